Background: an optimization exercise with open tools, aiming at small area. Do not read the settings as production practice. Where RTL was checked, it was by simulation tests only, not by an equivalence proof against the original. Order is by start time. A run may have started before the one above it ended, and the first run may already hold edits. The series may have gaps, and a smaller design here may also do less where the tests do not look. Only the layout flow was run in runs 1 to 4; the RTL was not checked for function there. No activity file was given, so power comes from the tool's default toggle rates.

===== constraint.sdc =====
create_clock -name core_clock -period 10.0 [get_ports {sys_clk}]
set_input_delay 2.0000 -clock core_clock [delete_from_list [all_inputs] [get_ports {sys_clk}]]
set_output_delay 2.0000 -clock core_clock [all_outputs]
set_load 0.01 [all_outputs]

===== design.v =====
module my_rand(clk,
               rst,
               seed0,
               num
              );
input clk;
input rst;
input [31:0]  seed0;
output [31:0] num;
reg [31:0] num;
reg [31:0] seed;
reg [31:0] seed1,seed2;
reg [5:0]  rst_d;
always @(posedge clk) begin
  rst_d <= {rst_d[4:0], rst};
end
wire rnd_rst = | rst_d ;
always @(posedge clk) begin
      seed <= seed0;
end
always @(posedge clk) begin
    num <= seed ^ seed1 ^ ~seed2;
end
reg [31:0] s1,s2;
always @(posedge clk) begin
  s1 = seed1;
  s2 = seed2;
  if(rnd_rst) begin
    seed1 <= 32'hab312def;
    seed2 <= 32'hcd975130;
  end else begin
	s1[31] = s2[00]|  ~s1[09]| s1[13];
	s1[30] =  ~seed[17]^  ~s1[06]|  ~s2[01];
	s1[29] = s1[08]^  ~seed[07]^ s1[03];
	s1[28] = s2[20]^ s1[02]&  ~s2[01];
	s1[27] =  ~s1[01]& seed[18]^  ~s1[13];
	s1[26] = seed[04]^ seed[16]|  ~s2[22];
	s1[25] =  ~s2[20]| s1[14]^  ~seed[05];
	s1[24] =  ~seed[04]^ seed[20]&  ~s1[22];
	s1[23] = seed[15]^  ~s2[07]^ s1[08];
	s1[22] = s2[05]| s1[13]^ s1[20];
	s1[21] =  ~s1[12]& seed[14]^  ~s1[16];
	s1[20] =  ~seed[11]^  ~s1[11]^ s2[01];
	s1[19] = s2[00]^ seed[08]^  ~s2[18];
	s1[18] =  ~s1[13]^ s2[08]^ s2[15];
	s1[17] =  ~seed[12]&  ~seed[16]| seed[15];
	s1[16] =  ~s2[14]|  ~s1[17]|  ~seed[20];
	s1[15] =  ~seed[18]&  ~s1[08]^ s2[07];
	s1[14] = seed[13]^  ~seed[15]^  ~s1[12];
	s1[13] = seed[10]^  ~s1[13]^  ~seed[22];
	s1[12] =  ~s2[07]& s2[03]& s2[01];
	s1[11] =  ~seed[06]^  ~s2[11]|  ~s1[02];
	s1[10] = s1[19]^ s1[03]^  ~s1[22];
	s1[09] = seed[15]^ s2[11]^  ~s1[10];
	s1[08] =  ~s1[15]^ s2[22]^ seed[07];
	s1[07] =  ~s1[10]&  ~s2[10]| seed[01];
	s1[06] =  ~s2[05]^  ~seed[16]^  ~s1[01];
	s1[05] = s1[22]&  ~s2[00]^ s1[07];
	s1[04] = seed[12]&  ~s1[15]^  ~seed[02];
	s1[03] =  ~s2[22]&  ~seed[12]|  ~s1[03];
	s1[02] = s2[17]^  ~s1[02]^  ~s1[21];
	s1[01] = s2[05]^  ~s2[09]^  ~seed[02];
	s1[00] = s1[31] ^ s2[16]^  ~s1[14];
	s2[31] =  ~s1[20]& s1[14]^ s1[18];
	s2[30] = s1[12]&  ~s1[04]^  ~seed[15];
	s2[29] =  ~s2[04]^ s1[02]| s1[02];
	s2[28] = s2[15]^  ~seed[10]| seed[15];
	s2[27] = s2[04]& seed[01]^ s1[18];
	s2[26] =  ~seed[09]^ s1[22]^  ~s1[20];
	s2[25] =  ~seed[08]|  ~seed[19]^  ~seed[02];
	s2[24] = seed[19]^ s1[09]|  ~seed[08];
	s2[23] = s1[21]^ s1[13]^  ~s2[02];
	s2[22] = s2[16]|  ~seed[03]|  ~s2[17];
	s2[21] = seed[07]| s1[20]^ s1[13];
	s2[20] =  ~s2[22]& seed[22]& s1[15];
	s2[19] = seed[06]& s2[04]^ s2[12];
	s2[18] = s2[21]^ s2[01]^  ~s2[21];
	s2[17] =  ~s1[00]^  ~seed[15]^ s2[08];
	s2[16] =  ~s2[21]^  ~s1[07]^  ~s1[06];
	s2[15] =  ~s2[20]^ seed[20]| s1[00];
	s2[14] =  ~s2[09]^ s2[18]^ s1[14];
	s2[13] =  ~seed[02]&  ~seed[08]^  ~s1[02];
	s2[12] =  ~seed[10]| s1[19]^  ~s2[03];
	s2[11] = seed[02]^  ~seed[15]^ seed[11];
	s2[10] = seed[15]^  ~s1[19]^  ~seed[03];
	s2[09] =  ~s2[14]^ s2[22]^  ~s1[06];
	s2[08] = seed[02]^ s1[21]|  ~s2[15];
	s2[07] =  ~s1[17]^ s1[03]^ s1[18];
	s2[06] =  ~seed[21]^ s1[16]^  ~s1[22];
	s2[05] = s2[20]^ s2[10]|  ~seed[09];
	s2[04] = s2[18]|  ~seed[21]^  ~seed[14];
	s2[03] = s2[14]^  ~s1[13]^  ~seed[10];
	s2[02] =  ~s2[06]|  ~seed[03]^  ~seed[15];
	s2[01] =  ~s2[03]^  ~seed[13]| s1[05];
	s2[00] =  ~s2[31] &  ~seed[15]&  ~s1[22];
	seed1 <= s1;
	seed2 <= s2;
  end
end
endmodule
module audio_driver( clk,
                     rst_n,
                     snd_sel,
                     audio_o
                   );
input clk;
input rst_n;
input wire[1:0] snd_sel;
output reg audio_o;
reg  [14:0] timer_1ms;
reg         msec;
reg  [3:0]  cycle_cnt;
reg  [3:0]  t1,t2,t3,t4;
reg  [3:0]  on_time,off_time;
always @(posedge clk) begin
   if(!rst_n) begin
      timer_1ms <= 15999;
   end else begin
      timer_1ms <= (timer_1ms==0) ? 15999 : timer_1ms -1;
   end
end
always @(posedge clk) begin
  if(!rst_n) begin
      msec <= 0;
  end else begin
      msec <= (timer_1ms==1) ? 1'b1 : 1'b0;
  end
end
reg[1:0] snd;
reg[3:0] state;
always @(posedge clk) begin
  if(!rst_n) begin
     snd     <= 0;
     t1      <= 0;
     t2      <= 0;
     t3      <= 0;
     t4      <= 0;
     audio_o <= 0;
     cycle_cnt <= 0;
     on_time   <= 0;
     off_time  <= 0;
     state <= 0;
  end else begin
     if( snd_sel!=0 && state ==0) begin
        cycle_cnt <= 10;
        state <= 1;
        case(snd_sel)
           0: begin   
                 t1 <= 0; t2 <= 0;
                 t3 <= 0; t4 <= 0;
              end
           1: begin  
                 on_time <= 3;
                 t1 <= 3; t2 <= 1;
                 t3 <= 0; t4 <= 10;
              end
           2: begin  
                 on_time <= 3;
                 t1 <= 3; t2 <= 1;
                 t3 <= 0; t4 <= 0;
              end
           3: begin  
                 on_time <= 0;
                 t1 <= 0; t2 <= 2;
                 t3 <= 2; t4 <= 2;
              end
        endcase
     end else begin
        if(msec==1) begin 
           case( state )
               1: begin
                     audio_o <= 1'b1;
                     on_time <=  (on_time==0) ? 0 : on_time-1;
                     if (on_time==0) begin
                        state <=2;
                        off_time <= t2;
                     end
                  end
               2: begin
                     audio_o <= 1'b0;
                     off_time <= ( off_time==0) ? 0 : off_time-1;
                     if (off_time==0) begin
                        cycle_cnt <= ( cycle_cnt==0) ? 0 : cycle_cnt-1;
                        if(cycle_cnt ==0) begin 
                           state <=3;
                           on_time <= t3;
                           cycle_cnt <= 10;
                        end else begin
                           state <=1;
                           on_time <= t1;
                        end
                     end
                  end
              3: begin
                     audio_o <= 1'b1;
                     on_time <= ( on_time==0) ? 0 : on_time-1;
                     if (on_time==0) begin
                        state <=4;
                        off_time <= t4;
                     end
                  end
               4: begin
                     audio_o <= 1'b0;
                     off_time <= ( off_time==0) ? 0 : off_time-1;
                     if (off_time==0) begin
                        cycle_cnt <= ( cycle_cnt==0) ? 0 : cycle_cnt-1;
                        if(cycle_cnt ==0) begin
                           state <=0;
                           on_time <= 0;
                           off_time <= 0;
                        end else begin
                           state <=3;
                           on_time <= t3;
                        end
                     end
                  end
           endcase 
        end  
     end 
  end  
end
endmodule
module vid_score #(parameter POSITION = 114 )
                  (clk,
                   rst_n,
                   score,
                   vid_time,
                   x,
                   y,
                   num 
                  );
localparam NUM_LOW = POSITION;
localparam NUM_HI  = POSITION+3;
input            clk;
input            rst_n;
input  wire[3:0] score;
input  wire      vid_time;
input  wire[8:0] x;
input  wire[7:0] y;
output reg       num;
always @(posedge clk) begin
   if(~rst_n) begin
      num <= 0;     
   end else begin
      case(score)
          0: begin
                num <= (vid_time==1 && (x>=NUM_LOW && x<=NUM_HI ) && (y==19  || y==20 ) ) ||
                        (vid_time==1 && (x==NUM_LOW || x==NUM_HI ) && (y>=19  && y<=32 ) ) ||
                        (vid_time==1 && (x>=NUM_LOW && x<=NUM_HI ) && (y==31  || y==32 ) ) ;
             end
          1: begin
                num <= (vid_time==1 && (         x==NUM_HI ) && (y>=19  && y<=32 ) ) ;
             end
          2: begin
                num <= (vid_time==1 && (x>=NUM_LOW && x<=NUM_HI ) && (y==19  || y==20 ) ) ||
                        (vid_time==1 && (x==NUM_HI          ) && (y>=19  && y<=26 ) ) ||
                        (vid_time==1 && (x>=NUM_LOW && x<=NUM_HI ) && (y==25  || y==26 ) ) ||
                        (vid_time==1 && (x==NUM_LOW          ) && (y>=25  && y<=32 ) ) ||
                        (vid_time==1 && (x>=NUM_LOW && x<=NUM_HI ) && (y==31  || y==32 ) ) ;
             end
          3: begin
                num <= (vid_time==1 && (x>=NUM_LOW    && x<=NUM_HI ) && (y==19  || y==20 ) ) ||
                       (vid_time==1 && (x>=(NUM_LOW+1) && x<=NUM_HI ) && (y==25  || y==26 ) ) ||
                       (vid_time==1 && (                   x==NUM_HI ) && (y>=19  && y<=32 ) ) ||
                       (vid_time==1 && (x>=NUM_LOW     && x<=NUM_HI ) && (y==31  || y==32 ) ) ;
             end
          4: begin
                num <= (vid_time==1 && (x==NUM_LOW          ) && (y>=19 && y<=26 ) ) ||
                       (vid_time==1 && (         x==NUM_HI ) && (y>=19 && y<=32 ) ) ||
                       (vid_time==1 && (x>=NUM_LOW && x<=NUM_HI ) && (y==25  || y==26 ) ) ;
             end
          5: begin
                num <= (vid_time==1 && (x>=NUM_LOW && x<=NUM_HI ) && (y==19  || y==20 ) ) ||
                       (vid_time==1 && (x==NUM_LOW          ) && (y>=19  && y<=26 ) ) ||
                       (vid_time==1 && (x>=NUM_LOW && x<=NUM_HI ) && (y==25  || y==26 ) ) ||
                       (vid_time==1 && (x==NUM_HI          ) && (y>=25  && y<=32 ) ) ||
                       (vid_time==1 && (x>=NUM_LOW && x<=NUM_HI ) && (y==31  || y==32 ) ) ;
             end
          6: begin
                num <= (vid_time==1 && (x>=NUM_LOW && x<=NUM_HI ) && (y==19  || y==20 ) ) ||
                       (vid_time==1 && (x==NUM_LOW          ) && (y>=19  && y<=32 ) ) ||
                       (vid_time==1 && (x>=NUM_LOW && x<=NUM_HI ) && (y==25  || y==26 ) ) ||
                       (vid_time==1 && (x==NUM_HI          ) && (y>=25  && y<=32 ) ) ||
                       (vid_time==1 && (x>=NUM_LOW && x<=NUM_HI ) && (y==31  || y==32 ) ) ;
             end
          7: begin
                num <= (vid_time==1 && (x>=NUM_LOW && x<=NUM_HI ) && (y==19  || y==20 ) ) ||
                       (vid_time==1 && (x==NUM_HI          ) && (y>=19  && y<=32 ) ) ;
             end
          8: begin
                num <= (vid_time==1 && (x>=NUM_LOW && x<=NUM_HI ) && (y==19  || y==20 ) ) ||
                       (vid_time==1 && (x==NUM_LOW          ) && (y>=19  && y<=32 ) ) ||
                       (vid_time==1 && (x>=NUM_LOW && x<=NUM_HI ) && (y==25  || y==26 ) ) ||
                       (vid_time==1 && (x==NUM_HI          ) && (y>=19  && y<=32 ) ) ||
                       (vid_time==1 && (x>=NUM_LOW && x<=NUM_HI ) && (y==31  || y==32 ) ) ;
             end
          9: begin
                num <= (vid_time==1 && (x>=NUM_LOW && x<=NUM_HI ) && (y==19  || y==20 ) ) ||
                       (vid_time==1 && (x==NUM_LOW          ) && (y>=19  && y<=26 ) ) ||
                       (vid_time==1 && (x>=NUM_LOW && x<=NUM_HI ) && (y==25  || y==26 ) ) ||
                       (vid_time==1 && (x==NUM_HI          ) && (y>=19  && y<=32 ) ) ||
                       (vid_time==1 && (x>=NUM_LOW && x<=NUM_HI ) && (y==31  || y==32 ) ) ;
             end
      endcase
   end
end
endmodule 
module vid_timer16(clk,
                 rst_n,
                 vid_sync,
                 vid_time,
                 x,
                 y
                 );
input           clk;
input           rst_n;
output reg      vid_sync;
output          vid_time;
output reg[8:0] x;
output reg[8:0] y;
parameter FULL_TIMER = 1016;
parameter HALF_TIMER = 507;
parameter TIMEA    = 1016-75;
parameter TIMEB    = 507-75;
reg[10:0] sf_cnt;
reg[11:0] timer;
wire      hs_time;
wire      hs1_time;
reg[7:0]  h_pulse;
reg[7:0]  h1_pulse;
reg[4:0]  state;
reg       hs;
reg       vid_time;
reg[4:0]  x_timer;
always @(posedge clk) begin
  vid_sync <= (~hs) ^ (h_pulse!=0 && (state != 1 && state!=5)) ^ (h1_pulse!=0 && (state==1 || state==5 ));
end
always @(posedge clk) begin
   if(rst_n==0) begin
      sf_cnt  <= 0;
   end else begin
      if(timer==FULL_TIMER || timer==HALF_TIMER) begin
        sf_cnt <= (sf_cnt==1049) ? 11'h0 : sf_cnt+11'h1;   
      end
   end
end
assign hs_time =  (timer==0 || (( sf_cnt<=17 || (sf_cnt>=524 && sf_cnt<=541 )) && timer==HALF_TIMER) );
assign hs1_time = (state==1  && (timer==HALF_TIMER || timer==TIMEA) ) ||
                  (state==5  && (timer==TIMEA) || (timer==TIMEB) );
always @(posedge clk) begin
   if(rst_n==0) begin
      hs <= 1;
      state <= 0; 
   end else begin
      case( state) 
        5'h0:  begin   
                 hs <= 0;
                 if(sf_cnt== 6) state <= 5'h1;   
               end
        5'h1:  begin   
                 hs <= 1;
                 if(sf_cnt== 12) state <= 5'h2;   
               end
        5'h2:  begin   
                 hs <= 0;
                 if(sf_cnt== 18) state <= 5'h3;   
               end
        5'h3:  begin   
                 hs <= 0;
                 if(sf_cnt== 525) state <= 5'h4;   
               end
        5'h4:  begin   
                 hs <= 0;
                 if(sf_cnt== 531) state <= 5'h5;   
               end
        5'h5:  begin   
                 hs <= 1;
                 if(sf_cnt== 537) state <= 5'h6;   
               end
        5'h6:  begin   
                 hs <= 0;
                 if(sf_cnt== 542) state <= 5'h7;   
               end
        5'h7:  begin   
                 hs <= 0;
                 if(sf_cnt== 1049) state <= 5'h0;   
               end
      endcase
   end
end
always @(posedge clk) begin
  if(rst_n==0) begin
     vid_time    <= 0;
     x_timer     <= 5'h0;
  end else begin
     vid_time    <= (((state==3 && sf_cnt>21)  || (state==7 && sf_cnt>545)) && h_pulse==0 && hs_time==0 ) ? 1'b1 : 1'b0;
     x_timer <= (vid_time ==1'b0 || x_timer==3) ? 5'h0 :  x_timer+1 ;
  end
end
always @(posedge clk) begin
  x <= (vid_time ==1'b0) ? 9'h000 : x_timer==3 ? x+1 : x;
end
always @(posedge clk) begin
  y <= (state==3 && sf_cnt==22) ? 8'h00 : (state==7 && sf_cnt==546) ? 9'h001 : (timer==0) ? y+9'h002 : y;
end
always @(posedge clk) begin
  if(rst_n==0) begin
    h_pulse  <= 8'h0;
    h1_pulse <= 8'h0;
  end else begin
    h_pulse  <= (hs_time ==1'b1 ) ? 75 : (h_pulse  !=0) ? h_pulse  -1 : 0;
    h1_pulse <= (hs1_time==1'b1 ) ? 75 : (h1_pulse !=0) ? h1_pulse -1 : 0;
  end
end
always @(posedge clk) begin
 if(rst_n==0) begin
   timer <= 12'h0;
 end else begin
   timer <= (timer==FULL_TIMER) ? 12'h0 : timer+12'h001;
 end
end
endmodule
module vid_driver(clk,
                  rst_n,
                  vid_time,
                  x,
                  y,
                  padl0,
                  padl1,
                  vid,
                  audio_o,
                  DEMO_MODE,
                  serv_ball,
                  game_rst,
                  ball_speed
                 );
input  clk;
input  rst_n;
input  vid_time;
input  wire[8:0] x;
input  wire[7:0] y;
input  wire[7:0] padl0;
input  wire[7:0] padl1;
input  DEMO_MODE;
input  serv_ball;
input  game_rst;
input  wire[1:0] ball_speed;
output reg vid;
output     audio_o;
localparam  X_L = 27;    
localparam  X_R = 219;   
localparam  Y_T = 17;    
localparam  Y_B = 243;   
localparam  BAR      = 124;   
localparam  NUM0_POS = BAR-10;  
localparam  NUM1_POS = BAR+7;   
localparam  MISS     = 2'b01;
localparam  BOUNCE   = 2'b10;
localparam  HIT      = 2'b11;
wire      num0,num1;
reg       ball;
reg [2:0] new_dir;   
reg [2:0] newy_dir;  
reg       p0,p1,bar,xlr8;
reg [7:0] padl0_l;  
reg [7:0] padl0_m0;  
reg [7:0] padl0_m1;  
reg [7:0] padl0_h;  
reg       p0_hit;   
reg       stop_game;
reg [7:0] padl1_l;  
reg [7:0] padl1_m0;  
reg [7:0] padl1_m1;  
reg [7:0] padl1_h;   
reg       p1_hit;    
reg [1:0] snd_sel;
reg [1:0] pad_snd_sel; 
reg [1:0] wall_snd_sel; 
reg      GO_GAME;
reg      winner;
reg[3:0] score0;
reg[3:0] score1;
reg       frame0;
reg       frame0_dly;
wire      sof;
reg[7:0] ballx;
reg[7:0] ballx_step;
reg[1:0] ballx_dir;   
reg[7:0] bally;
reg[7:0] bally_step;
reg[1:0] bally_dir;   
reg rst_n1;
reg rst_n2;
reg rst_n3;
reg rst_n4;
always @(posedge clk) begin
   if(!rst_n) begin
       GO_GAME <= 0;
   end else begin
       case( {serv_ball, stop_game})
          2'b00: GO_GAME <= GO_GAME;
          2'b01: GO_GAME <= 1'b0;
          2'b10: GO_GAME <= 1'b1;
          2'b11: GO_GAME <= 1'b1;
       endcase
   end
end
always @(posedge clk) begin
   if(!rst_n) begin
      vid <=0;
   end else begin
      vid <= ( p0   ||    
               p1   ||    
               num0 ||    
               num1 ||    
               ball ||    
               xlr8 ||
               bar ) ? 1'b1 : 1'b0; 
   end
end
always @(posedge clk) begin
    p0  <= ( vid_time==1 && (x>=25  && x<=26)  && (y>=padl0_l && y<=padl0_h) ) ;  
    p1  <= ( vid_time==1 && (x>=221 && x<=222) && (y>=padl1_l && y<=padl1_h) ) ;  
    bar <= ( vid_time==1 && (x==BAR) && (y>=18 && y<=243) ) ;                     
end
reg xx;
reg xl;
reg xr;
reg x8;
always @(posedge clk) begin
   xlr8 <= (vid_time==1 && winner==1 && (xx || xl || xr || x8) );
   xx   <= ( y==80 &&                              (x>=79 && x<=90 )) ||
           ((y==81 || y==82 || y==101|| y==102) && (x==91 || x==102)) ||
           ((y==83 || y==84 || y==99 || y==100) && (x==92 || x==101)) ||
           ((y==85 || y==86 || y==97 || y==98 ) && (x==93 || x==100)) ||
           ((y==87 || y==88 || y==95 || y==96 ) && (x==94 || x==99)) ||
           ((y==89 || y==90 || y==93 || y==94 ) && (x==95 || x==98)) ||
           ((y==91 || y==92)                    && (x==96 || x==97) );
   xl   <= (x>=110 && x<=119 && y==102) || (x==110 && y >=80 && y<= 102) ;
   xr   <= (x>=130 && x<=138 && y==80)   || (x==130 && y >=80 && y<=102) ||
           (x>=130 && x<=138 && y==91)   || (x==139 && y >=81 && y<= 90) ||
           (x==133 && (y==91  || y==92)) || (x==134 && (y==93 || y==94)) ||
           (x==135 && (y==95  || y==96)) || (x==136 && (y==97 || y==98)) ||
           (x==137 && (y==99  || y==100))|| (x==138 && (y==101 || y==102)) ||
           ((x>=139 && x<=151) && y==102);
   x8   <= ((x>=144 && x<=150)  && (y==85 || y==92 || y==99)) ||
           ((x==143 || x==151)  && y>=86 && y<=91) ||
           ((x==143 || x==151)  && y>=93 && y<=98) ;
end
always @(posedge clk) begin
   if (sof==1) begin
      if(padl0 <= 17 ) begin
         padl0_l  <= 17;
         padl0_m0 <= 17+5;
         padl0_m1 <= 17+10;
         padl0_h  <= 17+14;
      end 
      if(padl0 > 17 && padl0<= 228) begin 
         padl0_l  <= padl0;
         padl0_m0 <= padl0+5;
         padl0_m1 <= padl0+10;
         padl0_h  <= padl0+15;
      end
      if(padl0 >  228) begin
         padl0_l  <= 229;
         padl0_m0 <= 229+5;
         padl0_m1 <= 229+10;
         padl0_h  <= 243;
      end 
   end 
end
always @(posedge clk) begin
   if (sof==1) begin
       if(padl1 <= 17 ) begin
         padl1_l  <= 17;
         padl1_m0 <= 17+5;
         padl1_m1 <= 17+10;
         padl1_h  <= 17+14;
      end 
      if(padl1 > 17 && padl1<= 228) begin 
         padl1_l  <= padl1;
         padl1_m0 <= padl1+5;
         padl1_m1 <= padl1+10;
         padl1_h  <= padl1+15;
      end
      if(padl1 > 228) begin
         padl1_l  <= 229;
         padl1_m0 <= 229+5;
         padl1_m1 <= 229+10;
         padl1_h  <= 243;
      end 
   end 
end
reg[25:0] cnt;
always @(posedge clk) begin
   if(~rst_n) begin
      cnt <= 50000000;
   end else begin
      cnt <= (cnt!=0) ? cnt-1 : 50000000;
   end
end
always @(posedge clk) begin
   if(!rst_n) begin
       snd_sel <= 2'b00;
   end else begin
       snd_sel <= (pad_snd_sel!=0) ? pad_snd_sel : (wall_snd_sel != 0) ? wall_snd_sel : 2'b00;
   end
end
always @(posedge clk) begin
   if(~rst_n || game_rst) begin
      score0    <= 0;   
      score1    <= 0;   
      p0_hit    <= 0;
      p1_hit    <= 0;
      new_dir   <= 3'b100;
      stop_game <= 0;
      winner    <= 0;
      pad_snd_sel <= 2'b00;
   end else begin
      new_dir <= 3'b100;
      pad_snd_sel <= 2'b00;
      if( ! DEMO_MODE ) begin  
         if(serv_ball) begin
            stop_game <= 1'b0;
         end
         if( ballx <= X_L ) begin
            if( (bally >= padl0_l)  &&  (bally <= padl0_h)) begin  
               p0_hit    <= 1'b1;
               stop_game <= 1'b0;
               pad_snd_sel   <= HIT;
               casez( { (bally >= padl0_l && bally < padl0_m0), (bally > padl0_m1 && bally <= padl0_h)} )
                  2'b01:   new_dir <= 3'b110;  
                  2'b10:   new_dir <= 3'b101;  
                  default: new_dir <= 3'b111;  
               endcase
            end else begin
               if(stop_game==0 && winner==0) score1 <= (score1==9) ? 9 : score1+1;
               if(score1==9) winner <= 1;
               p0_hit <=0;
               stop_game <= 1'b1;
               pad_snd_sel   <= MISS;
            end
         end
         if( ballx >= X_R ) begin
            if( (bally >= padl1_l)  &&  (bally <= padl1_h)) begin  
               p1_hit    <= 1'b1;
               stop_game <= 1'b0;
               pad_snd_sel   <= HIT;
               casez( { (bally >= padl1_l && bally < padl1_m0), (bally > padl1_m1 && bally <= padl1_h)} )
                  2'b01:   new_dir <= 3'b110;  
                  2'b10:   new_dir <= 3'b101;  
                  default: new_dir <= 3'b111;  
               endcase
            end else begin
               if(stop_game == 0 && winner==0) score0 <= (score0==9) ? 9 : score0+1;
               if(score0 == 9) winner <=1;
               p1_hit <=0;
               stop_game <= 1'b1;
               pad_snd_sel   <= MISS;
            end
         end 
      end else begin
         stop_game <= 1'b0;
      end
   end
end
vid_score #(.POSITION (NUM0_POS))
      p0_score (.clk      (clk),
                .rst_n    (rst_n),
                .score    (score0),
                .vid_time (vid_time),
                .x        (x),
                .y        (y),
                .num      (num0)
               );
vid_score #(.POSITION (NUM1_POS))
      p1_score (.clk      (clk),
                .rst_n    (rst_n),
                .score    (score1),
                .vid_time (vid_time),
                .x        (x),
                .y        (y),
                .num      (num1)
               );
always @(posedge clk) begin
    frame0_dly <= frame0;
    frame0     <= (vid_time==1 && x==0 && y==0);
end
assign sof = frame0 && ~frame0_dly;
reg[31:0]  new_sd;
wire[31:0] rnd_data;
always @(posedge clk) begin
  if(rst_n==0 && rst_n4==1) begin
     new_sd <= 82582568;
  end else begin
     new_sd <= {rnd_data[30:0], rnd_data[31]};
  end
end
my_rand gen_rnd(.clk (clk),
                 .rst ( ((~rst_n) && (rst_n1))),
                 .seed0 (new_sd),
                 .num   (rnd_data)
                );
audio_driver audio(.clk     (clk),
                   .rst_n   (rst_n),
                   .snd_sel (snd_sel),
                   .audio_o (audio_o)
                  );
wire end_rst = (rst_n3==1) && (rst_n4==0);
wire [3:0] x_state = {end_rst, sof==1 , ballx_dir};
wire [3:0] y_state = {end_rst, sof==1 , bally_dir};
always @(posedge clk) begin
  if(~rst_n) begin
     bally_dir <= 2'b00;
  end else begin
     if(new_dir == 3'b111 || newy_dir == 3'b111) bally_dir <= 2'b00;   
     if(new_dir == 3'b110 || newy_dir == 3'b110) bally_dir <= 2'b10;   
     if(new_dir == 3'b101 || newy_dir == 3'b101) bally_dir <= 2'b01;   
  end 
end
always @(posedge clk) begin
 if(~rst_n) begin
    ball <= 0;
    newy_dir <= 3'b100;
    wall_snd_sel <= 2'b00;
 end else begin
    ball <= (vid_time==1 && (GO_GAME||DEMO_MODE) && (x==ballx ) && (y==bally || y==bally+1 )) ? 1'b1 : 1'b0;
    wall_snd_sel <= 2'b00;
    casez( {(DEMO_MODE && end_rst),(GO_GAME|| DEMO_MODE), sof==1 , ballx_dir}) 
      5'b010??: ballx <= ballx;
      5'b01100: ballx <= ballx;
      5'b01101: begin  
                 if(ballx <= X_L ) begin
                    ballx <= ballx + ballx_step;   
                    ballx_dir <= 2;
                    wall_snd_sel <= BOUNCE;
                 end else begin
                    ballx <= ballx - ballx_step;
                 end            
              end
      5'b01110: begin 
                 if(ballx >= X_R ) begin
                    ballx <= ballx - ballx_step;   
                    ballx_dir <= 1;
                    wall_snd_sel <= BOUNCE;
                 end else begin
                    ballx <= ballx + ballx_step;
                 end            
              end
      5'b01111: ballx <= ballx;
      5'b00???: begin
                  ballx      <= 124;
                  ballx_step <= ball_speed;
                  ballx_dir  <=  (rnd_data[13]==1) ? 2'b01 : 2'b10;
                end
      5'b1????: begin
                  ballx      <= 124;
                  ballx_step <= ball_speed;
                  ballx_dir  <=  (rnd_data[13]==1) ? 2'b01 : 2'b10;
               end
    endcase
    casez( {(DEMO_MODE && end_rst),(GO_GAME || DEMO_MODE), sof==1 , bally_dir}) 
      5'b010??: begin 
                   bally <= bally;
                   newy_dir <= 3'b000;
                end
      5'b01100: begin
                   bally <= bally;
                   newy_dir <= 3'b000;
                end
      5'b01101: begin  
                   if( bally <= Y_T ) begin   
                      bally <= bally + bally_step;  
                      newy_dir <= 3'b110;
                      wall_snd_sel <= BOUNCE;
                   end else begin
                      bally <= bally - bally_step;
                      newy_dir <= 3'b000;
                   end            
                end
      5'b01110: begin 
                   if( bally >= Y_B ) begin   
                      bally <= bally - bally_step;   
                      newy_dir <= 3'b101;            
                      wall_snd_sel <= BOUNCE;
                   end else begin
                      bally <= bally + bally_step;
                      newy_dir <= 3'b000;
                   end            
                end
      5'b01111: begin
                   bally <= bally;
                   newy_dir <= 3'b000;
                end
      5'b00???: begin
                  bally      <=  rnd_data[6:0]+67;
                  case(rnd_data[9:8])
                     2'b00: newy_dir <= 3'b100;
                     2'b01: newy_dir <= 3'b101;
                     2'b10: newy_dir <= 3'b110;
                     2'b11: newy_dir <= 3'b111;
                  endcase
                  bally_step <= {6'h0, ball_speed};
                end
      5'b1????: begin 
                  bally      <=  rnd_data[6:0]+67;
                  case(rnd_data[9:8])
                     2'b00: newy_dir <= 3'b100;
                     2'b01: newy_dir <= 3'b101;
                     2'b10: newy_dir <= 3'b110;
                     2'b11: newy_dir <= 3'b111;
                  endcase
                  bally_step <= {6'h0,ball_speed};
                end
    endcase
 end  
end  
always @(posedge clk) begin
  rst_n4 <= rst_n3;
  rst_n3 <= rst_n2;
  rst_n2 <= rst_n1;
  rst_n1 <= rst_n;
end
endmodule
module pong16 (sys_clk,
               rst_n,
               dm_sel,
               ramadr,
               ramwe,
               ramre,
               dbus_in,
               vid_sync_o,
               vid_o,
               audio_o
              );
input            sys_clk;
input            rst_n;
input wire       dm_sel;
input wire       ramwe;
input wire       ramre;
input wire [7:0] ramadr;
input [7:0]      dbus_in;
output      vid_sync_o;
output      vid_o;
output      audio_o;
localparam PAD0_ADDR  = 8'hE0;
localparam PAD1_ADDR  = 8'hE1;
localparam PNGCR_ADDR = 8'hE2;
wire vid_sync;
wire vid;
reg vid_sync_o;
reg vid_o;
reg       rst_ph;
always @(posedge sys_clk) begin
   if(!rst_n) rst_ph <= 1'b0;
   else       rst_ph <= ~rst_ph;
end
reg[7:0]  PAD0;
reg[7:0]  PAD1;
reg       DEMO_MODE;
wire      serv_ball;
wire      game_rst;
reg[3:0]  serv_ball_cnt;
reg[3:0]  game_rst_cnt;
reg[1:0]  ball_speed;
assign pad0_sel  = (dm_sel && ramadr == PAD0_ADDR);
assign pad1_sel  = (dm_sel && ramadr == PAD1_ADDR);
assign pngcr_sel = (dm_sel && ramadr == PNGCR_ADDR);
assign pad0_we   = pad0_sel & ramwe;
assign pad1_we   = pad1_sel & ramwe;
assign pngcr_we  = pngcr_sel & ramwe;
always @(posedge sys_clk) begin
  if(!rst_n) begin
     PAD0 <= 100;
  end else if( pad0_we) begin
     PAD0  <= dbus_in ;
  end
end
always @(posedge sys_clk) begin
  if(!rst_n) begin
     PAD1 <= 100;
  end else if( pad1_we) begin
     PAD1  <= dbus_in ;
  end
end
assign serv_ball = | serv_ball_cnt;
always @(posedge sys_clk) begin
  if(!rst_n) begin
     serv_ball_cnt <= 0; 
  end else begin
     serv_ball_cnt <= (pngcr_we && dbus_in[1] ) ? 10 : (serv_ball_cnt != 0) ? serv_ball_cnt-1 : 0;
  end
end
assign game_rst = | game_rst_cnt;
always @(posedge sys_clk) begin
  if(!rst_n) begin
     game_rst_cnt <= 0; 
  end else begin
     game_rst_cnt <= (pngcr_we && dbus_in[0] ) ? 10 : (game_rst_cnt != 0) ? game_rst_cnt-1 : 0;
  end
end
always @(posedge sys_clk) begin
  if(!rst_n) begin
     ball_speed <= 2'b01;
  end else if( pngcr_we) begin
     ball_speed <= (dbus_in[4]==1) ? 2'b10 : 2'b01;
  end
end
always @(posedge sys_clk) begin
  if(!rst_n) begin
     DEMO_MODE <= 1;
  end else if( pngcr_we) begin
     DEMO_MODE <= dbus_in[7];
  end
end
reg[23:0] cntr;
reg       rst_na;
always @(posedge sys_clk) begin
  if(~rst_n) begin
     cntr <= 400;
  end else if(!rst_ph) begin
     cntr <= (cntr!=0) ? cntr-1 : 0;
  end
end
always @(posedge sys_clk) begin
  if(~rst_n) begin
     rst_na <= 1'b1;
  end else if(rst_ph) begin
     rst_na <= (cntr>10 && cntr <200) ? 1'b0 : 1'b1;
  end
end
always @(posedge sys_clk) begin
  vid_sync_o <= vid_sync;
  vid_o <= vid;
end
wire[8:0] x,y;
wire      vid_time;
vid_timer16 v_timer(.clk       (sys_clk),
                    .rst_n     (rst_na),
                    .vid_sync  (vid_sync),
                    .vid_time  (vid_time),
                    .x         (x),
                    .y         (y)
                   );
vid_driver v_drvr(.clk        (sys_clk),
                  .rst_n      (rst_na),
                  .vid_time   (vid_time),
                  .x          (x),
                  .y          (y[8:1]), 
                  .vid        (vid),
                  .audio_o    (audio_o),
                  .padl0      (PAD0),
                  .padl1      (PAD1),
                  .DEMO_MODE  (DEMO_MODE),
                  .serv_ball  (serv_ball),
                  .game_rst   (game_rst),
                  .ball_speed (ball_speed)
                 );
endmodule

===== run.sh =====
#!/bin/bash
# synth_recipe.tcl (not shown) runs the flow's synth.tcl, then flattens the netlist and writes it again
# the make line also repeats each setting of config.mk as NAME=value (left out here)
make -C /OpenROAD-flow-scripts/flow DESIGN_CONFIG=/design/flow/config.mk WORK_HOME=/design/flow/orfs CLKGATE_MAP_FILE= SYNTH_SCRIPT=/design/flow/synth_recipe.tcl finish

===== config.mk =====
export PLATFORM = sky130hd
export DESIGN_NAME = pong16
export DESIGN_NICKNAME = pong16
export VERILOG_FILES = /design/flow/design.v
export SDC_FILE = /design/flow/constraint.sdc
export NUM_CORES = 4
export LEC_CHECK = 0
export CAP_MARGIN = 20
export CORE_MARGIN = 2
export CORE_UTILIZATION = 40
export SLEW_MARGIN = 20

==> results.cfg, run 1 <==
[logic_synthesis]
syn_nets = 2736
syn_area_sq_um = 23000
synth_top_area_share_pct = 31.7
yosys.cell_types.count = 86
synth-main-ff-cell = dfxtp_1
syn_inst = 2561
synth_top_area_cell = dfxtp_1
syn_avg_cell_area_sq_um = 9.00
synth-seq-cells = 447
synth_edf_count = 82
synthTopCellsByArea = dfxtp_1, edfxtp_1, ha_1
synth.most_common_cell = dfxtp_1
ys_top_cells_by_count = dfxtp_1, nor2_1, nand2_1
ys_seq_area_share_pct = 42.4
async_flop_share_pct = 0
ys_warn_count = 13

[die]
core_area_sq_um = 56700
fp-row-count = 87
start_util_pct = 40.6
ioPinCount = 24
die_h_um = 244
die_w_um = 244
fp.dieArea_sq_um = 59500

[worst_setup_path]
start_kind = primary input
r2r_end = v_drvr.p0_score.num
r2r_slack_ns = 6.72
critPathRequiredTime_ns = 10.51
regToRegStartpoint = v_timer.y[1]
cp_max_fo = 6
worstRegToRegCells = 10
cp-end-kind = flip-flop
crit_arrival_ns = 4.12
critical_path_class = primary input to flip-flop

[global_route]
grt_max_degree = 64
antenna_found_initial = 0
grt-ovfl-total = 0
grt_pass1_wl_mm = 90.0
grt_pass1_vias = 17400
grt_util_all_layers_pct = 18.3

[clocking]
cts.sink_count = 447
htreeDepth = 2
ctsHoldBuffers = 0
cts_tree = done
numCtsBuffers = 51
ctsRootBufferMaster = clkbuf_16
post_cts_buffers = 0
clkLatencyLatePin_ns = 0.62
clk_pin_slew_ns = 0.06
ctsResizeCount = 0
max-clock-path-buffers = 3

[pwr]
powerDensity_nw_per_um2 = 238
sw_frac_of_total_pct = 31.7
pwr-share-seq_pct = 43.6
pwr-share-clk_pct = 31.4
pwr-share-comb_pct = 25.1
p_leak_nw = 10.2
p_int_mw = 4.17
peakVddDrop_mv = 0.192
p_sw_mw = 1.93

[routing]
wire_per_inst_um = 16.4
vias = 17800
dr.pass1.iters = 7
drc_errors = 0
viasPerCell = 5.35
ant_nets = 0
drt_iter0_markers = 1318
wl_mm = 54.7

[sta]
drv_slew = 0
hold_viol_final = 0
tightest_slew_ns = 0.965
period_minus_slack_ns = 3.61
clock.fmax_mhz = 277
relSlewSlack_pct = 34.7
finalSetupViolCount = 0
min_period_over_period_pct = 36.1
rsz0062_at_grt = false
fin_skew_ns = 0.0339
setup_tns_ns = 0

[run_status]
outcome = timing/DRC/antenna clean

[placement]
place_area_sq_um = 23900
io_buffers = 22
hpwl_mm = 38.8
gp_congestion = 0.915

[layout]
nets = 2706
nFillCells = 5371
antenna_cells = 0
ff_latch_area_sq_um = 9770
multi_input_area_sq_um = 12400
area_delta_synth_final_pct = 11.4
final_area_sq_um = 25700
drive_above_1_share_pct = 4.82

[hold_path]
hp-start = v_drvr.new_sd[27]
min_delay_worst_endpoint = v_drvr.gen_rnd.seed[27]
min_path_cells = 0
hold_class = flip-flop to flip-flop

[job]
cap_violations = 0
[routing by layer]
metal / part of all wire [%] / vias to the layer above / global-route usage, %
met2: 46 / 439 / 29.7
met4: 2.5 / 0 / 6.01
met1: 47 / 8448 / 24.8
met5: 0 / - / 0
li1: - / 8833 / -
met3: 4.9 / 99 / 2.86
[final cells by class]
type	instances	share of cell area, %
clock buffers	71	5.67
well taps	756	3.69
flip-flops and latches	447	38.1
repair buffers	38	1.33
clock inverters	25	1.23
inverters	129	1.89
multi-input cells	1864	48.1
[sequential cells by signal (all words and copies together) (netlist names), 9 cells and up]
name                    count
v_drvr.gen_rnd.num         32
v_drvr.gen_rnd.seed1       32
v_drvr.gen_rnd.seed2       32
v_drvr.gen_rnd.seed        32
v_drvr.new_sd              32
cntr                       24
v_drvr.audio.timer_1ms     15
v_timer.timer              12
v_timer.sf_cnt             11
v_timer.x                   9
[cells by family after synthesis]
| logic type | count (synthesis) | share of synthesized area [%] |
|---|---|---|
| buf+inv | 250 | 4.10 |
| xor+xnor | 283 | 10.8 |
| simple gates | 940 | 20.4 |
| fa+ha+maj | 154 | 8.49 |
| compound gates | 462 | 12.8 |
| flops | 447 | 42.4 |
| mux | 25 | 1.09 |
[layout by cell type (no fill, tap or decap), drive strengths merged, types with 17 or more instances in the layout]
cell	synthesis	routed
o21a	22	22
xor2	137	137
clkinv	1	17
nor3	64	64
a21oi	119	119
ha	150	150
nor3b	17	17
nor2b	44	44
clkdlybuf4s50	0	22
or3	26	26
nand3	71	71
a21o	20	20
edfxtp	82	82
nor2	244	244
nand2b	57	57
nand2	230	230
clkbuf	107	71
nand4	28	28
xnor2	146	146
inv	128	128
nor4	34	34
dfxtp	365	365
mux2i	24	24
and3	28	28
and2	45	45
o21ai	126	126
[power by group through the flow]
| stage | logic (mW) | clock network [mW] | registers, mW |
|---|---|---|---|
| final | 1.53 | 1.92 | 2.66 |
| after global routing | 1.73 | 2.04 | 2.71 |
| after CTS | 1.55 | 1.97 | 2.66 |
| after detailed placement | 1.53 | 0 | 2.69 |
| after global placement | 1.49 | 0 | 2.68 |
| after floorplan | 1.28 | 0 | 2.53 |
[worst max path at each step]
| stage | startpoint | end | slack, ns | cells after the start |
|---|---|---|---|---|
| after floorplan | v_drvr.frame0 | v_drvr.ballx[5] | 6.10 | 7 |
| after global placement | ramadr[6] | game_rst_cnt[0] | 5.78 | 7 |
| after detailed placement | ramadr[7] | game_rst_cnt[2] | 5.74 | 7 |
| after CTS | v_drvr.audio.audio_o | audio_o | 6.35 | 1 |
| after global routing | ramadr[7] | game_rst_cnt[0] | 6.19 | 7 |
| final | ramadr[7] | serv_ball_cnt[0] | 6.39 | 7 |
[critical path: stages]
cell and delay, ns:
clkdlybuf4s50_1 0.46, nand4_1 0.08, or4_1 0.53, nor3b_1 0.64, nand2_1 0.19, nand3b_1 0.16
nor2_1 0.05
[metrics by stage]
| stage | utilization [%] | hold slack (ns) | setup slack (ns) | power (mW) | std cells |
|---|---|---|---|---|---|
| after CTS | 45.2 | 0.326 | 6.35 | 6.18 | 3330 |
| after global routing | 45.2 | 0.328 | 6.19 | 6.48 | 3330 |
| after global placement | 42.1 | 0.309 | 5.78 | 4.18 | 3234 |
| after detailed placement | 42.1 | 0.312 | 5.74 | 4.23 | 3234 |
| final | 45.2 | 0.323 | 6.39 | 6.11 | 3330 |
| after floorplan | - | 0.310 | 6.10 | 3.82 | 2561 |
==> inputs of run 2 (changes only) <==
--- a/config.mk
+++ b/config.mk
@@ -7,2 +7,3 @@
 export LEC_CHECK = 0
+export ABC_AREA = 1
 export CAP_MARGIN = 20
==> results.cfg, run 2 <==
[pwr]
peakVddDrop_mv = 0.205
powerDensity_nw_per_um2 = 235
power_mw = 6.15
p_leak_nw = 11.6

[logic_synthesis]
syn_avg_cell_area_sq_um = 7.89
synth_xor_xnor_area_share_pct = 7.66
syn_area_sq_um = 23500
synthAdderAreaFrac_pct = 8.34
synth-main-ff-cell = dfxtp_1
yosys.area_share.simple_pct = 21.8
syn_nets = 3149
synth_compound_area_share_pct = 12.1
synth_edf_count = 82
synth_top_family_by_area = simple AND/OR/NAND/NOR gates
synthTopCellsByArea = dfxtp_1, edfxtp_1, ha_1
yosys.cell_types.count = 73
ys_top_cells_by_count = nand2_1, inv_1, dfxtp_1
synth_top_area_cell = dfxtp_1
synth_top_area_share_pct = 31.1
muxShareOfSynthArea_pct = 0.0426
ys_warn_count = 13
ys_seq_area_share_pct = 41.6
syn_inst = 2974
async_flop_share_pct = 0
synth-seq-cells = 447
synth.most_common_cell = nand2_1

[sta]
fin_skew_ns = 0.0584
tightest_slew_ns = 0.956
finalSetupViolCount = 0
period_minus_slack_ns = 3.53
rsz0062_at_grt = false
hold_viol_final = 0
drv_slew = 0
layout_setup_ws_ns = 6.47
clock.fmax_mhz = 284
min_period_over_period_pct = 35.3
setup_tns_ns = 0
relSlewSlack_pct = 36.0

[layout]
area_delta_synth_final_pct = 11.6
ff_latch_area_sq_um = 9770
multi_input_area_sq_um = 11700
antenna_cells = 0
mostFrequentLayoutCell = nand2_1
final_util_pct = 45.3
drive_above_1_share_pct = 5.93
nFillCells = 5718
nets = 3166
final_cell_mix = nand2_1, inv_1, dfxtp_1

[global_route]
antenna_found_initial = 0
grt_pass1_wl_mm = 93.7
grt_max_degree = 65
grt-ovfl-total = 0
met1_usage_pct = 24.7
met2_usage_pct = 31.7
grt_util_all_layers_pct = 18.9
grt_pass1_vias = 18800
use_met3_pct = 3.22
top_usage_layer = met2

[clocking]
ctsHoldBuffers = 0
clk_pin_slew_ns = 0.06
htreeDepth = 2
post_cts_buffers = 0
max-clock-path-buffers = 3
ctsRootBufferMaster = clkbuf_16
cts.sink_count = 447
clkLatencyLatePin_ns = 0.63
cts_tree = done
numCtsBuffers = 50
ctsResizeCount = 0

[worst_setup_path]
crit_arrival_ns = 4.08
worstRegToRegCells = 7
worst_path_max_delay_cell = clkdlybuf4s50_1
cp_slowest_stage_delay_ns = 0.90
r2r_slack_ns = 6.81
critPathRequiredTime_ns = 10.56
cp-end-kind = flip-flop
critical_path_class = primary input to flip-flop
cp_max_fo = 19
path_cells = clkdlybuf4s50_1 > inv_1 > nor2_1 > inv_2 > a21oi_1
regToRegStartpoint = DEMO_MODE
r2r_end = v_drvr.ballx[3]
start_kind = primary input

[run_status]
outcome = timing/DRC/antenna clean

[die]
die_w_um = 246
core_area_sq_um = 57800
fp.dieArea_sq_um = 60600
ioPinCount = 24
fp-row-count = 88
start_util_pct = 40.6
die_h_um = 246

[hold_path]
hold_class = flip-flop to flip-flop
min_path_cells = 0
hp-start = v_drvr.new_sd[31]
min_delay_worst_endpoint = v_drvr.gen_rnd.seed[31]

[routing]
wire_per_inst_um = 15.1
viasPerCell = 5.07
wl_mm = 57.4
ant_nets = 0
drc_errors = 0
vias = 19300
drt_iter0_markers = 1226
dr.pass1.iters = 6

[job]
cap_violations = 0

[placement]
hpwl_mm = 42.3
io_buffers = 22
gp_congestion = 0.919
dpl_worst_slack_ns = 5.80
run 2: changes by cell type after synthesis, moves of 57 or more:
| cell | change |
|---|---|
| inv_1 | +313 |
| a21oi_1 | +73 |
| clkbuf_1 | -63 |
| nand2b_1 | -57 |
| nand2_1 | +250 |
| xnor2_1 | -64 |
| nor2_1 | +114 |
run 2: worst max-delay path: cells and delay by family:
family                 cells  cell delay (ns)
buffers and inverters      3             1.50
and+or+nand+nor            1             0.41
AOI/OAI and AO/OA          1             0.17
run 2: where the power goes:
group / total, mW / switching, mW / leakage [nW] / internal [mW]
registers: 2.64 / 0.342 / 3.75 / 2.30
clock network: 1.94 / 0.783 / 0.858 / 1.16
logic: 1.57 / 0.899 / 7.03 / 0.671
total: 6.15 / 2.02 / 11.6 / 4.13
run 2: worst max path at each step:
stage,startpoint,end,slack [ns]
after floorplan,v_drvr.frame0,v_drvr.ballx[0],5.28
after CTS,v_drvr.audio.audio_o,audio_o,6.43
after detailed placement,rst_n,cntr[13],5.80
after global placement,rst_n,cntr[19],5.83
after global routing,rst_n,cntr[12],6.26
final,rst_n,cntr[13],6.47
run 2: cells by family (layout without fill, tap and decap cells):
group	count (synthesis)	after routing
AND/OR/NAND/NOR	1170	1170
AO/OA/AOI/OAI	485	485
buffers and inverters	515	574
adder cells (fa/ha/maj)	154	154
XOR/XNOR	202	202
multiplexers	1	1
flip-flops	447	447
run 2: per-stage QoR:
step | hold WS [ns] | instances | cell area, sq um
final | 0.320 | 3798 | 26200
after global routing | 0.327 | 3798 | 26200
after CTS | 0.319 | 3798 | 26200
after detailed placement | 0.312 | 3704 | 24400
after global placement | 0.310 | 3704 | 24400
after floorplan | 0.310 | 2974 | 23500
run 2: cell type report:
class                           count  area share (%)
Clock buffer                       66            5.36
Clock inverter                     28            1.44
Inverter                          452            6.47
Multi-Input combinational cell   2012            44.8
Sequential cell                   447            37.3
Tap cell                          765            3.65
Timing Repair Buffer               28            1.01
run 2: routing by layer:
layer  wire (um)  share of wire (%)
met1       26100                 46
met2       26400                 46
met3        3220                5.6
met4        1570                2.7
met5           0                  0
==> inputs of run 3 (changes only) <==
==> design.v (replaced) <==
module my_rand(clk,
               rnd_rst,
               seed0,
               num
              );
input clk;
input rnd_rst;
input [31:0]  seed0;
output [31:0] num;
reg [31:0] num;
reg [31:0] seed;
reg [31:0] seed1,seed2;
always @(posedge clk) begin
      seed <= seed0;
end
always @(posedge clk) begin
    num <= seed ^ seed1 ^ ~seed2;
end
reg [31:0] s1,s2;
always @(posedge clk) begin
  s1 = seed1;
  s2 = seed2;
  if(rnd_rst) begin
    seed1 <= 32'hab312def;
    seed2 <= 32'hcd975130;
  end else begin
	s1[31] = s2[00]|  ~s1[09]| s1[13];
	s1[30] =  ~seed[17]^  ~s1[06]|  ~s2[01];
	s1[29] = s1[08]^  ~seed[07]^ s1[03];
	s1[28] = s2[20]^ s1[02]&  ~s2[01];
	s1[27] =  ~s1[01]& seed[18]^  ~s1[13];
	s1[26] = seed[04]^ seed[16]|  ~s2[22];
	s1[25] =  ~s2[20]| s1[14]^  ~seed[05];
	s1[24] =  ~seed[04]^ seed[20]&  ~s1[22];
	s1[23] = seed[15]^  ~s2[07]^ s1[08];
	s1[22] = s2[05]| s1[13]^ s1[20];
	s1[21] =  ~s1[12]& seed[14]^  ~s1[16];
	s1[20] =  ~seed[11]^  ~s1[11]^ s2[01];
	s1[19] = s2[00]^ seed[08]^  ~s2[18];
	s1[18] =  ~s1[13]^ s2[08]^ s2[15];
	s1[17] =  ~seed[12]&  ~seed[16]| seed[15];
	s1[16] =  ~s2[14]|  ~s1[17]|  ~seed[20];
	s1[15] =  ~seed[18]&  ~s1[08]^ s2[07];
	s1[14] = seed[13]^  ~seed[15]^  ~s1[12];
	s1[13] = seed[10]^  ~s1[13]^  ~seed[22];
	s1[12] =  ~s2[07]& s2[03]& s2[01];
	s1[11] =  ~seed[06]^  ~s2[11]|  ~s1[02];
	s1[10] = s1[19]^ s1[03]^  ~s1[22];
	s1[09] = seed[15]^ s2[11]^  ~s1[10];
	s1[08] =  ~s1[15]^ s2[22]^ seed[07];
	s1[07] =  ~s1[10]&  ~s2[10]| seed[01];
	s1[06] =  ~s2[05]^  ~seed[16]^  ~s1[01];
	s1[05] = s1[22]&  ~s2[00]^ s1[07];
	s1[04] = seed[12]&  ~s1[15]^  ~seed[02];
	s1[03] =  ~s2[22]&  ~seed[12]|  ~s1[03];
	s1[02] = s2[17]^  ~s1[02]^  ~s1[21];
	s1[01] = s2[05]^  ~s2[09]^  ~seed[02];
	s1[00] = s1[31] ^ s2[16]^  ~s1[14];
	s2[31] =  ~s1[20]& s1[14]^ s1[18];
	s2[30] = s1[12]&  ~s1[04]^  ~seed[15];
	s2[29] =  ~s2[04]^ s1[02]| s1[02];
	s2[28] = s2[15]^  ~seed[10]| seed[15];
	s2[27] = s2[04]& seed[01]^ s1[18];
	s2[26] =  ~seed[09]^ s1[22]^  ~s1[20];
	s2[25] =  ~seed[08]|  ~seed[19]^  ~seed[02];
	s2[24] = seed[19]^ s1[09]|  ~seed[08];
	s2[23] = s1[21]^ s1[13]^  ~s2[02];
	s2[22] = s2[16]|  ~seed[03]|  ~s2[17];
	s2[21] = seed[07]| s1[20]^ s1[13];
	s2[20] =  ~s2[22]& seed[22]& s1[15];
	s2[19] = seed[06]& s2[04]^ s2[12];
	s2[18] = s2[21]^ s2[01]^  ~s2[21];
	s2[17] =  ~s1[00]^  ~seed[15]^ s2[08];
	s2[16] =  ~s2[21]^  ~s1[07]^  ~s1[06];
	s2[15] =  ~s2[20]^ seed[20]| s1[00];
	s2[14] =  ~s2[09]^ s2[18]^ s1[14];
	s2[13] =  ~seed[02]&  ~seed[08]^  ~s1[02];
	s2[12] =  ~seed[10]| s1[19]^  ~s2[03];
	s2[11] = seed[02]^  ~seed[15]^ seed[11];
	s2[10] = seed[15]^  ~s1[19]^  ~seed[03];
	s2[09] =  ~s2[14]^ s2[22]^  ~s1[06];
	s2[08] = seed[02]^ s1[21]|  ~s2[15];
	s2[07] =  ~s1[17]^ s1[03]^ s1[18];
	s2[06] =  ~seed[21]^ s1[16]^  ~s1[22];
	s2[05] = s2[20]^ s2[10]|  ~seed[09];
	s2[04] = s2[18]|  ~seed[21]^  ~seed[14];
	s2[03] = s2[14]^  ~s1[13]^  ~seed[10];
	s2[02] =  ~s2[06]|  ~seed[03]^  ~seed[15];
	s2[01] =  ~s2[03]^  ~seed[13]| s1[05];
	s2[00] =  ~s2[31] &  ~seed[15]&  ~s1[22];
	seed1 <= s1;
	seed2 <= s2;
  end
end
endmodule
module audio_driver( clk,
                     rst_n,
                     snd_sel,
                     audio_o
                   );
input clk;
input rst_n;
input wire[1:0] snd_sel;
output reg audio_o;
reg  [13:0] timer_1ms;
reg  [3:0]  cycle_cnt;
reg  [3:0]  tm;
reg  [2:0]  state;
reg  [1:0]  kind;
always @(posedge clk) begin
   if(!rst_n) timer_1ms <= 14'd15999;
   else       timer_1ms <= (timer_1ms==0) ? 14'd15999 : timer_1ms - 14'd1;
end
wire msec = (timer_1ms == 0);
wire [3:0] t1 = (kind == 2'd3) ? 4'd0 : 4'd3;
wire [3:0] t2 = (kind == 2'd3) ? 4'd2 : 4'd1;
wire [3:0] t3 = (kind == 2'd3) ? 4'd2 : 4'd0;
wire [3:0] t4 = (kind == 2'd3) ? 4'd2 : (kind == 2'd1) ? 4'd10 : 4'd0;
wire tz = (tm == 0);
always @(posedge clk) begin
  if(!rst_n) begin
     audio_o   <= 0;
     cycle_cnt <= 0;
     tm        <= 0;
     state     <= 0;
  end else if(snd_sel!=0 && state==0) begin
     cycle_cnt <= 10;
     state     <= 1;
     kind      <= snd_sel;
     tm        <= (snd_sel == 2'd3) ? 4'd0 : 4'd3;
  end else if(msec) begin
     case(state)
       3'd1: begin
                audio_o <= 1'b1;
                if (tz) begin state <= 2; tm <= t2; end
                else    tm <= tm - 4'd1;
             end
       3'd2: begin
                audio_o <= 1'b0;
                if (tz) begin
                   if (cycle_cnt == 0) begin
                      state <= 3; tm <= t3; cycle_cnt <= 10;
                   end else begin
                      state <= 1; tm <= t1; cycle_cnt <= cycle_cnt - 4'd1;
                   end
                end else tm <= tm - 4'd1;
             end
       3'd3: begin
                audio_o <= 1'b1;
                if (tz) begin state <= 4; tm <= t4; end
                else    tm <= tm - 4'd1;
             end
       3'd4: begin
                audio_o <= 1'b0;
                if (tz) begin
                   if (cycle_cnt == 0) begin
                      state <= 0; tm <= 0;
                   end else begin
                      state <= 3; tm <= t3; cycle_cnt <= cycle_cnt - 4'd1;
                   end
                end else tm <= tm - 4'd1;
             end
       default: ;
     endcase
  end
end
endmodule
module vid_score #(parameter POSITION = 114 )
                  (score,
                   x,
                   y,
                   num
                  );
localparam NUM_LOW = POSITION;
localparam NUM_HI  = POSITION+3;
input  wire[3:0] score;
input  wire[7:0] x;
input  wire[7:0] y;
output reg       num;
wire xl  = (x == NUM_LOW);
wire xh  = (x == NUM_HI);
wire xa  = (x >= NUM_LOW && x <= NUM_HI);
wire xa1 = (x >= NUM_LOW+1 && x <= NUM_HI);
wire yt  = (y == 19 || y == 20);             
wire ym  = (y == 25 || y == 26);             
wire yb  = (y == 31 || y == 32);             
wire yu  = (y >= 19 && y <= 26);             
wire yl  = (y >= 25 && y <= 32);             
wire yf  = (y >= 19 && y <= 32);             
always @(*) begin
   case(score)
      4'd0: num = (xa && (yt || yb)) || ((xl || xh) && yf);
      4'd1: num = xh && yf;
      4'd2: num = (xa && (yt || ym || yb)) || (xh && yu) || (xl && yl);
      4'd3: num = (xa && (yt || yb)) || (xa1 && ym) || (xh && yf);
      4'd4: num = (xl && yu) || (xh && yf) || (xa && ym);
      4'd5: num = (xa && (yt || ym || yb)) || (xl && yu) || (xh && yl);
      4'd6: num = (xa && (yt || ym || yb)) || (xl && yf) || (xh && yl);
      4'd7: num = (xa && yt) || (xh && yf);
      4'd8: num = (xa && (yt || ym || yb)) || ((xl || xh) && yf);
      4'd9: num = (xa && (yt || ym || yb)) || (xl && yu) || (xh && yf);
      default: num = 1'b0;
   endcase
end
endmodule
module vid_timer16(clk,
                 rst_n,
                 vid_sync,
                 vid_time,
                 xstart,
                 x,
                 y
                 );
input           clk;
input           rst_n;
output reg      vid_sync;
output reg      vid_time;
output          xstart;
output [7:0]    x;
output reg[7:0] y;
localparam T_FULL = 10'd939;    
localparam T_HALF = 10'd430;    
localparam T_A    = 10'd864;    
localparam T_B    = 10'd355;    
localparam T_ZERO = 10'd940;    
reg[10:0] sf_cnt;
reg[9:0]  tq;
reg[2:0]  state;
reg       hs;
assign x = tq[9:2];
assign xstart = (tq == 10'd0);
wire t_full = (tq == T_FULL);
wire t_half = (tq == T_HALF);
wire t_zero = (tq == T_ZERO);
wire w_a = (tq >= 10'd941) && (tq <= 10'd1015);    
wire w_b = (tq >= 10'd431) && (tq <= 10'd505);     
wire w_c = (tq >= 10'd356) && (tq <= 10'd430);     
wire w_d = (tq >= 10'd865) && (tq <= 10'd939);     
wire half_sf = ((sf_cnt >= 11'd1) && (sf_cnt <= 11'd17)) || ((sf_cnt >= 11'd525) && (sf_cnt <= 11'd541));
wire s1  = (state == 3'd1);
wire s15 = (state == 3'd1) || (state == 3'd5);
wire hp  = w_a || (w_b && half_sf);
wire h1p = w_c || (w_d && s15) || (w_b && s1);
always @(posedge clk) begin
  vid_sync <= (~hs) ^ (hp && !s15) ^ (h1p && s15);
end
always @(posedge clk) begin
   if(rst_n==0) begin
      sf_cnt  <= 0;
   end else if(t_full || t_half) begin
      sf_cnt <= (sf_cnt==11'd1049) ? 11'h0 : sf_cnt+11'h1;
   end
end
wire hs_time = t_zero || (((sf_cnt<=11'd17) || (sf_cnt>=11'd524 && sf_cnt<=11'd541)) && t_half);
always @(posedge clk) begin
   if(rst_n==0) begin
      hs <= 1;
      state <= 0;
   end else begin
      hs <= s15;
      case(state)
        3'h0: if(sf_cnt== 6)    state <= 3'h1;
        3'h1: if(sf_cnt== 12)   state <= 3'h2;
        3'h2: if(sf_cnt== 18)   state <= 3'h3;
        3'h3: if(sf_cnt== 525)  state <= 3'h4;
        3'h4: if(sf_cnt== 531)  state <= 3'h5;
        3'h5: if(sf_cnt== 537)  state <= 3'h6;
        3'h6: if(sf_cnt== 542)  state <= 3'h7;
        3'h7: if(sf_cnt== 1049) state <= 3'h0;
      endcase
   end
end
always @(posedge clk) begin
  if(rst_n==0) vid_time <= 0;
  else         vid_time <= ((state==3 && sf_cnt>21) || (state==7 && sf_cnt>545)) && !hp && !hs_time;
end
always @(posedge clk) begin
  y <= ((state==3 && sf_cnt==22) || (state==7 && sf_cnt==546)) ? 8'h00 : t_zero ? y+8'h01 : y;
end
always @(posedge clk) begin
 if(rst_n==0)   tq <= T_ZERO;
 else           tq <= (tq==10'd1016) ? 10'h0 : tq+10'd1;
end
endmodule
module vid_driver(clk,
                  rst_n,
                  vid_time,
                  xstart,
                  x,
                  y,
                  padl0,
                  padl1,
                  vid,
                  audio_o,
                  DEMO_MODE,
                  serv_ball,
                  game_rst,
                  speed2
                 );
input  clk;
input  rst_n;
input  vid_time;
input  xstart;       
input  wire[7:0] x;
input  wire[7:0] y;
input  wire[7:0] padl0;
input  wire[7:0] padl1;
input  DEMO_MODE;
input  serv_ball;
input  game_rst;
input  speed2;
output reg vid;
output     audio_o;
localparam  X_L = 27;
localparam  X_R = 219;
localparam  Y_T = 17;
localparam  Y_B = 243;
localparam  BAR      = 124;
localparam  NUM0_POS = BAR-10;
localparam  NUM1_POS = BAR+7;
localparam  MISS     = 2'b01;
localparam  BOUNCE   = 2'b10;
localparam  HIT      = 2'b11;
localparam  DIR_STR  = 2'b00;
localparam  DIR_UP   = 2'b01;
localparam  DIR_DOWN = 2'b10;
localparam  DIR_NONE = 2'b11;
reg       GO_GAME;
reg       stop_game;
reg       winner;
reg [3:0] score0;
reg [3:0] score1;
reg [7:0] ballx;
reg       ballx_inc;    
reg [7:0] bally;
reg [1:0] bally_dir;    
reg       step2;        
wire[7:0] step = {6'd0, step2, ~step2};
reg [1:0] dir_cmd;      
reg [1:0] snd_pre;      
reg [1:0] snd_sel;
reg rst_n1, rst_n2, rst_n3, rst_n4, rst_n5, rst_n6, rst_n7;
always @(posedge clk) begin
  rst_n7 <= rst_n6;
  rst_n6 <= rst_n5;
  rst_n5 <= rst_n4;
  rst_n4 <= rst_n3;
  rst_n3 <= rst_n2;
  rst_n2 <= rst_n1;
  rst_n1 <= rst_n;
end
wire end_rst = rst_n3 & ~rst_n4;
reg  sof;
always @(posedge clk) sof <= vid_time && xstart && (y == 8'd0);
reg [7:0] pl0, pl1;
reg       ps0, ps1;
always @(posedge clk) begin
   if (sof) begin
      if (padl0 <= 17)       begin pl0 <= 8'd17;  ps0 <= 1'b1; end
      else if (padl0 <= 228) begin pl0 <= padl0;  ps0 <= 1'b0; end
      else                   begin pl0 <= 8'd229; ps0 <= 1'b1; end
      if (padl1 <= 17)       begin pl1 <= 8'd17;  ps1 <= 1'b1; end
      else if (padl1 <= 228) begin pl1 <= padl1;  ps1 <= 1'b0; end
      else                   begin pl1 <= 8'd229; ps1 <= 1'b1; end
   end
end
wire [8:0] bd0 = {1'b0, bally} - {1'b0, pl0};
wire [8:0] bd1 = {1'b0, bally} - {1'b0, pl1};
wire hit0 = ~bd0[8] && (bd0[7:4] == 4'd0) && !(ps0 && bd0[3:0] == 4'd15);
wire hit1 = ~bd1[8] && (bd1[7:4] == 4'd0) && !(ps1 && bd1[3:0] == 4'd15);
wire top0 = ~bd0[8] && (bd0[7:0] <= 8'd4);
wire top1 = ~bd1[8] && (bd1[7:0] <= 8'd4);
wire bot0 = hit0 && (bd0[3:0] >= 4'd11);
wire bot1 = hit1 && (bd1[3:0] >= 4'd11);
wire [1:0] hdir0 = top0 ? DIR_UP : bot0 ? DIR_DOWN : DIR_STR;
wire [1:0] hdir1 = top1 ? DIR_UP : bot1 ? DIR_DOWN : DIR_STR;
wire [8:0] yd0 = {1'b0, y} - {1'b0, pl0};
wire [8:0] yd1 = {1'b0, y} - {1'b0, pl1};
wire yin0 = ~yd0[8] && (yd0[7:4] == 4'd0) && !(ps0 && yd0[3:0] == 4'd15);
wire yin1 = ~yd1[8] && (yd1[7:4] == 4'd0) && !(ps1 && yd1[3:0] == 4'd15);
always @(posedge clk) begin
   if(!rst_n) begin
       GO_GAME <= 0;
   end else if (serv_ball) begin
       GO_GAME <= 1'b1;
   end else if (stop_game) begin
       GO_GAME <= 1'b0;
   end
end
wire go = GO_GAME | DEMO_MODE;
wire at_l = (ballx <= X_L);
wire at_r = (ballx >= X_R);
reg [1:0] pad_snd;
reg [1:0] pad_dir;
always @(*) begin
   pad_snd = 2'b00;
   pad_dir = DIR_NONE;
   if (!DEMO_MODE && !game_rst) begin
      if (at_l) begin
         pad_snd = hit0 ? HIT : MISS;
         if (hit0) pad_dir = hdir0;
      end
      if (at_r) begin
         pad_snd = hit1 ? HIT : MISS;
         if (hit1) pad_dir = hdir1;
      end
   end
end
always @(posedge clk) begin
   if(~rst_n || game_rst) begin
      score0    <= 0;
      score1    <= 0;
      stop_game <= 0;
      winner    <= 0;
   end else if (DEMO_MODE) begin
      stop_game <= 1'b0;
   end else begin
      if(serv_ball) stop_game <= 1'b0;
      if (at_l) begin
         if (hit0) begin
            stop_game <= 1'b0;
         end else begin
            if(stop_game==0 && winner==0 && score1!=9) score1 <= score1+1;
            if(score1==9) winner <= 1;
            stop_game <= 1'b1;
         end
      end
      if (at_r) begin
         if (hit1) begin
            stop_game <= 1'b0;
         end else begin
            if(stop_game==0 && winner==0 && score0!=9) score0 <= score0+1;
            if(score0==9) winner <= 1;
            stop_game <= 1'b1;
         end
      end
   end
end
reg [1:0] wall_snd;
reg [1:0] wall_dir;
wire serve = (DEMO_MODE && end_rst) || !go;
always @(*) begin
   wall_snd = 2'b00;
   wall_dir = DIR_NONE;
   if (serve) begin
      case (rnd_data[9:8])
         2'b00: wall_dir = DIR_NONE;
         2'b01: wall_dir = DIR_UP;
         2'b10: wall_dir = DIR_DOWN;
         2'b11: wall_dir = DIR_STR;
      endcase
   end else if (sof) begin
      if ((!ballx_inc && at_l) || (ballx_inc && at_r)) wall_snd = BOUNCE;
      if (bally_dir == 2'b01 && bally <= Y_T) begin
         wall_snd = BOUNCE;
         wall_dir = DIR_DOWN;
      end
      if (bally_dir == 2'b10 && bally >= Y_B) begin
         wall_snd = BOUNCE;
         wall_dir = DIR_UP;
      end
   end
end
always @(posedge clk) begin
   if (rst_n) begin
      if (serve) begin
         ballx     <= 8'd124;
         step2     <= speed2;
         ballx_inc <= ~rnd_data[13];
         bally     <= rnd_data[6:0] + 8'd67;
      end else if (sof) begin
         if (!ballx_inc) begin
            if (at_l) begin
               ballx     <= ballx + step;
               ballx_inc <= 1'b1;
            end else begin
               ballx     <= ballx - step;
            end
         end else begin
            if (at_r) begin
               ballx     <= ballx - step;
               ballx_inc <= 1'b0;
            end else begin
               ballx     <= ballx + step;
            end
         end
         if (bally_dir == 2'b01) bally <= (bally <= Y_T) ? bally + step : bally - step;
         if (bally_dir == 2'b10) bally <= (bally >= Y_B) ? bally - step : bally + step;
      end
   end
end
wire [1:0] next_cmd = (pad_dir == DIR_UP   || wall_dir == DIR_UP)   ? DIR_UP :
                      (pad_dir == DIR_DOWN || wall_dir == DIR_DOWN) ? DIR_DOWN :
                      (pad_dir == DIR_STR  || wall_dir == DIR_STR)  ? DIR_STR : DIR_NONE;
always @(posedge clk) begin
   if (~rst_n) begin
      dir_cmd   <= DIR_NONE;
      snd_pre   <= 2'b00;
      snd_sel   <= 2'b00;
      bally_dir <= 2'b00;
   end else begin
      dir_cmd   <= next_cmd;
      snd_pre   <= (pad_snd != 2'b00) ? pad_snd : wall_snd;
      snd_sel   <= snd_pre;
      if (dir_cmd != DIR_NONE) bally_dir <= dir_cmd;
   end
end
reg xlr8_pix;    
always @(posedge clk) begin
   xlr8_pix <= ( y==80 &&                              (x>=79 && x<=90 )) ||
               ((y==81 || y==82 || y==101|| y==102) && (x==91 || x==102)) ||
               ((y==83 || y==84 || y==99 || y==100) && (x==92 || x==101)) ||
               ((y==85 || y==86 || y==97 || y==98 ) && (x==93 || x==100)) ||
               ((y==87 || y==88 || y==95 || y==96 ) && (x==94 || x==99)) ||
               ((y==89 || y==90 || y==93 || y==94 ) && (x==95 || x==98)) ||
               ((y==91 || y==92)                    && (x==96 || x==97) ) ||
               (x>=110 && x<=119 && y==102) || (x==110 && y >=80 && y<= 102) ||
               (x>=130 && x<=138 && y==80)   || (x==130 && y >=80 && y<=102) ||
               (x>=130 && x<=138 && y==91)   || (x==139 && y >=81 && y<= 90) ||
               (x==133 && (y==91  || y==92)) || (x==134 && (y==93 || y==94)) ||
               (x==135 && (y==95  || y==96)) || (x==136 && (y==97 || y==98)) ||
               (x==137 && (y==99  || y==100))|| (x==138 && (y==101 || y==102)) ||
               ((x>=139 && x<=151) && y==102) ||
               ((x>=144 && x<=150)  && (y==85 || y==92 || y==99)) ||
               ((x==143 || x==151)  && y>=86 && y<=91) ||
               ((x==143 || x==151)  && y>=93 && y<=98);
end
wire num0, num1;
vid_score #(.POSITION (NUM0_POS)) p0_score (.score(score0), .x(x), .y(y), .num(num0));
vid_score #(.POSITION (NUM1_POS)) p1_score (.score(score1), .x(x), .y(y), .num(num1));
wire p0   = (x==25  || x==26)  && yin0;
wire p1   = (x==221 || x==222) && yin1;
wire bar  = (x==BAR) && (y>=18 && y<=243);
wire ball = go && (x==ballx) && (y==bally || {1'b0,y}=={1'b0,bally}+9'd1);
reg pix;
always @(posedge clk) begin
   pix <= vid_time && (p0 || p1 || bar || (winner && xlr8_pix) || (rst_n && (num0 || num1 || ball)));
end
always @(posedge clk) begin
   if(!rst_n) vid <= 0;
   else       vid <= pix;
end
reg [31:0]  new_sd;
wire[31:0]  rnd_data;
always @(posedge clk) begin
  if(rst_n==0 && rst_n4==1) new_sd <= 82582568;
  else                      new_sd <= {rnd_data[30:0], rnd_data[31]};
end
wire rnd_rst = (~rst_n1 & rst_n2) | (~rst_n2 & rst_n3) | (~rst_n3 & rst_n4) |
               (~rst_n4 & rst_n5) | (~rst_n5 & rst_n6) | (~rst_n6 & rst_n7);
my_rand gen_rnd(.clk     (clk),
                .rnd_rst (rnd_rst),
                .seed0   (new_sd),
                .num     (rnd_data)
               );
audio_driver audio(.clk     (clk),
                   .rst_n   (rst_n),
                   .snd_sel (snd_sel),
                   .audio_o (audio_o)
                  );
endmodule
module pong16 (sys_clk,
               rst_n,
               dm_sel,
               ramadr,
               ramwe,
               ramre,
               dbus_in,
               vid_sync_o,
               vid_o,
               audio_o
              );
input            sys_clk;
input            rst_n;
input wire       dm_sel;
input wire       ramwe;
input wire       ramre;
input wire [7:0] ramadr;
input [7:0]      dbus_in;
output      vid_sync_o;
output      vid_o;
output      audio_o;
localparam PAD0_ADDR  = 8'hE0;
localparam PAD1_ADDR  = 8'hE1;
localparam PNGCR_ADDR = 8'hE2;
wire vid_sync;
wire vid;
reg vid_sync_o;
reg vid_o;
reg[7:0]  PAD0;
reg[7:0]  PAD1;
reg       DEMO_MODE;
reg[3:0]  serv_ball_cnt;
reg[3:0]  game_rst_cnt;
reg       speed2;
wire wsel = dm_sel & ramwe & (ramadr[7:2] == 6'b111000);
wire pad0_we  = wsel & (ramadr[1:0] == 2'd0);
wire pad1_we  = wsel & (ramadr[1:0] == 2'd1);
wire pngcr_we = wsel & (ramadr[1:0] == 2'd2);
always @(posedge sys_clk) begin
  if(!rst_n)       PAD0 <= 100;
  else if(pad0_we) PAD0 <= dbus_in;
end
always @(posedge sys_clk) begin
  if(!rst_n)       PAD1 <= 100;
  else if(pad1_we) PAD1 <= dbus_in;
end
wire serv_ball = |serv_ball_cnt;
always @(posedge sys_clk) begin
  if(!rst_n) serv_ball_cnt <= 0;
  else       serv_ball_cnt <= (pngcr_we && dbus_in[1]) ? 4'd10 : serv_ball ? serv_ball_cnt-4'd1 : 4'd0;
end
wire game_rst = |game_rst_cnt;
always @(posedge sys_clk) begin
  if(!rst_n) game_rst_cnt <= 0;
  else       game_rst_cnt <= (pngcr_we && dbus_in[0]) ? 4'd10 : game_rst ? game_rst_cnt-4'd1 : 4'd0;
end
always @(posedge sys_clk) begin
  if(!rst_n) begin
     speed2    <= 1'b0;
     DEMO_MODE <= 1'b1;
  end else if(pngcr_we) begin
     speed2    <= dbus_in[4];
     DEMO_MODE <= dbus_in[7];
  end
end
reg [9:0] cntr;
always @(posedge sys_clk) begin
  if(~rst_n)          cntr <= 10'd800;
  else if(cntr != 0)  cntr <= cntr - 10'd1;
end
wire rst_na = ~((cntr >= 10'd21) && (cntr <= 10'd398));
always @(posedge sys_clk) begin
  vid_sync_o <= vid_sync;
  vid_o <= vid;
end
wire [7:0] x, y;
wire       vid_time;
wire       xstart;
vid_timer16 v_timer(.clk       (sys_clk),
                    .rst_n     (rst_na),
                    .vid_sync  (vid_sync),
                    .vid_time  (vid_time),
                    .xstart    (xstart),
                    .x         (x),
                    .y         (y)
                   );
vid_driver v_drvr(.clk        (sys_clk),
                  .rst_n      (rst_na),
                  .vid_time   (vid_time),
                  .xstart     (xstart),
                  .x          (x),
                  .y          (y),
                  .vid        (vid),
                  .audio_o    (audio_o),
                  .padl0      (PAD0),
                  .padl1      (PAD1),
                  .DEMO_MODE  (DEMO_MODE),
                  .serv_ball  (serv_ball),
                  .game_rst   (game_rst),
                  .speed2     (speed2)
                 );
endmodule
--- a/config.mk
+++ b/config.mk
@@ -7,3 +7,2 @@
 export LEC_CHECK = 0
-export ABC_AREA = 1
 export CAP_MARGIN = 20
==> results.cfg, run 3 <==
[placement]
hpwl_mm = 29.5
gp_congestion = 0.914
dpl_worst_slack_ns = 5.77
io_buffers = 22

[job]
cap_violations = 0

[layout]
antenna_cells = 0
final_cell_mix = dfxtp_1, nor2_1, nand2_1
mostFrequentLayoutCell = dfxtp_1
final_util_pct = 45.3
drive_above_1_share_pct = 5.18
area_delta_synth_final_pct = 11.3
nets = 2026
nFillCells = 4006

[die]
fp.dieArea_sq_um = 44500
start_util_pct = 40.7
die_h_um = 211
ioPinCount = 24
die_w_um = 211
core_area_sq_um = 42100
fp-row-count = 75

[clocking]
clkLatencyLatePin_ns = 0.58
cts.sink_count = 327
ctsRootBufferMaster = clkbuf_16
post_cts_buffers = 0
htreeDepth = 2
cts_tree = done
max-clock-path-buffers = 3
ctsResizeCount = 0
ctsHoldBuffers = 0
clk_pin_slew_ns = 0.06
numCtsBuffers = 37

[routing]
vias = 13600
drc_errors = 0
wire_per_inst_um = 16.7
wl_mm = 41.6
dr.pass1.iters = 6
ant_nets = 0
drt_iter0_markers = 932
viasPerCell = 5.47

[pwr]
sw_frac_of_total_pct = 36.3
pwr-share-seq_pct = 40.0
pwr-share-clk_pct = 25.9
pwr-share-comb_pct = 34.1
power_mw = 5.46
peakVddDrop_mv = 0.189
p_leak_nw = 7.47
p_sw_mw = 1.98
powerDensity_nw_per_um2 = 286
p_int_mw = 3.48

[global_route]
grt_pass1_wl_mm = 68.0
grt-ovfl-total = 0
grt_pass1_vias = 13100
grt_util_all_layers_pct = 18.8
antenna_found_initial = 0
grt_max_degree = 35

[hold_path]
hold_class = flip-flop to flip-flop

[logic_synthesis]
synth-main-ff-cell = dfxtp_1
ys_seq_area_share_pct = 40.4
ys_warn_count = 7
syn_avg_cell_area_sq_um = 8.82
syn_area_sq_um = 17100
synth-seq-cells = 327
synth.most_common_cell = dfxtp_1
synth_top_area_share_pct = 33.8
synthTopCellsByArea = dfxtp_1, edfxtp_1, xnor2_1
syn_nets = 2049
ys_top_cells_by_count = dfxtp_1, nor2_1, nand2_1
yosys.cell_types.count = 82
syn_inst = 1943
synth_top_area_cell = dfxtp_1
synth_edf_count = 38
async_flop_share_pct = 0

[worst_setup_path]
critical_path_class = flip-flop to flip-flop
cp_max_fo = 8
cp_slowest_stage_delay_ns = 0.56
r2r_slack_ns = 6.34
cp-end-kind = flip-flop
critPathRequiredTime_ns = 10.45
start_kind = flip-flop
worst_path_max_delay_cell = o21ai_1
critPathMostFrequentCell = inv_1
crit_arrival_ns = 4.11
path_cells = inv_1 > ha_1 > inv_1 > fa_1 > a211oi_1 > o21ai_0 > a21oi_1 > nor2_1 > o21ai_1 > a2bb2oi_1 > o31ai_1 > a211o_1

[sta]
setup_tns_ns = 0
clock.fmax_mhz = 273
rsz0062_at_grt = false
fin_skew_ns = 0.0310
period_minus_slack_ns = 3.66
drv_slew = 0
min_period_over_period_pct = 36.6
finalSetupViolCount = 0
relSlewSlack_pct = 33.4
hold_viol_final = 0
layout_setup_ws_ns = 6.34
tightest_slew_ns = 0.997

[run_status]
outcome = timing/DRC/antenna clean
[run 3: cells by family after synthesis]
kind of cell	Yosys count	share of synthesized area [%]
simple gates	728	21.7
flops	327	40.4
compound gates	353	13.4
buf+inv	184	4.05
fa+ha+maj	85	6.56
xor+xnor	231	11.8
mux	35	2.07
[run 3: routing by layer]
layer	up-vias	global-route usage [%]	routed length (um)
met2	349	29.4	18500
met3	100	2.82	2270
met4	0	7.33	1350
li1	6725	-	-
met5	-	0	0
met1	6421	26.2	19500
[run 3: cell type report]
type	count	area, sq um	area share, %
clock inverters	19	262	1.37
well taps	539	674	3.54
clock buffers	48	1050	5.50
multi-input cells	1432	9520	49.9
repair buffers	35	318	1.67
inverters	87	327	1.71
flip-flops and latches	327	6930	36.3
[run 3: critical path, delay by kind of cell, from the launching register on]
kind,cells,cell delay (ns)
AND/OR/NAND/NOR,1,0.07
adder cells (fa/ha/maj),2,0.68
AO/OA/AOI/OAI,7,1.99
buffers and inverters,2,0.30
flip-flops,1,0.50
[run 3: path summary, 6_finish.rpt]
| kind | from | end | depth (start not counted) |
|---|---|---|---|
| worst max-delay path | v_drvr.bally[0] | v_drvr.dir_cmd[1] | 12 |
| worst min register to register | v_drvr.new_sd[22] | v_drvr.gen_rnd.seed[22] | 0 |
| worst min-delay path | v_drvr.new_sd[22] | v_drvr.gen_rnd.seed[22] | 0 |
| worst max register to register | v_drvr.bally[0] | v_drvr.dir_cmd[1] | 12 |
[run 3: stage by stage]
| step | instance area [sq um] | cells | hold WS [ns] |
|---|---|---|---|
| final | 19100 | 2487 | 0.326 |
| after global routing | 19100 | 2487 | 0.329 |
| after CTS | 19100 | 2487 | 0.325 |
| after detailed placement | 17800 | 2420 | 0.312 |
| after global placement | 17800 | 2420 | 0.310 |
| after floorplan | 17100 | 1943 | 0.310 |
[run 3: power groups by stage]
stage / Sequential, mW / Combinational, mW / Clock (mW)
final: 2.18 / 1.86 / 1.41
after detailed placement: 2.20 / 1.84 / 0
after global routing: 2.23 / 2.08 / 1.50
after global placement: 2.19 / 1.81 / 0
after floorplan: 2.00 / 1.54 / 0
after CTS: 2.18 / 1.86 / 1.45
==> inputs of run 4 (changes only) <==
--- a/design.v
+++ b/design.v
@@ -167,4 +167,5 @@
 endmodule
-module vid_score #(parameter POSITION = 114 )
-                  (score,
+module vid_score #(parameter NUM0_POS = 114, parameter NUM1_POS = 131)
+                  (score0,
+                   score1,
                    x,
@@ -173,5 +174,4 @@
                   );
-localparam NUM_LOW = POSITION;
-localparam NUM_HI  = POSITION+3;
-input  wire[3:0] score;
+input  wire[3:0] score0;
+input  wire[3:0] score1;
 input  wire[7:0] x;
@@ -179,6 +179,7 @@
 output reg       num;
-wire xl  = (x == NUM_LOW);
-wire xh  = (x == NUM_HI);
-wire xa  = (x >= NUM_LOW && x <= NUM_HI);
-wire xa1 = (x >= NUM_LOW+1 && x <= NUM_HI);
+wire [3:0] score = x[7] ? score1 : score0;
+wire xl  = (x == NUM0_POS)   || (x == NUM1_POS);
+wire xh  = (x == NUM0_POS+3) || (x == NUM1_POS+3);
+wire xa  = (x >= NUM0_POS && x <= NUM0_POS+3) || (x >= NUM1_POS && x <= NUM1_POS+3);
+wire xa1 = xa && !xl;
 wire yt  = (y == 19 || y == 20);             
@@ -366,16 +367,13 @@
 end
-wire [8:0] bd0 = {1'b0, bally} - {1'b0, pl0};
-wire [8:0] bd1 = {1'b0, bally} - {1'b0, pl1};
-wire hit0 = ~bd0[8] && (bd0[7:4] == 4'd0) && !(ps0 && bd0[3:0] == 4'd15);
-wire hit1 = ~bd1[8] && (bd1[7:4] == 4'd0) && !(ps1 && bd1[3:0] == 4'd15);
-wire top0 = ~bd0[8] && (bd0[7:0] <= 8'd4);
-wire top1 = ~bd1[8] && (bd1[7:0] <= 8'd4);
-wire bot0 = hit0 && (bd0[3:0] >= 4'd11);
-wire bot1 = hit1 && (bd1[3:0] >= 4'd11);
-wire [1:0] hdir0 = top0 ? DIR_UP : bot0 ? DIR_DOWN : DIR_STR;
-wire [1:0] hdir1 = top1 ? DIR_UP : bot1 ? DIR_DOWN : DIR_STR;
-wire [8:0] yd0 = {1'b0, y} - {1'b0, pl0};
-wire [8:0] yd1 = {1'b0, y} - {1'b0, pl1};
-wire yin0 = ~yd0[8] && (yd0[7:4] == 4'd0) && !(ps0 && yd0[3:0] == 4'd15);
-wire yin1 = ~yd1[8] && (yd1[7:4] == 4'd0) && !(ps1 && yd1[3:0] == 4'd15);
+wire [7:0] plb = ballx[7] ? pl1 : pl0;
+wire       psb = ballx[7] ? ps1 : ps0;
+wire [8:0] bd  = {1'b0, bally} - {1'b0, plb};
+wire hit  = ~bd[8] && (bd[7:4] == 4'd0) && !(psb && bd[3:0] == 4'd15);
+wire top  = ~bd[8] && (bd[7:0] <= 8'd4);
+wire bot  = hit && (bd[3:0] >= 4'd11);
+wire [1:0] hdir = top ? DIR_UP : bot ? DIR_DOWN : DIR_STR;
+wire [7:0] ply = x[7] ? pl1 : pl0;
+wire       psy = x[7] ? ps1 : ps0;
+wire [8:0] yd  = {1'b0, y} - {1'b0, ply};
+wire yin = ~yd[8] && (yd[7:4] == 4'd0) && !(psy && yd[3:0] == 4'd15);
 always @(posedge clk) begin
@@ -398,9 +396,5 @@
    if (!DEMO_MODE && !game_rst) begin
-      if (at_l) begin
-         pad_snd = hit0 ? HIT : MISS;
-         if (hit0) pad_dir = hdir0;
-      end
-      if (at_r) begin
-         pad_snd = hit1 ? HIT : MISS;
-         if (hit1) pad_dir = hdir1;
+      if (at_l || at_r) begin
+         pad_snd = hit ? HIT : MISS;
+         if (hit) pad_dir = hdir;
       end
@@ -419,3 +413,3 @@
       if (at_l) begin
-         if (hit0) begin
+         if (hit) begin
             stop_game <= 1'b0;
@@ -428,3 +422,3 @@
       if (at_r) begin
-         if (hit1) begin
+         if (hit) begin
             stop_game <= 1'b0;
@@ -441,2 +435,7 @@
 wire serve = (DEMO_MODE && end_rst) || !go;
+wire x_bounce = ballx_inc ? at_r : at_l;
+wire x_up     = ballx_inc ^ x_bounce;
+wire y_top    = (bally <= Y_T);
+wire y_bot    = (bally >= Y_B);
+wire y_up     = bally_dir[1] ? !y_bot : y_top;    
 always @(*) begin
@@ -452,4 +451,4 @@
    end else if (sof) begin
-      if ((!ballx_inc && at_l) || (ballx_inc && at_r)) wall_snd = BOUNCE;
-      if (bally_dir == 2'b01 && bally <= Y_T) begin
+      if (x_bounce) wall_snd = BOUNCE;
+      if (bally_dir == 2'b01 && y_top) begin
          wall_snd = BOUNCE;
@@ -457,3 +456,3 @@
       end
-      if (bally_dir == 2'b10 && bally >= Y_B) begin
+      if (bally_dir == 2'b10 && y_bot) begin
          wall_snd = BOUNCE;
@@ -471,19 +470,5 @@
       end else if (sof) begin
-         if (!ballx_inc) begin
-            if (at_l) begin
-               ballx     <= ballx + step;
-               ballx_inc <= 1'b1;
-            end else begin
-               ballx     <= ballx - step;
-            end
-         end else begin
-            if (at_r) begin
-               ballx     <= ballx - step;
-               ballx_inc <= 1'b0;
-            end else begin
-               ballx     <= ballx + step;
-            end
-         end
-         if (bally_dir == 2'b01) bally <= (bally <= Y_T) ? bally + step : bally - step;
-         if (bally_dir == 2'b10) bally <= (bally >= Y_B) ? bally - step : bally + step;
+         ballx <= ballx + (x_up ? step : -step);
+         if (x_bounce) ballx_inc <= ~ballx_inc;
+         if (bally_dir == 2'b01 || bally_dir == 2'b10) bally <= bally + (y_up ? step : -step);
       end
@@ -527,12 +512,11 @@
 end
-wire num0, num1;
-vid_score #(.POSITION (NUM0_POS)) p0_score (.score(score0), .x(x), .y(y), .num(num0));
-vid_score #(.POSITION (NUM1_POS)) p1_score (.score(score1), .x(x), .y(y), .num(num1));
-wire p0   = (x==25  || x==26)  && yin0;
-wire p1   = (x==221 || x==222) && yin1;
+wire num;
+vid_score #(.NUM0_POS (NUM0_POS), .NUM1_POS (NUM1_POS)) scores (.score0(score0), .score1(score1), .x(x), .y(y), .num(num));
+wire pad  = (x==25 || x==26 || x==221 || x==222) && yin;
+wire [8:0] byd = {1'b0, y} - {1'b0, bally};
 wire bar  = (x==BAR) && (y>=18 && y<=243);
-wire ball = go && (x==ballx) && (y==bally || {1'b0,y}=={1'b0,bally}+9'd1);
+wire ball = go && (x==ballx) && (byd[8:1] == 8'd0);
 reg pix;
 always @(posedge clk) begin
-   pix <= vid_time && (p0 || p1 || bar || (winner && xlr8_pix) || (rst_n && (num0 || num1 || ball)));
+   pix <= vid_time && (pad || bar || (winner && xlr8_pix) || (rst_n && (num || ball)));
 end
==> results.cfg, run 4 <==
[routing]
viasPerCell = 5.41
ant_nets = 0
wire_per_inst_um = 16.1
drc_errors = 0
dr.pass1.iters = 7
vias = 12900
drt_iter0_markers = 906
wl_mm = 38.5

[run_status]
outcome = timing/DRC/antenna clean

[global_route]
use_met3_pct = 2.49
grt_util_all_layers_pct = 17.6
grt_pass1_wl_mm = 63.5
grt-ovfl-total = 0
top_usage_layer = met2
grt_pass1_vias = 12300
met2_usage_pct = 27.8
grt_max_degree = 37
antenna_found_initial = 0
met1_usage_pct = 24.6

[placement]
gp_congestion = 0.908
hpwl_mm = 26.9
io_buffers = 22

[clocking]
ctsHoldBuffers = 0
clkLatencyLatePin_ns = 0.58
clk_pin_slew_ns = 0.06
post_cts_buffers = 0
htreeDepth = 2
cts.sink_count = 327
cts_tree = done
ctsRootBufferMaster = clkbuf_16
numCtsBuffers = 38
ctsResizeCount = 0
max-clock-path-buffers = 3

[sta]
setup_tns_ns = 0
clock.fmax_mhz = 272
drv_slew = 0
min_period_over_period_pct = 36.8
relSlewSlack_pct = 32.9
fin_skew_ns = 0.0293
tightest_slew_ns = 1.00
hold_viol_final = 0
rsz0062_at_grt = false
finalHoldWorstSlack_ns = 0.323
finalSetupViolCount = 0
period_minus_slack_ns = 3.68

[layout]
area_delta_synth_final_pct = 11.7
mostFrequentLayoutCell = dfxtp_1
drive_above_1_share_pct = 6.05
nets = 1915
final_cell_mix = dfxtp_1, nor2_1, nand2_1
antenna_cells = 0

[logic_synthesis]
syn_avg_cell_area_sq_um = 9.05
ys_seq_area_share_pct = 41.6
synth-main-ff-cell = dfxtp_1
syn_inst = 1839
synth_top_area_share_pct = 34.8
synth_top_area_cell = dfxtp_1
synth.most_common_cell = dfxtp_1
syn_area_sq_um = 16600
yosys.cell_types.count = 89
ys_warn_count = 6
synth_edf_count = 38
synthTopCellsByArea = dfxtp_1, edfxtp_1, xnor2_1
async_flop_share_pct = 0
synth-seq-cells = 327
syn_nets = 1932
ys_top_cells_by_count = dfxtp_1, nor2_1, nand2_1

[die]
fp-row-count = 74
core_area_sq_um = 40900
die_w_um = 208
fp.dieArea_sq_um = 43200
die_h_um = 208
start_util_pct = 40.7
ioPinCount = 24

[worst_setup_path]
critPathRequiredTime_ns = 10.41
cp_max_fo = 9
crit_arrival_ns = 4.09
cp-end-kind = flip-flop
start_kind = primary input
critical_path_class = primary input to flip-flop

[pwr]
powerDensity_nw_per_um2 = 285
power_mw = 5.29
peakVddDrop_mv = 0.234
p_leak_nw = 7.31

[job]
cap_violations = 0

[hold_path]
hold_class = flip-flop to flip-flop
[run 4: cells by family (layout without fill, tap and decap cells)]
group                      Yosys count  after routing  share of synthesized area [%]
AOI/OAI and AO/OA                  341            341                           13.3
xor gates and xnor gates           208            208                           10.9
adders and majority gates           72             72                           5.64
buffers and inverters              163            176                           3.84
DFF                                327            327                           41.6
muxes                               48             48                           2.93
and+or+nand+nor                    680            680                           21.7
[run 4: where the power goes]
part	internal (mW)	switching (mW)
combinational	0.809	0.870
sequential	1.77	0.390
clock	0.857	0.595
[run 4: worst max-delay path, cell delays in order]
cell and delay [ns]:
clkdlybuf4s50_1 0.46, nand4b_1 0.08, or4_1 0.56, nor2_1 0.46, nand2_1 0.31, nand2_1 0.14
nand3_1 0.08
[run 4: area by class of cell]
class                   count  area [sq um]
flip-flops and latches    327          6930
multi-input cells        1349          9080
repair buffers             32           295
well taps                 532           666
clock buffers              51          1080
fillers                  3925         22300
inverters                  74           278
clock inverters            19           255
[run 4: stage by stage]
stage                     utilization [%]  std cells  setup slack, ns  instance area (sq um)
final                                45.4       2384             6.32                  18600
after floorplan                         -       1839             6.44                  16600
after global routing                 45.4       2384             5.99                  18600
after detailed placement             42.1       2314             5.69                  17200
after CTS                            45.4       2384             6.31                  18600
after global placement               42.1       2314             5.71                  17200
[run 4: metal layers]
metal / share of wire (%) / up-vias
met1: 48 / 6130
met5: 0 / -
met4: 2.5 / 0
li1: - / 6418
met3: 4.2 / 66
met2: 45 / 280
[run 4: final timing paths]
check | depth (start not counted) | startpoint | slack [ns] | end
hold reg to reg | 0 | v_drvr.new_sd[17] | 0.32 | v_drvr.gen_rnd.seed[17]
setup / recovery | 7 | ramadr[7] | 6.32 | PAD1[2]
setup reg to reg | 11 | v_drvr.ballx[7] | 6.37 | v_drvr.score1[3]
hold / removal | 0 | v_drvr.new_sd[17] | 0.32 | v_drvr.gen_rnd.seed[17]
==> inputs of run 5 (changes only) <==
--- a/design.v
+++ b/design.v
@@ -220,11 +220,10 @@
 output [7:0]    x;
-output reg[7:0] y;
+output [7:0]    y;
 localparam T_FULL = 10'd939;    
 localparam T_HALF = 10'd430;    
-localparam T_A    = 10'd864;    
-localparam T_B    = 10'd355;    
 localparam T_ZERO = 10'd940;    
-reg[10:0] sf_cnt;
 reg[9:0]  tq;
-reg[2:0]  state;
+reg       fld;
+reg[9:0]  hl;
+reg       s1, s5;
 reg       hs;
@@ -232,2 +231,3 @@
 assign xstart = (tq == 10'd0);
+assign y = hl[8:1];
 wire t_full = (tq == T_FULL);
@@ -239,7 +239,7 @@
 wire w_d = (tq >= 10'd865) && (tq <= 10'd939);     
-wire half_sf = ((sf_cnt >= 11'd1) && (sf_cnt <= 11'd17)) || ((sf_cnt >= 11'd525) && (sf_cnt <= 11'd541));
-wire s1  = (state == 3'd1);
-wire s15 = (state == 3'd1) || (state == 3'd5);
+wire half_sf = fld ? (hl >= 10'd504 && hl <= 10'd521) : (hl >= 10'd502 && hl <= 10'd519);
+wire s15 = s1 | s5;
 wire hp  = w_a || (w_b && half_sf);
 wire h1p = w_c || (w_d && s15) || (w_b && s1);
+wire hs_time = t_zero || (half_sf && t_half);
 always @(posedge clk) begin
@@ -249,8 +249,13 @@
    if(rst_n==0) begin
-      sf_cnt  <= 0;
+      fld <= 1'b1;
+      hl  <= 10'd504;
    end else if(t_full || t_half) begin
-      sf_cnt <= (sf_cnt==11'd1049) ? 11'h0 : sf_cnt+11'h1;
+      if (hl == (fld ? 10'd525 : 10'd523)) begin
+         fld <= ~fld;
+         hl  <= 10'd0;
+      end else begin
+         hl  <= hl + 10'd1;
+      end
    end
 end
-wire hs_time = t_zero || (((sf_cnt<=11'd17) || (sf_cnt>=11'd524 && sf_cnt<=11'd541)) && t_half);
 always @(posedge clk) begin
@@ -258,15 +263,10 @@
       hs <= 1;
-      state <= 0;
+      s1 <= 0;
+      s5 <= 0;
    end else begin
       hs <= s15;
-      case(state)
-        3'h0: if(sf_cnt== 6)    state <= 3'h1;
-        3'h1: if(sf_cnt== 12)   state <= 3'h2;
-        3'h2: if(sf_cnt== 18)   state <= 3'h3;
-        3'h3: if(sf_cnt== 525)  state <= 3'h4;
-        3'h4: if(sf_cnt== 531)  state <= 3'h5;
-        3'h5: if(sf_cnt== 537)  state <= 3'h6;
-        3'h6: if(sf_cnt== 542)  state <= 3'h7;
-        3'h7: if(sf_cnt== 1049) state <= 3'h0;
-      endcase
+      if (fld && hl == 10'd510) s1 <= 1'b1;       
+      if (fld && hl == 10'd516) s1 <= 1'b0;       
+      if (!fld && hl == 10'd509) s5 <= 1'b1;      
+      if (!fld && hl == 10'd515) s5 <= 1'b0;      
    end
@@ -275,6 +275,3 @@
   if(rst_n==0) vid_time <= 0;
-  else         vid_time <= ((state==3 && sf_cnt>21) || (state==7 && sf_cnt>545)) && !hp && !hs_time;
-end
-always @(posedge clk) begin
-  y <= ((state==3 && sf_cnt==22) || (state==7 && sf_cnt==546)) ? 8'h00 : t_zero ? y+8'h01 : y;
+  else         vid_time <= ((hl <= 10'd502) || (fld && hl == 10'd503 && tq == 10'd431)) && !hp && !hs_time;
 end
--- a/config.mk
+++ b/config.mk
@@ -10,2 +10,5 @@
 export CORE_UTILIZATION = 40
+export CTS_BUF_LIST = sky130_fd_sc_hd__clkbuf_8
+export CTS_CLUSTER_DIAMETER = 60
+export CTS_CLUSTER_SIZE = 20
 export SLEW_MARGIN = 20
==> results.cfg, run 5 <==
[worst_setup_path]
crit_arrival_ns = 4.35
start_kind = flip-flop
cp_max_fo = 16
regToRegStartpoint = v_drvr.ballx[7]
critPathRequiredTime_ns = 10.54
cp-end-kind = flip-flop
r2r_end = v_drvr.score1[3]
critical_path_class = flip-flop to flip-flop
worstRegToRegCells = 11
r2r_slack_ns = 6.19
endpoint = v_drvr.score1[3]
cp-startpoint = v_drvr.ballx[7]

[run_status]
outcome = timing/DRC/antenna clean

[clocking]
ctsResizeCount = 0
cts_tree = done
htreeDepth = 1
max-clock-path-buffers = 3
post_cts_buffers = 0
ctsHoldBuffers = 0
ctsRootBufferMaster = clkbuf_8
clk_pin_slew_ns = 0.10
clkLatencyLatePin_ns = 0.62
cts.sink_count = 318
numCtsBuffers = 29

[routing]
dr.pass1.iters = 5
vias = 11900
viasPerCell = 5.33
wl_mm = 36.4
drc_errors = 0
ant_nets = 0
drt_iter0_markers = 801
wire_per_inst_um = 16.3

[sta]
finalSetupViolCount = 0
setup_tns_ns = 0
hold_viol_final = 0
period_minus_slack_ns = 3.81
min_period_over_period_pct = 38.1
rsz0062_at_grt = false
fin_skew_ns = 0.0349
relSlewSlack_pct = 26.6
drv_slew = 0
clock.fmax_mhz = 262
tightest_slew_ns = 1.10
finalHoldWorstSlack_ns = 0.317

[layout]
nets = 1790
drive_above_1_share_pct = 5.11
mostFrequentLayoutCell = dfxtp_1
final_cell_mix = dfxtp_1, nand2_1, nor2_1
nFillCells = 3773
area_delta_synth_final_pct = 8.15
antenna_cells = 0

[logic_synthesis]
syn_nets = 1804
async_flop_share_pct = 0
ys_warn_count = 6
syn_inst = 1715
yosys.cell_types.count = 83
ys_seq_area_share_pct = 43.1
syn_area_sq_um = 15700
synth-seq-cells = 318
synth_top_area_cell = dfxtp_1
synthTopCellsByArea = dfxtp_1, edfxtp_1, xnor2_1
syn_avg_cell_area_sq_um = 9.13
synth_top_area_share_pct = 35.8
synth-main-ff-cell = dfxtp_1
synth.most_common_cell = dfxtp_1
ys_top_cells_by_count = dfxtp_1, nand2_1, nor2_1
synth_edf_count = 38

[die]
fp.dieArea_sq_um = 40700
die_w_um = 202
die_h_um = 202
fp-row-count = 72
core_area_sq_um = 38600
start_util_pct = 40.5
ioPinCount = 24

[global_route]
grt_util_all_layers_pct = 17.9
grt_pass1_vias = 11400
grt_pass1_wl_mm = 59.9
grt-ovfl-total = 0
grt_max_degree = 36
antenna_found_initial = 0

[placement]
hpwl_mm = 25.7
io_buffers = 22
gp_congestion = 0.884

[pwr]
power_mw = 4.68
powerDensity_nw_per_um2 = 276
peakVddDrop_mv = 0.229
p_leak_nw = 6.67

[job]
cap_violations = 0

[hold_path]
hold_class = flip-flop to flip-flop
==> run 5: critical path: stages (launching register included) <==
cell and delay (ns):
edfxtp_1 0.85, mux2_2 0.29, ha_1 0.16, inv_1 0.06, fa_1 0.42, a21o_1 0.20
a221o_1 0.36, o22ai_1 0.15, nand2_1 0.16, o311ai_2 0.73, o21ai_0 0.21, a21oi_1 0.15
==> run 5: report_power, final <==
group,internal [mW],switching [mW]
combinational,0.812,0.872
clock,0.317,0.524
sequential,1.73,0.425
==> run 5: kinds of logic (layout without fill, tap and decap cells) <==
group                      after synthesis  in the layout  synth area share (%)
AOI/OAI and AO/OA                      316            316                  12.8
adders and majority gates               68             68                  5.67
muxes                                   54             54                  3.52
buffers and inverters                  153            159                  3.84
xor gates and xnor gates               203            203                  11.4
DFF                                    318            318                  43.1
and+or+nand+nor                        603            603                  19.7
==> run 5: per-stage QoR <==
| stage | setup slack, ns | instance area [sq um] | utilization (%) | std cells |
|---|---|---|---|---|
| final | 6.19 | 16900 | 43.8 | 2239 |
| after floorplan | 6.29 | 15700 | - | 1715 |
| after CTS | 6.17 | 16900 | 43.8 | 2239 |
| after global routing | 5.80 | 16900 | 43.8 | 2239 |
| after global placement | 5.54 | 16300 | 42.2 | 2188 |
| after detailed placement | 5.49 | 16300 | 42.2 | 2188 |
==> run 5: final cells by class <==
cell class / count / area (sq um) / area share (%)
Clock buffer: 29 / 399 / 2.36
Inverter: 74 / 278 / 1.64
Timing Repair Buffer: 34 / 310 / 1.83
Sequential cell: 318 / 6750 / 39.8
Clock inverter: 22 / 241 / 1.43
Multi-Input combinational cell: 1244 / 8310 / 49.1
Tap cell: 518 / 648 / 3.83
==> run 5: layer usage <==
layer / wire [um] / global-route usage [%]
met1: 17400 / 25.4
met4: 750 / 4.41
met2: 16500 / 28.8
met3: 1820 / 2.35
met5: 0 / 0
==> run 5: worst min-delay path by stage <==
stage	startpoint	to	slack, ns	cells after the start
floorplan	v_drvr.new_sd[0]	v_drvr.gen_rnd.seed[0]	0.31	0
CTS	v_drvr.new_sd[28]	v_drvr.gen_rnd.seed[28]	0.32	0
global placement	v_drvr.new_sd[23]	v_drvr.gen_rnd.seed[23]	0.31	0
global route	v_drvr.new_sd[28]	v_drvr.gen_rnd.seed[28]	0.31	0
finish	v_drvr.new_sd[28]	v_drvr.gen_rnd.seed[28]	0.32	0
detailed placement	v_drvr.new_sd[22]	v_drvr.gen_rnd.seed[22]	0.31	0
==> inputs of run 6 (changes only) <==
--- a/config.mk
+++ b/config.mk
@@ -10,5 +10,5 @@
 export CORE_UTILIZATION = 40
-export CTS_BUF_LIST = sky130_fd_sc_hd__clkbuf_8
-export CTS_CLUSTER_DIAMETER = 60
-export CTS_CLUSTER_SIZE = 20
+export CTS_BUF_LIST = sky130_fd_sc_hd__clkbuf_4
+export CTS_CLUSTER_DIAMETER = 50
+export CTS_CLUSTER_SIZE = 10
 export SLEW_MARGIN = 20
==> results.cfg, run 6 <==
[run_status]
outcome = timing/DRC/antenna clean

[sta]
rsz0062_at_grt = false
fin_skew_ns = 0.0467
hold_viol_final = 0
period_minus_slack_ns = 3.86
tightest_slew_ns = 1.04
drv_slew = 0
finalSetupViolCount = 0
relSlewSlack_pct = 30.6
min_period_over_period_pct = 38.6
clock.fmax_mhz = 259
setup_tns_ns = 0

[routing]
ant_nets = 0
viasPerCell = 5.33
dr.pass1.iters = 6
wl_mm = 36.9
wire_per_inst_um = 16.3
drc_errors = 0
met2RoutedLength_mm = 16.7
drt_iter0_markers = 842
met3WireLength_mm = 1.91
met1_length_mm = 17.4
top_layer_used = met4
vias = 12100

[pwr]
peakVddDrop_mv = 0.200
p_leak_nw = 6.66
powerDensity_nw_per_um2 = 276

[die]
core_area_sq_um = 38600
start_util_pct = 40.5
die_w_um = 202
fp-row-count = 72
die_h_um = 202
ioPinCount = 24
fp.dieArea_sq_um = 40700

[placement]
io_buffers = 22
gp_congestion = 0.884
dp_cells = 2188
hpwl_mm = 25.7

[clocking]
post_cts_buffers = 0
clk_pin_slew_ns = 0.10
ctsResizeCount = 0
ctsHoldBuffers = 0
clkLatencyLatePin_ns = 0.80
ctsRootBufferMaster = clkbuf_4
numCtsBuffers = 44
max-clock-path-buffers = 3
cts.sink_count = 318
htreeDepth = 2
cts_tree = done

[global_route]
antenna_found_initial = 2
grt-ovfl-total = 0
grt_pass1_vias = 11700
grt_pass1_wl_mm = 60.7
grt_max_degree = 36
grt_util_all_layers_pct = 18.3

[logic_synthesis]
ys_warn_count = 6
synth_edf_count = 38
syn_inst = 1715
ys_seq_area_share_pct = 43.1
synth_top_area_cell = dfxtp_1
syn_avg_cell_area_sq_um = 9.13
synth.most_common_cell = dfxtp_1
synth-seq-cells = 318
synthTopCellsByArea = dfxtp_1, edfxtp_1, xnor2_1
syn_area_sq_um = 15700
ys_top_cells_by_count = dfxtp_1, nand2_1, nor2_1
syn_nets = 1804
yosys.cell_types.count = 83
synth_top_area_share_pct = 35.8
async_flop_share_pct = 0
synth-main-ff-cell = dfxtp_1

[layout]
area_delta_synth_final_pct = 7.82
final_cells = 2261
nets = 1805
drive_above_1_share_pct = 6.15
mostFrequentLayoutCell = dfxtp_1
final_cell_mix = dfxtp_1, nand2_1, nor2_1

[hold_path]
hold_class = flip-flop to flip-flop
min_path_cells = 0
hp-start = v_drvr.new_sd[22]
min_delay_worst_endpoint = v_drvr.gen_rnd.seed[22]

[worst_setup_path]
cp-end-kind = flip-flop
critPathRequiredTime_ns = 10.68
r2r_end = v_drvr.score1[1]
regToRegStartpoint = v_drvr.ballx[7]
r2r_slack_ns = 6.14
cp_max_fo = 16
critical_path_class = flip-flop to flip-flop
worstRegToRegCells = 11
start_kind = flip-flop
crit_arrival_ns = 4.54

[job]
cap_violations = 0
-- run 6: cell counts after synthesis --
Identical to the previous run, type by type.
-- run 6: per-stage QoR --
| step | utilization (%) | setup WS, ns | hold slack (ns) | instance area, sq um | power [mW] |
|---|---|---|---|---|---|
| after global routing | 43.7 | 5.78 | 0.329 | 16900 | 5.01 |
| after detailed placement | 42.2 | 5.49 | 0.312 | 16300 | 3.86 |
| after floorplan | - | 6.29 | 0.310 | 15700 | 3.42 |
| after CTS | 43.6 | 6.12 | 0.319 | 16900 | 4.69 |
| after global placement | 42.2 | 5.54 | 0.309 | 16300 | 3.83 |
| final | 43.7 | 6.14 | 0.326 | 16900 | 4.65 |
-- run 6: layer usage --
layer / up-vias / global-route usage (%)
li1: 5993 / -
met1: 5696 / 25.1
met2: 301 / 29.3
met3: 60 / 3.56
met4: 0 / 5.30
met5: - / 0
-- run 6: cells by family after synthesis --
group / share of synthesized area [%]
xor gates and xnor gates: 11.4
adders and majority gates: 5.67
AOI/OAI and AO/OA: 12.8
buffers and inverters: 3.84
DFF: 43.1
and+or+nand+nor: 19.7
muxes: 3.52
-- run 6: layout make-up --
type / count / area, sq um
Sequential cell: 318 / 6750
Clock buffer: 54 / 405
Clock inverter: 15 / 173
Tap cell: 518 / 648
Multi-Input combinational cell: 1244 / 8310
Inverter: 74 / 278
Timing Repair Buffer: 34 / 310
Fill cell: 3803 / 21800
Antenna cell: 4 / 10.0
-- run 6: how the worst max path moves through the flow --
| stage | from | cells past startpoint | endpoint | slack, ns |
|---|---|---|---|---|
| detailed placement | ramadr[4] | 7 | game_rst_cnt[2] | 5.49 |
| finish | v_drvr.ballx[7] | 11 | v_drvr.score1[1] | 6.14 |
| global route | v_drvr.ballx[7] | 11 | v_drvr.score1[0] | 5.78 |
| floorplan | ramadr[4] | 6 | PAD1[2] | 6.29 |
| global placement | ramadr[4] | 7 | game_rst_cnt[2] | 5.54 |
| CTS | v_drvr.ballx[7] | 11 | v_drvr.score1[1] | 6.12 |
-- run 6: critical path, cell delays in order, from the launching register on --
cell and delay [ns]:
edfxtp_1 0.84, mux2_2 0.29, ha_1 0.17, inv_1 0.06, fa_1 0.42, a21o_1 0.20, a221o_1 0.36, o22ai_1 0.15
nand2_1 0.16, o311ai_2 0.74, o21ai_0 0.21, a21oi_1 0.15
-- run 6: where the power goes --
part,switching [mW],total (mW),internal [mW]
logic,0.871,1.68,0.812
registers,0.425,2.16,1.73
clock network,0.472,0.811,0.338
==> inputs of run 7 (changes only) <==
--- a/design.v
+++ b/design.v
@@ -104,2 +104,4 @@
 output reg audio_o;
+localparam MS_START = 14'd2298;
+localparam MS_END   = 14'd1149;
 reg  [13:0] timer_1ms;
@@ -109,7 +111,8 @@
 reg  [1:0]  kind;
+wire msec = (timer_1ms == MS_END);
+wire ms_fb = timer_1ms[13] ^ timer_1ms[11] ^ timer_1ms[1] ^ timer_1ms[0] ^ msec;
 always @(posedge clk) begin
-   if(!rst_n) timer_1ms <= 14'd15999;
-   else       timer_1ms <= (timer_1ms==0) ? 14'd15999 : timer_1ms - 14'd1;
+   if(!rst_n) timer_1ms <= MS_START;
+   else       timer_1ms <= {timer_1ms[12:0], ms_fb};
 end
-wire msec = (timer_1ms == 0);
 wire [3:0] t1 = (kind == 2'd3) ? 4'd0 : 4'd3;
==> flow/run.sh (new file) <==
#!/bin/bash
# Layout flow: the standard synthesis, then the combinational logic
# re-mapped by ABC for area (the registers, their names and cell types are
# left as the standard synthesis made them), then the standard layout.
set -euo pipefail
W=$(pwd)
R=$W/orfs/results/$FLOW_PLATFORM/pong16/base
LIB=$FLOW_HOME/platforms/$FLOW_PLATFORM/lib/sky130_fd_sc_hd__tt_025C_1v80.lib
YOSYS=$FLOW_HOME/../tools/install/yosys/bin/yosys
[ -x "$YOSYS" ] || YOSYS=$(command -v yosys)

# 1. standard synthesis
bash standard.sh "$R/1_2_yosys.v" > "$W/flow_synth.log" 2>&1

# 2. re-map the combinational logic
DONT=$(sed -n '/DONT_USE_CELLS += /,/^$/p' "$FLOW_HOME/platforms/$FLOW_PLATFORM/config.mk" \
       | grep -o 'sky130_fd_sc_hd__[a-z0-9_]*' | sed 's/^/-dont_use /' | tr '\n' ' ')
FLOPS=$(grep -o '^ *sky130_fd_sc_hd__[a-z0-9_]*' "$R/1_2_yosys.v" | sort -u | grep -E 'df|dl|sdf|edf' | tr '\n' ' ')
cp "$R/1_2_yosys.v" "$W/std_synth.v"
sed -e "s#@LIB@#$LIB#g" -e "s#@DONT@#$DONT#g" -e "s#@FLOPS@#$FLOPS#g" \
    -e "s#@IN@#$W/std_synth.v#g" -e "s#@OUT@#$W/reabc.v#g" -e "s#@TOP@#$FLOW_TOP#g" \
    "$W/flow/reabc.ys.in" > "$W/reabc.ys"
"$YOSYS" -s "$W/reabc.ys" > "$W/flow_reabc.log" 2>&1
cp "$W/reabc.v" "$R/1_2_yosys.v"

# 3. the rest of the standard layout
bash standard.sh "$@" > "$W/flow_layout.log" 2>&1
==> flow/reabc.ys.in (new file) <==
read_liberty -ignore_miss_func -ignore_miss_dir @LIB@
read_verilog @IN@
hierarchy -top @TOP@
blackbox @FLOPS@
flatten
hierarchy -top @TOP@
opt_clean
tee -o std_stat.txt stat
abc -liberty @LIB@ @DONT@ -script +strash;ifraig;scorr;dc2;dch,-f;map,-a;topo
opt_clean -purge
hilomap -singleton -hicell sky130_fd_sc_hd__conb_1 HI -locell sky130_fd_sc_hd__conb_1 LO
insbuf -buf sky130_fd_sc_hd__buf_1 A X
read_liberty -lib -ignore_miss_dir @LIB@
tee -o reabc_stat.txt stat -liberty @LIB@
check -assert -mapped
write_verilog -noattr -nohex -nodec @OUT@
==> standard.sh (new file) <==
#!/bin/bash
# synth_recipe.tcl (not shown) runs the flow's synth.tcl, then flattens the netlist and writes it again
# the make line also repeats each setting of config.mk as NAME=value (left out here)
make -C /OpenROAD-flow-scripts/flow DESIGN_CONFIG=/design/flow/config.mk WORK_HOME=/design/flow/orfs CLKGATE_MAP_FILE= SYNTH_SCRIPT=/design/flow/synth_recipe.tcl "${@:-finish}"
removed: run.sh
==> results.cfg, run 7 <==
[run_status]
outcome = timing/DRC/antenna clean

[layout]
mostFrequentLayoutCell = nor2_1
drive_above_1_share_pct = 5.71
area_delta_synth_final_pct = 10.0
final_cell_mix = nor2_1, clkinv_1, dfxtp_1
nets = 1923

[worst_setup_path]
critical_path_class = flip-flop to flip-flop
critPathRequiredTime_ns = 10.62
crit_arrival_ns = 4.66
cp-end-kind = flip-flop
cp_max_fo = 19
start_kind = flip-flop

[clocking]
clkLatencyLatePin_ns = 0.72
ctsHoldBuffers = 0
clk_pin_slew_ns = 0.11
max-clock-path-buffers = 3
htreeDepth = 2
post_cts_buffers = 0
numCtsBuffers = 42
ctsResizeCount = 0
cts_tree = done
ctsRootBufferMaster = clkbuf_4
cts.sink_count = 318

[die]
die_h_um = 192
fp.dieArea_sq_um = 37000
start_util_pct = 40.8
fp-row-count = 68
ioPinCount = 24
core_area_sq_um = 34700
die_w_um = 192

[routing]
viasPerCell = 5.18
drc_errors = 0
wire_per_inst_um = 15.4
drt_iter0_markers = 892
dr.pass1.iters = 6
wl_mm = 36.8
ant_nets = 0
vias = 12300

[placement]
io_buffers = 22
gp_congestion = 0.911
hpwl_mm = 27.5

[global_route]
grt_pass1_vias = 11600
grt_max_degree = 37
grt_pass1_wl_mm = 59.9
grt_util_all_layers_pct = 20.5
antenna_found_initial = 2
grt-ovfl-total = 0

[sta]
relSlewSlack_pct = 33.8
finalSetupViolCount = 0
hold_viol_final = 0
fin_skew_ns = 0.0444
clock.fmax_mhz = 247
setup_tns_ns = 0
period_minus_slack_ns = 4.04
tightest_slew_ns = 0.988
min_period_over_period_pct = 40.4
rsz0062_at_grt = false
drv_slew = 0

[pwr]
peakVddDrop_mv = 0.199
p_leak_nw = 5.85
powerDensity_nw_per_um2 = 287
power_mw = 4.47

[logic_synthesis]
syn_nets = 1847
syn_avg_cell_area_sq_um = 7.76
syn_area_sq_um = 14200
syn_inst = 1826
ys_warn_count = 6

[hold_path]
hold_class = flip-flop to flip-flop

[job]
cap_violations = 0
## run 7: final cells by class
type,count,area [sq um]
antenna,2,5.00
clock buffer,54,405
inverter,284,1070
clock inverter,13,135
multi-input combinational,1224,6370
timing repair buffer,32,303
fill,3584,19100
tap,455,569
sequential,318,6750
## run 7: path summary, 6_finish.rpt
kind                                   startpoint                      end  slack, ns  cells past startpoint
worst max-delay path              v_drvr.ballx[7]         v_drvr.score1[3]       5.96                     20
worst min-delay path            v_drvr.new_sd[10]  v_drvr.gen_rnd.seed[10]       0.32                      0
worst max register to register    v_drvr.ballx[7]         v_drvr.score1[3]       5.96                     20
worst min register to register  v_drvr.new_sd[10]  v_drvr.gen_rnd.seed[10]       0.32                      0
## run 7: power breakdown
part	internal, mW	switching, mW	total [mW]
Sequential	1.74	0.344	2.09
Combinational	0.647	0.974	1.62
Clock	0.311	0.451	0.762
## run 7: per-layer routing
metal	up-vias	track usage (%)	wire (um)
met5	-	0	0
met2	339	31.9	15900
met1	5677	28.5	17800
li1	6250	-	-
met3	77	4.20	2210
met4	0	6.08	884
## run 7: critical path: stages, from the launching register on
cell	delay (ns)
edfxtp_1	0.68
clkinv_1	0.35
or2_2	0.36
o21ai_0	0.14
nor2_1	0.10
nor2_1	0.15
a21oi_1	0.11
maj3_1	0.39
xnor2_1	0.26
o2111ai_1	0.15
o2111ai_1	0.10
a221oi_1	0.07
nand2_1	0.20
clkinv_1	0.12
nor3_1	0.19
nand3_1	0.10
clkinv_1	0.08
nand2_1	0.08
nor2_1	0.14
nand2_1	0.06
a21oi_1	0.12
## run 7: stage by stage
step                worst slack (ns)  area (sq um)  hold WS (ns)  util (%)  instances
global route                    5.44         15600         0.334      44.9       2382
global placement                5.96         15000         0.310      43.3       2312
floorplan                       5.51         14200         0.310         -       1826
CTS                             5.97         15600         0.325      44.9       2379
detailed placement              5.88         15000         0.312      43.3       2312
finish                          5.96         15600         0.324      44.9       2382
==> inputs of run 8 (changes only) <==
--- a/flow/run.sh
+++ b/flow/run.sh
@@ -25,3 +25,6 @@
 
-# 3. the rest of the standard layout
+# 3. the rest of the standard layout, with smaller port buffers and a
+# clock tree of clkbuf_4 without dummy loads
+export BUFFER_PORTS_ARGS="-buffer_cell sky130_fd_sc_hd__buf_1"
+export CTS_ARGS="-sink_clustering_enable -repair_clock_nets -sink_clustering_size 10 -sink_clustering_max_diameter 50 -buf_list sky130_fd_sc_hd__clkbuf_4 -dont_use_dummy_load"
 bash standard.sh "$@" > "$W/flow_layout.log" 2>&1
--- a/flow/reabc.ys.in
+++ b/flow/reabc.ys.in
@@ -8,3 +8,3 @@
 tee -o std_stat.txt stat
-abc -liberty @LIB@ @DONT@ -script +strash;ifraig;scorr;dc2;dch,-f;map,-a;topo
+abc -liberty @LIB@ @DONT@ -script +strash;dch,-f;amap,-F,2;topo
 opt_clean -purge
--- a/config.mk
+++ b/config.mk
@@ -10,5 +10,2 @@
 export CORE_UTILIZATION = 40
-export CTS_BUF_LIST = sky130_fd_sc_hd__clkbuf_4
-export CTS_CLUSTER_DIAMETER = 50
-export CTS_CLUSTER_SIZE = 10
 export SLEW_MARGIN = 20
==> results.cfg, run 8 <==
[run_status]
outcome = timing/DRC/antenna clean

[sta]
clock.fmax_mhz = 216
rsz0062_at_grt = false
fin_skew_ns = 0.0975
setup_tns_ns = 0
drv_slew = 0
tightest_slew_ns = 0.962
finalSetupViolCount = 0
min_period_over_period_pct = 46.3
layout_setup_ws_ns = 5.37
period_minus_slack_ns = 4.63
hold_viol_final = 0
relSlewSlack_pct = 35.6

[pwr]
peakVddDrop_mv = 0.139
powerDensity_nw_per_um2 = 258
p_leak_nw = 5.23

[logic_synthesis]
syn_nets = 1784
ys_warn_count = 6
syn_area_sq_um = 14000
syn_inst = 1763
syn_avg_cell_area_sq_um = 7.94

[placement]
gp_congestion = 0.943
hpwl_mm = 27.6
dp_cells = 2251
io_buffers = 22
dpl_worst_slack_ns = 5.54
place_area_sq_um = 14800

[layout]
area_delta_synth_final_pct = 7.65
final_area_sq_um = 15100
final_cells = 2293
final_cell_mix = nor2_1, dfxtp_1, clkinv_1
nFillCells = 3568
mostFrequentLayoutCell = nor2_1
multi_input_area_sq_um = 6420
ff_latch_area_sq_um = 6750
nets = 1860
drive_above_1_share_pct = 2.99

[routing]
dr.pass1.iters = 5
drt_iter0_markers = 921
viasPerCell = 5.59
ant_nets = 0
vias = 12800
wire_per_inst_um = 16.5
drc_errors = 0
wl_mm = 37.8

[clocking]
ctsResizeCount = 0
clk_pin_slew_ns = 0.12
post_cts_buffers = 0
numCtsBuffers = 41
htreeDepth = 2
max-clock-path-buffers = 3
clkLatencyLatePin_ns = 0.70
ctsHoldBuffers = 0
cts_tree = done
cts.sink_count = 318
ctsRootBufferMaster = clkbuf_4

[job]
cap_violations = 0

[worst_setup_path]
critPathRequiredTime_ns = 10.57
r2r_slack_ns = 5.37
regToRegStartpoint = v_drvr.ballx[7]
start_kind = flip-flop
cp_max_fo = 16
worstRegToRegCells = 19
crit_arrival_ns = 5.21
cp-startpoint = v_drvr.ballx[7]
r2r_end = v_drvr.score1[2]
critical_path_class = flip-flop to flip-flop
cp-end-kind = flip-flop
endpoint = v_drvr.score1[2]

[global_route]
grt_pass1_vias = 11800
grt-ovfl-total = 0
grt_pass1_wl_mm = 61.3
antenna_found_initial = 3
grt_max_degree = 44
grt_util_all_layers_pct = 20.8

[die]
fp-row-count = 68
die_h_um = 191
start_util_pct = 40.5
die_w_um = 191
fp.dieArea_sq_um = 36500
ioPinCount = 24
core_area_sq_um = 34500

[hold_path]
hold_class = flip-flop to flip-flop
run 8: through the flow:
step	power [mW]	hold WS, ns	util, %
3_5_place_dp	3.30	0.312	42.7
2_1_floorplan	2.87	0.310	-
6_report	3.89	0.293	43.6
4_1_cts	3.90	0.286	43.6
3_3_place_gp	3.28	0.311	42.7
5_1_grt	4.20	0.297	43.6
run 8: cell type report:
type	instances	area share (%)
sequential	318	44.7
multi-input combinational	1214	42.6
inverter	231	5.75
tap	455	3.78
clock buffer	41	2.04
timing repair buffer	33	1.10
antenna	1	0.0166
run 8: metal layers:
metal	vias up	global-route usage (%)	routed length, um
met3	93	3.51	2580
met4	4	6.98	1080
li1	6450	-	-
met2	449	32.9	16500
met1	5830	28.8	17500
met5	-	0	27
run 8: worst min path at each step:
| stage | from | end | slack (ns) | depth (start not counted) |
|---|---|---|---|---|
| finish | v_drvr.new_sd[14] | v_drvr.gen_rnd.seed[14] | 0.29 | 0 |
| CTS | v_drvr.new_sd[21] | v_drvr.gen_rnd.seed[21] | 0.29 | 0 |
| floorplan | v_drvr.new_sd[0] | v_drvr.gen_rnd.seed[0] | 0.31 | 0 |
| global placement | v_drvr.new_sd[19] | v_drvr.gen_rnd.seed[19] | 0.31 | 0 |
| global route | v_drvr.new_sd[14] | v_drvr.gen_rnd.seed[14] | 0.30 | 0 |
| detailed placement | v_drvr.new_sd[18] | v_drvr.gen_rnd.seed[18] | 0.31 | 0 |
run 8: critical path, cell delays in order, from the launching register on:
cell,delay (ns)
edfxtp_1,0.68
clkinv_1,0.40
o22ai_1,0.30
nor2_1,0.12
nor2_1,0.17
nor2_1,0.06
a21oi_1,0.16
nand2_1,0.08
o21ai_0,0.12
nor2b_1,0.26
nor2_1,0.06
nor3_1,0.35
nor4b_1,0.10
o21ai_0,0.54
clkinv_1,0.32
or3_1,0.42
nor2_1,0.19
nor2_1,0.06
a21oi_1,0.11
nor2_1,0.05
run 8: power breakdown:
| part | internal [mW] | total (mW) | leakage, nW | switching (mW) |
|---|---|---|---|---|
| Sequential | 1.71 | 2.02 | 2.69 | 0.309 |
| Clock | 0.189 | 0.588 | 0.189 | 0.399 |
| Combinational | 0.454 | 1.28 | 2.35 | 0.825 |
==> inputs of run 9 (changes only) <==
--- a/design.v
+++ b/design.v
@@ -181,8 +181,24 @@
 input  wire[7:0] y;
-output reg       num;
+output wire      num;
 wire [3:0] score = x[7] ? score1 : score0;
+reg [6:0] seg;    
+always @(*) begin
+   case(score)
+      4'd0: seg = 7'b1111110;
+      4'd1: seg = 7'b0110000;
+      4'd2: seg = 7'b1101101;
+      4'd3: seg = 7'b1111001;
+      4'd4: seg = 7'b0110011;
+      4'd5: seg = 7'b1011011;
+      4'd6: seg = 7'b1011111;
+      4'd7: seg = 7'b1110000;
+      4'd8: seg = 7'b1111111;
+      4'd9: seg = 7'b1111011;
+      default: seg = 7'b0000000;
+   endcase
+end
+wire sa = seg[6], sb = seg[5], sc = seg[4], sd = seg[3], se = seg[2], sf = seg[1], sg = seg[0];
 wire xl  = (x == NUM0_POS)   || (x == NUM1_POS);
 wire xh  = (x == NUM0_POS+3) || (x == NUM1_POS+3);
-wire xa  = (x >= NUM0_POS && x <= NUM0_POS+3) || (x >= NUM1_POS && x <= NUM1_POS+3);
-wire xa1 = xa && !xl;
+wire xm  = (x == NUM0_POS+1) || (x == NUM0_POS+2) || (x == NUM1_POS+1) || (x == NUM1_POS+2);
 wire yt  = (y == 19 || y == 20);             
@@ -192,18 +208,7 @@
 wire yl  = (y >= 25 && y <= 32);             
-wire yf  = (y >= 19 && y <= 32);             
-always @(*) begin
-   case(score)
-      4'd0: num = (xa && (yt || yb)) || ((xl || xh) && yf);
-      4'd1: num = xh && yf;
-      4'd2: num = (xa && (yt || ym || yb)) || (xh && yu) || (xl && yl);
-      4'd3: num = (xa && (yt || yb)) || (xa1 && ym) || (xh && yf);
-      4'd4: num = (xl && yu) || (xh && yf) || (xa && ym);
-      4'd5: num = (xa && (yt || ym || yb)) || (xl && yu) || (xh && yl);
-      4'd6: num = (xa && (yt || ym || yb)) || (xl && yf) || (xh && yl);
-      4'd7: num = (xa && yt) || (xh && yf);
-      4'd8: num = (xa && (yt || ym || yb)) || ((xl || xh) && yf);
-      4'd9: num = (xa && (yt || ym || yb)) || (xl && yu) || (xh && yf);
-      default: num = 1'b0;
-   endcase
-end
+wire horiz = (yt && sa) || (yb && sd);
+assign num = ((xl || xm || xh) && horiz) ||
+             ((xm || xh) && ym && sg) ||
+             (xl && ((yu && sf) || (yl && se))) ||
+             (xh && ((yu && sb) || (yl && sc)));
 endmodule
@@ -338,3 +343,2 @@
 reg       step2;        
-wire[7:0] step = {6'd0, step2, ~step2};
 reg [1:0] dir_cmd;      
@@ -440,2 +444,4 @@
 wire y_up     = bally_dir[1] ? !y_bot : y_top;    
+wire [7:0] x_delta = {{6{~x_up}}, step2 | ~x_up, ~step2};
+wire [7:0] y_delta = {{6{~y_up}}, step2 | ~y_up, ~step2};
 always @(*) begin
@@ -470,5 +476,5 @@
       end else if (sof) begin
-         ballx <= ballx + (x_up ? step : -step);
+         ballx <= ballx + x_delta;
          if (x_bounce) ballx_inc <= ~ballx_inc;
-         if (bally_dir == 2'b01 || bally_dir == 2'b10) bally <= bally + (y_up ? step : -step);
+         if (bally_dir == 2'b01 || bally_dir == 2'b10) bally <= bally + y_delta;
       end
@@ -591,6 +597,9 @@
 end
+localparam PULSE_START = 4'd6;
+localparam PULSE_LAST  = 4'd8;
 wire serv_ball = |serv_ball_cnt;
 always @(posedge sys_clk) begin
-  if(!rst_n) serv_ball_cnt <= 0;
-  else       serv_ball_cnt <= (pngcr_we && dbus_in[1]) ? 4'd10 : serv_ball ? serv_ball_cnt-4'd1 : 4'd0;
+  if(!rst_n)                      serv_ball_cnt <= 4'd0;
+  else if(pngcr_we && dbus_in[1]) serv_ball_cnt <= PULSE_START;
+  else                            serv_ball_cnt <= {serv_ball_cnt[2:0], (serv_ball_cnt[3] ^ serv_ball_cnt[2]) & (serv_ball_cnt != PULSE_LAST)};
 end
@@ -598,4 +607,5 @@
 always @(posedge sys_clk) begin
-  if(!rst_n) game_rst_cnt <= 0;
-  else       game_rst_cnt <= (pngcr_we && dbus_in[0]) ? 4'd10 : game_rst ? game_rst_cnt-4'd1 : 4'd0;
+  if(!rst_n)                      game_rst_cnt <= 4'd0;
+  else if(pngcr_we && dbus_in[0]) game_rst_cnt <= PULSE_START;
+  else                            game_rst_cnt <= {game_rst_cnt[2:0], (game_rst_cnt[3] ^ game_rst_cnt[2]) & (game_rst_cnt != PULSE_LAST)};
 end
@@ -610,8 +620,17 @@
 end
+localparam CNT_START = 10'd732;
+localparam CNT_FALL  = 10'd838;
+localparam CNT_RISE  = 10'd690;
+localparam CNT_LAST  = 10'd512;
 reg [9:0] cntr;
+reg       rst_na;
+always @(posedge sys_clk) begin
+  if(~rst_n) cntr <= CNT_START;
+  else       cntr <= {cntr[8:0], (cntr[9] ^ cntr[6]) & (cntr != CNT_LAST)};
+end
 always @(posedge sys_clk) begin
-  if(~rst_n)          cntr <= 10'd800;
-  else if(cntr != 0)  cntr <= cntr - 10'd1;
+  if(~rst_n)                  rst_na <= 1'b1;
+  else if(cntr == CNT_FALL)   rst_na <= 1'b0;
+  else if(cntr == CNT_RISE)   rst_na <= 1'b1;
 end
-wire rst_na = ~((cntr >= 10'd21) && (cntr <= 10'd398));
 always @(posedge sys_clk) begin
--- a/config.mk
+++ b/config.mk
@@ -7,5 +7,5 @@
 export LEC_CHECK = 0
-export CAP_MARGIN = 20
+export CAP_MARGIN = 5
 export CORE_MARGIN = 2
 export CORE_UTILIZATION = 40
-export SLEW_MARGIN = 20
+export SLEW_MARGIN = 5
==> results.cfg, run 9 <==
[routing]
wire_per_inst_um = 16.2
vias = 12200
drc_errors = 0
dr.pass1.iters = 8
viasPerCell = 5.51
ant_nets = 0
drt_iter0_markers = 1209
wl_mm = 35.9

[global_route]
grt_pass1_vias = 11200
grt_pass1_wl_mm = 58.2
antenna_found_initial = 1
grt-ovfl-total = 0
grt_util_all_layers_pct = 20.3
grt_max_degree = 41

[clocking]
ctsRootBufferMaster = clkbuf_4
post_cts_buffers = 0
htreeDepth = 2
max-clock-path-buffers = 3
clk_pin_slew_ns = 0.11
numCtsBuffers = 43
ctsHoldBuffers = 0
ctsResizeCount = 0
clkLatencyLatePin_ns = 0.78
cts.sink_count = 319
cts_tree = done

[die]
fp.dieArea_sq_um = 35800
die_h_um = 189
fp-row-count = 67
core_area_sq_um = 33700
ioPinCount = 24
start_util_pct = 40.7
die_w_um = 189

[worst_setup_path]
critPathBufInv = 4
cp_max_fo = 14
worst_path_max_delay_cell = edfxtp_1
start_kind = flip-flop
path_cells = clkinv_1 > o22ai_1 > nor2_1 > nor2_1 > nor2_1 > a21oi_1 > nand2_1 > o21ai_0 > nor2_1 > nor2_1 > clkinv_1 > o221ai_1 > clkinv_1 > nor4b_1 > nand2_1 > clkinv_1 > nand2_1 > nor2_1 > nor2_1 > a21oi_1 > nor2_1
crit_family = simple AND/OR/NAND/NOR gates
crit_arrival_ns = 5.02
critPathRequiredTime_ns = 10.57
cp_slowest_stage_delay_ns = 0.65
critPathMostFrequentCell = nor2_1
cp-end-kind = flip-flop
critical_path_class = flip-flop to flip-flop

[sta]
layout_setup_ws_ns = 5.55
clock.fmax_mhz = 225
relSlewSlack_pct = 26.9
setup_tns_ns = 0
hold_viol_final = 0
period_minus_slack_ns = 4.45
fin_skew_ns = 0.151
min_period_over_period_pct = 44.5
finalSetupViolCount = 0
drv_slew = 0
rsz0062_at_grt = false
tightest_slew_ns = 1.10

[placement]
gp_congestion = 0.927
io_buffers = 22
place_area_sq_um = 14500
hpwl_mm = 26.4
dpl_worst_slack_ns = 5.65
dp_cells = 2174

[layout]
drive_above_1_share_pct = 3.11
area_delta_synth_final_pct = 7.66
final_area_sq_um = 14800
final_cells = 2218
mostFrequentLayoutCell = nor2_1
final_cell_mix = nor2_1, dfxtp_1, clkinv_1
nets = 1792

[job]
cap_violations = 0

[pwr]
p_leak_nw = 5.19
pwr-share-seq_pct = 52.4
sw_frac_of_total_pct = 38.6
p_int_mw = 2.32
powerDensity_nw_per_um2 = 255
p_sw_mw = 1.46
pwr-share-comb_pct = 31.5
peakVddDrop_mv = 0.168
pwr-share-clk_pct = 16.0
power_mw = 3.78

[logic_synthesis]
syn_nets = 1715
syn_inst = 1694
ys_warn_count = 6
syn_area_sq_um = 13700
syn_avg_cell_area_sq_um = 8.10

[run_status]
outcome = timing/DRC/antenna clean

[hold_path]
hold_class = flip-flop to flip-flop
## run 9: layer usage
metal | vias up | share of wire [%] | global-route usage, % | wire length (um)
met5 | - | 0 | 0 | 0
met4 | 0 | 3.8 | 9.24 | 1350
met3 | 92 | 6.1 | 3.32 | 2200
met2 | 381 | 43 | 31.2 | 15500
met1 | 5556 | 47 | 28.0 | 16900
li1 | 6191 | - | - | -
## run 9: layout make-up
| type | count | area, sq um |
|---|---|---|
| Sequential cell | 319 | 6770 |
| Timing Repair Buffer | 32 | 158 |
| Inverter | 218 | 818 |
| Multi-Input combinational cell | 1157 | 6150 |
| Clock buffer | 43 | 323 |
| Tap cell | 448 | 561 |
| Antenna cell | 1 | 2.50 |
| Fill cell | 3391 | 18900 |
## run 9: final timing paths
path / slack (ns) / endpoint / cells past startpoint / start
max: 5.55 / v_drvr.score1[3] / 21 / v_drvr.ballx[7]
min: 0.26 / v_drvr.gen_rnd.seed[10] / 0 / v_drvr.new_sd[10]
max reg2reg: 5.55 / v_drvr.score1[3] / 21 / v_drvr.ballx[7]
min reg2reg: 0.26 / v_drvr.gen_rnd.seed[10] / 0 / v_drvr.new_sd[10]
## run 9: power by group through the flow
stage / logic [mW] / registers [mW] / clock network, mW
after global placement: 1.17 / 2.00 / 0
after CTS: 1.19 / 1.98 / 0.639
final: 1.19 / 1.98 / 0.605
after global routing: 1.36 / 2.03 / 0.687
after floorplan: 0.873 / 1.91 / 0
after detailed placement: 1.18 / 2.00 / 0
## run 9: per-stage QoR
step	utilization, %	hold slack [ns]
floorplan	-	0.310
global placement	42.9	0.310
detailed placement	42.9	0.312
CTS	43.9	0.286
global route	43.9	0.295
finish	43.9	0.262
==> inputs of run 10 (changes only) <==
--- a/flow/run.sh
+++ b/flow/run.sh
@@ -28,3 +28,3 @@
 export BUFFER_PORTS_ARGS="-buffer_cell sky130_fd_sc_hd__buf_1"
-export CTS_ARGS="-sink_clustering_enable -repair_clock_nets -sink_clustering_size 10 -sink_clustering_max_diameter 50 -buf_list sky130_fd_sc_hd__clkbuf_4 -dont_use_dummy_load"
+export CTS_ARGS="-sink_clustering_enable -repair_clock_nets -sink_clustering_size 8 -sink_clustering_max_diameter 40 -buf_list sky130_fd_sc_hd__clkbuf_4 -dont_use_dummy_load"
 bash standard.sh "$@" > "$W/flow_layout.log" 2>&1
--- a/config.mk
+++ b/config.mk
@@ -9,3 +9,3 @@
 export CORE_MARGIN = 2
-export CORE_UTILIZATION = 40
+export CORE_UTILIZATION = 55
 export SLEW_MARGIN = 5
==> results.cfg, run 10 <==
[routing]
wl_mm = 34.9
wire_per_inst_um = 16.6
dr.pass1.iters = 7
viasPerCell = 5.82
drc_errors = 0
drt_iter0_markers = 1123
vias = 12200
ant_nets = 0

[worst_setup_path]
worstRegToRegCells = 17
start_kind = flip-flop
crit_arrival_ns = 5.32
cp_max_fo = 10
regToRegStartpoint = v_drvr.ballx[3]
critical_path_class = flip-flop to flip-flop
cp-end-kind = flip-flop
critPathRequiredTime_ns = 10.38
r2r_slack_ns = 5.06
r2r_end = v_drvr.ballx[7]

[layout]
final_cell_mix = nor2_1, dfxtp_1, clkinv_1
area_delta_synth_final_pct = 6.90
drive_above_1_share_pct = 3.44
nFillCells = 2239
mostFrequentLayoutCell = nor2_1
ff_latch_area_sq_um = 6770
multi_input_area_sq_um = 6150
nets = 1798

[logic_synthesis]
syn_area_sq_um = 13700
syn_avg_cell_area_sq_um = 8.10
syn_nets = 1715
ys_warn_count = 6
syn_inst = 1694

[clocking]
cts.sink_count = 319
cts_tree = done
clkLatencyLatePin_ns = 0.68
ctsHoldBuffers = 0
ctsResizeCount = 0
post_cts_buffers = 0
ctsRootBufferMaster = clkbuf_4
max-clock-path-buffers = 3
htreeDepth = 2
clk_pin_slew_ns = 0.09
numCtsBuffers = 51

[die]
fp-row-count = 57
fp.dieArea_sq_um = 26200
die_h_um = 162
ioPinCount = 24
core_area_sq_um = 24400
start_util_pct = 56.3
die_w_um = 162

[sta]
tightest_slew_ns = 1.14
finalSetupViolCount = 0
min_period_over_period_pct = 49.4
setup_tns_ns = 0
clock.fmax_mhz = 202
relSlewSlack_pct = 23.3
period_minus_slack_ns = 4.94
drv_slew = 0
rsz0062_at_grt = false
fin_skew_ns = 0.0639
hold_viol_final = 0

[job]
cap_violations = 0

[pwr]
peakVddDrop_mv = 0.209
powerDensity_nw_per_um2 = 260
p_leak_nw = 5.22
p_sw_mw = 1.46
p_int_mw = 2.35
power_mw = 3.81
sw_frac_of_total_pct = 38.3
pwr-share-comb_pct = 31.3
pwr-share-clk_pct = 16.7
pwr-share-seq_pct = 52.0

[global_route]
grt-ovfl-total = 0
grt_max_degree = 41
grt_pass1_wl_mm = 57.6
antenna_found_initial = 2
grt_pass1_vias = 11500
grt_util_all_layers_pct = 27.1

[placement]
gp_congestion = 0.930
io_buffers = 22
hpwl_mm = 25.9

[hold_path]
min_delay_worst_endpoint = vid_o
hold_class = flip-flop to flip-flop
min_path_cells = 0
hp-start = v_drvr.vid

[run_status]
outcome = timing/DRC/antenna clean
run 10: final cells by class:
class / count / share of cell area (%)
sequential: 319 / 46.1
timing repair buffer: 30 / 0.972
antenna: 3 / 0.0512
tap: 324 / 2.76
clock buffer: 51 / 2.61
multi-input combinational: 1157 / 41.9
inverter: 218 / 5.58
run 10: layer usage:
layer  wire length (um)  track usage, %  vias to the layer above
li1                   -               -                     6204
met1              16400            38.4                     5524
met2              14800            42.0                      417
met3               2590            4.67                       87
met4               1070            9.73                        0
met5                  0               0                        -
run 10: worst max-delay path: stages (launching register included):
cell and delay (ns):
edfxtp_1 0.44, clkinv_1 0.12, nor3_1 0.08, o311ai_0 0.96
clkinv_1 0.37, nor2_1 0.58, clkinv_1 0.42, nor3_1 0.31
o21bai_1 0.19, o21ai_0 0.12, o21ai_0 0.12, nor2_1 0.08
a21oi_1 0.21, o22ai_1 0.18, nand3_1 0.14, o211ai_1 0.11
xor2_1 0.20, nor2_1 0.05
run 10: worst max-delay path by stage:
stage,from,to,slack [ns],cells past startpoint
CTS,v_drvr.ballx[3],v_drvr.ballx[7],5.21,17
global route,v_drvr.ballx[3],v_drvr.ballx[7],4.61,17
floorplan,v_drvr.rst_n4,v_drvr.gen_rnd.seed2[12],4.84,4
finish,v_drvr.ballx[3],v_drvr.ballx[7],5.06,17
detailed placement,v_drvr.ballx[3],v_drvr.ballx[7],5.27,17
global placement,v_drvr.ballx[3],v_drvr.ballx[7],5.28,17
run 10: power by group through the flow:
stage                     clock (mW)  combinational (mW)  sequential, mW
final                          0.636                1.20            1.98
after global routing           0.713                1.36            2.03
after CTS                      0.660                1.18            1.98
after detailed placement           0                1.17            2.00
after global placement             0                1.17            2.00
after floorplan                    0               0.873            1.91
run 10: per-stage QoR:
step           cell area, sq um  worst slack (ns)  std cells  hold slack [ns]  utilization [%]
2_1_floorplan             13700              4.84       1694            0.310                -
3_3_place_gp              14300              5.28       2048            0.310             58.6
3_5_place_dp              14300              5.27       2048            0.312             58.6
4_1_cts                   14700              5.21       2099            0.322             60.1
5_1_grt                   14700              4.61       2102            0.330             60.2
6_report                  14700              5.06       2102            0.311             60.2
==> inputs of run 11 (changes only) <==
--- a/flow/run.sh
+++ b/flow/run.sh
@@ -28,3 +28,3 @@
 export BUFFER_PORTS_ARGS="-buffer_cell sky130_fd_sc_hd__buf_1"
-export CTS_ARGS="-sink_clustering_enable -repair_clock_nets -sink_clustering_size 8 -sink_clustering_max_diameter 40 -buf_list sky130_fd_sc_hd__clkbuf_4 -dont_use_dummy_load"
+export CTS_ARGS="-sink_clustering_enable -repair_clock_nets -sink_clustering_size 10 -sink_clustering_max_diameter 50 -buf_list sky130_fd_sc_hd__clkbuf_4 -dont_use_dummy_load"
 bash standard.sh "$@" > "$W/flow_layout.log" 2>&1
==> results.cfg, run 11 <==
[die]
core_area_sq_um = 24400
die_h_um = 162
fp.dieArea_sq_um = 26200
die_w_um = 162
start_util_pct = 56.3
ioPinCount = 24
fp-row-count = 57

[logic_synthesis]
syn_area_sq_um = 13700
syn_inst = 1694
syn_avg_cell_area_sq_um = 8.10
syn_nets = 1715
ys_warn_count = 6

[sta]
period_minus_slack_ns = 4.95
finalSetupViolCount = 0
clock.fmax_mhz = 202
min_period_over_period_pct = 49.5
rsz0062_at_grt = false
setup_tns_ns = 0
drv_slew = 0
tightest_slew_ns = 1.14
layout_setup_ws_ns = 5.05
relSlewSlack_pct = 23.1
fin_skew_ns = 0.0682
finalHoldWorstSlack_ns = 0.323
hold_viol_final = 0

[layout]
ff_latch_area_sq_um = 6770
nets = 1789
area_delta_synth_final_pct = 6.37
final_cell_mix = nor2_1, dfxtp_1, clkinv_1
mostFrequentLayoutCell = nor2_1
final_util_pct = 59.9
nFillCells = 2254
drive_above_1_share_pct = 2.94
final_area_sq_um = 14600
final_cells = 2091
multi_input_area_sq_um = 6150

[clocking]
htreeDepth = 2
numCtsBuffers = 42
ctsRootBufferMaster = clkbuf_4
cts.sink_count = 319
ctsResizeCount = 0
max-clock-path-buffers = 3
clkLatencyLatePin_ns = 0.67
clk_pin_slew_ns = 0.10
post_cts_buffers = 0
ctsHoldBuffers = 0
cts_tree = done

[routing]
top_layer_used = met4
dr.pass1.iters = 5
wl_mm = 35.0
met3WireLength_mm = 2.54
met2RoutedLength_mm = 14.9
drt_iter0_markers = 1127
drc_errors = 0
wire_per_inst_um = 16.7
met1_length_mm = 16.5
vias = 12200
ant_nets = 0
viasPerCell = 5.86

[placement]
io_buffers = 22
hpwl_mm = 25.9
dpl_worst_slack_ns = 5.27
gp_congestion = 0.930
dp_cells = 2048
place_area_sq_um = 14300

[worst_setup_path]
worst_path_max_delay_cell = o311ai_0
r2r_slack_ns = 5.05
cp_max_fo = 10
regToRegStartpoint = v_drvr.ballx[3]
critPathRequiredTime_ns = 10.37
start_kind = flip-flop
critical_path_class = flip-flop to flip-flop
cp-end-kind = flip-flop
worstRegToRegCells = 17
crit_arrival_ns = 5.33
critPathBufInv = 3
r2r_end = v_drvr.ballx[7]
path_cells = clkinv_1 > nor3_1 > o311ai_0 > clkinv_1 > nor2_1 > clkinv_1 > nor3_1 > o21bai_1 > o21ai_0 > o21ai_0 > nor2_1 > a21oi_1 > o22ai_1 > nand3_1 > o211ai_1 > xor2_1 > nor2_1
crit_family = compound AO/OA/AOI/OAI gates
cp_slowest_stage_delay_ns = 0.97

[pwr]
p_int_mw = 2.31
pwr-share-clk_pct = 15.7
p_sw_mw = 1.45
powerDensity_nw_per_um2 = 258
peakVddDrop_mv = 0.214
pwr-share-seq_pct = 52.6
p_leak_nw = 5.18
sw_frac_of_total_pct = 38.6
power_mw = 3.77
pwr-share-comb_pct = 31.7

[global_route]
grt_max_degree = 41
antenna_found_initial = 2
grt_util_all_layers_pct = 27.1
grt_pass1_vias = 11500
grt_pass1_wl_mm = 57.5
grt-ovfl-total = 0

[run_status]
outcome = timing/DRC/antenna clean

[job]
cap_violations = 0

[hold_path]
hp-start = v_timer.vid_sync
min_path_cells = 0
hold_class = flip-flop to flip-flop
min_delay_worst_endpoint = vid_sync_o
## run 11: worst reg2reg max path, stage by stage, from the launching register on
cell and delay, ns:
edfxtp_1 0.45, clkinv_1 0.12, nor3_1 0.07, o311ai_0 0.97, clkinv_1 0.36, nor2_1 0.59, clkinv_1 0.43, nor3_1 0.31
o21bai_1 0.19, o21ai_0 0.12, o21ai_0 0.13, nor2_1 0.08, a21oi_1 0.21, o22ai_1 0.18, nand3_1 0.14, o211ai_1 0.10
xor2_1 0.20, nor2_1 0.05
## run 11: area by class of cell
cell class / count / share of cell area (%)
repair buffers: 30 / 0.977
inverters: 218 / 5.60
diodes: 1 / 0.0171
flip-flops and latches: 319 / 46.3
multi-input cells: 1157 / 42.1
well taps: 324 / 2.78
clock buffers: 42 / 2.16
## run 11: worst max path at each step
| stage | from | endpoint | slack (ns) | cells after the start |
|---|---|---|---|---|
| after detailed placement | v_drvr.ballx[3] | v_drvr.ballx[7] | 5.27 | 17 |
| after CTS | v_drvr.ballx[3] | v_drvr.ballx[7] | 5.22 | 17 |
| after global routing | v_drvr.ballx[3] | v_drvr.ballx[7] | 4.62 | 17 |
| final | v_drvr.ballx[3] | v_drvr.ballx[7] | 5.05 | 17 |
| after global placement | v_drvr.ballx[3] | v_drvr.ballx[7] | 5.28 | 17 |
| after floorplan | v_drvr.rst_n4 | v_drvr.gen_rnd.seed2[12] | 4.84 | 4 |
## run 11: layer usage
layer | up-vias | global-route usage (%)
li1 | 6187 | -
met1 | 5552 | 38.7
met2 | 427 | 41.9
met3 | 81 | 4.62
met4 | 0 | 9.17
met5 | - | 0
## run 11: power groups by stage
stage	Sequential, mW	Combinational [mW]	Clock [mW]
global placement	2.00	1.17	0
detailed placement	2.00	1.17	0
CTS	1.98	1.18	0.608
finish	1.98	1.19	0.591
global route	2.03	1.36	0.664
floorplan	1.91	0.873	0
==> inputs of run 12 (changes only) <==
--- a/config.mk
+++ b/config.mk
@@ -9,3 +9,3 @@
 export CORE_MARGIN = 2
-export CORE_UTILIZATION = 55
+export CORE_UTILIZATION = 70
 export SLEW_MARGIN = 5
==> results.cfg, run 12 <==
[routing]
wl_mm = 35.3
viasPerCell = 6.29
wire_per_inst_um = 17.4
dr.pass1.iters = 7
drc_errors = 0
ant_nets = 0
drt_iter0_markers = 1228
vias = 12800

[layout]
multi_input_area_sq_um = 6150
nets = 1787
final_cells = 2030
final_util_pct = 75.1
final_area_sq_um = 14500
ff_latch_area_sq_um = 6770
area_delta_synth_final_pct = 5.72
mostFrequentLayoutCell = nor2_1
final_cell_mix = nor2_1, dfxtp_1, clkinv_1
nFillCells = 1502
drive_above_1_share_pct = 2.83

[sta]
drv_slew = 0
fin_skew_ns = 0.0888
rsz0062_at_grt = false
period_minus_slack_ns = 4.88
layout_setup_ws_ns = 5.12
tightest_slew_ns = 1.08
hold_viol_final = 0
setup_tns_ns = 0
finalHoldWorstSlack_ns = 0.323
min_period_over_period_pct = 48.8
finalSetupViolCount = 0
clock.fmax_mhz = 205
relSlewSlack_pct = 26.9

[clocking]
htreeDepth = 2
ctsRootBufferMaster = clkbuf_4
cts.sink_count = 319
ctsResizeCount = 0
clk_pin_slew_ns = 0.10
numCtsBuffers = 40
post_cts_buffers = 0
ctsHoldBuffers = 0
clkLatencyLatePin_ns = 0.69
max-clock-path-buffers = 3
cts_tree = done

[pwr]
pwr-share-seq_pct = 52.4
power_mw = 3.80
pwr-share-clk_pct = 15.3
p_sw_mw = 1.49
powerDensity_nw_per_um2 = 262
p_leak_nw = 5.17
peakVddDrop_mv = 0.233
pwr-share-comb_pct = 32.3
sw_frac_of_total_pct = 39.3
p_int_mw = 2.31

[worst_setup_path]
r2r_end = v_drvr.ballx[7]
crit_arrival_ns = 5.28
start_kind = flip-flop
regToRegStartpoint = v_drvr.ballx[3]
critPathRequiredTime_ns = 10.41
r2r_slack_ns = 5.12
worstRegToRegCells = 17
cp-end-kind = flip-flop
endpoint = v_drvr.ballx[7]
critical_path_class = flip-flop to flip-flop
cp_max_fo = 10
cp-startpoint = v_drvr.ballx[3]

[die]
ioPinCount = 24
fp.dieArea_sq_um = 20700
die_w_um = 144
core_area_sq_um = 19300
fp-row-count = 51
start_util_pct = 71.0
die_h_um = 144

[logic_synthesis]
ys_warn_count = 6
syn_inst = 1694
syn_area_sq_um = 13700
syn_avg_cell_area_sq_um = 8.10
syn_nets = 1715

[placement]
place_area_sq_um = 14200
dp_cells = 1989
hpwl_mm = 26.1
gp_congestion = 1.04
io_buffers = 22
dpl_worst_slack_ns = 5.27

[global_route]
grt_pass1_wl_mm = 56.4
antenna_found_initial = 1
grt_max_degree = 41
grt-ovfl-total = 0
grt_util_all_layers_pct = 34.2
grt_pass1_vias = 11700

[job]
cap_violations = 0

[hold_path]
hold_class = flip-flop to flip-flop
hp-start = v_timer.vid_sync

[run_status]
outcome = timing/DRC/antenna clean
run 12: cell types whose count changed in the layout (fill, tap and decap cells not counted):
| cell | delta |
|---|---|
| clkbuf_4 | -2 |
run 12: routing by layer:
layer	vias up	share of wire, %	global-route usage (%)
met2	665	45	54.6
li1	6187	-	-
met3	109	9.7	6.16
met1	5815	43	47.0
met5	-	0	0
met4	0	2.8	12.4
run 12: final cells by class:
cell class,count,share of cell area (%)
Multi-Input combinational cell,1157,42.4
Sequential cell,319,46.6
Tap cell,265,2.28
Timing Repair Buffer,30,0.983
Antenna cell,1,0.0172
Inverter,218,5.64
Clock buffer,40,2.07
run 12: worst min path at each step:
stage,end,slack [ns],cells past startpoint
global route,vid_sync_o,0.33,0
detailed placement,v_drvr.gen_rnd.seed[15],0.31,0
global placement,vid_sync_o,0.31,0
finish,vid_sync_o,0.32,0
CTS,vid_sync_o,0.33,0
floorplan,v_drvr.gen_rnd.seed[0],0.31,0
run 12: worst max-delay path: stages, from the launching register on:
cell and delay, ns:
edfxtp_1 0.46, clkinv_1 0.12, nor3_1 0.07, o311ai_0 0.92, clkinv_1 0.36, nor2_1 0.57, clkinv_1 0.42, nor3_1 0.29
o21bai_1 0.18, o21ai_0 0.11, o21ai_0 0.14, nor2_1 0.10, a21oi_1 0.23, o22ai_1 0.18, nand3_1 0.14, o211ai_1 0.10
xor2_1 0.19, nor2_1 0.05
run 12: power groups by stage:
stage	clock (mW)	sequential, mW	combinational [mW]
finish	0.580	1.99	1.23
global route	0.631	2.03	1.38
CTS	0.586	1.98	1.20
detailed placement	0	2.01	1.19
global placement	0	1.99	1.14
floorplan	0	1.91	0.873
==> inputs of run 13 (changes only) <==
--- a/flow/run.sh
+++ b/flow/run.sh
@@ -3,3 +3,5 @@
 # re-mapped by ABC for area (the registers, their names and cell types are
-# left as the standard synthesis made them), then the standard layout.
+# left as the standard synthesis made them; of a few area-mapping scripts the
+# one with the smallest cell area is kept), then the standard layout with
+# smaller port buffers and a clock tree of clkbuf_4 without dummy loads.
 set -euo pipefail
@@ -19,10 +21,25 @@
 cp "$R/1_2_yosys.v" "$W/std_synth.v"
-sed -e "s#@LIB@#$LIB#g" -e "s#@DONT@#$DONT#g" -e "s#@FLOPS@#$FLOPS#g" \
-    -e "s#@IN@#$W/std_synth.v#g" -e "s#@OUT@#$W/reabc.v#g" -e "s#@TOP@#$FLOW_TOP#g" \
-    "$W/flow/reabc.ys.in" > "$W/reabc.ys"
-"$YOSYS" -s "$W/reabc.ys" > "$W/flow_reabc.log" 2>&1
-cp "$W/reabc.v" "$R/1_2_yosys.v"
+best=""; best_area=""
+i=0
+for SCRIPT in "strash;dch,-f;amap,-F,2;topo" \
+              "strash;dch,-f;amap,-F,2,-E,0;topo" \
+              "strash;dc2;dch,-f;amap,-F,2;topo" \
+              "strash;balance;rewrite,-z;refactor,-z;rewrite,-z;dch,-f;amap,-F,2;topo"; do
+  i=$((i+1))
+  sed -e "s#@LIB@#$LIB#g" -e "s#@DONT@#$DONT#g" -e "s#@FLOPS@#$FLOPS#g" \
+      -e "s#@IN@#$W/std_synth.v#g" -e "s#@OUT@#$W/reabc_$i.v#g" -e "s#@TOP@#$FLOW_TOP#g" \
+      -e "s#@SCRIPT@#$SCRIPT#g" -e "s#@STAT@#reabc_stat_$i.txt#g" \
+      "$W/flow/reabc.ys.in" > "$W/reabc_$i.ys"
+  if "$YOSYS" -s "$W/reabc_$i.ys" > "$W/flow_reabc_$i.log" 2>&1; then
+    a=$(awk '/Chip area for module/ {print $NF}' "$W/reabc_stat_$i.txt")
+    echo "script $i ($SCRIPT): area $a" >> "$W/flow_reabc_choice.log"
+    if [ -z "$best_area" ] || awk -v a="$a" -v b="$best_area" 'BEGIN{exit !(a<b)}'; then
+      best=$i; best_area=$a
+    fi
+  fi
+done
+echo "kept script $best: area $best_area" >> "$W/flow_reabc_choice.log"
+cp "$W/reabc_$best.v" "$R/1_2_yosys.v"
 
-# 3. the rest of the standard layout, with smaller port buffers and a
-# clock tree of clkbuf_4 without dummy loads
+# 3. the rest of the standard layout
 export BUFFER_PORTS_ARGS="-buffer_cell sky130_fd_sc_hd__buf_1"
--- a/flow/reabc.ys.in
+++ b/flow/reabc.ys.in
@@ -8,3 +8,3 @@
 tee -o std_stat.txt stat
-abc -liberty @LIB@ @DONT@ -script +strash;dch,-f;amap,-F,2;topo
+abc -liberty @LIB@ @DONT@ -script +@SCRIPT@
 opt_clean -purge
@@ -13,3 +13,3 @@
 read_liberty -lib -ignore_miss_dir @LIB@
-tee -o reabc_stat.txt stat -liberty @LIB@
+tee -o @STAT@ stat -liberty @LIB@
 check -assert -mapped
--- a/config.mk
+++ b/config.mk
@@ -9,3 +9,3 @@
 export CORE_MARGIN = 2
-export CORE_UTILIZATION = 70
+export CORE_UTILIZATION = 55
 export SLEW_MARGIN = 5
==> results.cfg, run 13 <==
[pwr]
powerDensity_nw_per_um2 = 259
p_leak_nw = 5.51
peakVddDrop_mv = 0.194

[logic_synthesis]
syn_inst = 1675
syn_nets = 1696
syn_avg_cell_area_sq_um = 8.13
ys_warn_count = 6
syn_area_sq_um = 13600

[job]
cap_violations = 0

[global_route]
grt_util_all_layers_pct = 27.2
grt_pass1_vias = 11300
grt_max_degree = 46
antenna_found_initial = 1
grt-ovfl-total = 0
grt_pass1_wl_mm = 57.0

[sta]
fin_skew_ns = 0.0663
layout_setup_ws_ns = 5.61
min_period_over_period_pct = 43.9
period_minus_slack_ns = 4.39
setup_tns_ns = 0
hold_viol_final = 0
clock.fmax_mhz = 228
rsz0062_at_grt = false
relSlewSlack_pct = 25.9
finalSetupViolCount = 0
finalHoldWorstSlack_ns = 0.309
drv_slew = 0
tightest_slew_ns = 1.11

[worst_setup_path]
cp-end-kind = flip-flop
cp_max_fo = 14
regToRegStartpoint = v_drvr.ballx[7]
critPathRequiredTime_ns = 10.51
crit_arrival_ns = 4.90
endpoint = v_drvr.score1[3]
worstRegToRegCells = 21
critical_path_class = flip-flop to flip-flop
r2r_slack_ns = 5.61
start_kind = flip-flop
cp-startpoint = v_drvr.ballx[7]
r2r_end = v_drvr.score1[3]

[routing]
ant_nets = 0
wire_per_inst_um = 17.1
vias = 12400
viasPerCell = 5.98
drc_errors = 0
dr.pass1.iters = 8
wl_mm = 35.4
drt_iter0_markers = 1310

[clocking]
ctsRootBufferMaster = clkbuf_4
clk_pin_slew_ns = 0.11
htreeDepth = 2
cts.sink_count = 319
ctsHoldBuffers = 0
ctsResizeCount = 0
numCtsBuffers = 40
post_cts_buffers = 0
max-clock-path-buffers = 3
clkLatencyLatePin_ns = 0.65
cts_tree = done

[placement]
dpl_worst_slack_ns = 5.80
io_buffers = 22
place_area_sq_um = 14200
hpwl_mm = 25.8
gp_congestion = 0.956

[die]
die_w_um = 161
fp-row-count = 57
fp.dieArea_sq_um = 26000
die_h_um = 161
start_util_pct = 56.0
ioPinCount = 24
core_area_sq_um = 24300

[layout]
final_area_sq_um = 14500
area_delta_synth_final_pct = 6.28
final_cell_mix = nand2_1, dfxtp_1, clkinv_1
drive_above_1_share_pct = 2.75
mostFrequentLayoutCell = nand2_1
nets = 1766
final_util_pct = 59.5

[hold_path]
hold_class = flip-flop to flip-flop

[run_status]
outcome = timing/DRC/antenna clean
[run 13: how the worst min path moves through the flow]
stage	cells after the start	to	from
floorplan	0	v_drvr.gen_rnd.seed[0]	v_drvr.new_sd[0]
global placement	0	vid_o	v_drvr.vid
detailed placement	0	v_drvr.gen_rnd.seed[13]	v_drvr.new_sd[13]
CTS	0	v_drvr.gen_rnd.seed[10]	v_drvr.new_sd[10]
global route	0	v_drvr.gen_rnd.seed[10]	v_drvr.new_sd[10]
finish	0	v_drvr.gen_rnd.seed[9]	v_drvr.new_sd[9]
[run 13: power breakdown]
part           switching (mW)  leakage, nW  internal, mW
Clock                   0.392        0.184         0.185
Sequential              0.285         2.67          1.70
Combinational           0.771         2.66         0.415
[run 13: layout make-up]
cell class,instances,area (sq um)
fillers,2248,9850
flip-flops and latches,319,6770
multi-input cells,1135,6040
inverters,221,830
well taps,324,405
clock buffers,40,300
repair buffers,28,128
diodes,1,2.50
[run 13: through the flow]
stage | power, mW | cells
2_1_floorplan | 2.76 | 1675
3_5_place_dp | 3.16 | 2027
4_1_cts | 3.74 | 2067
3_3_place_gp | 3.13 | 2027
5_1_grt | 4.01 | 2068
6_report | 3.74 | 2068
[run 13: worst max-delay path, cell delays in order (launching register included)]
cell and delay, ns:
edfxtp_1 0.65, clkinv_1 0.51, o22ai_1 0.31, nand2_1 0.12
or2_0 0.25, nand2_1 0.09, nor2_1 0.05, a21oi_1 0.20
nand2_1 0.07, o21ai_0 0.17, nand2_1 0.10, o21ai_0 0.09
nand3_1 0.09, o2111ai_1 0.25, clkinv_1 0.18, nor3_1 0.35
nand2_1 0.17, nor2_1 0.18, nand2_1 0.11, nand2_1 0.07
o21ai_0 0.07, and3_1 0.18
[run 13: per-layer routing]
layer  up-vias  global-route usage (%)  wire [um]
met5         -                       0          0
met4         0                    8.69        908
li1       6159                       -          -
met3        79                    4.44       2890
met2       517                    41.9      15200
met1      5619                    39.2      16400
==> inputs of run 14 (changes only) <==
--- a/design.v
+++ b/design.v
@@ -359,16 +359,16 @@
 always @(posedge clk) sof <= vid_time && xstart && (y == 8'd0);
-reg [7:0] pl0, pl1;
-reg       ps0, ps1;
+reg [7:0] pc0, pc1;
 always @(posedge clk) begin
    if (sof) begin
-      if (padl0 <= 17)       begin pl0 <= 8'd17;  ps0 <= 1'b1; end
-      else if (padl0 <= 228) begin pl0 <= padl0;  ps0 <= 1'b0; end
-      else                   begin pl0 <= 8'd229; ps0 <= 1'b1; end
-      if (padl1 <= 17)       begin pl1 <= 8'd17;  ps1 <= 1'b1; end
-      else if (padl1 <= 228) begin pl1 <= padl1;  ps1 <= 1'b0; end
-      else                   begin pl1 <= 8'd229; ps1 <= 1'b1; end
+      pc0 <= padl0;
+      pc1 <= padl1;
    end
 end
-wire [7:0] plb = ballx[7] ? pl1 : pl0;
-wire       psb = ballx[7] ? ps1 : ps0;
+function [8:0] clamp;    
+   input [7:0] v;
+   clamp = (v <= 17) ? {1'b1, 8'd17} : (v <= 228) ? {1'b0, v} : {1'b1, 8'd229};
+endfunction
+wire [7:0] plb;
+wire       psb;
+assign {psb, plb} = clamp(ballx[7] ? pc1 : pc0);
 wire [8:0] bd  = {1'b0, bally} - {1'b0, plb};
@@ -378,4 +378,5 @@
 wire [1:0] hdir = top ? DIR_UP : bot ? DIR_DOWN : DIR_STR;
-wire [7:0] ply = x[7] ? pl1 : pl0;
-wire       psy = x[7] ? ps1 : ps0;
+wire [7:0] ply;
+wire       psy;
+assign {psy, ply} = clamp(x[7] ? pc1 : pc0);
 wire [8:0] yd  = {1'b0, y} - {1'b0, ply};
--- a/flow/run.sh
+++ b/flow/run.sh
@@ -45,3 +45,3 @@
 export BUFFER_PORTS_ARGS="-buffer_cell sky130_fd_sc_hd__buf_1"
-export CTS_ARGS="-sink_clustering_enable -repair_clock_nets -sink_clustering_size 10 -sink_clustering_max_diameter 50 -buf_list sky130_fd_sc_hd__clkbuf_4 -dont_use_dummy_load"
+export CTS_ARGS="-sink_clustering_enable -repair_clock_nets -sink_clustering_size 18 -sink_clustering_max_diameter 60 -buf_list sky130_fd_sc_hd__clkbuf_8 -dont_use_dummy_load"
 bash standard.sh "$@" > "$W/flow_layout.log" 2>&1
==> results.cfg, run 14 <==
[run_status]
outcome = timing/DRC/antenna clean

[pwr]
p_sw_mw = 1.62
p_int_mw = 2.43
pwr-share-clk_pct = 15.7
pwr-share-comb_pct = 34.2
sw_frac_of_total_pct = 40.0
p_leak_nw = 5.14
peakVddDrop_mv = 0.206
powerDensity_nw_per_um2 = 279
pwr-share-seq_pct = 50.1

[logic_synthesis]
ys_warn_count = 6
syn_nets = 1691
syn_inst = 1670
syn_avg_cell_area_sq_um = 8.12
syn_area_sq_um = 13600

[placement]
gp_congestion = 0.972
place_area_sq_um = 14100
io_buffers = 22
dp_cells = 2027
hpwl_mm = 26.4

[worst_setup_path]
r2r_slack_ns = 4.60
cp_max_fo = 14
crit_family = compound AO/OA/AOI/OAI gates
regToRegStartpoint = v_drvr.ballx[7]
start_kind = flip-flop
worstRegToRegCells = 20
path_cells = clkinv_1 > o22ai_1 > clkinv_1 > nor4_1 > nor2_1 > clkinv_1 > nor2_1 > nor2_1 > nor2_1 > o22ai_1 > nor2_1 > nor2_1 > nand2_1 > o32a_1 > a2111oi_0 > clkinv_1 > nor2_1 > clkinv_1 > o21a_1 > o221ai_1
cp_slowest_stage_delay_ns = 0.65
cp-end-kind = flip-flop
worst_path_max_delay_cell = a2111oi_0
critPathMostFrequentCell = nor2_1
crit_arrival_ns = 5.91
r2r_end = v_drvr.dir_cmd[1]
critPathBufInv = 5
critical_path_class = flip-flop to flip-flop
critPathRequiredTime_ns = 10.52

[clocking]
htreeDepth = 1
cts.sink_count = 317
ctsRootBufferMaster = clkbuf_8
ctsResizeCount = 0
clk_pin_slew_ns = 0.11
ctsHoldBuffers = 0
clkLatencyLatePin_ns = 0.61
numCtsBuffers = 28
cts_tree = done
post_cts_buffers = 0
max-clock-path-buffers = 3

[sta]
clock.fmax_mhz = 185
finalSetupViolCount = 0
rsz0062_at_grt = false
setup_tns_ns = 0
tightest_slew_ns = 1.21
drv_slew = 0
hold_viol_final = 0
relSlewSlack_pct = 18.2
period_minus_slack_ns = 5.40
min_period_over_period_pct = 54.0
fin_skew_ns = 0.0791

[die]
ioPinCount = 24
start_util_pct = 55.9
die_w_um = 161
core_area_sq_um = 24200
die_h_um = 161
fp-row-count = 57
fp.dieArea_sq_um = 25900

[routing]
drc_errors = 0
wl_mm = 35.9
wire_per_inst_um = 17.5
dr.pass1.iters = 7
viasPerCell = 5.91
drt_iter0_markers = 1185
vias = 12200
ant_nets = 0

[layout]
area_delta_synth_final_pct = 7.20
mostFrequentLayoutCell = nor2_1
final_cells = 2055
drive_above_1_share_pct = 2.37
ff_latch_area_sq_um = 6710
final_area_sq_um = 14500
multi_input_area_sq_um = 6070
final_cell_mix = nor2_1, dfxtp_1, clkinv_1
nFillCells = 2252
antenna_cells = 0
nets = 1754

[job]
cap_violations = 0

[global_route]
grt_util_all_layers_pct = 27.5
grt_pass1_vias = 10800
grt_pass1_wl_mm = 57.4
grt_max_degree = 45
antenna_found_initial = 0
grt-ovfl-total = 0

[hold_path]
hp-start = v_drvr.new_sd[21]
min_path_cells = 0
hold_class = flip-flop to flip-flop
min_delay_worst_endpoint = v_drvr.gen_rnd.seed[21]
run 14: cell types whose count changed in the layout (fill, tap and decap cells not counted), sizes merged, moves of 31 or more:
cell / previous run / this run
nand2: 319 / 137
and2: 39 / 2
o22ai: 114 / 83
nor2: 114 / 297
nor3: 26 / 68
nor2b: 1 / 37
nand3: 59 / 18
run 14: worst max path at each step:
| stage | startpoint | endpoint | slack, ns | cells after the start |
|---|---|---|---|---|
| finish | v_drvr.ballx[7] | v_drvr.dir_cmd[1] | 4.60 | 20 |
| global placement | v_drvr.ballx[7] | v_drvr.dir_cmd[1] | 4.83 | 20 |
| global route | v_drvr.ballx[7] | v_drvr.dir_cmd[1] | 4.12 | 21 |
| detailed placement | v_drvr.ballx[7] | v_drvr.dir_cmd[1] | 4.77 | 21 |
| floorplan | v_drvr.ballx[7] | v_drvr.dir_cmd[1] | 5.89 | 20 |
| CTS | v_drvr.ballx[7] | v_drvr.dir_cmd[1] | 4.73 | 21 |
run 14: cell type report:
type	instances	share of cell area (%)
Inverter	212	5.48
Multi-Input combinational cell	1141	41.8
Tap cell	324	2.79
Timing Repair Buffer	33	1.14
Sequential cell	317	46.2
Clock buffer	28	2.65
run 14: layer usage:
metal / global-route usage, % / up-vias / part of all wire (%)
met5: 0 / - / 0
met4: 8.00 / 0 / 2.9
met3: 5.57 / 87 / 8.8
met2: 40.4 / 475 / 41
met1: 41.0 / 5533 / 48
li1: - / 6057 / -
run 14: power groups by stage:
stage          Combinational [mW]  Sequential, mW  Clock [mW]
5_1_grt                      1.56            2.08       0.705
2_1_floorplan               0.991            1.95           0
6_report                     1.39            2.03       0.637
4_1_cts                      1.36            2.02       0.657
3_3_place_gp                 1.34            2.05           0
3_5_place_dp                 1.36            2.05           0
run 14: per-stage QoR:
step | util, % | power (mW) | setup slack (ns) | hold WS [ns]
3_3_place_gp | 58.3 | 3.38 | 4.83 | 0.310
5_1_grt | 59.9 | 4.34 | 4.12 | 0.329
4_1_cts | 59.9 | 4.04 | 4.73 | 0.327
2_1_floorplan | - | 2.94 | 5.89 | 0.310
3_5_place_dp | 58.3 | 3.40 | 4.77 | 0.312
6_report | 59.9 | 4.06 | 4.60 | 0.327
==> inputs of run 15 (changes only) <==
--- a/flow/run.sh
+++ b/flow/run.sh
@@ -45,3 +45,3 @@
 export BUFFER_PORTS_ARGS="-buffer_cell sky130_fd_sc_hd__buf_1"
-export CTS_ARGS="-sink_clustering_enable -repair_clock_nets -sink_clustering_size 18 -sink_clustering_max_diameter 60 -buf_list sky130_fd_sc_hd__clkbuf_8 -dont_use_dummy_load"
+export CTS_ARGS="-sink_clustering_enable -repair_clock_nets -sink_clustering_size 10 -sink_clustering_max_diameter 50 -buf_list sky130_fd_sc_hd__clkbuf_4 -dont_use_dummy_load"
 bash standard.sh "$@" > "$W/flow_layout.log" 2>&1
==> results.cfg, run 15 <==
[layout]
final_util_pct = 59.6
final_area_sq_um = 14500
nets = 1767
final_cell_mix = nor2_1, dfxtp_1, clkinv_1
mostFrequentLayoutCell = nor2_1
final_cells = 2070
drive_above_1_share_pct = 3.10
nFillCells = 2277
area_delta_synth_final_pct = 6.66

[pwr]
pwr-share-comb_pct = 34.7
peakVddDrop_mv = 0.190
p_leak_nw = 5.12
power_mw = 4.01
p_int_mw = 2.37
p_sw_mw = 1.63
powerDensity_nw_per_um2 = 277
pwr-share-clk_pct = 14.5
sw_frac_of_total_pct = 40.8
pwr-share-seq_pct = 50.7

[worst_setup_path]
critPathBufInv = 5
start_kind = flip-flop
cp_max_fo = 14
crit_family = compound AO/OA/AOI/OAI gates
worst_path_max_delay_cell = a2111oi_0
cp-end-kind = flip-flop
crit_arrival_ns = 5.91
cp_slowest_stage_delay_ns = 0.69
critPathMostFrequentCell = nor2_1
critical_path_class = flip-flop to flip-flop
critPathRequiredTime_ns = 10.55
path_cells = clkinv_1 > o22ai_1 > clkinv_1 > nor4_1 > nor2_1 > clkinv_1 > nor2_1 > nor2_1 > nor2_1 > o22ai_1 > nor2_1 > nor2_1 > nand2_1 > o32a_1 > a2111oi_0 > clkinv_1 > nor2_1 > clkinv_1 > o21a_1 > o221ai_1

[global_route]
grt_pass1_wl_mm = 57.4
antenna_found_initial = 1
grt_pass1_vias = 11000
grt_util_all_layers_pct = 27.6
grt_max_degree = 45
grt-ovfl-total = 0

[placement]
dp_cells = 2027
gp_congestion = 0.972
hpwl_mm = 26.4
dpl_worst_slack_ns = 4.77
place_area_sq_um = 14100
io_buffers = 22

[logic_synthesis]
ys_warn_count = 6
syn_area_sq_um = 13600
syn_inst = 1670
syn_nets = 1691
syn_avg_cell_area_sq_um = 8.12

[sta]
period_minus_slack_ns = 5.36
relSlewSlack_pct = 21.2
fin_skew_ns = 0.0592
drv_slew = 0
finalHoldWorstSlack_ns = 0.323
layout_setup_ws_ns = 4.64
hold_viol_final = 0
setup_tns_ns = 0
rsz0062_at_grt = false
tightest_slew_ns = 1.17
min_period_over_period_pct = 53.6
clock.fmax_mhz = 186
finalSetupViolCount = 0

[clocking]
cts.sink_count = 317
cts_tree = done
clk_pin_slew_ns = 0.11
htreeDepth = 2
clkLatencyLatePin_ns = 0.67
max-clock-path-buffers = 3
numCtsBuffers = 41
post_cts_buffers = 0
ctsRootBufferMaster = clkbuf_4
ctsResizeCount = 0
ctsHoldBuffers = 0

[die]
die_h_um = 161
fp-row-count = 57
fp.dieArea_sq_um = 25900
ioPinCount = 24
die_w_um = 161
core_area_sq_um = 24200
start_util_pct = 55.9

[routing]
vias = 12200
wl_mm = 36.1
drc_errors = 0
ant_nets = 0
dr.pass1.iters = 6
viasPerCell = 5.90
wire_per_inst_um = 17.4
drt_iter0_markers = 1135

[job]
cap_violations = 0

[hold_path]
hold_class = flip-flop to flip-flop

[run_status]
outcome = timing/DRC/antenna clean
[run 15: worst reg2reg max path: stages, from the launching register on]
cell and delay (ns):
edfxtp_1 0.62, clkinv_1 0.48, o22ai_1 0.41, clkinv_1 0.19, nor4_1 0.49, nor2_1 0.16, clkinv_1 0.10, nor2_1 0.05
nor2_1 0.12, nor2_1 0.09, o22ai_1 0.20, nor2_1 0.07, nor2_1 0.15, nand2_1 0.09, o32a_1 0.28, a2111oi_0 0.69
clkinv_1 0.30, nor2_1 0.22, clkinv_1 0.18, o21a_1 0.22, o221ai_1 0.18
[run 15: metal layers]
layer | global-route usage (%) | wire (um) | share of wire, %
met1 | 40.6 | 17300 | 48
met5 | 0 | 0 | 0
met4 | 9.05 | 1050 | 2.9
met3 | 6.39 | 3040 | 8.4
met2 | 40.2 | 14700 | 41
[run 15: cell type report]
cell class / count / area (sq um) / area share, %
Antenna cell: 2 / 5.00 / 0.0346
Clock buffer: 41 / 308 / 2.13
Inverter: 212 / 796 / 5.50
Multi-Input combinational cell: 1141 / 6070 / 42.0
Sequential cell: 317 / 6710 / 46.4
Tap cell: 324 / 405 / 2.80
Timing Repair Buffer: 33 / 165 / 1.14
[run 15: power groups by stage]
stage                     Clock (mW)  Combinational [mW]  Sequential [mW]
final                          0.582                1.39             2.03
after CTS                      0.601                1.36             2.02
after global routing           0.645                1.56             2.08
after detailed placement           0                1.36             2.05
after floorplan                    0               0.991             1.95
after global placement             0                1.34             2.05
[run 15: final timing paths]
kind	startpoint	to	slack, ns	cells past startpoint
setup / recovery	v_drvr.ballx[7]	v_drvr.dir_cmd[1]	4.64	20
hold / removal	v_drvr.new_sd[2]	v_drvr.gen_rnd.seed[2]	0.32	0
setup reg to reg	v_drvr.ballx[7]	v_drvr.dir_cmd[1]	4.64	20
hold reg to reg	v_drvr.new_sd[2]	v_drvr.gen_rnd.seed[2]	0.32	0

[re-timing with driven ports]
No port has a modelled driver above. Below, the same layouts with a new extraction and two added sets of constraints.
Step 1: set_driving_cell puts a clkbuf_16 on sys_clk and a buf_2 on each other input, an assumption about the parent block.
Step 2 also shifts input and output timing later by t, the mid clock arrival at the registers, as if the neighbouring blocks saw the same clock.
Three values: ideal, step 1, step 2; two values: the first two.
run	shift t [ns]	setup slack, ns	worst register clock-pin slew, ns
run 1	0.663	6.392 / 6.341 / 5.765	0.06 / 0.06
run 2	0.663	6.475 / 6.447 / 5.850	0.06 / 0.06
run 3	0.619	6.340 / 6.340 / 5.750	0.06 / 0.06
run 4	0.617	6.319 / 6.341 / 5.725	0.06 / 0.06
run 5	0.657	6.187 / 6.187 / 5.559	0.12 / 0.12
run 6	0.822	6.141 / 6.141 / 5.527	0.12 / 0.12
run 7	0.742	5.959 / 5.959 / 5.934	0.11 / 0.11
run 8	0.686	5.366 / 5.366 / 5.366	0.12 / 0.12
run 9	0.749	5.547 / 5.547 / 5.547	0.12 / 0.12
run 10	0.696	5.059 / 5.059 / 5.059	0.10 / 0.10
run 11	0.672	5.046 / 5.046 / 5.046	0.11 / 0.11
run 12	0.692	5.124 / 5.124 / 5.124	0.11 / 0.11
run 13	0.674	5.608 / 5.608 / 5.608	0.12 / 0.12
run 14	0.613	4.605 / 4.605 / 4.605	0.11 / 0.11
run 15	0.685	4.637 / 4.637 / 4.637	0.11 / 0.11
After both steps setup and hold are still met in every run listed. The setup slack of run 5, which loses most, moves by 0.000 ns with the drivers and by -0.628 ns with both steps.
